Context: an optimization exercise on an open-source flow, tuned for small area. The choices shown serve that exercise and are no tape-out recipe.
At most, simulation tests tie the RTL to the original design; equivalence was not proved.
Runs are listed by start time; runs that overlapped did not see each other's results, and the first one shown may already differ from the original design.
Not every run is shown, and edits may drop behaviour that the tests do not exercise.
For runs 4 to 8, only the layout was checked, not whether the RTL still works.
The flow treats the clock pin as an ideal source, which a real chip does not have.

## flow/config.mk

```make
export PLATFORM = sky130hd
export DESIGN_NAME = bdm
export DESIGN_NICKNAME = bdm
export VERILOG_FILES = /design/flow/design.v
export SDC_FILE = /design/flow/constraint.sdc
export NUM_CORES = 4
export LEC_CHECK = 0
export CAP_MARGIN = 20
export CORE_MARGIN = 2
export CORE_UTILIZATION = 40
export SLEW_MARGIN = 20
```

## flow/constraint.sdc

```tcl
create_clock -name core_clock -period 5.0 [get_ports {clk}]
set_input_delay 1.0000 -clock core_clock [delete_from_list [all_inputs] [get_ports {clk}]]
set_output_delay 1.0000 -clock core_clock [all_outputs]
set_load 0.01 [all_outputs]
```

## flow/design.v

```verilog
`timescale 1ns / 1ps
module startup_controller(
	input clk,
	input rst,
	input start,
	input stop,
	output reg mcu_pwr,
	output reg is_sending,
	output reg ready
);
reg is_pulling_low, is_waiting_for_clock, is_waiting_for_bkgd_stable;
reg [15:0] timer;
always @(posedge clk) begin
	if (rst || stop) begin  
		is_pulling_low <= 0;
		is_waiting_for_clock <= 0;
		is_waiting_for_bkgd_stable <= 0;
		is_sending <= 0;
		mcu_pwr <= 0;
		ready <= 1;
	end else if (start) begin
		is_pulling_low <= 1;
		is_sending <= 1;
		timer <= 250;  
		ready <= 0;
	end else if (is_pulling_low) begin
		if (timer == 0) begin
			mcu_pwr <= 1;
			is_pulling_low <= 0;
			is_waiting_for_clock <= 1;
			timer <= 1200;  
		end else begin
			timer <= timer - 1;
		end
	end else if (is_waiting_for_clock) begin
		if (timer == 0) begin
			is_sending <= 0;  
			is_waiting_for_clock <= 0;
			is_waiting_for_bkgd_stable <= 1;
			timer <= 500;  
		end else begin
			timer <= timer - 1;
		end
	end else if (is_waiting_for_bkgd_stable) begin
		if (timer == 0) begin
			is_waiting_for_bkgd_stable <= 0;
			ready <= 1;
		end else begin
			timer <= timer - 1;
		end
	end
end
endmodule
`timescale 1ns / 1ps
module sync_controller(
	input clk,
	input rst,
	input bkgd_in,
	output is_sending,
	input start_sync,
	output [31:0] sync_length,
	output sync_length_is_ready,
	output reg ready,
	output [4:0] debug
);
parameter HIGHTIME = 32'd6500;  
reg [2:0] state;
reg [31:0] sync_count;
assign debug = {2'd0, state};
assign is_sending = state == 1;
assign sync_length = sync_count;
assign sync_length_is_ready = (state != 1) && (state != 4);
always @(posedge clk) begin
	sync_count <= sync_count;
	if (rst) begin
		state <= 0;
		sync_count <= HIGHTIME;  
		ready <= 0;
	end else if (start_sync) begin
		state <= 1;
		sync_count <= HIGHTIME;
		ready <= 0;
	end else if (state == 1) begin
		if (sync_count == 0) begin
			state <= 2;
			sync_count <= 8'h0f;
		end else begin
			sync_count <= sync_count - 1;
		end
	end else if (state == 2) begin
		if (sync_count == 0) begin
			state <= 3;
		end else begin
			sync_count <= sync_count - 1;
		end
	end else if (state == 3) begin
		if (bkgd_in == 0) begin
			state <= 4;
		end
	end else if (state == 4) begin
		if (bkgd_in == 1) begin
			state <= 0;
			ready <= 1;
		end else begin
			sync_count <= sync_count + 1;
		end
	end
end
endmodule
`timescale 1ns / 1ps
module bdc_clk_pulse_generator(
	input clk,
	input rst,
	output bdc_clk_pulse,
	input [31:0] sync_length,
	input set_sync_length
);
reg [15:0] counter;
reg [31:0] target_time;  
reg [31:0] residual;
assign bdc_clk_pulse = counter == 0;
always @(posedge clk) begin
	if (rst) begin
		counter <= 0;
		target_time <= 0;
		residual <= 0;
	end else if (set_sync_length) begin
		target_time <= sync_length;
		residual <= sync_length;
	end else if (counter > residual[31:7]) begin
		counter <= 0;
		residual <= residual[6:0] + target_time;
	end else begin
		counter <= counter + 1;
	end
end
endmodule
`timescale 1ns / 1ps
module bdc_interface(
	input clk,
	input rst,
	output reg is_sending,
	input bkgd_in,
	input tgt_clk_pulse,
	input [7:0] data_in,
	input send_data,
	output reg [7:0] data_out,
	input read_data,
	output ready
);
reg [3:0] state;
reg [7:0] tgt_clk_timer;
reg [7:0] data;
reg [3:0] bitsleft;
assign ready = state == 0 && !read_data && !send_data;
always @(posedge clk) begin
	if (rst) begin
		state <= 0;
		tgt_clk_timer <= 0;
		is_sending <= 0;
	end else if (tgt_clk_timer > 0) begin
		if (tgt_clk_pulse) begin
			tgt_clk_timer <= tgt_clk_timer - 1;
		end
	end else begin
		case (state)
		0: begin
			if (send_data) begin
				state <= 1;
				data <= data_in;
				bitsleft <= 8;
			end else if (read_data) begin
				state <= 3;
				bitsleft <= 8;
			end
		end
		1: begin
			if (bitsleft > 0) begin
				state <= 2;
				is_sending <= 1;
				if (data[7]) begin
					tgt_clk_timer <= 4;
				end else begin
					tgt_clk_timer <= 14;
				end
			end else begin
				state <= 0;
			end
		end
		2: begin
			is_sending <= 0;
			if (data[7]) begin
				tgt_clk_timer <= 14;
			end else begin
				tgt_clk_timer <= 4;
			end
			state <= 1;
			bitsleft <= bitsleft - 1;
			data <= {data[6:0], 1'd0};
		end
		3: begin
			if (bitsleft > 0) begin
				is_sending <= 1;
				tgt_clk_timer <= 3;
				state <= 4;
			end else begin
				data_out <= data;
				state <= 0;
			end
		end
		4: begin
			is_sending <= 0;
			tgt_clk_timer <= 7;
			state <= 5;
		end
		5: begin
			data <= {data[6:0], bkgd_in};
			bitsleft <= bitsleft - 1;
			tgt_clk_timer <= 6;
			state <= 3;
		end
		endcase
	end
end
endmodule
`timescale 1ns / 1ps
module bdm(
	input clk,
	input rst,
	input bkgd_in,
	output bkgd_out,
	output bkgd_is_high_z,
	output mcu_pwr,
	output mcu_vpp,
	input do_read,
	input do_write,
	input do_start_mcu,
	input do_stop_mcu,
	input do_delay,
	input do_echo_test,
	input do_enable_vpp,
	input do_disable_vpp,
	input do_echo_sync_value,
	input do_resync,
	input [7:0] data_in,
	output [7:0] data_out,
	output ready,
	output reg valid,
	output [3:0] debug
);
reg [7:0] echo_data;
wire [31:0] sync_count;
wire sync_is_sending;
wire [4:0] sync_debug;
reg sync_start;
wire sync_ready;
wire startup_start;
reg startup_stop;
wire startup_is_sending, startup_ready;
wire bdc_is_sending, bdc_ready;
wire [7:0] bdc_data_out;
wire bdc_read_data, bdc_send_data;
wire hold_commands_in_reset;
assign hold_commands_in_reset = 1'd0;  
wire bdc_clk_pulse;
reg [3:0] state;
reg [7:0] delay_counter;
startup_controller startup_controller(
	.clk(clk),
	.rst(rst || hold_commands_in_reset),
	.start(startup_start),
	.stop(startup_stop),
	.mcu_pwr(mcu_pwr),
	.is_sending(startup_is_sending),
	.ready(startup_ready)
);
sync_controller sync_controller(
	.clk(clk),
	.rst(rst || hold_commands_in_reset || do_stop_mcu || do_resync),
	.bkgd_in(bkgd_in),
	.is_sending(sync_is_sending),
	.start_sync(sync_start),
	.sync_length(sync_count),
	.sync_length_is_ready(),
	.ready(sync_ready),
	.debug(sync_debug)
);
reg set_bdc_pulse_gen;
bdc_clk_pulse_generator bdc_clk_pulse_generator(
	.clk(clk),
	.rst(rst || hold_commands_in_reset),
	.bdc_clk_pulse(bdc_clk_pulse),
	.sync_length(sync_count),
	.set_sync_length(set_bdc_pulse_gen)
);
bdc_interface bdc_interface(
	.clk(clk),
	.rst(rst || hold_commands_in_reset),
	.is_sending(bdc_is_sending),
	.bkgd_in(bkgd_in),
	.tgt_clk_pulse(bdc_clk_pulse),
	.data_in(data_in),
	.send_data(bdc_send_data),
	.data_out(bdc_data_out),
	.read_data(bdc_read_data),
	.ready(bdc_ready)
);
assign debug = sync_debug; 
assign bkgd_out = 1'd0;
assign bkgd_is_high_z =
	(state == 1 && startup_is_sending) ? 1'd0 :
	(state == 2 && sync_is_sending) ? 1'd0 :
	(state == 3 && bdc_is_sending) ? 1'd0 :
	(state == 4 && bdc_is_sending) ? 1'd0 :
	1'd1;
assign startup_start = state == 0 && do_start_mcu;
assign bdc_read_data = state == 0 && do_read;
assign bdc_send_data = state == 0 && do_write;
assign data_out =
	state == 5 ? echo_data :
	state == 7 ? sync_count[15:8] :
	state == 8 ? sync_count[7:0] :
	bdc_data_out;
assign ready = state == 0 && !do_start_mcu && !do_stop_mcu && !do_read && !do_write && !do_delay && !do_echo_test && !do_echo_sync_value && !do_resync;
reg vpp_enabled;
assign mcu_vpp = vpp_enabled;
always @(posedge clk) begin
	startup_stop <= 0;
	sync_start <= 0;
	set_bdc_pulse_gen <= 0;
	valid <= 0;
	if (rst) begin
		state <= 0;
		vpp_enabled <= 0;
	end else if (state == 0) begin
		if (do_start_mcu) begin
			state <= 1;
		end else if (do_stop_mcu) begin
			startup_stop <= 1;
		end else if (do_read) begin
			state <= 3;
		end else if (do_write) begin
			state <= 4;
		end else if (do_delay) begin
			state <= 6;
			delay_counter <= {data_in, 4'd0};
		end else if (do_echo_test) begin
			state <= 5;
			echo_data <= data_in;
			valid <= 1;
		end else if (do_enable_vpp) begin
			vpp_enabled <= 1;
		end else if (do_disable_vpp) begin
			vpp_enabled <= 0;
		end else if (do_echo_sync_value) begin
			state <= 7;
			valid <= 1;
		end else if (do_resync) begin
			state <= 2;
			sync_start <= 1;
		end
	end else if (state == 1) begin
		if (startup_ready) begin
			state <= 2;
			sync_start <= 1;
		end
	end else if (state == 2) begin
		if (sync_ready) begin
			set_bdc_pulse_gen <= 1;
			state <= 0;
		end
	end else if (state == 3) begin
		if (bdc_ready) begin
			state <= 0;
			valid <= 1;
		end
	end else if (state == 4) begin
		if (bdc_ready) begin
			state <= 0;
		end
	end else if (state == 6) begin
		if (delay_counter == 0) begin
			state <= 0;
		end else begin
			delay_counter <= delay_counter - 1;
		end
	end else if (state == 5) begin
		state <= 0;
	end else if (state == 7) begin
		state <= 8;
		valid <= 1;
	end else if (state == 8) begin
		state <= 0;
	end
end
endmodule
```

## flow/run.sh

```bash
#!/bin/bash
# synth_recipe.tcl (not shown) runs the flow's synth.tcl, then flattens the netlist and writes it again
# the make line also repeats each setting of config.mk as NAME=value (left out here)
make -C /OpenROAD-flow-scripts/flow DESIGN_CONFIG=/design/flow/config.mk WORK_HOME=/design/flow/orfs CLKGATE_MAP_FILE= SYNTH_SCRIPT=/design/flow/synth_recipe.tcl finish
```

==> impl_metrics.toml, run 1 <==
[status]
status = "timing/DRC/antenna clean"

[critical_path]
critical_path.max_fanout = 6
critPathRequiredTime_ns = 4.00
ff2ff_setup_slack_ns = 1.66
crit_type = "in2out"
worstPathArrival_ns = 3.06
startpoint_type = "primary input"
cp-end-kind = "output port"

[grt]
grt_max_degree = 43
grt_util_all_layers = 0.201
antenna_found_initial = 0
grt_pass1_vias = 8745
grt-ovfl-total = 0
grt_pass1_wl_um = 46400

[final_layout]
final_area_um2 = 12200
nets = 1344
drive_above_1_share = 0.0660
fillCellCount = 2670
stdcell_count = 1644
utilization = 0.450
antenna_cells = 0
mostFrequentLayoutCells = "nor2_1, dfxtp_1, nand2_1"
syn_to_final_growth_pct = 10.4
layout_commonest_cell = "nor2_1"

[placement]
place.gp.congestion = 0.891
dp_hpwl_um = 20400
dp.cells = 1612
postPlaceCellArea_um2 = 11600
port_buffers = 36

[clock_tree]
cts_buffer_depth = 2
root_buffer = "clkbuf_16"
cts_tree = "yes"
htreeDepth = 4
cts.sinks = 195
clkLatencyLatePin_ns = 0.46
cts_hold_buf = 0
path_clk_slew_ns = 0.08
cts-buffers-inserted = 17
cts_setup_buffers = 0
cts-resized-gates = 0

[synth]
synthXorXnorAreaFrac = 0.0501
synth_compound_area_frac = 0.166
syn-mean-instance-area_um2 = 8.49
synth_flop_cell = "dfxtp_1"
synth_simple_gate_area_share = 0.248
ys_ff_latch = 195
synth_warnings = 5
synth_top_family_by_area = "simple AND/OR/NAND/NOR gates"
ys_seq_area_frac = 0.402
synth.distinct_cells = 79
synthMuxAreaShare = 0.0492
synth-edff-count = 52
syn_area_um2 = 11000
syn_inst = 1297
ys_async_sr_fraction = 0
synthAdderAreaFrac = 0.0382

[timing]
max_slew_margin = 0.382
rsz0062_at_grt = "false"
timing.final.hold_violations = 0
setup_viol = 0
worst_pin_slew_ns = 0.927
finClkSkew_ns = 0.0175
setup_tns_ns = 0
final.min_clock_period_ns = 4.06
max_freq_mhz = 246
drv_slew = 0
finalCritPeriodShare = 0.812

[floorplan]
dieArea_um2 = 28900
io_pins = 39
die_w_um = 170
start_util = 0.408
dieHeight_um = 170
core_um2 = 27000
rows = 60

[worst_hold_path]
hp-class = "reg2reg"

[drt]
drtPass1Iterations = 5
drcViolationCount = 0
routed_wl_um = 28200
post_drt_wl_per_cell_um = 17.1
via_count = 9366
avgViaCountPerCell = 5.70
initialDrtViolationCount = 534
ant_nets = 0

[job]
max-cap-violations = 0
synth_stat cells, types with 4 or more instances:
cell	n	area share
nor2_1	157	0.053
dfxtp_1	143	0.26
nand2_1	110	0.037
a21oi_1	88	0.040
o21ai_0	62	0.028
clkbuf_1	56	0.019
edfxtp_1	52	0.14
nand3_1	52	0.024
inv_1	48	0.016
mux2i_1	44	0.040
nor3_1	36	0.016
ha_1	32	0.036
xor2_1	32	0.025
xnor2_1	31	0.025
nand4_1	29	0.016
or3_1	29	0.016
nor4_1	28	0.016
a31oi_1	20	0.011
and3_1	17	0.0097
a211oi_1	12	0.0082
buf_2	12	0.0055
nand2b_1	12	0.0068
or2_2	11	0.0062
or4_1	11	0.0075
a21o_1	10	0.0068
a22o_1	9	0.0072
mux2_2	9	0.0092
nor4b_1	9	0.0072
a22oi_1	8	0.0055
nor2b_1	8	0.0045
nor3b_1	8	0.0055
a32o_1	7	0.0064
buf_1	7	0.0024
o21a_1	7	0.0048
o31ai_1	7	0.0048
a32oi_1	6	0.0048
and2_1	6	0.0034
o22ai_1	6	0.0034
and4_1	4	0.0032
o211ai_1	4	0.0027
o21bai_1	4	0.0027
or3b_2	4	0.0032
kinds of logic after synthesis:
logic type / after synthesis
and+or+nand+nor: 543
AOI/OAI and AO/OA: 282
DFF: 195
xor gates and xnor gates: 63
buffers and inverters: 127
adders and majority gates: 33
other: 1
muxes: 53
area by class of cell:
class,count,area [um^2],area share
Tap cell,341,427,0.0351
Clock buffer,17,425,0.0350
Inverter,49,184,0.0151
Sequential cell,195,4430,0.364
Timing Repair Buffer,51,468,0.0385
Multi-Input combinational cell,976,6090,0.501
Clock inverter,15,141,0.0116
through the flow:
step | hold WS (ns) | worst slack [ns]
after global routing | 0.459 | 0.785
final | 0.447 | 0.938
after CTS | 0.451 | 0.917
after global placement | 0.424 | 0.927
after floorplan | 0.422 | 1.94
after detailed placement | 0.432 | 0.936
state kept, by name, indices dropped and copies added (netlist names), 3 cells and up:
name / count
bdc_clk_pulse_generator.counter: 16
bdc_clk_pulse_generator.residual: 32
bdc_clk_pulse_generator.target_time: 32
bdc_interface.bitsleft: 4
bdc_interface.data: 8
bdc_interface.data_out: 8
bdc_interface.state: 3
bdc_interface.tgt_clk_timer: 8
delay_counter: 8
echo_data: 8
startup_controller.timer: 16
state: 4
sync_controller.state: 3
sync_controller.sync_count: 32
worst max-delay path, cell delays in order:
cell and delay [ns]:
clkdlybuf4s50_1 0.50, nor2_1 0.17, nand2_1 0.12, or4_1 0.48
nor4_1 0.20, clkdlybuf4s50_1 0.59
path summary, 6_finish.rpt:
check	start	endpoint	depth (start not counted)
setup reg to reg	sync_controller.sync_count[11]	sync_controller.sync_count[3]	7
setup / recovery	do_start_mcu	ready	6
hold / removal	bdc_interface.data[2]	bdc_interface.data_out[2]	0
hold reg to reg	bdc_interface.data[2]	bdc_interface.data_out[2]	0
metal layers:
metal,GRT usage,wire length (um),vias up,share of wire
met5,0,0,-,0
met4,0.0665,558,0,0.020
met3,0.0349,1130,31,0.040
met2,0.328,13200,214,0.47
met1,0.270,13300,4417,0.47
li1,-,-,4704,-
Power of run 1 is not shown: the default activity estimate is doubtful for this run.
==> run 2: changes to the inputs <==
==> flow/design.v (replaced) <==
module sync_controller(
	input clk,
	input rst,
	input bkgd_in,
	input start_sync,
	output [19:0] sync_length,
	output reg ready,
	output reg [2:0] state
);
localparam HIGHTIME = 20'd6500;
localparam S_IDLE = 3'd0;
localparam S_SENDING_SYNC = 3'd1;
localparam S_WAITING_FOR_SETTLE = 3'd2;
localparam S_WAITING_FOR_PULL_LOW = 3'd3;
localparam S_COUNTING_SYNC = 3'd4;
reg [19:0] sync_count;
assign sync_length = sync_count;
wire down_zero = sync_count[12:0] == 13'd0;
always @(posedge clk) begin
	if (rst) begin
		state <= S_IDLE;
		sync_count <= HIGHTIME;
		ready <= 0;
	end else if (start_sync) begin
		state <= S_SENDING_SYNC;
		sync_count <= HIGHTIME;
		ready <= 0;
	end else begin
		case (state)
		S_SENDING_SYNC:
			if (down_zero) begin
				state <= S_WAITING_FOR_SETTLE;
				sync_count[12:0] <= 13'h0f;
			end else
				sync_count[12:0] <= sync_count[12:0] - 1'd1;
		S_WAITING_FOR_SETTLE:
			if (down_zero)
				state <= S_WAITING_FOR_PULL_LOW;
			else
				sync_count[12:0] <= sync_count[12:0] - 1'd1;
		S_WAITING_FOR_PULL_LOW:
			if (!bkgd_in)
				state <= S_COUNTING_SYNC;
		S_COUNTING_SYNC:
			if (bkgd_in) begin
				state <= S_IDLE;
				ready <= 1;
			end else
				sync_count <= sync_count + 1'd1;
		default: ;
		endcase
	end
end
endmodule
module bdc_clk_pulse_generator(
	input clk,
	input rst,
	output bdc_clk_pulse,
	input [19:0] sync_length,
	input set_sync_length
);
reg [13:0] counter;
reg [19:0] target_time;  
reg [6:0] frac;
reg carry;
assign bdc_clk_pulse = counter == 0;
wire [13:0] whole = target_time[19:7] + carry;
always @(posedge clk) begin
	if (rst) begin
		counter <= 0;
		target_time <= 0;
		frac <= 0;
		carry <= 0;
	end else if (set_sync_length) begin
		target_time <= sync_length;
		frac <= sync_length[6:0];
		carry <= 0;
	end else if (counter > whole) begin
		counter <= 0;
		{carry, frac} <= frac + target_time[6:0];
	end else begin
		counter <= counter + 1'd1;
	end
end
endmodule
module bdm(
	input clk,
	input rst,
	input bkgd_in,
	output bkgd_out,
	output bkgd_is_high_z,
	output mcu_pwr,
	output mcu_vpp,
	input do_read,
	input do_write,
	input do_start_mcu,
	input do_stop_mcu,
	input do_delay,
	input do_echo_test,
	input do_enable_vpp,
	input do_disable_vpp,
	input do_echo_sync_value,
	input do_resync,
	input [7:0] data_in,
	output [7:0] data_out,
	output ready,
	output reg valid,
	output [3:0] debug
);
localparam ST_IDLE        = 4'd0;
localparam ST_BOOT_SEND   = 4'd1;   
localparam ST_BOOT_STABLE = 4'd2;   
localparam ST_SYNC_START  = 4'd3;   
localparam ST_SYNCING     = 4'd4;
localparam ST_W_SEND      = 4'd5;
localparam ST_W_WAIT      = 4'd6;   
localparam ST_R_RX        = 4'd7;
localparam ST_R_REPLY     = 4'd8;   
localparam ST_R_BIT       = 4'd9;
localparam ST_R_DONE      = 4'd10;
localparam ST_ONE         = 4'd11;  
localparam ST_DELAY       = 4'd12;
localparam ST_ESYNC_HI    = 4'd13;
localparam ST_ESYNC_LO    = 4'd14;
reg [3:0] state;
reg [10:0] timer;
reg [7:0] data;
reg set_bdc_pulse_gen;
reg stop_pending;
reg pwr;
reg vpp_enabled;
wire [19:0] sync_count;
wire [2:0] sync_state;
wire sync_ready;
wire bdc_clk_pulse;
sync_controller sync_controller(
	.clk(clk),
	.rst(rst || do_stop_mcu || do_resync),
	.bkgd_in(bkgd_in),
	.start_sync(state == ST_SYNC_START),
	.sync_length(sync_count),
	.ready(sync_ready),
	.state(sync_state)
);
bdc_clk_pulse_generator bdc_clk_pulse_generator(
	.clk(clk),
	.rst(rst),
	.bdc_clk_pulse(bdc_clk_pulse),
	.sync_length(sync_count),
	.set_sync_length(set_bdc_pulse_gen)
);
assign debug = {1'b0, sync_state};
assign bkgd_out = 1'd0;
assign mcu_pwr = pwr;
assign mcu_vpp = vpp_enabled;
wire sync_sending = sync_state == 3'd1;
assign bkgd_is_high_z = !(state == ST_BOOT_SEND || state == ST_W_WAIT || state == ST_R_REPLY ||
	((state == ST_SYNC_START || state == ST_SYNCING) && sync_sending));
assign ready = state == ST_IDLE && !do_start_mcu && !do_stop_mcu && !do_read && !do_write &&
	!do_delay && !do_echo_test && !do_echo_sync_value && !do_resync;
assign data_out =
	state == ST_ESYNC_HI ? sync_count[15:8] :
	state == ST_ESYNC_LO ? sync_count[7:0] :
	data;
wire timer_zero = timer == 11'd0;
wire tclk_zero = timer[3:0] == 4'd0;
wire bits_left = |timer[7:4];
wire [10:0] timer_dec = timer - 1'd1;
always @(posedge clk) begin
	set_bdc_pulse_gen <= 0;
	stop_pending <= 0;
	valid <= 0;
	if (rst) begin
		state <= ST_IDLE;
		vpp_enabled <= 0;
		pwr <= 0;
	end else begin
		if (stop_pending)
			pwr <= 0;
		case (state)
		ST_IDLE:
			if (do_start_mcu) begin
				state <= ST_BOOT_SEND;
				timer <= 11'd1451;
			end else if (do_stop_mcu) begin
				stop_pending <= 1;
			end else if (do_read) begin
				state <= ST_R_RX;
				timer <= 11'd128;
			end else if (do_write) begin
				state <= ST_W_SEND;
				timer <= 11'd128;
				data <= data_in;
			end else if (do_delay) begin
				state <= ST_DELAY;
				timer <= {3'd0, data_in[3:0], 4'd0};
			end else if (do_echo_test) begin
				state <= ST_ONE;
				data <= data_in;
				valid <= 1;
			end else if (do_enable_vpp) begin
				vpp_enabled <= 1;
			end else if (do_disable_vpp) begin
				vpp_enabled <= 0;
			end else if (do_echo_sync_value) begin
				state <= ST_ESYNC_HI;
				valid <= 1;
			end else if (do_resync) begin
				state <= ST_SYNC_START;
			end
		ST_BOOT_SEND: begin
			if (timer == 11'd1201)
				pwr <= 1;
			if (timer_zero) begin
				state <= ST_BOOT_STABLE;
				timer <= 11'd501;
			end else
				timer <= timer_dec;
		end
		ST_BOOT_STABLE:
			if (timer_zero)
				state <= ST_SYNC_START;
			else
				timer <= timer_dec;
		ST_SYNC_START, ST_SYNCING:
			if (sync_ready) begin
				set_bdc_pulse_gen <= 1;
				state <= ST_IDLE;
			end else
				state <= ST_SYNCING;
		ST_W_SEND, ST_W_WAIT, ST_R_RX, ST_R_REPLY, ST_R_BIT:
			if (!tclk_zero) begin
				if (bdc_clk_pulse)
					timer <= timer_dec;
			end else case (state)
			ST_W_SEND:
				if (bits_left) begin
					state <= ST_W_WAIT;
					timer <= {timer_dec[10:4], data[7] ? 4'd4 : 4'd14};
				end else
					state <= ST_ONE;
			ST_W_WAIT: begin
				state <= ST_W_SEND;
				timer[3:0] <= data[7] ? 4'd14 : 4'd4;
				data <= {data[6:0], 1'd0};
			end
			ST_R_RX:
				if (bits_left) begin
					state <= ST_R_REPLY;
					timer <= {timer_dec[10:4], 4'd3};
				end else
					state <= ST_R_DONE;
			ST_R_REPLY: begin
				state <= ST_R_BIT;
				timer[3:0] <= 4'd7;
			end
			default: begin  
				state <= ST_R_RX;
				timer[3:0] <= 4'd6;
				data <= {data[6:0], bkgd_in};
			end
			endcase
		ST_R_DONE: begin
			state <= ST_IDLE;
			valid <= 1;
		end
		ST_DELAY:
			if (timer_zero)
				state <= ST_IDLE;
			else
				timer <= timer_dec;
		ST_ESYNC_HI: begin
			state <= ST_ESYNC_LO;
			valid <= 1;
		end
		default:  
			state <= ST_IDLE;
		endcase
	end
end
endmodule
==> impl_metrics.toml, run 2 <==
[drt]
avgViaCountPerCell = 5.73
ant_nets = 0
drcViolationCount = 0
drtPass1Iterations = 5
routed_wl_um = 16800
post_drt_wl_per_cell_um = 16.9
initialDrtViolationCount = 572
via_count = 5677

[critical_path]
timing.rr.end = "timer[6]"
ff2ff_setup_slack_ns = 1.48
critPathCapture = "data_out[7]"
crit_type = "reg2out"
startpoint_type = "flop"
cp-end-kind = "output port"
max_stage_delay_ns = 0.73
crit-reg2reg-launch = "state[3]"
worstPathCellList = "inv_1 > nor2_1 > nand3_1 > a21oi_1 > clkdlybuf4s50_1"
critPathSlowestCell = "dfxtp_1"
worstPathArrival_ns = 3.14
critPathRequiredTime_ns = 4.00
r2r_cells = 7
critPathLaunch = "state[0]"
critical_path.max_fanout = 19

[synth]
synth_flop_cell = "dfxtp_1"
synth-edff-count = 19
synthTopCellsByArea = "dfxtp_1, edfxtp_1, ha_1, nor2_1, a21oi_1"
ys_ff_latch = 94
yosys.area.top_type = "dfxtp_1"
syn_area_um2 = 6270
syn-mean-instance-area_um2 = 8.22
synth.distinct_cells = 81
synth_common_cells = "nor2_1, dfxtp_1, a21oi_1"
netlist.area_leader.share = 0.240
synth_warnings = 3
syn_inst = 762
synthMostInstantiatedCell = "nor2_1"
ys_async_sr_fraction = 0
ys_seq_area_frac = 0.331

[timing]
drv_slew = 0
final.min_clock_period_ns = 4.14
worst_pin_slew_ns = 0.918
max_slew_margin = 0.385
finClkSkew_ns = 0.00465
setup_viol = 0
finalCritPeriodShare = 0.829
max_freq_mhz = 241
rsz0062_at_grt = "false"
timing.final.hold_violations = 0
setup_tns_ns = 0

[clock_tree]
root_buffer = "clkbuf_16"
cts_hold_buf = 0
cts_setup_buffers = 0
cts.sinks = 94
cts_tree = "yes"
cts-resized-gates = 0
htreeDepth = 3
path_clk_slew_ns = 0.07
cts_buffer_depth = 2
clkLatencyLatePin_ns = 0.34
cts-buffers-inserted = 9

[final_layout]
top_regs = "bdc_clk_pulse_generator.target_time x20, sync_controller.sync_count x20, bdc_clk_pulse_generator.counter x14"
nets = 827
antenna_cells = 0
layout_commonest_cell = "nor2_1"
fillCellCount = 1521
syn_to_final_growth_pct = 12.5
mostFrequentLayoutCells = "nor2_1, dfxtp_1, a21oi_1"
drive_above_1_share = 0.0641

[floorplan]
start_util = 0.411
dieArea_um2 = 16700
die_w_um = 129
core_um2 = 15300
io_pins = 39
rows = 45
dieHeight_um = 129

[grt]
grt_pass1_vias = 5353
grt_max_degree = 38
grt-ovfl-total = 0
antenna_found_initial = 0
grt_pass1_wl_um = 27700
grt_util_all_layers = 0.207

[worst_hold_path]
hp-class = "reg2reg"
holdPathStages = 2

[placement]
dp_hpwl_um = 12400
port_buffers = 36
place.gp.congestion = 0.949

[job]
max-cap-violations = 0

[status]
status = "timing/DRC/antenna clean"
==> run 2: cell count changes after synthesis, moves of 16 or more <==
cell and change:
inv_1 -29, mux2i_1 -21, clkbuf_1 -37, nor2_1 -60, or3_1 -21, dfxtp_1 -68
xnor2_1 -16, a21oi_1 -22, o21ai_0 -31, nor4_1 -21, nor3_1 -16, edfxtp_1 -33
nand3_1 -23, nand2_1 -47
==> run 2: metal layers <==
metal / vias up / share of wire / GRT usage
li1: 2810 / - / -
met3: 16 / 0.041 / 0.0235
met5: - / 0 / 0
met4: 0 / 0.015 / 0.0582
met1: 2699 / 0.50 / 0.299
met2: 152 / 0.44 / 0.326
==> run 2: logic make-up after synthesis <==
family	Yosys count	synth area share
AND/OR/NAND/NOR	316	0.256
flip-flops	94	0.331
other	1	0.000598
buffers and inverters	62	0.0457
multiplexers	31	0.0511
AO/OA/AOI/OAI	186	0.195
XOR/XNOR	41	0.0573
adder cells (fa/ha/maj)	31	0.0631
==> run 2: worst min path at each step <==
stage,startpoint,to,slack (ns)
floorplan,bdc_clk_pulse_generator.frac[4],bdc_clk_pulse_generator.frac[4],0.44
global placement,bdc_clk_pulse_generator.target_time[3],bdc_clk_pulse_generator.target_time[3],0.46
detailed placement,bdc_clk_pulse_generator.target_time[2],bdc_clk_pulse_generator.target_time[2],0.47
CTS,bdc_clk_pulse_generator.target_time[2],bdc_clk_pulse_generator.target_time[2],0.47
global route,bdc_clk_pulse_generator.target_time[2],bdc_clk_pulse_generator.target_time[2],0.50
finish,bdc_clk_pulse_generator.target_time[2],bdc_clk_pulse_generator.target_time[2],0.48
==> run 2: area by class of cell <==
type / instances / area [um^2] / area share
sequential: 94 / 2070 / 0.294
multi-input combinational: 607 / 3910 / 0.555
tap: 211 / 264 / 0.0374
inverter: 20 / 75.1 / 0.0106
clock inverter: 6 / 66.3 / 0.00940
clock buffer: 10 / 250 / 0.0355
timing repair buffer: 43 / 413 / 0.0586
==> run 2: stage by stage <==
stage	utilization	cell area (um^2)	instances	setup slack (ns)	hold slack [ns]
floorplan	-	6270	763	1.96	0.440
global placement	0.441	6740	975	0.902	0.455
detailed placement	0.441	6740	975	0.903	0.465
CTS	0.462	7050	991	0.867	0.474
global route	0.462	7050	991	0.606	0.499
finish	0.462	7050	991	0.857	0.477
==> run 2: worst max-delay path: cells and delay by family (launching register included) <==
kind	cells	cell delay [ns]
AO/OA/AOI/OAI	1	0.37
buffers and inverters	2	0.97
flip-flops	1	0.73
AND/OR/NAND/NOR	2	0.72
Power of run 2 is not shown: the default activity estimate is doubtful for this run.
==> run 3: changes to the inputs <==
--- a/flow/config.mk
+++ b/flow/config.mk
@@ -5,6 +5,7 @@
 export SDC_FILE = /design/flow/constraint.sdc
 export NUM_CORES = 4
 export LEC_CHECK = 0
+export ABC_AREA = 1
 export CAP_MARGIN = 20
 export CORE_MARGIN = 2
 export CORE_UTILIZATION = 40
==> impl_metrics.toml, run 3 <==
[final_layout]
fillCellCount = 1671
multiInputGateArea_um2 = 3800
regArea_um2 = 2070
nets = 1040
drive_above_1_share = 0.0675
top_regs = "bdc_clk_pulse_generator.target_time x20, sync_controller.sync_count x20, bdc_clk_pulse_generator.counter x14"
mostFrequentLayoutCells = "nand2_1, inv_1, nor2_1"
antenna_cells = 0
layout_commonest_cell = "nand2_1"
syn_to_final_growth_pct = 12.9

[clock_tree]
clkLatencyLatePin_ns = 0.36
root_buffer = "clkbuf_16"
cts_tree = "yes"
cts_setup_buffers = 0
cts-buffers-inserted = 9
cts_hold_buf = 0
cts-resized-gates = 0
htreeDepth = 3
cts_buffer_depth = 2
cts.sinks = 94
path_clk_slew_ns = 0.06

[floorplan]
start_util = 0.409
core_um2 = 15800
rows = 46
dieHeight_um = 131
dieArea_um2 = 17200
io_pins = 39
die_w_um = 131

[synth]
ys_async_sr_fraction = 0
synth_simple_gate_area_share = 0.344
synth_compound_area_frac = 0.129
synthMostInstantiatedCell = "nand2_1"
synth.distinct_cells = 49
synth_flop_cell = "dfxtp_1"
ys_seq_area_frac = 0.320
synth_top_family_by_area = "simple AND/OR/NAND/NOR gates"
syn_area_um2 = 6480
synthTopCellsByArea = "dfxtp_1, nand2_1, edfxtp_1, inv_1, a21oi_1"
syn_inst = 963
netlist.area_leader.share = 0.232
yosys.area.top_type = "dfxtp_1"
synthXorXnorAreaFrac = 0.0514
synth_common_cells = "nand2_1, inv_1, nor2_1"
ys_ff_latch = 94
synth-edff-count = 19
synthAdderAreaFrac = 0.0611
synth_warnings = 3
syn-mean-instance-area_um2 = 6.73
synthMuxAreaShare = 0

[timing]
worst_pin_slew_ns = 1.02
setup_tns_ns = 0
final.min_clock_period_ns = 3.88
finalCritPeriodShare = 0.777
rsz0062_at_grt = "false"
max_slew_margin = 0.318
timing.final.hold_violations = 0
finClkSkew_ns = 0.00792
setup_viol = 0
max_freq_mhz = 258
drv_slew = 0

[grt]
grt_util_all_layers = 0.205
antenna_found_initial = 0
grt_pass1_wl_um = 29000
grt_pass1_vias = 5681
grt_max_degree = 45
grt-ovfl-total = 0

[worst_hold_path]
hp-class = "reg2reg"
holdPathStages = 2
holdPathEnd = "set_bdc_pulse_gen"
min_from = "sync_controller.ready"

[drt]
ant_nets = 0
routed_wl_um = 17300
initialDrtViolationCount = 415
avgViaCountPerCell = 5.03
drtPass1Iterations = 5
post_drt_wl_per_cell_um = 14.3
drcViolationCount = 0
via_count = 6082

[critical_path]
worstPathArrival_ns = 2.88
crit-reg2reg-launch = "bdc_clk_pulse_generator.carry"
crit_type = "in2out"
r2r_cells = 16
startpoint_type = "primary input"
critPathRequiredTime_ns = 4.00
timing.rr.end = "bdc_clk_pulse_generator.frac[3]"
ff2ff_setup_slack_ns = 1.92
cp-end-kind = "output port"
critical_path.max_fanout = 4

[placement]
port_buffers = 36
dp_hpwl_um = 13200
place.gp.congestion = 0.947

[job]
max-cap-violations = 0

[status]
status = "timing/DRC/antenna clean"
[run 3: per-layer routing]
| layer | share of wire | routed length (um) | global-route usage |
|---|---|---|---|
| met1 | 0.51 | 8800 | 0.298 |
| met2 | 0.43 | 7400 | 0.312 |
| met3 | 0.046 | 792 | 0.0409 |
| met4 | 0.016 | 273 | 0.0519 |
| met5 | 0 | 0 | 0 |
[run 3: area by class of cell]
type	count	area share
clock inverters	5	0.00787
inverters	120	0.0616
multi-input cells	721	0.520
repair buffers	42	0.0555
clock buffers	11	0.0346
well taps	216	0.0370
flip-flops and latches	94	0.283
[run 3: cell families (layout without fill, tap and decap cells)]
| family | Yosys count | in the layout |
|---|---|---|
| xor+xnor | 38 | 38 |
| fa+ha+maj | 31 | 31 |
| compound gates | 160 | 160 |
| flops | 94 | 94 |
| buf+inv | 149 | 178 |
| other cells | 1 | 2 |
| simple gates | 490 | 490 |
[run 3: worst max-delay path by stage]
| stage | from | end | slack (ns) | depth (start not counted) |
|---|---|---|---|---|
| floorplan | do_start_mcu | ready | 2.15 | 5 |
| global placement | do_start_mcu | ready | 1.14 | 7 |
| detailed placement | do_start_mcu | ready | 1.12 | 7 |
| CTS | do_start_mcu | ready | 1.11 | 7 |
| global route | do_start_mcu | ready | 0.93 | 7 |
| finish | do_start_mcu | ready | 1.12 | 7 |
[run 3: worst max-delay path, cell delays in order]
cell and delay [ns]:
clkdlybuf4s50_1 0.48, nor2_1 0.21, nand2_1 0.07, nor2_1 0.24
nand2_1 0.13, nor4_1 0.17, clkdlybuf4s50_1 0.57
[run 3: stage by stage]
step            util  area (um^2)  hold slack (ns)  setup WS [ns]  instances
2_1_floorplan      -         6480            0.419           2.15        964
3_3_place_gp   0.442         7000            0.431           1.14       1193
3_5_place_dp   0.442         7000            0.429           1.12       1193
4_1_cts        0.462         7310            0.439           1.11       1209
5_1_grt        0.462         7310            0.484          0.929       1209
6_report       0.462         7310            0.438           1.12       1209
Power of run 3 is not shown: the default activity estimate is doubtful for this run.
==> run 4: changes to the inputs <==
--- a/flow/design.v
+++ b/flow/design.v
@@ -7,37 +7,40 @@
 	output reg ready,
 	output reg [2:0] state
 );
-localparam HIGHTIME = 20'd6500;
 localparam S_IDLE = 3'd0;
 localparam S_SENDING_SYNC = 3'd1;
 localparam S_WAITING_FOR_SETTLE = 3'd2;
 localparam S_WAITING_FOR_PULL_LOW = 3'd3;
 localparam S_COUNTING_SYNC = 3'd4;
-reg [19:0] sync_count;
-assign sync_length = sync_count;
-wire down_zero = sync_count[12:0] == 13'd0;
+reg [19:0] cnt;
+wire inverted = state == S_SENDING_SYNC || state == S_WAITING_FOR_SETTLE ||
+	(state == S_IDLE && !ready);
+assign sync_length = {cnt[19:13] & {7{!inverted}}, cnt[12:0] ^ {13{inverted}}};
+wire down_zero = &cnt[12:0];
+wire [19:0] cnt_inc = cnt + 1'd1;
 always @(posedge clk) begin
 	if (rst) begin
 		state <= S_IDLE;
-		sync_count <= HIGHTIME;
+		cnt <= ~20'd6500;
 		ready <= 0;
 	end else if (start_sync) begin
 		state <= S_SENDING_SYNC;
-		sync_count <= HIGHTIME;
+		cnt <= ~20'd6500;
 		ready <= 0;
 	end else begin
 		case (state)
 		S_SENDING_SYNC:
 			if (down_zero) begin
 				state <= S_WAITING_FOR_SETTLE;
-				sync_count[12:0] <= 13'h0f;
-			end else
-				sync_count[12:0] <= sync_count[12:0] - 1'd1;
+				cnt[12:0] <= ~13'h0f;
+			end else
+				cnt <= cnt_inc;
 		S_WAITING_FOR_SETTLE:
-			if (down_zero)
+			if (down_zero) begin
 				state <= S_WAITING_FOR_PULL_LOW;
-			else
-				sync_count[12:0] <= sync_count[12:0] - 1'd1;
+				cnt <= 20'd0;
+			end else
+				cnt <= cnt_inc;
 		S_WAITING_FOR_PULL_LOW:
 			if (!bkgd_in)
 				state <= S_COUNTING_SYNC;
@@ -46,7 +49,7 @@
 				state <= S_IDLE;
 				ready <= 1;
 			end else
-				sync_count <= sync_count + 1'd1;
+				cnt <= cnt_inc;
 		default: ;
 		endcase
 	end
@@ -63,20 +66,28 @@
 reg [19:0] target_time;  
 reg [6:0] frac;
 reg carry;
+reg stall;
 assign bdc_clk_pulse = counter == 0;
-wire [13:0] whole = target_time[19:7] + carry;
+wire at_end = counter > target_time[19:7];
 always @(posedge clk) begin
 	if (rst) begin
 		counter <= 0;
 		target_time <= 0;
 		frac <= 0;
 		carry <= 0;
+		stall <= 0;
 	end else if (set_sync_length) begin
 		target_time <= sync_length;
 		frac <= sync_length[6:0];
 		carry <= 0;
-	end else if (counter > whole) begin
+		stall <= 0;
+		if (stall)
+			counter <= counter + 1'd1;
+	end else if (at_end && carry && !stall) begin
+		stall <= 1;
+	end else if (at_end) begin
 		counter <= 0;
+		stall <= 0;
 		{carry, frac} <= frac + target_time[6:0];
 	end else begin
 		counter <= counter + 1'd1;
--- a/flow/config.mk
+++ b/flow/config.mk
@@ -5,7 +5,6 @@
 export SDC_FILE = /design/flow/constraint.sdc
 export NUM_CORES = 4
 export LEC_CHECK = 0
-export ABC_AREA = 1
 export CAP_MARGIN = 20
 export CORE_MARGIN = 2
 export CORE_UTILIZATION = 40
==> impl_metrics.toml, run 4 <==
[synth]
netlist.area_leader.share = 0.244
synth-edff-count = 19
synth_common_cells = "dfxtp_1, nor2_1, a21oi_1"
yosys.area.top_type = "dfxtp_1"
synthMostInstantiatedCell = "dfxtp_1"
ys_async_sr_fraction = 0
synth_warnings = 3
synth.distinct_cells = 80
syn_inst = 775
syn-mean-instance-area_um2 = 8.06
synthTopCellsByArea = "dfxtp_1, edfxtp_1, ha_1, a21oi_1, nor2_1"
synth_flop_cell = "dfxtp_1"
ys_seq_area_frac = 0.335
syn_area_um2 = 6250
ys_ff_latch = 95

[grt]
gr-usage-met2 = 0.321
grt_max_degree = 41
antenna_found_initial = 0
top_usage_layer = "met2"
grt_pass1_wl_um = 27500
grt_pass1_vias = 5293
met3_usage = 0.0220
grt_util_all_layers = 0.207
grt-ovfl-total = 0
met1_usage = 0.298

[timing]
finalCritPeriodShare = 0.829
final.min_clock_period_ns = 4.14
setup_viol = 0
rsz0062_at_grt = "false"
worst_pin_slew_ns = 1.07
setup_tns_ns = 0
timing.final.hold_violations = 0
max_freq_mhz = 241
max_slew_margin = 0.288
drv_slew = 0
fin_hold_ws_ns = 0.472
finClkSkew_ns = 0.00896
setup_ws_ns = 0.856

[clock_tree]
cts_tree = "yes"
cts_hold_buf = 0
root_buffer = "clkbuf_16"
path_clk_slew_ns = 0.06
cts_setup_buffers = 0
cts-resized-gates = 0
cts_buffer_depth = 2
htreeDepth = 3
clkLatencyLatePin_ns = 0.35
cts.sinks = 95
cts-buffers-inserted = 9

[final_layout]
mostFrequentLayoutCells = "dfxtp_1, nor2_1, a21oi_1"
fillCellCount = 1490
top_regs = "bdc_clk_pulse_generator.target_time x20, sync_controller.cnt x20, bdc_clk_pulse_generator.counter x14"
antenna_cells = 0
syn_to_final_growth_pct = 11.2
layout_commonest_cell = "dfxtp_1"
nets = 826
regArea_um2 = 2090
multiInputGateArea_um2 = 3820
drive_above_1_share = 0.0550

[worst_hold_path]
holdPathEnd = "bdc_clk_pulse_generator.target_time[15]"
holdPathStages = 2
hp-class = "reg2reg"
min_from = "bdc_clk_pulse_generator.target_time[15]"

[drt]
routed_wl_um = 16800
post_drt_wl_per_cell_um = 17.0
via_count = 5799
drtPass1Iterations = 5
initialDrtViolationCount = 552
drcViolationCount = 0
ant_nets = 0
avgViaCountPerCell = 5.84

[critical_path]
ff2ff_setup_slack_ns = 1.74
crit-reg2reg-launch = "state[1]"
worst_path_most_repeated_cell = "clkdlybuf4s50_1"
r2r_cells = 5
crit_type = "in2out"
timing.rr.end = "timer[4]"
critPathSlowestCell = "clkdlybuf4s50_1"
cp-end-kind = "output port"
worstPathCellList = "clkdlybuf4s50_1 > nor3_1 > nand2_1 > nor4_1 > nor3b_1 > clkdlybuf4s50_1"
max_stage_delay_ns = 0.57
worstPathArrival_ns = 3.14
startpoint_type = "primary input"
critPathRequiredTime_ns = 4.00
critical_path.max_fanout = 6

[floorplan]
die_w_um = 129
dieArea_um2 = 16600
io_pins = 39
core_um2 = 15300
start_util = 0.409
rows = 45
dieHeight_um = 129

[status]
status = "timing/DRC/antenna clean"

[job]
max-cap-violations = 0

[placement]
place_worst_setup_slack_ns = 0.885
port_buffers = 36
place.gp.congestion = 0.898
dp_hpwl_um = 12400
[run 4: cell count changes after synthesis, sizes merged, moves of 13 or more]
cell | previous run | this run
nand2 | 248 | 54
inv | 118 | 33
nor2 | 112 | 69
nand3 | 78 | 38
xor2 | 31 | 5
clkbuf | 15 | 38
o21ai | 70 | 52
a21oi | 78 | 61
a211oi | 1 | 17
and3 | 0 | 14
nand2b | 0 | 14
xnor2 | 7 | 21
or3 | 0 | 13
[run 4: critical path, delay by kind of cell]
family | cells | cell delay [ns]
buf+inv | 2 | 1.08
simple gates | 4 | 1.07
[run 4: cell families (layout without fill, tap and decap cells)]
logic type | Yosys count | count (layout) | share of synthesized area
adders and majority gates | 26 | 26 | 0.0533
and+or+nand+nor | 301 | 301 | 0.253
muxes | 18 | 18 | 0.0304
DFF | 95 | 95 | 0.335
other | 1 | 2 | 0.000600
buffers and inverters | 83 | 89 | 0.0547
xor gates and xnor gates | 26 | 26 | 0.0365
AOI/OAI and AO/OA | 225 | 225 | 0.236
[run 4: cell type report]
cell class / count / share of cell area
clock buffers: 12 / 0.0340
clock inverters: 2 / 0.00144
inverters: 33 / 0.0178
multi-input cells: 598 / 0.550
flip-flops and latches: 95 / 0.301
well taps: 211 / 0.0380
repair buffers: 42 / 0.0576
[run 4: routing by layer]
layer,routed length [um],share of wire
met5,0,0
met4,353,0.021
met3,771,0.046
met2,7570,0.45
met1,8140,0.48
[run 4: worst max path at each step]
stage,startpoint,end,slack (ns)
floorplan,do_write,ready,1.97
global placement,do_start_mcu,ready,0.89
detailed placement,do_start_mcu,ready,0.89
CTS,do_start_mcu,ready,0.87
global route,do_start_mcu,ready,0.65
finish,do_start_mcu,ready,0.86
[run 4: per-stage QoR]
step / cells / cell area, um^2 / utilization
2_1_floorplan: 776 / 6250 / -
3_3_place_gp: 979 / 6700 / 0.439
3_5_place_dp: 979 / 6700 / 0.439
4_1_cts: 993 / 6940 / 0.455
5_1_grt: 993 / 6950 / 0.455
6_report: 993 / 6950 / 0.455
Power of run 4 is not shown: the default activity estimate is doubtful for this run.
==> run 5: changes to the inputs <==
--- a/flow/config.mk
+++ b/flow/config.mk
@@ -8,4 +8,6 @@
 export CAP_MARGIN = 20
 export CORE_MARGIN = 2
 export CORE_UTILIZATION = 40
+export CTS_BUF_LIST = sky130_fd_sc_hd__clkbuf_4 sky130_fd_sc_hd__clkbuf_8
+export CTS_CLUSTER_SIZE = 10
 export SLEW_MARGIN = 20
==> impl_metrics.toml, run 5 <==
[synth]
synthMuxAreaShare = 0.0304
syn_area_um2 = 6250
synth_flop_cell = "dfxtp_1"
synth.distinct_cells = 80
synthTopCellsByArea = "dfxtp_1, edfxtp_1, ha_1, a21oi_1, nor2_1"
ys_seq_area_frac = 0.335
synth_warnings = 3
ys_ff_latch = 95
synthXorXnorAreaFrac = 0.0365
syn_inst = 775
synthAdderAreaFrac = 0.0533
netlist.area_leader.share = 0.244
synth_top_family_by_area = "simple AND/OR/NAND/NOR gates"
ys_async_sr_fraction = 0
syn-mean-instance-area_um2 = 8.06
synthMostInstantiatedCell = "dfxtp_1"
synth-edff-count = 19
yosys.area.top_type = "dfxtp_1"
synth_simple_gate_area_share = 0.253
synth_compound_area_frac = 0.236
synth_common_cells = "dfxtp_1, nor2_1, a21oi_1"

[floorplan]
start_util = 0.409
dieHeight_um = 129
io_pins = 39
dieArea_um2 = 16600
die_w_um = 129
core_um2 = 15300
rows = 45

[timing]
rsz0062_at_grt = "false"
max_freq_mhz = 241
finClkSkew_ns = 0.0145
timing.final.hold_violations = 0
drv_slew = 0
final.min_clock_period_ns = 4.15
finalCritPeriodShare = 0.829
setup_tns_ns = 0
worst_pin_slew_ns = 1.10
max_slew_margin = 0.267
setup_viol = 0
fin_hold_ws_ns = 0.476

[clock_tree]
root_buffer = "clkbuf_8"
clkLatencyLatePin_ns = 0.38
cts-resized-gates = 0
cts_hold_buf = 0
htreeDepth = 3
cts_buffer_depth = 2
cts.sinks = 95
cts_tree = "yes"
path_clk_slew_ns = 0.09
cts-buffers-inserted = 9
cts_setup_buffers = 0

[drt]
wl_met3_um = 794
post_drt_wl_per_cell_um = 16.9
initialDrtViolationCount = 571
drcViolationCount = 0
ant_nets = 0
met1_length_um = 8030
avgViaCountPerCell = 5.86
routed_wl_um = 16800
wl_met2_um = 7580
via_count = 5817
drtPass1Iterations = 6
highest_layer = "met4"

[worst_hold_path]
hp-class = "reg2reg"

[grt]
grt_max_degree = 41
grt_pass1_vias = 5330
antenna_found_initial = 0
grt_pass1_wl_um = 27500
grt_util_all_layers = 0.207
grt-ovfl-total = 0

[final_layout]
drive_above_1_share = 0.0588
syn_to_final_growth_pct = 9.80
mostFrequentLayoutCells = "dfxtp_1, nor2_1, a21oi_1"
stdcell_count = 993
utilization = 0.449
top_regs = "bdc_clk_pulse_generator.target_time x20, sync_controller.cnt x20, bdc_clk_pulse_generator.counter x14"
fillCellCount = 1508
nets = 826
antenna_cells = 0
layout_commonest_cell = "dfxtp_1"

[critical_path]
critPathSlowestCell = "clkdlybuf4s50_1"
critPathBufInv = 2
max_stage_delay_ns = 0.57
startpoint_type = "primary input"
critPathRequiredTime_ns = 4.00
worstPathArrival_ns = 3.15
worstPathCellList = "clkdlybuf4s50_1 > nor3_1 > nand2_1 > nor4_1 > nor3b_1 > clkdlybuf4s50_1"
worst_path_most_repeated_cell = "clkdlybuf4s50_1"
critical_path.max_fanout = 6
crit_type = "in2out"
crit_family = "buffers and inverters"
cp-end-kind = "output port"

[placement]
port_buffers = 36
dp_hpwl_um = 12400
place.gp.congestion = 0.898
dp.cells = 979

[status]
status = "timing/DRC/antenna clean"

[job]
max-cap-violations = 0
run 5: metal layers:
| layer | vias up | GRT usage |
|---|---|---|
| li1 | 2869 | - |
| met3 | 27 | 0.0291 |
| met1 | 2741 | 0.293 |
| met5 | - | 0 |
| met2 | 180 | 0.320 |
| met4 | 0 | 0.0799 |
run 5: kinds of logic after synthesis:
group	Yosys count
AO/OA/AOI/OAI	225
XOR/XNOR	26
adder cells (fa/ha/maj)	26
buffers and inverters	83
flip-flops	95
multiplexers	18
other	1
AND/OR/NAND/NOR	301
run 5: final timing paths:
path                                           start                                      end  slack, ns  cells past startpoint
max                                     do_start_mcu                                    ready       0.85                      6
min          bdc_clk_pulse_generator.target_time[13]  bdc_clk_pulse_generator.target_time[13]       0.48                      2
max reg2reg                                 state[1]                                 timer[9]       1.75                      5
min reg2reg  bdc_clk_pulse_generator.target_time[13]  bdc_clk_pulse_generator.target_time[13]       0.48                      2
run 5: cell type report:
type	instances	area [um^2]	share of cell area
clock inverter	2	10.0	0.00146
inverter	33	124	0.0181
multi-input combinational	598	3820	0.557
timing repair buffer	42	400	0.0584
tap	211	264	0.0385
clock buffer	12	146	0.0213
sequential	95	2090	0.305
run 5: worst register-to-register path, cell delays in order, from the launching register on:
cell and delay, ns:
dfxtp_1 0.93, nor2_1 0.38, o2bb2ai_1 0.46, a311oi_1 0.36, nand3_1 0.17, a21oi_1 0.59
run 5: stage by stage:
stage          instance area [um^2]  worst slack (ns)
2_1_floorplan                  6250              1.97
3_3_place_gp                   6700             0.891
3_5_place_dp                   6700             0.885
4_1_cts                        6850             0.871
5_1_grt                        6860             0.613
6_report                       6860             0.855
Power of run 5 is not shown: the default activity estimate is doubtful for this run.
==> run 6: changes to the inputs <==
--- a/flow/config.mk
+++ b/flow/config.mk
@@ -8,6 +8,5 @@
 export CAP_MARGIN = 20
 export CORE_MARGIN = 2
 export CORE_UTILIZATION = 40
-export CTS_BUF_LIST = sky130_fd_sc_hd__clkbuf_4 sky130_fd_sc_hd__clkbuf_8
-export CTS_CLUSTER_SIZE = 10
+export CTS_BUF_LIST = sky130_fd_sc_hd__clkbuf_8
 export SLEW_MARGIN = 20
==> impl_metrics.toml, run 6 <==
[drt]
initialDrtViolationCount = 564
ant_nets = 0
post_drt_wl_per_cell_um = 16.9
via_count = 5807
drtPass1Iterations = 5
avgViaCountPerCell = 5.85
routed_wl_um = 16800
drcViolationCount = 0

[worst_hold_path]
hp-class = "reg2reg"
holdPathStages = 2

[final_layout]
syn_to_final_growth_pct = 9.62
antenna_cells = 0
layout_commonest_cell = "dfxtp_1"
nets = 826
top_regs = "bdc_clk_pulse_generator.target_time x20, sync_controller.cnt x20, bdc_clk_pulse_generator.counter x14"
drive_above_1_share = 0.0550
mostFrequentLayoutCells = "dfxtp_1, nor2_1, a21oi_1"
stdcell_count = 993
fillCellCount = 1508

[placement]
place.gp.congestion = 0.898
port_buffers = 36
dp.cells = 979
dp_hpwl_um = 12400

[critical_path]
critPathRequiredTime_ns = 4.00
max_stage_delay_ns = 0.57
critical_path.max_fanout = 6
crit_type = "in2out"
critPathSlowestCell = "clkdlybuf4s50_1"
r2r_cells = 5
cp-end-kind = "output port"
worstPathCellList = "clkdlybuf4s50_1 > nor3_1 > nand2_1 > nor4_1 > nor3b_1 > clkdlybuf4s50_1"
startpoint_type = "primary input"
worstPathArrival_ns = 3.15
worst_path_most_repeated_cell = "clkdlybuf4s50_1"

[synth]
syn-mean-instance-area_um2 = 8.06
synthTopCellsByArea = "dfxtp_1, edfxtp_1, ha_1, a21oi_1, nor2_1"
synth.distinct_cells = 80
synth-edff-count = 19
ys_async_sr_fraction = 0
synth_common_cells = "dfxtp_1, nor2_1, a21oi_1"
ys_seq_area_frac = 0.335
synthMostInstantiatedCell = "dfxtp_1"
synth_warnings = 3
yosys.area.top_type = "dfxtp_1"
synth_flop_cell = "dfxtp_1"
ys_ff_latch = 95
syn_area_um2 = 6250
syn_inst = 775
netlist.area_leader.share = 0.244

[timing]
finClkSkew_ns = 0.0158
max_freq_mhz = 241
setup_viol = 0
finalCritPeriodShare = 0.830
drv_slew = 0
max_slew_margin = 0.272
setup_tns_ns = 0
timing.final.hold_violations = 0
final.min_clock_period_ns = 4.15
worst_pin_slew_ns = 1.09
rsz0062_at_grt = "false"

[clock_tree]
cts-resized-gates = 0
cts_tree = "yes"
root_buffer = "clkbuf_8"
htreeDepth = 3
cts-buffers-inserted = 9
path_clk_slew_ns = 0.09
cts_setup_buffers = 0
cts_buffer_depth = 2
cts.sinks = 95
cts_hold_buf = 0
clkLatencyLatePin_ns = 0.38

[grt]
grt_util_all_layers = 0.206
grt_pass1_vias = 5296
antenna_found_initial = 0
grt_max_degree = 41
grt-ovfl-total = 0
grt_pass1_wl_um = 27400

[floorplan]
start_util = 0.409
die_w_um = 129
rows = 45
dieArea_um2 = 16600
dieHeight_um = 129
core_um2 = 15300
io_pins = 39

[job]
max-cap-violations = 0

[status]
status = "timing/DRC/antenna clean"
==> run 6: path summary, 6_finish.rpt <==
check	start	end	slack (ns)
max	do_start_mcu	ready	0.85
min	bdc_clk_pulse_generator.target_time[13]	bdc_clk_pulse_generator.target_time[13]	0.47
max reg2reg	state[1]	timer[9]	1.71
min reg2reg	bdc_clk_pulse_generator.target_time[13]	bdc_clk_pulse_generator.target_time[13]	0.47
==> run 6: cell families (layout without fill, tap and decap cells) <==
family          count (synthesis)  after routing  share of synthesized area
flops                          95             95                      0.335
xor+xnor                       26             26                     0.0365
simple gates                  301            301                      0.253
other cells                     1              2                   0.000600
compound gates                225            225                      0.236
fa+ha+maj                      26             26                     0.0533
mux                            18             18                     0.0304
buf+inv                        83             89                     0.0547
==> run 6: worst max-delay path, delay by kind of cell <==
| kind | cells | cell delay [ns] |
|---|---|---|
| simple gates | 4 | 1.07 |
| buf+inv | 2 | 1.08 |
==> run 6: layout make-up <==
class	count	area, um^2	share of cell area
Multi-Input combinational cell	598	3820	0.558
Sequential cell	95	2090	0.306
Timing Repair Buffer	42	400	0.0585
Tap cell	211	264	0.0386
Clock buffer	9	124	0.0181
Inverter	33	124	0.0181
Clock inverter	5	21.3	0.00311
==> run 6: layer usage <==
| layer | GRT usage | share of wire | routed length, um |
|---|---|---|---|
| met5 | 0 | 0 | 0 |
| met4 | 0.0742 | 0.021 | 355 |
| met3 | 0.0249 | 0.044 | 731 |
| met2 | 0.321 | 0.45 | 7540 |
| met1 | 0.295 | 0.49 | 8160 |
==> run 6: stage by stage <==
step | worst slack [ns] | area, um^2 | util | hold WS, ns
2_1_floorplan | 1.97 | 6250 | - | 0.441
3_3_place_gp | 0.891 | 6700 | 0.439 | 0.458
3_5_place_dp | 0.885 | 6700 | 0.439 | 0.463
4_1_cts | 0.871 | 6840 | 0.448 | 0.477
5_1_grt | 0.617 | 6850 | 0.449 | 0.500
6_report | 0.852 | 6850 | 0.449 | 0.473
Power of run 6 is not shown: the default activity estimate is doubtful for this run.
==> run 7: changes to the inputs <==
==> flow/flow/run.sh (new file) <==
#!/bin/bash
# Own layout flow: the standard flow (standard.sh) with one change to
# synthesis. ABC maps the combinational logic with an area-oriented script
# (abc_area.script) in place of ORFS's delay-oriented abc_speed.script; the
# script copy below differs from ORFS's scripts in that one file only.
# Everything before ABC (registers, their names and cells) and every step after
# synthesis are the standard flow's. Each tool's output goes to a log here and
# under orfs/logs/.
set -euo pipefail
W=$(pwd)
S="$W/orfs_scripts_area"
rm -rf "$S"
cp -r "$FLOW_HOME/scripts" "$S"
cp "$W/flow/abc_area.script" "$S/abc_speed.script"
bash "$W/standard.sh" SCRIPTS_DIR="$S" synth > "$W/run_synth.log" 2>&1
bash "$W/standard.sh" BUFFER_PORTS_ARGS="-buffer_cell sky130_fd_sc_hd__buf_1" finish > "$W/run_layout.log" 2>&1
==> flow/flow/abc_area.script (new file) <==
strash
dc2
dch -f
amap
strash
dch -f
amap
==> flow/standard.sh (new file) <==
#!/bin/bash
# synth_recipe.tcl (not shown) runs the flow's synth.tcl, then flattens the netlist and writes it again
# the make line also repeats each setting of config.mk as NAME=value (left out here)
make -C /OpenROAD-flow-scripts/flow DESIGN_CONFIG=/design/flow/config.mk WORK_HOME=/design/flow/orfs CLKGATE_MAP_FILE= SYNTH_SCRIPT=/design/flow/synth_recipe.tcl "${@:-finish}"
removed: flow/run.sh
==> impl_metrics.toml, run 7 <==
[synth]
synth_simple_gate_area_share = 0.242
synth_common_cells = "nor2_1, clkinv_1, dfxtp_1"
ys_async_sr_fraction = 0
synth.distinct_cells = 48
synth_warnings = 3
synth_compound_area_frac = 0.223
syn_inst = 697
netlist.area_leader.share = 0.289
synthAdderAreaFrac = 0.0632
syn-mean-instance-area_um2 = 7.55
synthMostInstantiatedCell = "nor2_1"
syn_area_um2 = 5260
ys_ff_latch = 95
synth_flop_cell = "dfxtp_1"
yosys.area.top_type = "dfxtp_1"
synth-edff-count = 19
synthMuxAreaShare = 0
synth_top_family_by_area = "simple AND/OR/NAND/NOR gates"
ys_seq_area_frac = 0.397
synthXorXnorAreaFrac = 0
synthTopCellsByArea = "dfxtp_1, edfxtp_1, nor2_1, clkinv_1, ha_1"

[clock_tree]
cts-resized-gates = 0
root_buffer = "clkbuf_8"
cts_hold_buf = 0
cts-buffers-inserted = 9
clkLatencyLatePin_ns = 0.38
cts_setup_buffers = 0
cts_buffer_depth = 2
htreeDepth = 3
path_clk_slew_ns = 0.10
cts.sinks = 95
cts_tree = "yes"

[floorplan]
dieHeight_um = 119
die_w_um = 119
core_um2 = 12700
io_pins = 39
rows = 41
start_util = 0.414
dieArea_um2 = 14100

[worst_hold_path]
hp-class = "reg2reg"
min_from = "bdc_clk_pulse_generator.frac[0]"

[grt]
grt_pass1_vias = 4738
grt_util_all_layers = 0.208
grt_max_degree = 24
antenna_found_initial = 0
grt-ovfl-total = 0
grt_pass1_wl_um = 23500

[placement]
port_buffers = 36
postPlaceCellArea_um2 = 5630
dp.cells = 908
place.gp.congestion = 0.931
dp_hpwl_um = 11100

[timing]
drv_slew = 0
setup_tns_ns = 0
rsz0062_at_grt = "false"
finalCritPeriodShare = 0.789
max_freq_mhz = 253
setup_viol = 0
final.min_clock_period_ns = 3.95
timing.final.hold_violations = 0
max_slew_margin = 0.284
finClkSkew_ns = 0.0128
worst_pin_slew_ns = 1.07

[critical_path]
critPathLaunch = "sync_controller.state[0]"
crit-reg2reg-launch = "state[1]"
critical_path.max_fanout = 16
startpoint_type = "flop"
critPathBufInv = 3
critPathSlowestCell = "o22ai_1"
crit_type = "reg2out"
crit_family = "compound AO/OA/AOI/OAI gates"
critPathRequiredTime_ns = 4.00
max_stage_delay_ns = 0.46
worstPathArrival_ns = 2.95
worstPathCellList = "or2_0 > o211ai_1 > buf_4 > clkinv_1 > o22ai_1 > nand2_1 > a32oi_1 > buf_1"
cp-end-kind = "output port"

[drt]
initialDrtViolationCount = 316
post_drt_wl_per_cell_um = 15.3
via_count = 5090
drtPass1Iterations = 5
routed_wl_um = 14200
drcViolationCount = 0
avgViaCountPerCell = 5.51
ant_nets = 0

[final_layout]
syn_to_final_growth_pct = 10.6
nets = 794
final_area_um2 = 5820
top_regs = "bdc_clk_pulse_generator.target_time x20, sync_controller.cnt x20, bdc_clk_pulse_generator.counter x14"
mostFrequentLayoutCells = "nor2_1, clkinv_1, dfxtp_1"
layout_commonest_cell = "nor2_1"
stdcell_count = 924
drive_above_1_share = 0.0239
antenna_cells = 0

[job]
max-cap-violations = 0

[status]
status = "timing/DRC/antenna clean"
==> run 7: cell types whose count changed after synthesis, sizes merged, moves of 14 or more <==
cell / before / now
o22ai: 6 / 31
nand3: 38 / 11
inv: 33 / 0
a21oi: 61 / 42
nand2: 54 / 68
o21ai: 52 / 36
xnor2: 21 / 0
clkbuf: 38 / 0
clkinv: 0 / 100
nor2: 69 / 129
==> run 7: per-layer routing <==
metal  routed length (um)  global-route usage  vias to the layer above
li1                     -                   -                     2584
met1                 7150               0.301                     2377
met2                 6220               0.319                      118
met3                  619              0.0294                       11
met4                  163              0.0677                        0
met5                    0                   0                        -
==> run 7: layout make-up <==
class | instances | area [um^2]
Timing Repair Buffer | 40 | 165
Fill cell | 1342 | 6900
Clock buffer | 9 | 124
Tap cell | 172 | 215
Sequential cell | 95 | 2090
Clock inverter | 7 | 63.8
Inverter | 100 | 375
Multi-Input combinational cell | 501 | 2790
==> run 7: tightest hold or removal path: stages (launching register included) <==
cell and delay (ns):
dfxtp_1 0.32, nand2_1 0.06, a21oi_1 0.05
==> run 7: worst paths after layout <==
check,cells after the start,slack [ns],to
worst min register to register,2,0.47,bdc_clk_pulse_generator.frac[0]
worst max register to register,10,1.06,timer[10]
worst min-delay path,2,0.47,bdc_clk_pulse_generator.frac[0]
worst max-delay path,8,1.05,data_out[3]
==> run 7: cells by family (layout without fill, tap and decap cells) <==
family | Yosys count | after routing
flops | 95 | 95
other cells | 1 | 2
buf+inv | 102 | 156
fa+ha+maj | 26 | 26
compound gates | 182 | 182
simple gates | 291 | 291
==> run 7: stage by stage <==
step	utilization	setup slack, ns	hold slack [ns]
after global routing	0.458	0.705	0.500
final	0.458	1.05	0.473
after global placement	0.443	1.23	0.446
after detailed placement	0.443	1.14	0.460
after CTS	0.458	1.07	0.474
after floorplan	-	1.52	0.429
Power of run 7 is not shown: the default activity estimate is doubtful for this run.
==> run 8: changes to the inputs <==
--- a/flow/flow/run.sh
+++ b/flow/flow/run.sh
@@ -13,4 +13,4 @@
 cp -r "$FLOW_HOME/scripts" "$S"
 cp "$W/flow/abc_area.script" "$S/abc_speed.script"
 bash "$W/standard.sh" SCRIPTS_DIR="$S" synth > "$W/run_synth.log" 2>&1
-bash "$W/standard.sh" BUFFER_PORTS_ARGS="-buffer_cell sky130_fd_sc_hd__buf_1" finish > "$W/run_layout.log" 2>&1
+bash "$W/standard.sh" ${BUFFER_ARGS:-} finish > "$W/run_layout.log" 2>&1
==> impl_metrics.toml, run 8 <==
[synth]
synth.distinct_cells = 48
ys_ff_latch = 95
synth_flop_cell = "dfxtp_1"
synth_warnings = 3
synthTopCellsByArea = "dfxtp_1, edfxtp_1, nor2_1, clkinv_1, ha_1"
yosys.area.top_type = "dfxtp_1"
netlist.area_leader.share = 0.289
syn_area_um2 = 5260
synth-edff-count = 19
ys_async_sr_fraction = 0
ys_seq_area_frac = 0.397
syn_inst = 697
syn-mean-instance-area_um2 = 7.55
synth_common_cells = "nor2_1, clkinv_1, dfxtp_1"
synthMostInstantiatedCell = "nor2_1"

[timing]
finalCritPeriodShare = 0.850
setup_viol = 0
setup_tns_ns = 0
max_slew_margin = 0.437
timing.final.hold_violations = 0
max_freq_mhz = 235
final.min_clock_period_ns = 4.25
worst_pin_slew_ns = 0.840
finClkSkew_ns = 0.0112
rsz0062_at_grt = "false"
drv_slew = 0

[drt]
drcViolationCount = 0
via_count = 5108
post_drt_wl_per_cell_um = 15.4
ant_nets = 0
drtPass1Iterations = 4
avgViaCountPerCell = 5.52
routed_wl_um = 14300
initialDrtViolationCount = 331

[floorplan]
core_um2 = 12700
dieHeight_um = 119
start_util = 0.414
dieArea_um2 = 14100
rows = 41
die_w_um = 119
io_pins = 39

[critical_path]
startpoint_type = "flop"
critPathLaunch = "sync_controller.state[0]"
cp-end-kind = "output port"
crit_type = "reg2out"
crit-reg2reg-launch = "bdc_clk_pulse_generator.target_time[8]"
critPathRequiredTime_ns = 4.00
critical_path.max_fanout = 16
worstPathArrival_ns = 3.25

[clock_tree]
cts_hold_buf = 0
cts.sinks = 95
cts_setup_buffers = 0
cts_tree = "yes"
cts_buffer_depth = 2
clkLatencyLatePin_ns = 0.37
cts-resized-gates = 0
root_buffer = "clkbuf_8"
path_clk_slew_ns = 0.09
cts-buffers-inserted = 9
htreeDepth = 3

[final_layout]
antenna_cells = 0
drive_above_1_share = 0.0266
stdcell_count = 925
syn_to_final_growth_pct = 15.5
nets = 795
mostFrequentLayoutCells = "nor2_1, clkinv_1, dfxtp_1"
top_regs = "bdc_clk_pulse_generator.target_time x20, sync_controller.cnt x20, bdc_clk_pulse_generator.counter x14"
final_area_um2 = 6080
layout_commonest_cell = "nor2_1"
fillCellCount = 1264

[grt]
grt-ovfl-total = 0
antenna_found_initial = 0
grt_max_degree = 23
grt_pass1_wl_um = 23500
grt_pass1_vias = 4678
grt_util_all_layers = 0.208

[placement]
place.gp.congestion = 0.931
postPlaceCellArea_um2 = 5870
dp.cells = 909
dp_hpwl_um = 11200
port_buffers = 36

[job]
max-cap-violations = 0

[worst_hold_path]
hp-class = "reg2reg"
min_from = "bdc_clk_pulse_generator.frac[0]"

[status]
status = "timing/DRC/antenna clean"
## run 8: worst paths after layout
check             slack [ns]  depth (start not counted)                             endpoint
hold / removal          0.46                          2      bdc_clk_pulse_generator.frac[0]
setup reg to reg        1.23                         20  bdc_clk_pulse_generator.counter[13]
setup / recovery        0.75                          8                          data_out[3]
hold reg to reg         0.46                          2      bdc_clk_pulse_generator.frac[0]
## run 8: per-stage QoR
step | utilization | hold slack [ns] | worst slack, ns
5_1_grt | 0.478 | 0.485 | 0.497
3_3_place_gp | 0.461 | 0.444 | 1.16
6_report | 0.478 | 0.464 | 0.751
4_1_cts | 0.478 | 0.465 | 0.781
2_1_floorplan | - | 0.429 | 1.52
3_5_place_dp | 0.461 | 0.455 | 1.04
## run 8: cell type report
type	instances	area, um^2	share of cell area
Clock buffer	12	165	0.0272
Sequential cell	95	2090	0.344
Tap cell	172	215	0.0354
Multi-Input combinational cell	501	2790	0.459
Timing Repair Buffer	41	398	0.0654
Clock inverter	4	45.0	0.00741
Inverter	100	375	0.0617
## run 8: layer usage
layer,wire (um),part of all wire,track usage,vias to the layer above
li1,-,-,-,2605
met1,7300,0.51,0.308,2362
met2,5980,0.42,0.305,122
met3,710,0.050,0.0280,19
met4,284,0.020,0.0759,0
met5,0,0,0,-
## run 8: kinds of logic after synthesis
family / count (synthesis) / synth area share
compound gates: 182 / 0.223
fa+ha+maj: 26 / 0.0632
buf+inv: 102 / 0.0742
flops: 95 / 0.397
other cells: 1 / 0.000712
simple gates: 291 / 0.242
## run 8: worst max-delay path, cell delays in order, from the launching register on
cell and delay, ns:
dfxtp_1 0.38, or2_0 0.28, o211ai_1 0.21, buf_4 0.23, clkinv_1 0.34, o22ai_1 0.36, nand2_1 0.09, a32oi_1 0.38
clkdlybuf4s50_1 0.61
Power of run 8 is not shown: the default activity estimate is doubtful for this run.
==> run 9: changes to the inputs <==
--- a/flow/design.v
+++ b/flow/design.v
@@ -253,7 +253,7 @@
 			ST_W_WAIT: begin
 				state <= ST_W_SEND;
 				timer[3:0] <= data[7] ? 4'd14 : 4'd4;
-				data <= {data[6:0], 1'd0};
+				data <= {data[6:0], bkgd_in};
 			end
 			ST_R_RX:
 				if (bits_left) begin
--- a/flow/flow/run.sh
+++ b/flow/flow/run.sh
@@ -13,4 +13,4 @@
 cp -r "$FLOW_HOME/scripts" "$S"
 cp "$W/flow/abc_area.script" "$S/abc_speed.script"
 bash "$W/standard.sh" SCRIPTS_DIR="$S" synth > "$W/run_synth.log" 2>&1
-bash "$W/standard.sh" ${BUFFER_ARGS:-} finish > "$W/run_layout.log" 2>&1
+bash "$W/standard.sh" BUFFER_PORTS_ARGS="-buffer_cell sky130_fd_sc_hd__buf_1" finish > "$W/run_layout.log" 2>&1
==> flow/flow/abc_area.script (replaced) <==
strash
dc2
dch -f
map -a
strash
dch -f
amap
==> impl_metrics.toml, run 9 <==
[synth]
synthTopCellsByArea = "dfxtp_1, edfxtp_1, nor2_1, clkinv_1, ha_1"
synth.distinct_cells = 45
syn-mean-instance-area_um2 = 7.65
syn_inst = 679
netlist.area_leader.share = 0.293
synthMostInstantiatedCell = "nor2_1"
synth_flop_cell = "dfxtp_1"
yosys.area.top_type = "dfxtp_1"
synth_warnings = 3
syn_area_um2 = 5190
ys_async_sr_fraction = 0
ys_ff_latch = 95
synth-edff-count = 19
synth_common_cells = "nor2_1, clkinv_1, dfxtp_1"
ys_seq_area_frac = 0.403

[grt]
grt_pass1_wl_um = 23300
grt-ovfl-total = 0
grt_pass1_vias = 4864
antenna_found_initial = 0
grt_util_all_layers = 0.207
grt_max_degree = 22

[worst_hold_path]
hp-class = "reg2reg"

[drt]
avgViaCountPerCell = 5.56
routed_wl_um = 13900
initialDrtViolationCount = 403
drtPass1Iterations = 4
ant_nets = 0
via_count = 5049
drcViolationCount = 0
post_drt_wl_per_cell_um = 15.3

[timing]
timing.final.hold_violations = 0
max_freq_mhz = 236
final.min_clock_period_ns = 4.24
max_slew_margin = 0.379
setup_viol = 0
drv_slew = 0
finalCritPeriodShare = 0.848
worst_pin_slew_ns = 0.922
rsz0062_at_grt = "false"
finClkSkew_ns = 0.0105
setup_tns_ns = 0

[floorplan]
rows = 41
io_pins = 39
core_um2 = 12700
dieArea_um2 = 13900
die_w_um = 118
dieHeight_um = 118
start_util = 0.410

[clock_tree]
cts-buffers-inserted = 9
htreeDepth = 3
cts_hold_buf = 0
cts_setup_buffers = 0
cts-resized-gates = 0
root_buffer = "clkbuf_8"
cts.sinks = 95
cts_buffer_depth = 2
cts_tree = "yes"
path_clk_slew_ns = 0.09
clkLatencyLatePin_ns = 0.39

[critical_path]
startpoint_type = "flop"
crit_type = "reg2reg"
critPathRequiredTime_ns = 5.30
cp-end-kind = "flop"
critical_path.max_fanout = 5
worstPathArrival_ns = 4.54

[final_layout]
top_regs = "bdc_clk_pulse_generator.target_time x20, sync_controller.cnt x20, bdc_clk_pulse_generator.counter x14"
antenna_cells = 0
nets = 778
layout_commonest_cell = "nor2_1"
mostFrequentLayoutCells = "nor2_1, clkinv_1, dfxtp_1"
fillCellCount = 1341
drive_above_1_share = 0.0258
syn_to_final_growth_pct = 11.1

[job]
max-cap-violations = 0

[placement]
port_buffers = 36
dp_hpwl_um = 10900
place.gp.congestion = 0.914

[status]
status = "timing/DRC/antenna clean"
## run 9: routing by layer
| metal | vias to the layer above | global-route usage | routed length (um) |
|---|---|---|---|
| li1 | 2539 | - | - |
| met5 | - | 0 | 0 |
| met1 | 2359 | 0.277 | 6640 |
| met4 | 0 | 0.0889 | 321 |
| met3 | 24 | 0.0305 | 582 |
| met2 | 127 | 0.334 | 6350 |
## run 9: per-stage QoR
step / instance area, um^2 / cells / utilization / hold WS [ns] / worst slack [ns]
final: 5770 / 908 / 0.456 / 0.475 / 0.761
after detailed placement: 5580 / 892 / 0.440 / 0.461 / 0.855
after floorplan: 5200 / 680 / - / 0.429 / 1.46
after global placement: 5580 / 892 / 0.440 / 0.442 / 1.05
after CTS: 5770 / 908 / 0.456 / 0.475 / 0.776
after global routing: 5770 / 908 / 0.456 / 0.495 / 0.184
## run 9: worst paths after layout
| check | cells past startpoint | start | end | slack [ns] |
|---|---|---|---|---|
| worst max-delay path | 23 | bdc_clk_pulse_generator.target_time[15] | bdc_clk_pulse_generator.counter[13] | 0.76 |
| worst min-delay path | 2 | bdc_clk_pulse_generator.target_time[14] | bdc_clk_pulse_generator.target_time[14] | 0.47 |
| worst max register to register | 23 | bdc_clk_pulse_generator.target_time[15] | bdc_clk_pulse_generator.counter[13] | 0.76 |
| worst min register to register | 2 | bdc_clk_pulse_generator.target_time[14] | bdc_clk_pulse_generator.target_time[14] | 0.47 |
## run 9: kinds of logic after synthesis
family	share of synthesized area
other	0.000722
buffers and inverters	0.0788
xor gates and xnor gates	0.00337
AOI/OAI and AO/OA	0.242
adders and majority gates	0.0641
and+or+nand+nor	0.209
DFF	0.403
## run 9: worst max-delay path: stages, from the launching register on
cell and delay, ns:
dfxtp_1 0.32, clkinv_1 0.08, ha_1 0.33, and2_0 0.18, a221o_1 0.33, a21oi_1 0.15, nor2_1 0.05, a211oi_1 0.19
nor2_1 0.07, a2111oi_0 0.44, a41oi_1 0.17, nand2_1 0.13, a21oi_1 0.13, nor4_1 0.28, nand2_1 0.12, nor2_1 0.14
nand2_1 0.09, nor2_1 0.14, clkinv_1 0.10, nor3_1 0.22, clkinv_1 0.12, nor2_1 0.15, nor2_1 0.05, a211oi_1 0.16
## run 9: cell type report
class,instances,area [um^2],area share
Tap cell,172,215,0.0373
Clock buffer,10,138,0.0238
Clock inverter,6,56.3,0.00975
Sequential cell,95,2090,0.362
Inverter,105,394,0.0683
Timing Repair Buffer,42,180,0.0312
Multi-Input combinational cell,478,2700,0.467
Power of run 9 is not shown: the default activity estimate is doubtful for this run.
==> run 10: changes to the inputs <==
--- a/flow/design.v
+++ b/flow/design.v
@@ -133,11 +133,10 @@
 localparam ST_DELAY       = 4'd12;
 localparam ST_ESYNC_HI    = 4'd13;
 localparam ST_ESYNC_LO    = 4'd14;
+localparam ST_SET_CLOCK   = 4'd15;  
 reg [3:0] state;
 reg [10:0] timer;
 reg [7:0] data;
-reg set_bdc_pulse_gen;
-reg stop_pending;
 reg pwr;
 reg vpp_enabled;
 wire [19:0] sync_count;
@@ -158,7 +157,7 @@
 	.rst(rst),
 	.bdc_clk_pulse(bdc_clk_pulse),
 	.sync_length(sync_count),
-	.set_sync_length(set_bdc_pulse_gen)
+	.set_sync_length(state == ST_SET_CLOCK)
 );
 assign debug = {1'b0, sync_state};
 assign bkgd_out = 1'd0;
@@ -167,7 +166,7 @@
 wire sync_sending = sync_state == 3'd1;
 assign bkgd_is_high_z = !(state == ST_BOOT_SEND || state == ST_W_WAIT || state == ST_R_REPLY ||
 	((state == ST_SYNC_START || state == ST_SYNCING) && sync_sending));
-assign ready = state == ST_IDLE && !do_start_mcu && !do_stop_mcu && !do_read && !do_write &&
+assign ready = (state == ST_IDLE || state == ST_SET_CLOCK) && !do_start_mcu && !do_stop_mcu && !do_read && !do_write &&
 	!do_delay && !do_echo_test && !do_echo_sync_value && !do_resync;
 assign data_out =
 	state == ST_ESYNC_HI ? sync_count[15:8] :
@@ -178,23 +177,19 @@
 wire bits_left = |timer[7:4];
 wire [10:0] timer_dec = timer - 1'd1;
 always @(posedge clk) begin
-	set_bdc_pulse_gen <= 0;
-	stop_pending <= 0;
 	valid <= 0;
 	if (rst) begin
 		state <= ST_IDLE;
 		vpp_enabled <= 0;
 		pwr <= 0;
 	end else begin
-		if (stop_pending)
+		if (state == ST_IDLE && sync_state == 3'd0 && !sync_ready)
 			pwr <= 0;
 		case (state)
 		ST_IDLE:
 			if (do_start_mcu) begin
 				state <= ST_BOOT_SEND;
 				timer <= 11'd1451;
-			end else if (do_stop_mcu) begin
-				stop_pending <= 1;
 			end else if (do_read) begin
 				state <= ST_R_RX;
 				timer <= 11'd128;
@@ -234,10 +229,9 @@
 			else
 				timer <= timer_dec;
 		ST_SYNC_START, ST_SYNCING:
-			if (sync_ready) begin
-				set_bdc_pulse_gen <= 1;
-				state <= ST_IDLE;
-			end else
+			if (sync_ready)
+				state <= ST_SET_CLOCK;
+			else
 				state <= ST_SYNCING;
 		ST_W_SEND, ST_W_WAIT, ST_R_RX, ST_R_REPLY, ST_R_BIT:
 			if (!tclk_zero) begin
==> flow/flow/run.sh (replaced) <==
#!/bin/bash
# Own layout flow: the standard flow (standard.sh) with two changes.
# 1. Synthesis: ABC maps the combinational logic with an area-oriented script
#    (abc_area.script) in place of ORFS's delay-oriented abc_speed.script; the
#    script copy below differs from ORFS's scripts in that one file only.
#    Everything before ABC (registers, their names and cells) is unchanged.
# 2. Placement: the port buffers that buffer_ports adds are buf_1 cells.
# Every other step is the standard flow's. Each tool's output goes to a log
# here (run_synth.log, run_layout.log) and under orfs/logs/.
set -euo pipefail
W=$(pwd)
S="$W/orfs_scripts_area"
rm -rf "$S"
cp -r "$FLOW_HOME/scripts" "$S"
cp "$W/flow/abc_area.script" "$S/abc_speed.script"
bash "$W/standard.sh" SCRIPTS_DIR="$S" synth > "$W/run_synth.log" 2>&1
bash "$W/standard.sh" BUFFER_PORTS_ARGS="-buffer_cell sky130_fd_sc_hd__buf_1" finish > "$W/run_layout.log" 2>&1
==> flow/flow/abc_area.script (replaced) <==
strash
&get -n
&deepsyn -T 60
&put
dch -f
amap
==> impl_metrics.toml, run 10 <==
[timing]
fin_hold_ws_ns = 0.467
setup_tns_ns = 0
max_slew_margin = 0.510
setup_viol = 0
worst_pin_slew_ns = 0.732
finalCritPeriodShare = 0.840
final.min_clock_period_ns = 4.20
rsz0062_at_grt = "false"
max_freq_mhz = 238
drv_slew = 0
timing.final.hold_violations = 0
finClkSkew_ns = 0.0157

[drt]
routed_wl_um = 13500
drcViolationCount = 0
drtPass1Iterations = 4
via_count = 4740
avgViaCountPerCell = 5.47
post_drt_wl_per_cell_um = 15.5
ant_nets = 0
initialDrtViolationCount = 316

[status]
status = "timing/DRC/antenna clean"

[clock_tree]
htreeDepth = 3
root_buffer = "clkbuf_8"
path_clk_slew_ns = 0.10
clkLatencyLatePin_ns = 0.38
cts_hold_buf = 0
cts_tree = "yes"
cts-buffers-inserted = 9
cts_buffer_depth = 2
cts_setup_buffers = 0
cts-resized-gates = 0
cts.sinks = 93

[critical_path]
r2r_cells = 23
worstPathArrival_ns = 3.20
cp-end-kind = "output port"
startpoint_type = "flop"
timing.rr.end = "bdc_clk_pulse_generator.counter[13]"
critPathRequiredTime_ns = 4.00
crit-reg2reg-launch = "bdc_clk_pulse_generator.target_time[8]"
ff2ff_setup_slack_ns = 1.06
critPathCapture = "data_out[0]"
critical_path.max_fanout = 11
crit_type = "reg2out"
critPathLaunch = "state[3]"

[final_layout]
mostFrequentLayoutCells = "nor2_1, clkinv_1, dfxtp_1"
fillCellCount = 1244
multiInputGateArea_um2 = 2550
stdcell_count = 867
drive_above_1_share = 0.0272
top_regs = "bdc_clk_pulse_generator.target_time x20, sync_controller.cnt x20, bdc_clk_pulse_generator.counter x14"
syn_to_final_growth_pct = 11.2
final_area_um2 = 5570
nets = 741
regArea_um2 = 2050
antenna_cells = 0
layout_commonest_cell = "nor2_1"

[grt]
grt_pass1_vias = 4418
grt_pass1_wl_um = 22300
antenna_found_initial = 0
grt_max_degree = 23
gr-usage-met2 = 0.322
grt-ovfl-total = 0
met1_usage = 0.303
met3_usage = 0.0497
grt_util_all_layers = 0.213
top_usage_layer = "met2"

[floorplan]
die_w_um = 116
dieHeight_um = 116
start_util = 0.413
io_pins = 39
dieArea_um2 = 13400
core_um2 = 12100
rows = 40

[synth]
synthMostInstantiatedCell = "nor2_1"
syn_inst = 645
syn_area_um2 = 5010
synth-edff-count = 19
netlist.area_leader.share = 0.296
synth_common_cells = "nor2_1, clkinv_1, dfxtp_1"
synth_warnings = 3
synthTopCellsByArea = "dfxtp_1, edfxtp_1, nor2_1, clkinv_1, ha_1"
synth_flop_cell = "dfxtp_1"
ys_seq_area_frac = 0.410
yosys.area.top_type = "dfxtp_1"
ys_ff_latch = 93
synth.distinct_cells = 44
syn-mean-instance-area_um2 = 7.76
ys_async_sr_fraction = 0

[placement]
dp_hpwl_um = 10500
place.gp.congestion = 0.952
port_buffers = 36
dp.cells = 851
postPlaceCellArea_um2 = 5360

[worst_hold_path]
holdPathStages = 1
hp-class = "reg2reg"

[job]
max-cap-violations = 0
==> run 10: cell types whose count changed after synthesis, sizes merged, moves of 4 or more <==
cell and change:
o22ai -14, nand2 -4, nor2 -19, o21ai +11
o221ai -4, and3 +5, nor3 -12, a21o +8
==> run 10: cells by family after synthesis <==
family                     share of synthesized area
AOI/OAI and AO/OA                              0.249
adders and majority gates                     0.0665
buffers and inverters                         0.0810
DFF                                            0.410
other                                       0.000749
and+or+nand+nor                                0.193
==> run 10: worst min path at each step <==
stage                                                 from                                     end  slack [ns]
floorplan           bdc_clk_pulse_generator.target_time[6]  bdc_clk_pulse_generator.target_time[6]        0.43
global placement    bdc_clk_pulse_generator.target_time[0]  bdc_clk_pulse_generator.target_time[0]        0.44
detailed placement  bdc_clk_pulse_generator.target_time[5]  bdc_clk_pulse_generator.target_time[5]        0.45
CTS                 bdc_clk_pulse_generator.target_time[5]  bdc_clk_pulse_generator.target_time[5]        0.47
global route        bdc_clk_pulse_generator.target_time[0]  bdc_clk_pulse_generator.target_time[0]        0.50
finish              bdc_clk_pulse_generator.target_time[5]  bdc_clk_pulse_generator.target_time[5]        0.47
==> run 10: layout make-up <==
type,count,area share
well taps,168,0.0378
multi-input cells,447,0.459
clock buffers,9,0.0223
inverters,104,0.0701
clock inverters,7,0.0142
flip-flops and latches,93,0.369
repair buffers,39,0.0283
==> run 10: per-layer routing <==
metal | vias up | part of all wire
li1 | 2387 | -
met1 | 2194 | 0.49
met2 | 139 | 0.43
met3 | 20 | 0.054
met4 | 0 | 0.018
met5 | - | 0
==> run 10: metrics by stage <==
| stage | setup WS, ns | utilization |
|---|---|---|
| after floorplan | 1.22 | - |
| after global placement | 0.748 | 0.443 |
| after detailed placement | 0.621 | 0.443 |
| after CTS | 0.850 | 0.460 |
| after global routing | 0.495 | 0.460 |
| final | 0.800 | 0.460 |
==> run 10: critical path: stages, from the launching register on <==
cell      delay [ns]
dfxtp_1         0.56
clkinv_1        0.25
nor2_1          0.19
clkinv_1        0.14
nor3_1          0.53
clkinv_1        0.28
nand2_1         0.25
nor2_1          0.07
a221oi_1        0.34
buf_1           0.20
Power of run 10 is not shown: the default activity estimate is doubtful for this run.
==> run 11: changes to the inputs <==
==> flow/flow/abc_area.script (replaced) <==
strash
&get -n
&deepsyn -J 200 -T 250
&put
dch -f
amap
==> impl_metrics.toml, run 11 <==
[status]
status = "timing/DRC/antenna clean"

[final_layout]
drive_above_1_share = 0.0272
nets = 741
utilization = 0.460
antenna_cells = 0
layout_commonest_cell = "nor2_1"
syn_to_final_growth_pct = 11.2
top_regs = "bdc_clk_pulse_generator.target_time x20, sync_controller.cnt x20, bdc_clk_pulse_generator.counter x14"
mostFrequentLayoutCells = "nor2_1, clkinv_1, dfxtp_1"

[drt]
routed_wl_um = 13500
drtPass1Iterations = 4
initialDrtViolationCount = 316
post_drt_wl_per_cell_um = 15.5
avgViaCountPerCell = 5.47
ant_nets = 0
drcViolationCount = 0
via_count = 4740

[critical_path]
cp-end-kind = "output port"
critPathLaunch = "state[3]"
critPathCapture = "data_out[0]"
r2r_cells = 23
crit_type = "reg2out"
startpoint_type = "flop"
critical_path.max_fanout = 11
timing.rr.end = "bdc_clk_pulse_generator.counter[13]"
worstPathArrival_ns = 3.20
ff2ff_setup_slack_ns = 1.06
crit-reg2reg-launch = "bdc_clk_pulse_generator.target_time[8]"
critPathRequiredTime_ns = 4.00

[synth]
yosys.area.top_type = "dfxtp_1"
synth-edff-count = 19
synth_flop_cell = "dfxtp_1"
syn_inst = 645
syn_area_um2 = 5010
netlist.area_leader.share = 0.296
ys_async_sr_fraction = 0
synthTopCellsByArea = "dfxtp_1, edfxtp_1, nor2_1, clkinv_1, ha_1"
syn-mean-instance-area_um2 = 7.76
ys_ff_latch = 93
synth_common_cells = "nor2_1, clkinv_1, dfxtp_1"
ys_seq_area_frac = 0.410
synth_warnings = 3
synth.distinct_cells = 44
synthMostInstantiatedCell = "nor2_1"

[timing]
max_freq_mhz = 238
final.min_clock_period_ns = 4.20
drv_slew = 0
rsz0062_at_grt = "false"
fin_hold_ws_ns = 0.467
finClkSkew_ns = 0.0157
setup_tns_ns = 0
max_slew_margin = 0.510
setup_ws_ns = 0.800
worst_pin_slew_ns = 0.732
timing.final.hold_violations = 0
finalCritPeriodShare = 0.840
setup_viol = 0

[floorplan]
rows = 40
die_w_um = 116
io_pins = 39
dieArea_um2 = 13400
core_um2 = 12100
dieHeight_um = 116
start_util = 0.413

[clock_tree]
clkLatencyLatePin_ns = 0.38
htreeDepth = 3
cts_tree = "yes"
cts-buffers-inserted = 9
cts.sinks = 93
cts_buffer_depth = 2
path_clk_slew_ns = 0.10
cts_setup_buffers = 0
cts_hold_buf = 0
cts-resized-gates = 0
root_buffer = "clkbuf_8"

[grt]
antenna_found_initial = 0
grt_util_all_layers = 0.213
grt_pass1_wl_um = 22300
grt_pass1_vias = 4418
grt-ovfl-total = 0
grt_max_degree = 23

[placement]
dp_hpwl_um = 10500
place_worst_setup_slack_ns = 0.621
port_buffers = 36
place.gp.congestion = 0.952

[job]
max-cap-violations = 0

[worst_hold_path]
hp-class = "reg2reg"
run 11: how the worst min path moves through the flow:
stage,start,to,depth (start not counted)
final,bdc_clk_pulse_generator.target_time[5],bdc_clk_pulse_generator.target_time[5],1
after global routing,bdc_clk_pulse_generator.target_time[0],bdc_clk_pulse_generator.target_time[0],1
after CTS,bdc_clk_pulse_generator.target_time[5],bdc_clk_pulse_generator.target_time[5],1
after detailed placement,bdc_clk_pulse_generator.target_time[5],bdc_clk_pulse_generator.target_time[5],1
after global placement,bdc_clk_pulse_generator.target_time[0],bdc_clk_pulse_generator.target_time[0],1
after floorplan,bdc_clk_pulse_generator.target_time[6],bdc_clk_pulse_generator.target_time[6],1
run 11: metal layers:
metal | up-vias | track usage | wire [um]
met4 | 0 | 0.0635 | 244
li1 | 2387 | - | -
met5 | - | 0 | 0
met1 | 2194 | 0.303 | 6670
met2 | 139 | 0.322 | 5830
met3 | 20 | 0.0497 | 729
run 11: layout make-up:
cell class / instances / area (um^2)
Clock inverter: 7 / 78.8
Fill cell: 1244 / 6550
Tap cell: 168 / 210
Multi-Input combinational cell: 447 / 2550
Timing Repair Buffer: 39 / 158
Sequential cell: 93 / 2050
Clock buffer: 9 / 124
Inverter: 104 / 390
run 11: metrics by stage:
step | cell area [um^2] | cells
after detailed placement | 5360 | 851
final | 5570 | 867
after CTS | 5570 | 867
after global placement | 5360 | 851
after global routing | 5570 | 867
after floorplan | 5010 | 646
run 11: worst max-delay path: stages, from the launching register on:
cell and delay [ns]:
dfxtp_1 0.56, clkinv_1 0.25, nor2_1 0.19, clkinv_1 0.14
nor3_1 0.53, clkinv_1 0.28, nand2_1 0.25, nor2_1 0.07
a221oi_1 0.34, buf_1 0.20
run 11: cells by family after synthesis:
kind of cell,after synthesis,synth area share
and+or+nand+nor,222,0.193
AOI/OAI and AO/OA,197,0.249
buffers and inverters,106,0.0810
DFF,93,0.410
adders and majority gates,26,0.0665
other,1,0.000749
Power of run 11 is not shown: the default activity estimate is doubtful for this run.
==> run 12: changes to the inputs <==
--- a/flow/config.mk
+++ b/flow/config.mk
@@ -5,8 +5,8 @@
 export SDC_FILE = /design/flow/constraint.sdc
 export NUM_CORES = 4
 export LEC_CHECK = 0
-export CAP_MARGIN = 20
+export CAP_MARGIN = 0
 export CORE_MARGIN = 2
 export CORE_UTILIZATION = 40
 export CTS_BUF_LIST = sky130_fd_sc_hd__clkbuf_8
-export SLEW_MARGIN = 20
+export SLEW_MARGIN = 0
==> impl_metrics.toml, run 12 <==
[grt]
antenna_found_initial = 0
grt_pass1_vias = 4418
grt_util_all_layers = 0.213
grt_max_degree = 23
grt-ovfl-total = 0
grt_pass1_wl_um = 22300

[timing]
timing.final.hold_violations = 0
rsz0062_at_grt = "false"
finClkSkew_ns = 0.0157
setup_viol = 0
setup_tns_ns = 0
drv_slew = 0
max_slew_margin = 0.510
fin_hold_ws_ns = 0.467
worst_pin_slew_ns = 0.732
max_freq_mhz = 238
finalCritPeriodShare = 0.840
final.min_clock_period_ns = 4.20

[drt]
via_count = 4740
drtPass1Iterations = 4
avgViaCountPerCell = 5.47
initialDrtViolationCount = 316
drcViolationCount = 0
ant_nets = 0
post_drt_wl_per_cell_um = 15.5
routed_wl_um = 13500

[final_layout]
drive_above_1_share = 0.0272
regArea_um2 = 2050
utilization = 0.460
top_regs = "bdc_clk_pulse_generator.target_time x20, sync_controller.cnt x20, bdc_clk_pulse_generator.counter x14"
antenna_cells = 0
multiInputGateArea_um2 = 2550
syn_to_final_growth_pct = 11.2
mostFrequentLayoutCells = "nor2_1, clkinv_1, dfxtp_1"
fillCellCount = 1244
final_area_um2 = 5570
layout_commonest_cell = "nor2_1"
nets = 741

[clock_tree]
cts_hold_buf = 0
path_clk_slew_ns = 0.10
cts.sinks = 93
cts_tree = "yes"
cts_buffer_depth = 2
htreeDepth = 3
clkLatencyLatePin_ns = 0.38
cts_setup_buffers = 0
cts-resized-gates = 0
cts-buffers-inserted = 9
root_buffer = "clkbuf_8"

[critical_path]
critPathSlowestCell = "dfxtp_1"
crit_type = "reg2out"
cp-end-kind = "output port"
max_stage_delay_ns = 0.56
worst_path_most_repeated_cell = "clkinv_1"
critPathBufInv = 4
worstPathArrival_ns = 3.20
critPathRequiredTime_ns = 4.00
worstPathCellList = "clkinv_1 > nor2_1 > clkinv_1 > nor3_1 > clkinv_1 > nand2_1 > nor2_1 > a221oi_1 > buf_1"
critical_path.max_fanout = 11
startpoint_type = "flop"
crit_family = "simple AND/OR/NAND/NOR gates"

[placement]
postPlaceCellArea_um2 = 5360
port_buffers = 36
dp_hpwl_um = 10500
place.gp.congestion = 0.952

[synth]
synthTopCellsByArea = "dfxtp_1, edfxtp_1, nor2_1, clkinv_1, ha_1"
synthMostInstantiatedCell = "nor2_1"
synth.distinct_cells = 44
synth_common_cells = "nor2_1, clkinv_1, dfxtp_1"
syn_area_um2 = 5010
ys_async_sr_fraction = 0
yosys.area.top_type = "dfxtp_1"
ys_ff_latch = 93
netlist.area_leader.share = 0.296
synth-edff-count = 19
syn-mean-instance-area_um2 = 7.76
synth_flop_cell = "dfxtp_1"
syn_inst = 645
synth_warnings = 3
ys_seq_area_frac = 0.410

[floorplan]
dieArea_um2 = 13400
die_w_um = 116
start_util = 0.413
rows = 40
io_pins = 39
dieHeight_um = 116
core_um2 = 12100

[worst_hold_path]
hp-class = "reg2reg"

[job]
max-cap-violations = 0

[status]
status = "timing/DRC/antenna clean"
-- run 12: cell counts in the layout (fill, tap and decap cells not counted) --
Identical to the previous run, type by type.
-- run 12: worst reg2reg max path: stages, from the launching register on --
cell and delay (ns):
dfxtp_1 0.33, clkinv_1 0.09, ha_1 0.33, clkinv_1 0.05, o21bai_1 0.06, a21o_1 0.18, a21oi_1 0.14, nor2_1 0.05
nor2_1 0.08, nor2_1 0.04, o21a_1 0.15, a2111oi_0 0.38, a41oi_1 0.15, nor2_1 0.17, nor2_1 0.09, nor2_1 0.13
nand3_1 0.14, nor3_1 0.28, and3_1 0.24, and3_1 0.20, and3_1 0.19, and3_1 0.18, nor2_1 0.05, a211oi_1 0.15
-- run 12: final timing paths --
kind | startpoint | endpoint | slack (ns) | depth (start not counted)
worst max-delay path | state[3] | data_out[0] | 0.80 | 9
worst min-delay path | bdc_clk_pulse_generator.target_time[5] | bdc_clk_pulse_generator.target_time[5] | 0.47 | 1
worst min register to register | bdc_clk_pulse_generator.target_time[5] | bdc_clk_pulse_generator.target_time[5] | 0.47 | 1
worst max register to register | bdc_clk_pulse_generator.target_time[8] | bdc_clk_pulse_generator.counter[13] | 1.06 | 23
-- run 12: kinds of logic (layout without fill, tap and decap cells) --
| kind of cell | after synthesis | in the layout | synth area share |
|---|---|---|---|
| simple gates | 222 | 222 | 0.193 |
| compound gates | 197 | 197 | 0.249 |
| buf+inv | 106 | 159 | 0.0810 |
| flops | 93 | 93 | 0.410 |
| fa+ha+maj | 26 | 26 | 0.0665 |
| other cells | 1 | 2 | 0.000749 |
-- run 12: per-stage QoR --
stage,worst slack [ns],cells
after floorplan,1.22,646
after global placement,0.748,851
after detailed placement,0.621,851
after CTS,0.850,867
after global routing,0.495,867
final,0.800,867
-- run 12: layer usage --
layer | global-route usage | routed length (um) | share of wire
met2 | 0.322 | 5830 | 0.43
met4 | 0.0635 | 244 | 0.018
met1 | 0.303 | 6670 | 0.49
met3 | 0.0497 | 729 | 0.054
met5 | 0 | 0 | 0
-- run 12: layout make-up --
cell class	count	area share
clock buffers	9	0.0223
clock inverters	7	0.0142
inverters	104	0.0701
multi-input cells	447	0.459
flip-flops and latches	93	0.369
well taps	168	0.0378
repair buffers	39	0.0283
Power of run 12 is not shown: the default activity estimate is doubtful for this run.
==> run 13: changes to the inputs <==
--- a/flow/config.mk
+++ b/flow/config.mk
@@ -5,8 +5,10 @@
 export SDC_FILE = /design/flow/constraint.sdc
 export NUM_CORES = 4
 export LEC_CHECK = 0
-export CAP_MARGIN = 0
+export CAP_MARGIN = 20
 export CORE_MARGIN = 2
 export CORE_UTILIZATION = 40
 export CTS_BUF_LIST = sky130_fd_sc_hd__clkbuf_8
-export SLEW_MARGIN = 0
+export CTS_CLUSTER_DIAMETER = 150
+export CTS_CLUSTER_SIZE = 40
+export SLEW_MARGIN = 20
==> impl_metrics.toml, run 13 <==
[status]
status = "timing/DRC/antenna clean"

[timing]
final.min_clock_period_ns = 4.20
drv_slew = 0
max_freq_mhz = 238
setup_tns_ns = 0
setup_viol = 0
fin_hold_ws_ns = 0.467
finClkSkew_ns = 0.0157
finalCritPeriodShare = 0.840
rsz0062_at_grt = "false"
worst_pin_slew_ns = 0.732
max_slew_margin = 0.510
timing.final.hold_violations = 0

[synth]
synth.distinct_cells = 44
yosys.area.top_type = "dfxtp_1"
ys_async_sr_fraction = 0
ys_ff_latch = 93
synth_flop_cell = "dfxtp_1"
synth_common_cells = "nor2_1, clkinv_1, dfxtp_1"
ys_seq_area_frac = 0.410
synth-edff-count = 19
synthMostInstantiatedCell = "nor2_1"
syn_inst = 645
synth_warnings = 3
syn-mean-instance-area_um2 = 7.76
syn_area_um2 = 5010
synthTopCellsByArea = "dfxtp_1, edfxtp_1, nor2_1, clkinv_1, ha_1"
netlist.area_leader.share = 0.296

[clock_tree]
cts.sinks = 93
path_clk_slew_ns = 0.10
root_buffer = "clkbuf_8"
cts-buffers-inserted = 9
cts-resized-gates = 0
cts_hold_buf = 0
htreeDepth = 3
cts_setup_buffers = 0
cts_buffer_depth = 2
clkLatencyLatePin_ns = 0.38
cts_tree = "yes"

[critical_path]
worst_path_most_repeated_cell = "clkinv_1"
max_stage_delay_ns = 0.56
critPathRequiredTime_ns = 4.00
critPathSlowestCell = "dfxtp_1"
crit_type = "reg2out"
critical_path.max_fanout = 11
cp-end-kind = "output port"
worstPathArrival_ns = 3.20
worstPathCellList = "clkinv_1 > nor2_1 > clkinv_1 > nor3_1 > clkinv_1 > nand2_1 > nor2_1 > a221oi_1 > buf_1"
startpoint_type = "flop"

[final_layout]
utilization = 0.460
layout_commonest_cell = "nor2_1"
nets = 741
syn_to_final_growth_pct = 11.2
top_regs = "bdc_clk_pulse_generator.target_time x20, sync_controller.cnt x20, bdc_clk_pulse_generator.counter x14"
final_area_um2 = 5570
drive_above_1_share = 0.0272
antenna_cells = 0
mostFrequentLayoutCells = "nor2_1, clkinv_1, dfxtp_1"

[worst_hold_path]
hp-class = "reg2reg"

[floorplan]
core_um2 = 12100
dieArea_um2 = 13400
rows = 40
start_util = 0.413
die_w_um = 116
dieHeight_um = 116
io_pins = 39

[grt]
grt-ovfl-total = 0
antenna_found_initial = 0
grt_pass1_vias = 4418
grt_util_all_layers = 0.213
grt_pass1_wl_um = 22300
grt_max_degree = 23

[drt]
ant_nets = 0
routed_wl_um = 13500
avgViaCountPerCell = 5.47
drtPass1Iterations = 4
via_count = 4740
initialDrtViolationCount = 316
drcViolationCount = 0
post_drt_wl_per_cell_um = 15.5

[placement]
place.gp.congestion = 0.952
postPlaceCellArea_um2 = 5360
dp_hpwl_um = 10500
port_buffers = 36

[job]
max-cap-violations = 0
[run 13: final cells by class]
cell class	instances	area [um^2]
Inverter	104	390
Tap cell	168	210
Sequential cell	93	2050
Clock inverter	7	78.8
Fill cell	1244	6550
Timing Repair Buffer	39	158
Clock buffer	9	124
Multi-Input combinational cell	447	2550
[run 13: cell families (layout without fill, tap and decap cells)]
family          after synthesis  in the layout  share of synthesized area
fa+ha+maj                    26             26                     0.0665
other cells                   1              2                   0.000749
buf+inv                     106            159                     0.0810
flops                        93             93                      0.410
compound gates              197            197                      0.249
simple gates                222            222                      0.193
[run 13: worst paths after layout]
kind,from,end,slack (ns),cells after the start
hold / removal,bdc_clk_pulse_generator.target_time[5],bdc_clk_pulse_generator.target_time[5],0.47,1
hold reg to reg,bdc_clk_pulse_generator.target_time[5],bdc_clk_pulse_generator.target_time[5],0.47,1
setup reg to reg,bdc_clk_pulse_generator.target_time[8],bdc_clk_pulse_generator.counter[13],1.06,23
setup / recovery,state[3],data_out[0],0.80,9
[run 13: critical path, delay by kind of cell, from the launching register on]
kind / cells / cell delay (ns)
AND/OR/NAND/NOR: 4 / 1.04
flip-flops: 1 / 0.56
buffers and inverters: 4 / 0.87
AO/OA/AOI/OAI: 1 / 0.34
[run 13: per-stage QoR]
| step | worst slack, ns | std cells |
|---|---|---|
| 3_3_place_gp | 0.748 | 851 |
| 6_report | 0.800 | 867 |
| 3_5_place_dp | 0.621 | 851 |
| 4_1_cts | 0.850 | 867 |
| 5_1_grt | 0.495 | 867 |
| 2_1_floorplan | 1.22 | 646 |
[run 13: routing by layer]
metal / track usage / routed length, um
met5: 0 / 0
met4: 0.0635 / 244
met3: 0.0497 / 729
met2: 0.322 / 5830
met1: 0.303 / 6670
Power of run 13 is not shown: the default activity estimate is doubtful for this run.
==> run 14: changes to the inputs <==
--- a/flow/config.mk
+++ b/flow/config.mk
@@ -7,8 +7,7 @@
 export LEC_CHECK = 0
 export CAP_MARGIN = 20
 export CORE_MARGIN = 2
-export CORE_UTILIZATION = 40
+export CORE_UTILIZATION = 65
 export CTS_BUF_LIST = sky130_fd_sc_hd__clkbuf_8
-export CTS_CLUSTER_DIAMETER = 150
-export CTS_CLUSTER_SIZE = 40
+export PLACE_DENSITY = 0.75
 export SLEW_MARGIN = 20
==> impl_metrics.toml, run 14 <==
[synth]
ys_async_sr_fraction = 0
syn_inst = 645
syn-mean-instance-area_um2 = 7.76
synthTopCellsByArea = "dfxtp_1, edfxtp_1, nor2_1, clkinv_1, ha_1"
syn_area_um2 = 5010
yosys.area.top_type = "dfxtp_1"
synth_flop_cell = "dfxtp_1"
synth_warnings = 3
netlist.area_leader.share = 0.296
synth_common_cells = "nor2_1, clkinv_1, dfxtp_1"
ys_ff_latch = 93
ys_seq_area_frac = 0.410
synth.distinct_cells = 44
synth-edff-count = 19
synthMostInstantiatedCell = "nor2_1"

[clock_tree]
cts-buffers-inserted = 9
root_buffer = "clkbuf_8"
cts-resized-gates = 0
clkLatencyLatePin_ns = 0.36
cts_buffer_depth = 2
cts.sinks = 93
cts_setup_buffers = 0
cts_tree = "yes"
htreeDepth = 3
cts_hold_buf = 0
path_clk_slew_ns = 0.10

[grt]
grt_util_all_layers = 0.318
antenna_found_initial = 0
grt_pass1_wl_um = 21500
grt_pass1_vias = 4508
grt_max_degree = 23
grt-ovfl-total = 0

[floorplan]
dieArea_um2 = 8420
die_w_um = 91.8
dieHeight_um = 91.8
start_util = 0.658
io_pins = 39
rows = 32
core_um2 = 7610

[drt]
initialDrtViolationCount = 323
avgViaCountPerCell = 6.09
post_drt_wl_per_cell_um = 16.1
via_count = 4882
ant_nets = 0
drtPass1Iterations = 5
drcViolationCount = 0
routed_wl_um = 12900

[status]
status = "timing/DRC/antenna clean"

[final_layout]
mostFrequentLayoutCells = "nor2_1, clkinv_1, dfxtp_1"
antenna_cells = 0
fillCellCount = 645
stdcell_count = 801
layout_commonest_cell = "nor2_1"
top_regs = "bdc_clk_pulse_generator.target_time x20, sync_controller.cnt x20, bdc_clk_pulse_generator.counter x14"
syn_to_final_growth_pct = 9.99
nets = 741
drive_above_1_share = 0.0272

[timing]
finClkSkew_ns = 0.0125
max_freq_mhz = 234
setup_viol = 0
drv_slew = 0
timing.final.hold_violations = 0
rsz0062_at_grt = "false"
max_slew_margin = 0.510
finalCritPeriodShare = 0.855
worst_pin_slew_ns = 0.729
fin_hold_ws_ns = 0.470
setup_tns_ns = 0
final.min_clock_period_ns = 4.28

[critical_path]
worst_path_most_repeated_cell = "clkinv_1"
worstPathCellList = "clkinv_1 > nor2_1 > clkinv_1 > nor3_1 > clkinv_1 > nand2_1 > nor2_1 > a221oi_1 > buf_1"
critPathSlowestCell = "nor3_1"
crit_type = "reg2out"
critical_path.max_fanout = 11
cp-end-kind = "output port"
startpoint_type = "flop"
worstPathArrival_ns = 3.28
critPathRequiredTime_ns = 4.00
max_stage_delay_ns = 0.58

[worst_hold_path]
hp-class = "reg2reg"

[job]
max-cap-violations = 0

[placement]
place.gp.congestion = 0.979
dp.cells = 785
port_buffers = 36
dp_hpwl_um = 10100
run 14: final cells by class:
class	instances	area, um^2	area share
Tap cell	102	128	0.0232
Clock inverter	7	103	0.0186
Multi-Input combinational cell	447	2550	0.464
Clock buffer	9	124	0.0225
Inverter	104	390	0.0709
Sequential cell	93	2050	0.373
Timing Repair Buffer	39	158	0.0286
run 14: logic make-up after synthesis:
kind of cell / after synthesis / synth area share
AND/OR/NAND/NOR: 222 / 0.193
AO/OA/AOI/OAI: 197 / 0.249
buffers and inverters: 106 / 0.0810
flip-flops: 93 / 0.410
adder cells (fa/ha/maj): 26 / 0.0665
other: 1 / 0.000749
run 14: final timing paths:
check / startpoint / endpoint / slack [ns] / cells after the start
setup / recovery: state[3] / data_out[1] / 0.72 / 9
hold / removal: bdc_clk_pulse_generator.target_time[6] / bdc_clk_pulse_generator.target_time[6] / 0.47 / 1
setup reg to reg: bdc_clk_pulse_generator.target_time[8] / bdc_clk_pulse_generator.counter[13] / 0.99 / 23
hold reg to reg: bdc_clk_pulse_generator.target_time[6] / bdc_clk_pulse_generator.target_time[6] / 0.47 / 1
run 14: stage by stage:
stage	util	instance area [um^2]	worst slack, ns
after floorplan	-	5010	1.22
after global placement	0.694	5280	0.836
after detailed placement	0.694	5280	0.649
after CTS	0.724	5510	0.830
after global routing	0.724	5510	0.444
final	0.724	5510	0.725
run 14: layer usage:
| layer | up-vias | GRT usage | share of wire | wire length, um |
|---|---|---|---|---|
| met1 | 2265 | 0.451 | 0.46 | 5900 |
| met5 | - | 0 | 0 | 0 |
| met4 | 0 | 0.111 | 0.021 | 277 |
| li1 | 2393 | - | - | - |
| met2 | 197 | 0.502 | 0.45 | 5810 |
| met3 | 27 | 0.0435 | 0.071 | 917 |
run 14: critical path, delay by kind of cell, from the launching register on:
family | cells | cell delay (ns)
compound gates | 1 | 0.30
buf+inv | 4 | 0.93
flops | 1 | 0.57
simple gates | 4 | 1.12
Power of run 14 is not shown: the default activity estimate is doubtful for this run.
==> run 15: changes to the inputs <==
--- a/flow/flow/run.sh
+++ b/flow/flow/run.sh
@@ -14,4 +14,4 @@
 cp -r "$FLOW_HOME/scripts" "$S"
 cp "$W/flow/abc_area.script" "$S/abc_speed.script"
 bash "$W/standard.sh" SCRIPTS_DIR="$S" synth > "$W/run_synth.log" 2>&1
-bash "$W/standard.sh" BUFFER_PORTS_ARGS="-buffer_cell sky130_fd_sc_hd__buf_1" finish > "$W/run_layout.log" 2>&1
+bash "$W/standard.sh" BUFFER_PORTS_ARGS="-buffer_cell sky130_fd_sc_hd__buf_1" CTS_ARGS="-sink_clustering_enable -repair_clock_nets -buf_list sky130_fd_sc_hd__clkbuf_8 -dont_use_dummy_load" finish > "$W/run_layout.log" 2>&1
--- a/flow/config.mk
+++ b/flow/config.mk
@@ -7,7 +7,6 @@
 export LEC_CHECK = 0
 export CAP_MARGIN = 20
 export CORE_MARGIN = 2
-export CORE_UTILIZATION = 65
+export CORE_UTILIZATION = 40
 export CTS_BUF_LIST = sky130_fd_sc_hd__clkbuf_8
-export PLACE_DENSITY = 0.75
 export SLEW_MARGIN = 20
==> impl_metrics.toml, run 15 <==
[critical_path]
worst_path_most_repeated_cell = "clkinv_1"
cp_num_cells = 9
ff2ff_setup_slack_ns = 1.08
critPathSlowestCell = "dfxtp_1"
critPathLaunch = "state[3]"
critPathCapture = "data_out[3]"
max_stage_delay_ns = 0.55
critPathRequiredTime_ns = 4.00
r2r_cells = 23
worstPathCellList = "clkinv_1 > nor2_1 > clkinv_1 > nor3_1 > clkinv_1 > nand2_1 > nor2_1 > a221oi_1 > buf_1"
startpoint_type = "flop"
timing.rr.end = "bdc_clk_pulse_generator.counter[13]"
crit-reg2reg-launch = "bdc_clk_pulse_generator.target_time[8]"
crit_family = "simple AND/OR/NAND/NOR gates"
crit_type = "reg2out"
worstPathArrival_ns = 3.18
cp-end-kind = "output port"
critPathBufInv = 4
critical_path.max_fanout = 11

[grt]
antenna_found_initial = 0
met1_usage = 0.303
grt_util_all_layers = 0.212
grt_max_degree = 23
grt_pass1_vias = 4396
met3_usage = 0.0513
grt-ovfl-total = 0
top_usage_layer = "met2"
gr-usage-met2 = 0.319
grt_pass1_wl_um = 22100

[timing]
max_slew_margin = 0.508
worst_pin_slew_ns = 0.736
finClkSkew_ns = 0.0369
max_freq_mhz = 240
setup_tns_ns = 0
rsz0062_at_grt = "false"
final.min_clock_period_ns = 4.18
drv_slew = 0
timing.final.hold_violations = 0
setup_viol = 0
finalCritPeriodShare = 0.835

[job]
max-cap-violations = 0

[drt]
post_drt_wl_per_cell_um = 15.6
routed_wl_um = 13400
via_count = 4753
drcViolationCount = 0
drtPass1Iterations = 4
ant_nets = 0
initialDrtViolationCount = 335
avgViaCountPerCell = 5.53

[final_layout]
stdcell_count = 860
nets = 741
top_regs = "bdc_clk_pulse_generator.target_time x20, sync_controller.cnt x20, bdc_clk_pulse_generator.counter x14"
drive_above_1_share = 0.0173
utilization = 0.453
mostFrequentLayoutCells = "nor2_1, clkinv_1, dfxtp_1"
syn_to_final_growth_pct = 9.60
layout_commonest_cell = "nor2_1"
final_area_um2 = 5490
antenna_cells = 0

[clock_tree]
cts-buffers-inserted = 9
root_buffer = "clkbuf_8"
path_clk_slew_ns = 0.09
cts-resized-gates = 0
cts_buffer_depth = 2
cts_setup_buffers = 0
cts_hold_buf = 0
clkLatencyLatePin_ns = 0.38
cts_tree = "yes"
cts.sinks = 93
htreeDepth = 3

[floorplan]
start_util = 0.413
rows = 40
io_pins = 39
core_um2 = 12100
dieHeight_um = 116
die_w_um = 116
dieArea_um2 = 13400

[placement]
dp.cells = 851
postPlaceCellArea_um2 = 5360
dp_hpwl_um = 10500
port_buffers = 36
place.gp.congestion = 0.952

[status]
status = "timing/DRC/antenna clean"

[synth]
synth-edff-count = 19
syn_area_um2 = 5010
syn-mean-instance-area_um2 = 7.76
synthMostInstantiatedCell = "nor2_1"
ys_async_sr_fraction = 0
synth.distinct_cells = 44
synth_common_cells = "nor2_1, clkinv_1, dfxtp_1"
ys_seq_area_frac = 0.410
yosys.area.top_type = "dfxtp_1"
synthTopCellsByArea = "dfxtp_1, edfxtp_1, nor2_1, clkinv_1, ha_1"
synth_flop_cell = "dfxtp_1"
ys_ff_latch = 93
syn_inst = 645
synth_warnings = 3
netlist.area_leader.share = 0.296

[worst_hold_path]
hp-class = "reg2reg"
[run 15: final cells by class]
type                            count  area, um^2
Tap cell                          168         210
Timing Repair Buffer               39         158
Inverter                          104         390
Sequential cell                    93        2050
Multi-Input combinational cell    447        2550
Fill cell                        1255        6620
Clock buffer                        9         124
[run 15: worst min-delay path by stage]
stage / start / endpoint / depth (start not counted)
2_1_floorplan: bdc_clk_pulse_generator.target_time[6] / bdc_clk_pulse_generator.target_time[6] / 1
3_3_place_gp: bdc_clk_pulse_generator.target_time[0] / bdc_clk_pulse_generator.target_time[0] / 1
3_5_place_dp: bdc_clk_pulse_generator.target_time[5] / bdc_clk_pulse_generator.target_time[5] / 1
4_1_cts: bdc_clk_pulse_generator.target_time[5] / bdc_clk_pulse_generator.target_time[5] / 1
5_1_grt: bdc_clk_pulse_generator.target_time[0] / bdc_clk_pulse_generator.target_time[0] / 1
6_report: bdc_clk_pulse_generator.target_time[5] / bdc_clk_pulse_generator.target_time[5] / 1
[run 15: metal layers]
layer / wire [um] / up-vias / share of wire
met5: 0 / - / 0
met4: 242 / 0 / 0.018
met3: 757 / 19 / 0.056
met2: 5730 / 140 / 0.43
met1: 6720 / 2215 / 0.50
li1: - / 2379 / -
[run 15: cell families after synthesis]
family	count (synthesis)	share of synthesized area
AOI/OAI and AO/OA	197	0.249
adders and majority gates	26	0.0665
buffers and inverters	106	0.0810
DFF	93	0.410
other	1	0.000749
and+or+nand+nor	222	0.193
[run 15: stage by stage]
stage / hold WS, ns / setup slack, ns
after floorplan: 0.430 / 1.22
after global placement: 0.439 / 0.748
after detailed placement: 0.448 / 0.621
after CTS: 0.469 / 0.880
after global routing: 0.499 / 0.526
final: 0.464 / 0.825
Power of run 15 is not shown: the default activity estimate is doubtful for this run.
==> run 16: changes to the inputs <==
--- a/flow/design.v
+++ b/flow/design.v
@@ -3,6 +3,8 @@
 	input rst,
 	input bkgd_in,
 	input start_sync,
+	output [19:0] count,       
+	output inverted,
 	output [19:0] sync_length,
 	output reg ready,
 	output reg [2:0] state
@@ -13,9 +15,10 @@
 localparam S_WAITING_FOR_PULL_LOW = 3'd3;
 localparam S_COUNTING_SYNC = 3'd4;
 reg [19:0] cnt;
-wire inverted = state == S_SENDING_SYNC || state == S_WAITING_FOR_SETTLE ||
+assign inverted = state == S_SENDING_SYNC || state == S_WAITING_FOR_SETTLE ||
 	(state == S_IDLE && !ready);
-assign sync_length = {cnt[19:13] & {7{!inverted}}, cnt[12:0] ^ {13{inverted}}};
+assign count = cnt;
+assign sync_length = inverted ? 20'd6500 : cnt;
 wire down_zero = &cnt[12:0];
 wire [19:0] cnt_inc = cnt + 1'd1;
 always @(posedge clk) begin
@@ -140,6 +143,8 @@
 reg pwr;
 reg vpp_enabled;
 wire [19:0] sync_count;
+wire [19:0] sync_cnt;
+wire sync_inverted;
 wire [2:0] sync_state;
 wire sync_ready;
 wire bdc_clk_pulse;
@@ -148,6 +153,8 @@
 	.rst(rst || do_stop_mcu || do_resync),
 	.bkgd_in(bkgd_in),
 	.start_sync(state == ST_SYNC_START),
+	.count(sync_cnt),
+	.inverted(sync_inverted),
 	.sync_length(sync_count),
 	.ready(sync_ready),
 	.state(sync_state)
@@ -168,10 +175,13 @@
 	((state == ST_SYNC_START || state == ST_SYNCING) && sync_sending));
 assign ready = (state == ST_IDLE || state == ST_SET_CLOCK) && !do_start_mcu && !do_stop_mcu && !do_read && !do_write &&
 	!do_delay && !do_echo_test && !do_echo_sync_value && !do_resync;
-assign data_out =
-	state == ST_ESYNC_HI ? sync_count[15:8] :
-	state == ST_ESYNC_LO ? sync_count[7:0] :
+wire echo_hi = state == ST_ESYNC_HI;
+wire echo_lo = state == ST_ESYNC_LO;
+wire [7:0] out_sel =
+	echo_hi ? {sync_cnt[15:13] & {3{!sync_inverted}}, sync_cnt[12:8]} :
+	echo_lo ? sync_cnt[7:0] :
 	data;
+assign data_out = out_sel ^ {{3{echo_lo && sync_inverted}}, {5{(echo_hi || echo_lo) && sync_inverted}}};
 wire timer_zero = timer == 11'd0;
 wire tclk_zero = timer[3:0] == 4'd0;
 wire bits_left = |timer[7:4];
==> flow/flow/run.sh (replaced) <==
#!/bin/bash
# Own layout flow: the standard flow (standard.sh) with these changes.
# 1. Synthesis: ABC maps the combinational logic with an area-oriented script
#    (abc_area.script) in place of ORFS's delay-oriented abc_speed.script; the
#    script copy below differs from ORFS's scripts in that one file only.
#    Everything before ABC (registers, their names and cells) is unchanged.
# 2. Placement: the port buffers that buffer_ports adds are buf_1 cells.
# 3. Clock tree: clkbuf_8 buffers (as config.mk's CTS_BUF_LIST) and no dummy
#    loads; the other clock_tree_synthesis options are ORFS's defaults.
# Every other step is the standard flow's. Each tool's output goes to a log
# here (run_synth.log, run_layout.log) and under orfs/logs/.
set -euo pipefail
W=$(pwd)
S="$W/orfs_scripts_area"
rm -rf "$S"
cp -r "$FLOW_HOME/scripts" "$S"
cp "$W/flow/abc_area.script" "$S/abc_speed.script"
bash "$W/standard.sh" SCRIPTS_DIR="$S" synth > "$W/run_synth.log" 2>&1
bash "$W/standard.sh" \
  BUFFER_PORTS_ARGS="-buffer_cell sky130_fd_sc_hd__buf_1" \
  CTS_ARGS="-sink_clustering_enable -repair_clock_nets -buf_list sky130_fd_sc_hd__clkbuf_8 -dont_use_dummy_load" \
  finish > "$W/run_layout.log" 2>&1
==> flow/flow/abc_area.script (replaced) <==
strash
&get -n
&deepsyn -J 200 -T 250
&put
&get -n
&dch -f
&nf -a -R 1000
&put
==> impl_metrics.toml, run 16 <==
[floorplan]
dieArea_um2 = 13300
io_pins = 39
core_um2 = 12100
rows = 40
start_util = 0.411
dieHeight_um = 115
die_w_um = 115

[synth]
synth_common_cells = "dfxtp_1, nor2_1, nand2_1"
synthTopCellsByArea = "dfxtp_1, edfxtp_1, ha_1, a21oi_1, nor2_1"
synth_warnings = 3
syn-mean-instance-area_um2 = 8.60
synth-edff-count = 19
ys_ff_latch = 93
ys_seq_area_frac = 0.414
syn_area_um2 = 4960
syn_inst = 577
yosys.area.top_type = "dfxtp_1"
synthMostInstantiatedCell = "dfxtp_1"
ys_async_sr_fraction = 0
netlist.area_leader.share = 0.299
synth_flop_cell = "dfxtp_1"
synth.distinct_cells = 51

[timing]
rsz0062_at_grt = "false"
final.min_clock_period_ns = 3.76
drv_slew = 0
setup_tns_ns = 0
finalCritPeriodShare = 0.752
worst_pin_slew_ns = 0.887
max_freq_mhz = 266
max_slew_margin = 0.407
timing.final.hold_violations = 0
setup_viol = 0
finClkSkew_ns = 0.0223

[final_layout]
layout_commonest_cell = "dfxtp_1"
syn_to_final_growth_pct = 9.98
drive_above_1_share = 0.0224
fillCellCount = 1251
utilization = 0.452
top_regs = "bdc_clk_pulse_generator.target_time x20, sync_controller.cnt x20, bdc_clk_pulse_generator.counter x14"
antenna_cells = 0
mostFrequentLayoutCells = "dfxtp_1, nor2_1, nand2_1"
nets = 675

[critical_path]
ff2ff_setup_slack_ns = 1.42
crit-reg2reg-launch = "bdc_clk_pulse_generator.target_time[8]"
r2r_cells = 18
crit_type = "reg2out"
worstPathArrival_ns = 2.76
critPathRequiredTime_ns = 4.00
critical_path.max_fanout = 20
worstPathCellList = "nand2_1 > nor3b_1 > nor2_1 > a221o_1 > buf_1"
startpoint_type = "flop"
critPathSlowestCell = "dfxtp_1"
cp-end-kind = "output port"
critPathLaunch = "state[3]"
max_stage_delay_ns = 0.72

[placement]
port_buffers = 36
dp_hpwl_um = 9870
place.gp.congestion = 0.833

[drt]
drcViolationCount = 0
drtPass1Iterations = 5
via_count = 4507
ant_nets = 0
post_drt_wl_per_cell_um = 16.5
initialDrtViolationCount = 266
routed_wl_um = 13100
avgViaCountPerCell = 5.68

[clock_tree]
cts_hold_buf = 0
cts_setup_buffers = 0
cts.sinks = 93
clkLatencyLatePin_ns = 0.39
cts-resized-gates = 0
cts-buffers-inserted = 9
path_clk_slew_ns = 0.08
cts_tree = "yes"

[grt]
met1_usage = 0.273
grt_max_degree = 25
antenna_found_initial = 0
grt_util_all_layers = 0.210
grt-ovfl-total = 0
gr-usage-met2 = 0.347
top_usage_layer = "met2"
grt_pass1_wl_um = 21700
met3_usage = 0.0469
grt_pass1_vias = 4376

[job]
max-cap-violations = 0

[worst_hold_path]
hp-class = "reg2reg"
min_from = "bdc_clk_pulse_generator.target_time[8]"
holdPathStages = 2

[status]
status = "timing/DRC/antenna clean"
==> run 16: cell types whose count changed in the layout (fill, tap and decap cells not counted), moves of 8 or more <==
cell and change:
xnor2_1 +9, and3_1 +8, o22ai_1 -23, nand2_1 +10
o21ai_0 -17, nor2_1 -44, a22o_1 +14, nor2b_1 +11
mux2_1 +8, clkinv_1 -78, a211oi_1 -10, and2_0 +9
==> run 16: routing by layer <==
| layer | share of wire | vias to the layer above |
|---|---|---|
| met4 | 0.021 | 0 |
| met1 | 0.45 | 2104 |
| li1 | - | 2238 |
| met2 | 0.47 | 146 |
| met5 | 0 | - |
| met3 | 0.060 | 19 |
==> run 16: logic make-up (layout without fill, tap and decap cells) <==
logic type | count (synthesis) | after routing | share of synthesized area
AOI/OAI and AO/OA | 168 | 168 | 0.220
xor gates and xnor gates | 14 | 14 | 0.0247
adders and majority gates | 26 | 26 | 0.0671
buffers and inverters | 28 | 76 | 0.0227
DFF | 93 | 93 | 0.414
muxes | 9 | 9 | 0.0202
other | 1 | 2 | 0.000756
and+or+nand+nor | 238 | 238 | 0.231
==> run 16: final cells by class <==
class                           instances  area, um^2  area share
Clock buffer                            9         124      0.0227
Timing Repair Buffer                   41         173      0.0316
Inverter                               26        97.6      0.0179
Sequential cell                        93        2050       0.376
Multi-Input combinational cell        457        2800       0.513
Tap cell                              168         210      0.0385
==> run 16: worst paths after layout <==
check / endpoint
setup / recovery: data_out[7]
setup reg to reg: bdc_clk_pulse_generator.counter[13]
hold / removal: bdc_clk_pulse_generator.target_time[8]
hold reg to reg: bdc_clk_pulse_generator.target_time[8]
==> run 16: critical path: cells and delay by family (launching register included) <==
family / cells / cell delay, ns
flip-flops: 1 / 0.72
AO/OA/AOI/OAI: 1 / 0.45
AND/OR/NAND/NOR: 3 / 1.06
buffers and inverters: 1 / 0.15
==> run 16: per-stage QoR <==
| step | setup slack (ns) | area, um^2 | instances | hold slack (ns) |
|---|---|---|---|---|
| 2_1_floorplan | 1.53 | 4970 | 578 | 0.423 |
| 3_3_place_gp | 1.53 | 5330 | 785 | 0.435 |
| 3_5_place_dp | 1.44 | 5330 | 785 | 0.443 |
| 4_1_cts | 1.27 | 5460 | 794 | 0.455 |
| 5_1_grt | 0.972 | 5460 | 794 | 0.475 |
| 6_report | 1.24 | 5460 | 794 | 0.450 |
Power of run 16 is not shown: the default activity estimate is doubtful for this run.
==> run 17: changes to the inputs <==
--- a/flow/design.v
+++ b/flow/design.v
@@ -138,8 +138,8 @@
 localparam ST_ESYNC_LO    = 4'd14;
 localparam ST_SET_CLOCK   = 4'd15;  
 reg [3:0] state;
-reg [10:0] timer;
-reg [7:0] data;
+reg [3:0] tclk;
+reg [8:0] data;
 reg pwr;
 reg vpp_enabled;
 wire [19:0] sync_count;
@@ -180,11 +180,11 @@
 wire [7:0] out_sel =
 	echo_hi ? {sync_cnt[15:13] & {3{!sync_inverted}}, sync_cnt[12:8]} :
 	echo_lo ? sync_cnt[7:0] :
-	data;
+	data[7:0];
 assign data_out = out_sel ^ {{3{echo_lo && sync_inverted}}, {5{(echo_hi || echo_lo) && sync_inverted}}};
+wire [10:0] timer = {data[6:0], tclk};
 wire timer_zero = timer == 11'd0;
-wire tclk_zero = timer[3:0] == 4'd0;
-wire bits_left = |timer[7:4];
+wire tclk_zero = tclk == 4'd0;
 wire [10:0] timer_dec = timer - 1'd1;
 always @(posedge clk) begin
 	valid <= 0;
@@ -199,20 +199,21 @@
 		ST_IDLE:
 			if (do_start_mcu) begin
 				state <= ST_BOOT_SEND;
-				timer <= 11'd1451;
+				{data[6:0], tclk} <= 11'd1451;
 			end else if (do_read) begin
 				state <= ST_R_RX;
-				timer <= 11'd128;
+				tclk <= 4'd0;
+				data <= 9'd1;
 			end else if (do_write) begin
 				state <= ST_W_SEND;
-				timer <= 11'd128;
-				data <= data_in;
+				tclk <= 4'd0;
+				data <= {data_in, 1'b1};
 			end else if (do_delay) begin
 				state <= ST_DELAY;
-				timer <= {3'd0, data_in[3:0], 4'd0};
+				{data[6:0], tclk} <= {3'd0, data_in[3:0], 4'd0};
 			end else if (do_echo_test) begin
 				state <= ST_ONE;
-				data <= data_in;
+				data[7:0] <= data_in;
 				valid <= 1;
 			end else if (do_enable_vpp) begin
 				vpp_enabled <= 1;
@@ -229,15 +230,15 @@
 				pwr <= 1;
 			if (timer_zero) begin
 				state <= ST_BOOT_STABLE;
-				timer <= 11'd501;
-			end else
-				timer <= timer_dec;
+				{data[6:0], tclk} <= 11'd501;
+			end else
+				{data[6:0], tclk} <= timer_dec;
 		end
 		ST_BOOT_STABLE:
 			if (timer_zero)
 				state <= ST_SYNC_START;
 			else
-				timer <= timer_dec;
+				{data[6:0], tclk} <= timer_dec;
 		ST_SYNC_START, ST_SYNCING:
 			if (sync_ready)
 				state <= ST_SET_CLOCK;
@@ -246,33 +247,33 @@
 		ST_W_SEND, ST_W_WAIT, ST_R_RX, ST_R_REPLY, ST_R_BIT:
 			if (!tclk_zero) begin
 				if (bdc_clk_pulse)
-					timer <= timer_dec;
+					tclk <= tclk - 1'd1;
 			end else case (state)
 			ST_W_SEND:
-				if (bits_left) begin
+				if (data[7:0] != 8'd0) begin
 					state <= ST_W_WAIT;
-					timer <= {timer_dec[10:4], data[7] ? 4'd4 : 4'd14};
+					tclk <= data[8] ? 4'd4 : 4'd14;
 				end else
 					state <= ST_ONE;
 			ST_W_WAIT: begin
 				state <= ST_W_SEND;
-				timer[3:0] <= data[7] ? 4'd14 : 4'd4;
-				data <= {data[6:0], bkgd_in};
+				tclk <= data[8] ? 4'd14 : 4'd4;
+				data <= {data[7:0], 1'b0};
 			end
 			ST_R_RX:
-				if (bits_left) begin
+				if (!data[8]) begin
 					state <= ST_R_REPLY;
-					timer <= {timer_dec[10:4], 4'd3};
+					tclk <= 4'd3;
 				end else
 					state <= ST_R_DONE;
 			ST_R_REPLY: begin
 				state <= ST_R_BIT;
-				timer[3:0] <= 4'd7;
+				tclk <= 4'd7;
 			end
 			default: begin  
 				state <= ST_R_RX;
-				timer[3:0] <= 4'd6;
-				data <= {data[6:0], bkgd_in};
+				tclk <= 4'd6;
+				data <= {data[7:0], bkgd_in};
 			end
 			endcase
 		ST_R_DONE: begin
@@ -283,7 +284,7 @@
 			if (timer_zero)
 				state <= ST_IDLE;
 			else
-				timer <= timer_dec;
+				{data[6:0], tclk} <= timer_dec;
 		ST_ESYNC_HI: begin
 			state <= ST_ESYNC_LO;
 			valid <= 1;
==> impl_metrics.toml, run 17 <==
[floorplan]
core_um2 = 12000
rows = 40
die_w_um = 114
dieArea_um2 = 13100
dieHeight_um = 114
start_util = 0.407
io_pins = 39

[clock_tree]
clkLatencyLatePin_ns = 0.37
cts.sinks = 87
cts_setup_buffers = 0
cts_hold_buf = 0
cts-buffers-inserted = 9
cts_tree = "yes"
cts-resized-gates = 0
path_clk_slew_ns = 0.09

[timing]
max_slew_margin = 0.479
setup_tns_ns = 0
rsz0062_at_grt = "false"
worst_pin_slew_ns = 0.762
final.min_clock_period_ns = 4.12
drv_slew = 0
finClkSkew_ns = 0.0266
timing.final.hold_violations = 0
max_freq_mhz = 243
setup_viol = 0
finalCritPeriodShare = 0.824

[placement]
dp_hpwl_um = 9950
port_buffers = 36
place.gp.congestion = 0.877

[critical_path]
crit_family = "simple AND/OR/NAND/NOR gates"
critPathRequiredTime_ns = 5.29
crit-reg2reg-launch = "bdc_clk_pulse_generator.target_time[14]"
worst_path_most_repeated_cell = "and3_1"
r2r_cells = 21
ff2ff_setup_slack_ns = 0.88
startpoint_type = "flop"
cp-end-kind = "flop"
crit_type = "reg2reg"
critical_path.max_fanout = 6
timing.rr.end = "bdc_clk_pulse_generator.counter[13]"
max_stage_delay_ns = 0.46
worstPathCellList = "clkinv_1 > ha_1 > a21o_1 > a21oi_1 > nor2b_1 > o21ai_0 > nand2b_1 > a21oi_1 > o21ai_0 > a211oi_1 > nor2_1 > o21ai_0 > and2_0 > and3_1 > and2_0 > and3_1 > and3_1 > and3_1 > and3_1 > a21oi_1 > nor3_1"
worstPathArrival_ns = 4.41
critPathBufInv = 1
critPathSlowestCell = "o21ai_0"

[drt]
routed_wl_um = 12900
initialDrtViolationCount = 232
drcViolationCount = 0
avgViaCountPerCell = 5.70
ant_nets = 0
post_drt_wl_per_cell_um = 16.3
drtPass1Iterations = 5
via_count = 4518

[job]
max-cap-violations = 0

[final_layout]
mostFrequentLayoutCells = "dfxtp_1, nor2_1, nand2_1"
fillCellCount = 1193
layout_commonest_cell = "dfxtp_1"
drive_above_1_share = 0.0248
syn_to_final_growth_pct = 9.94
antenna_cells = 0
top_regs = "bdc_clk_pulse_generator.target_time x20, sync_controller.cnt x20, bdc_clk_pulse_generator.counter x14"
nets = 694

[grt]
grt_pass1_vias = 4274
grt-ovfl-total = 0
grt_pass1_wl_um = 21100
grt_max_degree = 23
grt_util_all_layers = 0.205
antenna_found_initial = 0

[worst_hold_path]
holdPathEnd = "bdc_clk_pulse_generator.target_time[2]"
min_from = "bdc_clk_pulse_generator.target_time[2]"
holdPathStages = 2
hp-class = "reg2reg"

[synth]
synth-edff-count = 13
netlist.area_leader.share = 0.304
ys_ff_latch = 87
syn_inst = 594
synth.distinct_cells = 49
syn-mean-instance-area_um2 = 8.20
synth_flop_cell = "dfxtp_1"
yosys.area.top_type = "dfxtp_1"
synthTopCellsByArea = "dfxtp_1, edfxtp_1, ha_1, a21oi_1, nor2_1"
ys_async_sr_fraction = 0
synth_common_cells = "dfxtp_1, nor2_1, nand2_1"
synthMostInstantiatedCell = "dfxtp_1"
ys_seq_area_frac = 0.384
syn_area_um2 = 4870
synth_warnings = 3

[status]
status = "timing/DRC/antenna clean"
run 17: kinds of logic (layout without fill, tap and decap cells):
group	after synthesis	count (layout)	share of synthesized area
AOI/OAI and AO/OA	174	174	0.224
xor gates and xnor gates	20	20	0.0360
adders and majority gates	26	26	0.0683
buffers and inverters	29	79	0.0239
DFF	87	87	0.384
muxes	6	6	0.0123
other	1	2	0.000770
and+or+nand+nor	251	251	0.250
run 17: worst min-delay path, delay by kind of cell, from the launching register on:
kind | cells | cell delay [ns]
AND/OR/NAND/NOR | 2 | 0.09
flip-flops | 1 | 0.32
run 17: final cells by class:
class	count	area, um^2	share of cell area
Timing Repair Buffer	43	188	0.0350
Tap cell	147	184	0.0343
Inverter	27	101	0.0189
Clock buffer	9	124	0.0231
Multi-Input combinational cell	479	2890	0.539
Sequential cell	87	1870	0.350
run 17: worst max-delay path by stage:
stage                                                 start                                   to  slack [ns]  depth (start not counted)
finish              bdc_clk_pulse_generator.target_time[14]  bdc_clk_pulse_generator.counter[13]        0.88                         21
global route        bdc_clk_pulse_generator.target_time[14]  bdc_clk_pulse_generator.counter[13]        0.36                         21
CTS                 bdc_clk_pulse_generator.target_time[14]  bdc_clk_pulse_generator.counter[13]        0.86                         21
detailed placement  bdc_clk_pulse_generator.target_time[14]  bdc_clk_pulse_generator.counter[13]        0.89                         21
global placement    bdc_clk_pulse_generator.target_time[14]  bdc_clk_pulse_generator.counter[13]        1.08                         21
floorplan                                           do_read                                ready        1.31                          4
run 17: stage by stage:
step	hold slack, ns	setup slack, ns	area [um^2]	utilization	cells
CTS	0.452	0.856	5360	0.448	792
detailed placement	0.440	0.891	5230	0.437	783
global route	0.480	0.357	5360	0.448	792
global placement	0.438	1.08	5230	0.437	783
floorplan	0.424	1.31	4870	-	595
finish	0.451	0.880	5360	0.448	792
run 17: metal layers:
metal  global-route usage  wire (um)  vias up  part of all wire
met5                    0          0        -                 0
met4               0.0935        346        0             0.027
met3               0.0318        606       21             0.047
met2                0.333       6040      122              0.47
met1                0.268       5930     2097              0.46
li1                     -          -     2278                 -
Power of run 17 is not shown: the default activity estimate is doubtful for this run.
==> run 18: changes to the inputs <==
--- a/flow/config.mk
+++ b/flow/config.mk
@@ -9,4 +9,5 @@
 export CORE_MARGIN = 2
 export CORE_UTILIZATION = 40
 export CTS_BUF_LIST = sky130_fd_sc_hd__clkbuf_8
+export GPL_TIMING_DRIVEN = 0
 export SLEW_MARGIN = 20
==> impl_metrics.toml, run 18 <==
[clock_tree]
cts_hold_buf = 0
path_clk_slew_ns = 0.10
cts-buffers-inserted = 9
cts_setup_buffers = 0
cts_tree = "yes"
clkLatencyLatePin_ns = 0.38
cts-resized-gates = 0
cts.sinks = 87

[drt]
via_count = 4495
routed_wl_um = 12700
ant_nets = 0
avgViaCountPerCell = 5.70
drcViolationCount = 0
post_drt_wl_per_cell_um = 16.1
drtPass1Iterations = 6
initialDrtViolationCount = 294

[synth]
synthTopCellsByArea = "dfxtp_1, edfxtp_1, ha_1, a21oi_1, nor2_1"
synth_common_cells = "dfxtp_1, nor2_1, nand2_1"
synthMostInstantiatedCell = "dfxtp_1"
ys_async_sr_fraction = 0
syn_inst = 594
synth_flop_cell = "dfxtp_1"
ys_ff_latch = 87
synth.distinct_cells = 49
synth_simple_gate_area_share = 0.250
synth-edff-count = 13
synth_warnings = 3
synthMuxAreaShare = 0.0123
yosys.area.top_type = "dfxtp_1"
ys_seq_area_frac = 0.384
syn_area_um2 = 4870
synthAdderAreaFrac = 0.0683
syn-mean-instance-area_um2 = 8.20
synth_top_family_by_area = "simple AND/OR/NAND/NOR gates"
netlist.area_leader.share = 0.304
synthXorXnorAreaFrac = 0.0360
synth_compound_area_frac = 0.224

[timing]
setup_viol = 0
finClkSkew_ns = 0.0267
setup_tns_ns = 0
drv_slew = 0
final.min_clock_period_ns = 4.15
timing.final.hold_violations = 0
max_slew_margin = 0.320
max_freq_mhz = 241
rsz0062_at_grt = "false"
finalCritPeriodShare = 0.830
worst_pin_slew_ns = 1.01

[critical_path]
critPathSlowestCell = "o21ai_0"
critical_path.max_fanout = 6
cp-end-kind = "flop"
max_stage_delay_ns = 0.48
worstPathArrival_ns = 4.40
startpoint_type = "flop"
crit_type = "reg2reg"
ff2ff_setup_slack_ns = 0.85
worst_path_most_repeated_cell = "and3_1"
worstPathCellList = "clkinv_1 > ha_1 > a21o_1 > a21oi_1 > nor2b_1 > o21ai_0 > nand2b_1 > a21oi_1 > o21ai_0 > a211oi_1 > nor2_1 > o21ai_0 > and2_0 > and3_1 > and2_0 > and3_1 > and3_1 > and3_1 > and3_1 > and3_1 > nor3_1"
critPathRequiredTime_ns = 5.25

[floorplan]
dieHeight_um = 114
rows = 40
io_pins = 39
die_w_um = 114
dieArea_um2 = 13100
core_um2 = 12000
start_util = 0.407

[placement]
port_buffers = 36
dp_hpwl_um = 9680
place.gp.congestion = 0.925

[grt]
gr-usage-met2 = 0.319
met3_usage = 0.0402
grt-ovfl-total = 0
grt_pass1_wl_um = 21200
grt_max_degree = 23
met1_usage = 0.285
grt_util_all_layers = 0.205
antenna_found_initial = 0
grt_pass1_vias = 4201
top_usage_layer = "met2"

[final_layout]
regArea_um2 = 1870
fillCellCount = 1211
layout_commonest_cell = "dfxtp_1"
multiInputGateArea_um2 = 2910
top_regs = "bdc_clk_pulse_generator.target_time x20, sync_controller.cnt x20, bdc_clk_pulse_generator.counter x14"
syn_to_final_growth_pct = 9.97
drive_above_1_share = 0.0296
antenna_cells = 0
nets = 691
mostFrequentLayoutCells = "dfxtp_1, nor2_1, nand2_1"

[status]
status = "timing/DRC/antenna clean"

[worst_hold_path]
hp-class = "reg2reg"

[job]
max-cap-violations = 0
[run 18: cell counts after synthesis]
No cell type changed its count.
[run 18: stage by stage]
stage | worst slack [ns] | cells | hold WS [ns] | area (um^2) | util
4_1_cts | 0.790 | 789 | 0.454 | 5350 | 0.447
5_1_grt | 0.306 | 789 | 0.474 | 5360 | 0.448
3_3_place_gp | 0.894 | 778 | 0.437 | 5190 | 0.434
6_report | 0.849 | 789 | 0.453 | 5360 | 0.448
3_5_place_dp | 0.804 | 780 | 0.443 | 5230 | 0.437
2_1_floorplan | 1.31 | 595 | 0.424 | 4870 | -
[run 18: cell families (layout without fill, tap and decap cells)]
kind of cell	Yosys count	after routing
adder cells (fa/ha/maj)	26	26
buffers and inverters	29	76
other	1	2
XOR/XNOR	20	20
AND/OR/NAND/NOR	251	251
flip-flops	87	87
AO/OA/AOI/OAI	174	174
multiplexers	6	6
[run 18: per-layer routing]
| metal | routed length (um) | vias to the layer above |
|---|---|---|
| li1 | - | 2284 |
| met1 | 6050 | 2090 |
| met2 | 5910 | 105 |
| met3 | 524 | 16 |
| met4 | 212 | 0 |
| met5 | 0 | - |
[run 18: layout make-up]
type	instances	area share
buffer	2	0.00280
clock buffer	9	0.0231
inverter	27	0.0189
multi-input combinational	479	0.543
sequential	87	0.349
tap	147	0.0343
timing repair buffer	38	0.0283
[run 18: worst paths after layout]
kind,from,to,cells past startpoint
hold reg to reg,bdc_clk_pulse_generator.target_time[2],bdc_clk_pulse_generator.target_time[2],2
hold / removal,bdc_clk_pulse_generator.target_time[2],bdc_clk_pulse_generator.target_time[2],2
setup / recovery,bdc_clk_pulse_generator.target_time[14],bdc_clk_pulse_generator.counter[13],21
setup reg to reg,bdc_clk_pulse_generator.target_time[14],bdc_clk_pulse_generator.counter[13],21
[run 18: worst max-delay path: cells and delay by family, from the launching register on]
| family | cells | cell delay, ns |
|---|---|---|
| and+or+nand+nor | 12 | 1.90 |
| AOI/OAI and AO/OA | 7 | 1.41 |
| DFF | 1 | 0.35 |
| adders and majority gates | 1 | 0.30 |
| buffers and inverters | 1 | 0.07 |
Power of run 18 is not shown: the default activity estimate is doubtful for this run.
==> run 19: changes to the inputs <==
--- a/flow/flow/run.sh
+++ b/flow/flow/run.sh
@@ -18,5 +18,5 @@
 bash "$W/standard.sh" SCRIPTS_DIR="$S" synth > "$W/run_synth.log" 2>&1
 bash "$W/standard.sh" \
   BUFFER_PORTS_ARGS="-buffer_cell sky130_fd_sc_hd__buf_1" \
-  CTS_ARGS="-sink_clustering_enable -repair_clock_nets -buf_list sky130_fd_sc_hd__clkbuf_8 -dont_use_dummy_load" \
+  CTS_ARGS="-sink_clustering_enable -repair_clock_nets -buf_list sky130_fd_sc_hd__clkbuf_4 -root_buf sky130_fd_sc_hd__clkbuf_8 -sink_clustering_size 10 -dont_use_dummy_load" \
   finish > "$W/run_layout.log" 2>&1
--- a/flow/config.mk
+++ b/flow/config.mk
@@ -9,5 +9,4 @@
 export CORE_MARGIN = 2
 export CORE_UTILIZATION = 40
 export CTS_BUF_LIST = sky130_fd_sc_hd__clkbuf_8
-export GPL_TIMING_DRIVEN = 0
 export SLEW_MARGIN = 20
==> impl_metrics.toml, run 19 <==
[worst_hold_path]
hp-class = "reg2reg"

[floorplan]
die_w_um = 114
start_util = 0.407
dieHeight_um = 114
dieArea_um2 = 13100
core_um2 = 12000
rows = 40
io_pins = 39

[final_layout]
regArea_um2 = 1870
multiInputGateArea_um2 = 2890
fillCellCount = 1193
syn_to_final_growth_pct = 9.94
stdcell_count = 792
layout_commonest_cell = "dfxtp_1"
top_regs = "bdc_clk_pulse_generator.target_time x20, sync_controller.cnt x20, bdc_clk_pulse_generator.counter x14"
nets = 694
final_area_um2 = 5360
drive_above_1_share = 0.0248
antenna_cells = 0
mostFrequentLayoutCells = "dfxtp_1, nor2_1, nand2_1"

[clock_tree]
clkLatencyLatePin_ns = 0.37
path_clk_slew_ns = 0.09
cts_hold_buf = 0
cts_setup_buffers = 0
cts-resized-gates = 0
cts.sinks = 87
cts_tree = "yes"
cts-buffers-inserted = 9

[drt]
drcViolationCount = 0
post_drt_wl_per_cell_um = 16.3
avgViaCountPerCell = 5.70
routed_wl_um = 12900
ant_nets = 0
drtPass1Iterations = 5
initialDrtViolationCount = 232
via_count = 4518

[grt]
grt_pass1_vias = 4274
antenna_found_initial = 0
grt_max_degree = 23
grt-ovfl-total = 0
grt_util_all_layers = 0.205
grt_pass1_wl_um = 21100

[synth]
syn_inst = 594
ys_seq_area_frac = 0.384
synth_warnings = 3
syn_area_um2 = 4870
netlist.area_leader.share = 0.304
synthTopCellsByArea = "dfxtp_1, edfxtp_1, ha_1, a21oi_1, nor2_1"
ys_ff_latch = 87
syn-mean-instance-area_um2 = 8.20
synth.distinct_cells = 49
synthMostInstantiatedCell = "dfxtp_1"
synth-edff-count = 13
yosys.area.top_type = "dfxtp_1"
synth_common_cells = "dfxtp_1, nor2_1, nand2_1"
ys_async_sr_fraction = 0
synth_flop_cell = "dfxtp_1"

[critical_path]
worstPathArrival_ns = 4.41
cp-end-kind = "flop"
crit_type = "reg2reg"
worstPathCellList = "clkinv_1 > ha_1 > a21o_1 > a21oi_1 > nor2b_1 > o21ai_0 > nand2b_1 > a21oi_1 > o21ai_0 > a211oi_1 > nor2_1 > o21ai_0 > and2_0 > and3_1 > and2_0 > and3_1 > and3_1 > and3_1 > and3_1 > a21oi_1 > nor3_1"
startpoint_type = "flop"
critPathSlowestCell = "o21ai_0"
worst_path_most_repeated_cell = "and3_1"
max_stage_delay_ns = 0.46
critical_path.max_fanout = 6
critPathRequiredTime_ns = 5.29

[timing]
setup_tns_ns = 0
rsz0062_at_grt = "false"
max_freq_mhz = 243
finalCritPeriodShare = 0.824
worst_pin_slew_ns = 0.762
fin_hold_ws_ns = 0.451
setup_viol = 0
max_slew_margin = 0.479
finClkSkew_ns = 0.0266
drv_slew = 0
final.min_clock_period_ns = 4.12
timing.final.hold_violations = 0

[placement]
dp.cells = 783
port_buffers = 36
dp_hpwl_um = 9950
postPlaceCellArea_um2 = 5230
place.gp.congestion = 0.877

[job]
max-cap-violations = 0

[status]
status = "timing/DRC/antenna clean"
run 19: final timing paths:
kind,startpoint,to,slack [ns],cells past startpoint
setup / recovery,bdc_clk_pulse_generator.target_time[14],bdc_clk_pulse_generator.counter[13],0.88,21
hold / removal,bdc_clk_pulse_generator.target_time[2],bdc_clk_pulse_generator.target_time[2],0.45,2
setup reg to reg,bdc_clk_pulse_generator.target_time[14],bdc_clk_pulse_generator.counter[13],0.88,21
hold reg to reg,bdc_clk_pulse_generator.target_time[2],bdc_clk_pulse_generator.target_time[2],0.45,2
run 19: critical path, delay by kind of cell (launching register included):
kind | cells | cell delay, ns
AOI/OAI and AO/OA | 8 | 1.48
adders and majority gates | 1 | 0.31
buffers and inverters | 1 | 0.07
DFF | 1 | 0.35
and+or+nand+nor | 11 | 1.83
run 19: area by class of cell:
cell class,count,share of cell area
multi-input combinational,479,0.539
sequential,87,0.350
timing repair buffer,43,0.0350
tap,147,0.0343
clock buffer,9,0.0231
inverter,27,0.0189
run 19: kinds of logic after synthesis:
family | after synthesis | synth area share
AOI/OAI and AO/OA | 174 | 0.224
xor gates and xnor gates | 20 | 0.0360
adders and majority gates | 26 | 0.0683
buffers and inverters | 29 | 0.0239
DFF | 87 | 0.384
muxes | 6 | 0.0123
other | 1 | 0.000770
and+or+nand+nor | 251 | 0.250
run 19: metrics by stage:
step,worst slack (ns),util
after floorplan,1.31,-
after global placement,1.08,0.437
after detailed placement,0.891,0.437
after CTS,0.856,0.448
after global routing,0.357,0.448
final,0.880,0.448
run 19: routing by layer:
| layer | global-route usage | routed length (um) | vias up |
|---|---|---|---|
| li1 | - | - | 2278 |
| met1 | 0.268 | 5930 | 2097 |
| met2 | 0.333 | 6040 | 122 |
| met3 | 0.0318 | 606 | 21 |
| met4 | 0.0935 | 346 | 0 |
| met5 | 0 | 0 | - |
Power of run 19 is not shown: the default activity estimate is doubtful for this run.
==> run 20: changes to the inputs <==
--- a/flow/design.v
+++ b/flow/design.v
@@ -71,7 +71,24 @@
 reg carry;
 reg stall;
 assign bdc_clk_pulse = counter == 0;
-wire at_end = counter > target_time[19:7];
+reg at_end;
+integer i;
+always @(*) begin
+	at_end = 1'b0;
+	for (i = 0; i < 13; i = i + 1)
+		at_end = (counter[i] & !target_time[7 + i]) | (at_end & !(counter[i] ^ target_time[7 + i]));
+	at_end = at_end | counter[13];
+end
+reg [7:0] frac_sum;
+reg fc;
+always @(*) begin
+	fc = 1'b0;
+	for (i = 0; i < 7; i = i + 1) begin
+		frac_sum[i] = frac[i] ^ target_time[i] ^ fc;
+		fc = (frac[i] & target_time[i]) | (fc & (frac[i] ^ target_time[i]));
+	end
+	frac_sum[7] = fc;
+end
 always @(posedge clk) begin
 	if (rst) begin
 		counter <= 0;
@@ -91,7 +108,7 @@
 	end else if (at_end) begin
 		counter <= 0;
 		stall <= 0;
-		{carry, frac} <= frac + target_time[6:0];
+		{carry, frac} <= frac_sum;
 	end else begin
 		counter <= counter + 1'd1;
 	end
--- a/flow/flow/run.sh
+++ b/flow/flow/run.sh
@@ -18,5 +18,5 @@
 bash "$W/standard.sh" SCRIPTS_DIR="$S" synth > "$W/run_synth.log" 2>&1
 bash "$W/standard.sh" \
   BUFFER_PORTS_ARGS="-buffer_cell sky130_fd_sc_hd__buf_1" \
-  CTS_ARGS="-sink_clustering_enable -repair_clock_nets -buf_list sky130_fd_sc_hd__clkbuf_4 -root_buf sky130_fd_sc_hd__clkbuf_8 -sink_clustering_size 10 -dont_use_dummy_load" \
+  CTS_ARGS="-sink_clustering_enable -repair_clock_nets -buf_list sky130_fd_sc_hd__clkbuf_8 -dont_use_dummy_load" \
   finish > "$W/run_layout.log" 2>&1
==> flow/flow/abc_area.script (replaced) <==
strash
&get -n
&deepsyn -J 200 -T 250
&put
&get -n
&dch -f
&nf -R 1000 -F 10
&put
==> impl_metrics.toml, run 20 <==
[timing]
drv_slew = 0
final.min_clock_period_ns = 4.37
setup_tns_ns = 0
timing.final.hold_violations = 0
max_freq_mhz = 229
finalCritPeriodShare = 0.874
setup_viol = 0
max_slew_margin = 0.337
setup_ws_ns = 0.631
rsz0062_at_grt = "false"
finClkSkew_ns = 0.0136
fin_hold_ws_ns = 0.464
worst_pin_slew_ns = 0.990

[synth]
syn_inst = 554
synth_flop_cell = "dfxtp_1"
synthTopCellsByArea = "dfxtp_1, edfxtp_1, ha_1, o21ai_0, nor2_1"
synthMostInstantiatedCell = "dfxtp_1"
syn-mean-instance-area_um2 = 8.47
ys_ff_latch = 87
netlist.area_leader.share = 0.316
synth_warnings = 3
synth.distinct_cells = 51
syn_area_um2 = 4690
synth_common_cells = "dfxtp_1, nor2_1, nand2_1"
ys_async_sr_fraction = 0
yosys.area.top_type = "dfxtp_1"
synth-edff-count = 13
ys_seq_area_frac = 0.399

[grt]
grt_max_degree = 24
grt_util_all_layers = 0.208
grt_pass1_wl_um = 21200
grt_pass1_vias = 4161
antenna_found_initial = 0
grt-ovfl-total = 0

[critical_path]
critPathSlowestCell = "dfxtp_1"
crit_family = "simple AND/OR/NAND/NOR gates"
cp-end-kind = "flop"
critPathRequiredTime_ns = 5.21
crit_type = "reg2reg"
critPathBufInv = 1
worst_path_most_repeated_cell = "and3_1"
critical_path.max_fanout = 4
startpoint_type = "flop"
worstPathArrival_ns = 4.58
max_stage_delay_ns = 0.33

[final_layout]
mostFrequentLayoutCells = "dfxtp_1, nor2_1, nand2_1"
syn_to_final_growth_pct = 9.89
regArea_um2 = 1870
nets = 650
multiInputGateArea_um2 = 2670
drive_above_1_share = 0.0232
top_regs = "bdc_clk_pulse_generator.target_time x20, sync_controller.cnt x20, bdc_clk_pulse_generator.counter x14"
utilization = 0.452
antenna_cells = 0
fillCellCount = 1165
layout_commonest_cell = "dfxtp_1"

[clock_tree]
cts_setup_buffers = 0
cts.sinks = 87
cts_tree = "yes"
cts-resized-gates = 0
cts_hold_buf = 0
cts-buffers-inserted = 9
clkLatencyLatePin_ns = 0.37
path_clk_slew_ns = 0.07

[placement]
place_worst_setup_slack_ns = 0.662
dp_hpwl_um = 9440
place.gp.congestion = 0.961
port_buffers = 36

[status]
status = "timing/DRC/antenna clean"

[floorplan]
rows = 39
dieArea_um2 = 12600
core_um2 = 11400
io_pins = 39
dieHeight_um = 112
start_util = 0.411
die_w_um = 112

[drt]
drtPass1Iterations = 5
initialDrtViolationCount = 309
post_drt_wl_per_cell_um = 16.9
via_count = 4395
avgViaCountPerCell = 5.89
routed_wl_um = 12600
ant_nets = 0
drcViolationCount = 0

[job]
max-cap-violations = 0

[worst_hold_path]
hp-class = "reg2reg"
run 20: cell types whose count changed after synthesis, sizes merged, moves of 9 or more:
cell / change
nand2: -15
xor2: -9
nor3: +10
a21oi: -13
nor2: -10
clkinv: +10
run 20: layout make-up:
class / count / area share
clock buffers: 9 / 0.0240
inverters: 37 / 0.0269
multi-input cells: 429 / 0.518
flip-flops and latches: 87 / 0.363
well taps: 143 / 0.0347
repair buffers: 41 / 0.0335
run 20: worst register-to-register path: cells and delay by family, from the launching register on:
family                   cells  cell delay [ns]
adder cells (fa/ha/maj)      1             0.27
AO/OA/AOI/OAI                8             1.24
flip-flops                   1             0.33
buffers and inverters        1             0.07
AND/OR/NAND/NOR             18             2.32
run 20: worst paths after layout:
path                                                             start                                endpoint  depth (start not counted)  slack, ns
worst max-delay path            bdc_clk_pulse_generator.target_time[8]     bdc_clk_pulse_generator.counter[13]                         28       0.63
worst min register to register  bdc_clk_pulse_generator.target_time[8]  bdc_clk_pulse_generator.target_time[8]                          2       0.46
worst max register to register  bdc_clk_pulse_generator.target_time[8]     bdc_clk_pulse_generator.counter[13]                         28       0.63
worst min-delay path            bdc_clk_pulse_generator.target_time[8]  bdc_clk_pulse_generator.target_time[8]                          2       0.46
run 20: metal layers:
layer	part of all wire	vias up	routed length [um]	global-route usage
li1	-	2174	-	-
met1	0.48	2049	6060	0.300
met2	0.43	150	5390	0.307
met3	0.072	22	901	0.0432
met4	0.019	0	243	0.0797
met5	0	-	0	0
run 20: per-stage QoR:
stage          area [um^2]  instances
2_1_floorplan         4700        555
3_3_place_gp          5020        736
3_5_place_dp          5030        737
4_1_cts               5160        746
5_1_grt               5160        746
6_report              5160        746
run 20: kinds of logic after synthesis:
family / share of synthesized area
xor gates and xnor gates: 0.0149
adders and majority gates: 0.0736
and+or+nand+nor: 0.220
muxes: 0.00427
AOI/OAI and AO/OA: 0.254
DFF: 0.399
buffers and inverters: 0.0328
other: 0.000799
Power of run 20 is not shown: the default activity estimate is doubtful for this run.
==> run 21: changes to the inputs <==
--- a/flow/design.v
+++ b/flow/design.v
@@ -203,112 +203,114 @@
 wire timer_zero = timer == 11'd0;
 wire tclk_zero = tclk == 4'd0;
 wire [10:0] timer_dec = timer - 1'd1;
+wire load_cmd = do_start_mcu | do_read | do_write | do_delay | do_echo_test;
+wire [3:0] state_cmd =
+	({4{do_start_mcu}} & ST_BOOT_SEND) |
+	({4{do_read}} & ST_R_RX) |
+	({4{do_write}} & ST_W_SEND) |
+	({4{do_delay}} & ST_DELAY) |
+	({4{do_echo_test}} & ST_ONE) |
+	({4{do_echo_sync_value}} & ST_ESYNC_HI) |
+	({4{do_resync}} & ST_SYNC_START);
+wire [12:0] load_value =
+	({13{do_start_mcu}} & {2'd0, 11'd1451}) |
+	({13{do_read}} & {9'd1, 4'd0}) |
+	({13{do_write}} & {data_in, 1'b1, 4'd0}) |
+	({13{do_delay}} & {5'd0, data_in[3:0], 4'd0}) |
+	({13{do_echo_test}} & {1'b0, data_in, 4'd0});
+reg [3:0] fsm_state;
+reg [8:0] fsm_data;
+reg [3:0] fsm_tclk;
+reg set_pwr;
+always @(*) begin
+	fsm_state = ST_IDLE;
+	fsm_data = data;
+	fsm_tclk = tclk;
+	set_pwr = 1'b0;
+	case (state)
+	ST_BOOT_SEND: begin
+		set_pwr = timer == 11'd1201;
+		if (timer_zero) begin
+			fsm_state = ST_BOOT_STABLE;
+			{fsm_data[6:0], fsm_tclk} = 11'd501;
+		end else begin
+			fsm_state = ST_BOOT_SEND;
+			{fsm_data[6:0], fsm_tclk} = timer_dec;
+		end
+	end
+	ST_BOOT_STABLE:
+		if (timer_zero)
+			fsm_state = ST_SYNC_START;
+		else begin
+			fsm_state = ST_BOOT_STABLE;
+			{fsm_data[6:0], fsm_tclk} = timer_dec;
+		end
+	ST_SYNC_START, ST_SYNCING:
+		fsm_state = sync_ready ? ST_SET_CLOCK : ST_SYNCING;
+	ST_W_SEND, ST_W_WAIT, ST_R_RX, ST_R_REPLY, ST_R_BIT: begin
+		fsm_state = state;
+		if (!tclk_zero) begin
+			if (bdc_clk_pulse)
+				fsm_tclk = timer_dec[3:0];
+		end else case (state)
+		ST_W_SEND:
+			if (data[7:0] != 8'd0) begin
+				fsm_state = ST_W_WAIT;
+				fsm_tclk = data[8] ? 4'd4 : 4'd14;
+			end else
+				fsm_state = ST_ONE;
+		ST_W_WAIT: begin
+			fsm_state = ST_W_SEND;
+			fsm_tclk = data[8] ? 4'd14 : 4'd4;
+			fsm_data = {data[7:0], 1'b0};
+		end
+		ST_R_RX:
+			if (!data[8]) begin
+				fsm_state = ST_R_REPLY;
+				fsm_tclk = 4'd3;
+			end else
+				fsm_state = ST_R_DONE;
+		ST_R_REPLY: begin
+			fsm_state = ST_R_BIT;
+			fsm_tclk = 4'd7;
+		end
+		default: begin  
+			fsm_state = ST_R_RX;
+			fsm_tclk = 4'd6;
+			fsm_data = {data[7:0], bkgd_in};
+		end
+		endcase
+	end
+	ST_DELAY:
+		if (!timer_zero) begin
+			fsm_state = ST_DELAY;
+			{fsm_data[6:0], fsm_tclk} = timer_dec;
+		end
+	ST_ESYNC_HI:
+		fsm_state = ST_ESYNC_LO;
+	default: ;  
+	endcase
+end
 always @(posedge clk) begin
-	valid <= 0;
+	valid <= !rst && (do_echo_test || do_echo_sync_value || state == ST_ESYNC_HI || state == ST_R_DONE);
 	if (rst) begin
 		state <= ST_IDLE;
 		vpp_enabled <= 0;
 		pwr <= 0;
 	end else begin
+		state <= state_cmd | fsm_state;
+		if (load_cmd)
+			{data, tclk} <= load_value;
+		else
+			{data, tclk} <= {fsm_data, fsm_tclk};
+		if (do_enable_vpp)
+			vpp_enabled <= 1;
+		if (do_disable_vpp)
+			vpp_enabled <= 0;
 		if (state == ST_IDLE && sync_state == 3'd0 && !sync_ready)
 			pwr <= 0;
-		case (state)
-		ST_IDLE:
-			if (do_start_mcu) begin
-				state <= ST_BOOT_SEND;
-				{data[6:0], tclk} <= 11'd1451;
-			end else if (do_read) begin
-				state <= ST_R_RX;
-				tclk <= 4'd0;
-				data <= 9'd1;
-			end else if (do_write) begin
-				state <= ST_W_SEND;
-				tclk <= 4'd0;
-				data <= {data_in, 1'b1};
-			end else if (do_delay) begin
-				state <= ST_DELAY;
-				{data[6:0], tclk} <= {3'd0, data_in[3:0], 4'd0};
-			end else if (do_echo_test) begin
-				state <= ST_ONE;
-				data[7:0] <= data_in;
-				valid <= 1;
-			end else if (do_enable_vpp) begin
-				vpp_enabled <= 1;
-			end else if (do_disable_vpp) begin
-				vpp_enabled <= 0;
-			end else if (do_echo_sync_value) begin
-				state <= ST_ESYNC_HI;
-				valid <= 1;
-			end else if (do_resync) begin
-				state <= ST_SYNC_START;
-			end
-		ST_BOOT_SEND: begin
-			if (timer == 11'd1201)
-				pwr <= 1;
-			if (timer_zero) begin
-				state <= ST_BOOT_STABLE;
-				{data[6:0], tclk} <= 11'd501;
-			end else
-				{data[6:0], tclk} <= timer_dec;
-		end
-		ST_BOOT_STABLE:
-			if (timer_zero)
-				state <= ST_SYNC_START;
-			else
-				{data[6:0], tclk} <= timer_dec;
-		ST_SYNC_START, ST_SYNCING:
-			if (sync_ready)
-				state <= ST_SET_CLOCK;
-			else
-				state <= ST_SYNCING;
-		ST_W_SEND, ST_W_WAIT, ST_R_RX, ST_R_REPLY, ST_R_BIT:
-			if (!tclk_zero) begin
-				if (bdc_clk_pulse)
-					tclk <= tclk - 1'd1;
-			end else case (state)
-			ST_W_SEND:
-				if (data[7:0] != 8'd0) begin
-					state <= ST_W_WAIT;
-					tclk <= data[8] ? 4'd4 : 4'd14;
-				end else
-					state <= ST_ONE;
-			ST_W_WAIT: begin
-				state <= ST_W_SEND;
-				tclk <= data[8] ? 4'd14 : 4'd4;
-				data <= {data[7:0], 1'b0};
-			end
-			ST_R_RX:
-				if (!data[8]) begin
-					state <= ST_R_REPLY;
-					tclk <= 4'd3;
-				end else
-					state <= ST_R_DONE;
-			ST_R_REPLY: begin
-				state <= ST_R_BIT;
-				tclk <= 4'd7;
-			end
-			default: begin  
-				state <= ST_R_RX;
-				tclk <= 4'd6;
-				data <= {data[7:0], bkgd_in};
-			end
-			endcase
-		ST_R_DONE: begin
-			state <= ST_IDLE;
-			valid <= 1;
-		end
-		ST_DELAY:
-			if (timer_zero)
-				state <= ST_IDLE;
-			else
-				{data[6:0], tclk} <= timer_dec;
-		ST_ESYNC_HI: begin
-			state <= ST_ESYNC_LO;
-			valid <= 1;
-		end
-		default:  
-			state <= ST_IDLE;
-		endcase
+		if (set_pwr)
+			pwr <= 1;
 	end
 end
 endmodule
==> impl_metrics.toml, run 21 <==
[synth]
syn_inst = 548
ys_seq_area_frac = 0.404
synth_warnings = 3
synth-edff-count = 13
syn_area_um2 = 4630
synth_flop_cell = "dfxtp_1"
synth_common_cells = "dfxtp_1, nand2_1, nor2_1, o21ai_0, a21oi_1"
synth_top_family_by_area = "compound AO/OA/AOI/OAI gates"
synth.distinct_cells = 50
syn-mean-instance-area_um2 = 8.45
synthMuxAreaShare = 0.00216
netlist.area_leader.share = 0.320
ys_ff_latch = 87
synth_simple_gate_area_share = 0.231
ys_async_sr_fraction = 0
synthMostInstantiatedCell = "dfxtp_1"
synth_compound_area_frac = 0.232
synthTopCellsByArea = "dfxtp_1, edfxtp_1, o21ai_0, ha_1, a21oi_1"
synthXorXnorAreaFrac = 0.0208
synthAdderAreaFrac = 0.0746
yosys.area.top_type = "dfxtp_1"

[grt]
grt_util_all_layers = 0.206
grt_max_degree = 19
met3_usage = 0.0408
met1_usage = 0.278
grt_pass1_vias = 4101
top_usage_layer = "met2"
gr-usage-met2 = 0.330
antenna_found_initial = 0
grt_pass1_wl_um = 20800
grt-ovfl-total = 0

[clock_tree]
clkLatencyLatePin_ns = 0.36
cts_hold_buf = 0
cts-buffers-inserted = 9
cts_tree = "yes"
cts.sinks = 87
cts-resized-gates = 0
cts_setup_buffers = 0
path_clk_slew_ns = 0.07

[drt]
initialDrtViolationCount = 463
routed_wl_um = 12600
via_count = 4364
drcViolationCount = 0
post_drt_wl_per_cell_um = 17.0
ant_nets = 0
avgViaCountPerCell = 5.91
drtPass1Iterations = 5

[critical_path]
critPathRequiredTime_ns = 5.21
r2r_cells = 26
ff2ff_setup_slack_ns = 0.69
crit_type = "reg2reg"
max_stage_delay_ns = 0.32
worstPathArrival_ns = 4.52
critical_path.max_fanout = 5
worst_path_most_repeated_cell = "and3_1"
critPathBufInv = 1
critPathSlowestCell = "dfxtp_1"
crit_family = "simple AND/OR/NAND/NOR gates"
cp-end-kind = "flop"
cp_num_cells = 26
startpoint_type = "flop"

[floorplan]
rows = 39
dieHeight_um = 112
die_w_um = 112
start_util = 0.407
core_um2 = 11400
io_pins = 39
dieArea_um2 = 12500

[final_layout]
utilization = 0.449
layout_commonest_cell = "dfxtp_1"
top_regs = "bdc_clk_pulse_generator.target_time x20, sync_controller.cnt x20, bdc_clk_pulse_generator.counter x14"
final_area_um2 = 5100
mostFrequentLayoutCells = "dfxtp_1, nand2_1, nor2_1, o21ai_0, a21oi_1"
syn_to_final_growth_pct = 10.2
antenna_cells = 0
drive_above_1_share = 0.0252
nets = 643

[timing]
finClkSkew_ns = 0.0215
max_freq_mhz = 232
final.min_clock_period_ns = 4.31
setup_ws_ns = 0.690
setup_viol = 0
setup_tns_ns = 0
max_slew_margin = 0.395
worst_pin_slew_ns = 0.907
drv_slew = 0
finalCritPeriodShare = 0.862
timing.final.hold_violations = 0
rsz0062_at_grt = "false"

[placement]
postPlaceCellArea_um2 = 4970
dp_hpwl_um = 9530
place_worst_setup_slack_ns = 0.740
port_buffers = 36
place.gp.congestion = 0.942

[status]
status = "timing/DRC/antenna clean"

[worst_hold_path]
holdPathStages = 2
hp-class = "reg2reg"

[job]
max-cap-violations = 0
-- run 21: layout make-up --
cell class / count / area, um^2
Multi-Input combinational cell: 422 / 2620
Inverter: 38 / 143
Fill cell: 1120 / 6270
Tap cell: 143 / 179
Clock buffer: 9 / 124
Sequential cell: 87 / 1870
Timing Repair Buffer: 40 / 165
-- run 21: stage by stage --
step / std cells / hold WS, ns
4_1_cts: 739 / 0.473
3_5_place_dp: 730 / 0.462
6_report: 739 / 0.466
2_1_floorplan: 549 / 0.436
5_1_grt: 739 / 0.495
3_3_place_gp: 730 / 0.445
-- run 21: worst paths after layout --
kind | start | to
hold / removal | bdc_clk_pulse_generator.target_time[10] | bdc_clk_pulse_generator.target_time[10]
setup reg to reg | bdc_clk_pulse_generator.target_time[8] | bdc_clk_pulse_generator.counter[13]
hold reg to reg | bdc_clk_pulse_generator.target_time[10] | bdc_clk_pulse_generator.target_time[10]
setup / recovery | bdc_clk_pulse_generator.target_time[8] | bdc_clk_pulse_generator.counter[13]
-- run 21: cell families (layout without fill, tap and decap cells) --
family,Yosys count,in the layout
DFF,87,87
and+or+nand+nor,215,215
buffers and inverters,40,87
AOI/OAI and AO/OA,169,169
xor gates and xnor gates,11,11
adders and majority gates,24,24
other,1,2
muxes,1,1
-- run 21: metal layers --
metal	vias up	share of wire
met1	2046	0.45
met2	173	0.45
met5	-	0
met3	24	0.070
met4	0	0.022
li1	2121	-
-- run 21: worst reg2reg max path, cell delays in order, from the launching register on --
cell,delay (ns)
dfxtp_1,0.32
clkinv_1,0.07
ha_1,0.28
nor3b_1,0.14
o21a_1,0.16
o21ai_0,0.14
nand2b_1,0.08
a21oi_1,0.14
nor2b_1,0.05
o21ai_0,0.15
nand2b_1,0.08
a21oi_1,0.15
nor2b_1,0.05
o21ai_0,0.14
nand2b_1,0.07
a21oi_1,0.14
nor2b_1,0.05
o21ai_0,0.25
a31oi_1,0.22
nor2_1,0.22
and4_1,0.26
and3_1,0.21
and3_1,0.21
and3_1,0.20
and3_1,0.20
and3_1,0.16
nor3_1,0.05
Power of run 21 is not shown: the default activity estimate is doubtful for this run.
==> run 22: changes to the inputs <==
--- a/flow/design.v
+++ b/flow/design.v
@@ -139,21 +139,21 @@
 	output [3:0] debug
 );
 localparam ST_IDLE        = 4'd0;
-localparam ST_BOOT_SEND   = 4'd1;   
-localparam ST_BOOT_STABLE = 4'd2;   
-localparam ST_SYNC_START  = 4'd3;   
-localparam ST_SYNCING     = 4'd4;
-localparam ST_W_SEND      = 4'd5;
-localparam ST_W_WAIT      = 4'd6;   
-localparam ST_R_RX        = 4'd7;
-localparam ST_R_REPLY     = 4'd8;   
-localparam ST_R_BIT       = 4'd9;
-localparam ST_R_DONE      = 4'd10;
-localparam ST_ONE         = 4'd11;  
-localparam ST_DELAY       = 4'd12;
-localparam ST_ESYNC_HI    = 4'd13;
-localparam ST_ESYNC_LO    = 4'd14;
-localparam ST_SET_CLOCK   = 4'd15;  
+localparam ST_BOOT_SEND   = 4'd3;   
+localparam ST_BOOT_STABLE = 4'd8;   
+localparam ST_SYNC_START  = 4'd11;   
+localparam ST_SYNCING     = 4'd1;
+localparam ST_W_SEND      = 4'd9;
+localparam ST_W_WAIT      = 4'd13;   
+localparam ST_R_RX        = 4'd15;
+localparam ST_R_REPLY     = 4'd7;   
+localparam ST_R_BIT       = 4'd5;
+localparam ST_R_DONE      = 4'd4;
+localparam ST_ONE         = 4'd14;  
+localparam ST_DELAY       = 4'd2;
+localparam ST_ESYNC_HI    = 4'd12;
+localparam ST_ESYNC_LO    = 4'd6;
+localparam ST_SET_CLOCK   = 4'd10;  
 reg [3:0] state;
 reg [3:0] tclk;
 reg [8:0] data;
==> impl_metrics.toml, run 22 <==
[final_layout]
syn_to_final_growth_pct = 10.3
regArea_um2 = 1870
top_regs = "bdc_clk_pulse_generator.target_time x20, sync_controller.cnt x20, bdc_clk_pulse_generator.counter x14"
antenna_cells = 0
layout_commonest_cell = "dfxtp_1"
fillCellCount = 1137
nets = 626
drive_above_1_share = 0.0276
multiInputGateArea_um2 = 2570
mostFrequentLayoutCells = "dfxtp_1, nor2_1, a21oi_1"
utilization = 0.447

[synth]
netlist.area_leader.share = 0.323
syn_area_um2 = 4580
synthMostInstantiatedCell = "dfxtp_1"
synth_warnings = 3
syn-mean-instance-area_um2 = 8.66
syn_inst = 529
yosys.area.top_type = "dfxtp_1"
ys_ff_latch = 87
ys_seq_area_frac = 0.408
synth-edff-count = 13
synth_flop_cell = "dfxtp_1"
ys_async_sr_fraction = 0
synth_common_cells = "dfxtp_1, nor2_1, a21oi_1"
synth.distinct_cells = 51
synthTopCellsByArea = "dfxtp_1, edfxtp_1, ha_1, a21oi_1, nor2_1"

[critical_path]
r2r_cells = 27
crit_family = "simple AND/OR/NAND/NOR gates"
worstPathArrival_ns = 4.70
critPathLaunch = "bdc_clk_pulse_generator.counter[1]"
critPathRequiredTime_ns = 5.19
ff2ff_setup_slack_ns = 0.49
startpoint_type = "flop"
max_stage_delay_ns = 0.43
crit-reg2reg-launch = "bdc_clk_pulse_generator.counter[1]"
cp-end-kind = "flop"
crit_type = "reg2reg"
critPathCapture = "bdc_clk_pulse_generator.counter[13]"
critical_path.max_fanout = 6
timing.rr.end = "bdc_clk_pulse_generator.counter[13]"
critPathBufInv = 1
critPathSlowestCell = "dfxtp_1"
cp_num_cells = 27

[floorplan]
die_w_um = 111
rows = 39
io_pins = 39
dieArea_um2 = 12300
start_util = 0.405
core_um2 = 11300
dieHeight_um = 111

[grt]
grt-ovfl-total = 0
grt_pass1_vias = 4036
grt_util_all_layers = 0.203
grt_pass1_wl_um = 20100
antenna_found_initial = 0
grt_max_degree = 19

[timing]
max_freq_mhz = 222
worst_pin_slew_ns = 0.929
max_slew_margin = 0.378
setup_tns_ns = 0
finalCritPeriodShare = 0.902
drv_slew = 0
rsz0062_at_grt = "false"
timing.final.hold_violations = 0
setup_viol = 0
final.min_clock_period_ns = 4.51
finClkSkew_ns = 0.0204

[clock_tree]
cts_hold_buf = 0
cts_tree = "yes"
clkLatencyLatePin_ns = 0.36
cts-buffers-inserted = 9
path_clk_slew_ns = 0.07
cts.sinks = 87
cts-resized-gates = 0
cts_setup_buffers = 0

[drt]
drtPass1Iterations = 5
routed_wl_um = 12100
post_drt_wl_per_cell_um = 16.7
avgViaCountPerCell = 5.89
ant_nets = 0
via_count = 4251
drcViolationCount = 0
initialDrtViolationCount = 273

[worst_hold_path]
min_from = "bdc_clk_pulse_generator.target_time[2]"
hp-class = "reg2reg"

[placement]
port_buffers = 36
place.gp.congestion = 0.896
dp_hpwl_um = 9260

[job]
max-cap-violations = 0

[status]
status = "timing/DRC/antenna clean"
[run 22: how the worst min path moves through the flow]
stage	depth (start not counted)	end
2_1_floorplan	2	bdc_clk_pulse_generator.target_time[6]
3_3_place_gp	2	bdc_clk_pulse_generator.target_time[6]
3_5_place_dp	2	bdc_clk_pulse_generator.target_time[2]
4_1_cts	2	bdc_clk_pulse_generator.target_time[2]
5_1_grt	2	bdc_clk_pulse_generator.target_time[6]
6_report	2	bdc_clk_pulse_generator.target_time[2]
[run 22: tightest hold or removal path: cells and delay by family (launching register included)]
family	cells	cell delay, ns
AND/OR/NAND/NOR	2	0.09
flip-flops	1	0.32
[run 22: metal layers]
layer,global-route usage,vias up,routed length [um]
met3,0.0421,17,694
met4,0.0716,0,217
met5,0,-,0
li1,-,2092,-
met1,0.280,1999,5600
met2,0.316,143,5540
[run 22: logic make-up after synthesis]
| group | count (synthesis) | synth area share |
|---|---|---|
| muxes | 1 | 0.00218 |
| DFF | 87 | 0.408 |
| AOI/OAI and AO/OA | 158 | 0.231 |
| and+or+nand+nor | 210 | 0.230 |
| xor gates and xnor gates | 10 | 0.0191 |
| other | 1 | 0.000818 |
| buffers and inverters | 38 | 0.0328 |
| adders and majority gates | 24 | 0.0753 |
[run 22: layout make-up]
| type | instances | area share |
|---|---|---|
| Multi-Input combinational cell | 405 | 0.508 |
| Sequential cell | 87 | 0.370 |
| Timing Repair Buffer | 42 | 0.0356 |
| Tap cell | 143 | 0.0354 |
| Inverter | 36 | 0.0267 |
| Clock buffer | 9 | 0.0245 |
[run 22: through the flow]
step / instances / setup slack (ns) / area [um^2] / hold WS, ns
2_1_floorplan: 530 / 0.822 / 4590 / 0.427
3_3_place_gp: 713 / 0.670 / 4930 / 0.438
3_5_place_dp: 713 / 0.460 / 4930 / 0.452
4_1_cts: 722 / 0.425 / 5050 / 0.465
5_1_grt: 722 / 0.0554 / 5060 / 0.488
6_report: 722 / 0.489 / 5060 / 0.460
Power of run 22 is not shown: the default activity estimate is doubtful for this run.
==> run 23: changes to the inputs <==
--- a/flow/flow/run.sh
+++ b/flow/flow/run.sh
@@ -18,5 +18,5 @@
 bash "$W/standard.sh" SCRIPTS_DIR="$S" synth > "$W/run_synth.log" 2>&1
 bash "$W/standard.sh" \
   BUFFER_PORTS_ARGS="-buffer_cell sky130_fd_sc_hd__buf_1" \
-  CTS_ARGS="-sink_clustering_enable -repair_clock_nets -buf_list sky130_fd_sc_hd__clkbuf_8 -dont_use_dummy_load" \
+  CTS_ARGS="-repair_clock_nets -buf_list sky130_fd_sc_hd__clkbuf_8 -dont_use_dummy_load" \
   finish > "$W/run_layout.log" 2>&1
==> impl_metrics.toml, run 23 <==
[synth]
ys_async_sr_fraction = 0
synthMostInstantiatedCell = "dfxtp_1"
netlist.area_leader.share = 0.323
synthAdderAreaFrac = 0.0753
synth.distinct_cells = 51
synthTopCellsByArea = "dfxtp_1, edfxtp_1, ha_1, a21oi_1, nor2_1"
synthMuxAreaShare = 0.00218
synth_simple_gate_area_share = 0.230
syn-mean-instance-area_um2 = 8.66
synth_common_cells = "dfxtp_1, nor2_1, a21oi_1"
synth_compound_area_frac = 0.231
synth_flop_cell = "dfxtp_1"
syn_area_um2 = 4580
ys_seq_area_frac = 0.408
synth_top_family_by_area = "compound AO/OA/AOI/OAI gates"
ys_ff_latch = 87
yosys.area.top_type = "dfxtp_1"
syn_inst = 529
synth_warnings = 3
synth-edff-count = 13
synthXorXnorAreaFrac = 0.0191

[floorplan]
dieArea_um2 = 12300
io_pins = 39
die_w_um = 111
start_util = 0.405
core_um2 = 11300
dieHeight_um = 111
rows = 39

[final_layout]
top_regs = "bdc_clk_pulse_generator.target_time x20, sync_controller.cnt x20, bdc_clk_pulse_generator.counter x14"
layout_commonest_cell = "dfxtp_1"
antenna_cells = 0
syn_to_final_growth_pct = 10.3
stdcell_count = 722
nets = 626
mostFrequentLayoutCells = "dfxtp_1, nor2_1, a21oi_1"
drive_above_1_share = 0.0276

[drt]
routed_wl_um = 12100
avgViaCountPerCell = 5.89
initialDrtViolationCount = 273
drcViolationCount = 0
drtPass1Iterations = 5
ant_nets = 0
post_drt_wl_per_cell_um = 16.7
via_count = 4251

[grt]
met3_usage = 0.0421
grt-ovfl-total = 0
grt_pass1_vias = 4036
top_usage_layer = "met2"
grt_util_all_layers = 0.203
antenna_found_initial = 0
gr-usage-met2 = 0.316
grt_max_degree = 19
grt_pass1_wl_um = 20100
met1_usage = 0.280

[critical_path]
crit_family = "simple AND/OR/NAND/NOR gates"
crit_type = "reg2reg"
critPathSlowestCell = "dfxtp_1"
worstPathArrival_ns = 4.70
critPathBufInv = 1
startpoint_type = "flop"
max_stage_delay_ns = 0.43
critical_path.max_fanout = 6
critPathRequiredTime_ns = 5.19
cp-end-kind = "flop"

[timing]
setup_tns_ns = 0
drv_slew = 0
max_freq_mhz = 222
final.min_clock_period_ns = 4.51
rsz0062_at_grt = "false"
finalCritPeriodShare = 0.902
finClkSkew_ns = 0.0204
max_slew_margin = 0.378
worst_pin_slew_ns = 0.929
timing.final.hold_violations = 0
setup_viol = 0

[placement]
dp.cells = 713
dp_hpwl_um = 9260
place.gp.congestion = 0.896
port_buffers = 36

[worst_hold_path]
hp-class = "reg2reg"

[clock_tree]
clkLatencyLatePin_ns = 0.36
cts_setup_buffers = 0
cts_tree = "yes"
cts.sinks = 87
cts-resized-gates = 0
cts_hold_buf = 0
cts-buffers-inserted = 9
path_clk_slew_ns = 0.07

[job]
max-cap-violations = 0

[status]
status = "timing/DRC/antenna clean"
## run 23: cell counts after synthesis
Identical to the previous run, type by type.
## run 23: through the flow
stage / area (um^2) / setup WS [ns] / hold slack (ns) / util
2_1_floorplan: 4590 / 0.822 / 0.427 / -
3_3_place_gp: 4930 / 0.670 / 0.438 / 0.436
3_5_place_dp: 4930 / 0.460 / 0.452 / 0.436
4_1_cts: 5050 / 0.425 / 0.465 / 0.447
5_1_grt: 5060 / 0.0554 / 0.488 / 0.447
6_report: 5060 / 0.489 / 0.460 / 0.447
## run 23: logic make-up (layout without fill, tap and decap cells)
kind of cell,after synthesis,in the layout
and+or+nand+nor,210,210
AOI/OAI and AO/OA,158,158
DFF,87,87
buffers and inverters,38,87
adders and majority gates,24,24
xor gates and xnor gates,10,10
other,1,2
muxes,1,1
## run 23: worst register-to-register path, stage by stage, from the launching register on
cell and delay (ns):
dfxtp_1 0.43, ha_1 0.26, nor3b_1 0.13, o21a_1 0.15, o21ai_0 0.14, nand2b_1 0.08
a21oi_1 0.16, nor2b_1 0.06, o21ai_0 0.14, nand2b_1 0.07, a21oi_1 0.15, nor2b_1 0.06
o21ai_0 0.15, nand2b_1 0.07, a21oi_1 0.14, nor2b_1 0.06, o21ai_0 0.20, nand2_1 0.11
o21ai_0 0.16, buf_4 0.16, and2_0 0.19, and4_1 0.25, and3_1 0.20, and3_1 0.20
and3_1 0.20, and3_1 0.20, and3_1 0.16, nor3_1 0.05
## run 23: per-layer routing
layer | up-vias | wire length [um]
li1 | 2092 | -
met1 | 1999 | 5600
met5 | - | 0
met2 | 143 | 5540
met4 | 0 | 217
met3 | 17 | 694
## run 23: final timing paths
check	to	startpoint	slack [ns]	cells after the start
worst min register to register	bdc_clk_pulse_generator.target_time[2]	bdc_clk_pulse_generator.target_time[2]	0.46	2
worst max-delay path	bdc_clk_pulse_generator.counter[13]	bdc_clk_pulse_generator.counter[1]	0.49	27
worst min-delay path	bdc_clk_pulse_generator.target_time[2]	bdc_clk_pulse_generator.target_time[2]	0.46	2
worst max register to register	bdc_clk_pulse_generator.counter[13]	bdc_clk_pulse_generator.counter[1]	0.49	27
## run 23: layout make-up
class                           count  area [um^2]
Clock buffer                        9          124
Fill cell                        1137         6260
Inverter                           36          135
Multi-Input combinational cell    405         2570
Sequential cell                    87         1870
Tap cell                          143          179
Timing Repair Buffer               42          180
Power of run 23 is not shown: the default activity estimate is doubtful for this run.
==> run 24: changes to the inputs <==
--- a/flow/design.v
+++ b/flow/design.v
@@ -76,7 +76,7 @@
 always @(*) begin
 	at_end = 1'b0;
 	for (i = 0; i < 13; i = i + 1)
-		at_end = (counter[i] & !target_time[7 + i]) | (at_end & !(counter[i] ^ target_time[7 + i]));
+		at_end = (counter[i] & !target_time[7 + i]) | (counter[i] & at_end) | (!target_time[7 + i] & at_end);
 	at_end = at_end | counter[13];
 end
 reg [7:0] frac_sum;
--- a/flow/flow/run.sh
+++ b/flow/flow/run.sh
@@ -18,5 +18,5 @@
 bash "$W/standard.sh" SCRIPTS_DIR="$S" synth > "$W/run_synth.log" 2>&1
 bash "$W/standard.sh" \
   BUFFER_PORTS_ARGS="-buffer_cell sky130_fd_sc_hd__buf_1" \
-  CTS_ARGS="-repair_clock_nets -buf_list sky130_fd_sc_hd__clkbuf_8 -dont_use_dummy_load" \
+  CTS_ARGS="-sink_clustering_enable -repair_clock_nets -buf_list sky130_fd_sc_hd__clkbuf_8 -dont_use_dummy_load" \
   finish > "$W/run_layout.log" 2>&1
==> impl_metrics.toml, run 24 <==
[critical_path]
crit-reg2reg-launch = "bdc_clk_pulse_generator.counter[0]"
worstPathArrival_ns = 4.54
crit_type = "reg2reg"
r2r_cells = 23
cp-end-kind = "flop"
critPathLaunch = "bdc_clk_pulse_generator.counter[0]"
critical_path.max_fanout = 7
startpoint_type = "flop"
critPathRequiredTime_ns = 5.29

[timing]
setup_tns_ns = 0
timing.final.hold_violations = 0
setup_viol = 0
finalCritPeriodShare = 0.850
drv_slew = 0
max_freq_mhz = 235
final.min_clock_period_ns = 4.25
finClkSkew_ns = 0.0301
setup_ws_ns = 0.751
max_slew_margin = 0.436
worst_pin_slew_ns = 0.843
rsz0062_at_grt = "false"

[floorplan]
dieArea_um2 = 12100
core_um2 = 10900
start_util = 0.412
rows = 38
dieHeight_um = 110
io_pins = 39
die_w_um = 110

[final_layout]
regArea_um2 = 1870
final_area_um2 = 4950
fillCellCount = 1071
antenna_cells = 0
drive_above_1_share = 0.0242
top_regs = "bdc_clk_pulse_generator.target_time x20, sync_controller.cnt x20, bdc_clk_pulse_generator.counter x14"
mostFrequentLayoutCells = "dfxtp_1, nand2_1, nor2_1"
syn_to_final_growth_pct = 10.3
utilization = 0.454
multiInputGateArea_um2 = 2490
layout_commonest_cell = "dfxtp_1"
nets = 613

[clock_tree]
cts_tree = "yes"
cts_hold_buf = 0
cts-resized-gates = 0
path_clk_slew_ns = 0.09
cts_setup_buffers = 0
cts.sinks = 87
cts-buffers-inserted = 9
clkLatencyLatePin_ns = 0.36

[grt]
grt-ovfl-total = 0
grt_max_degree = 22
grt_util_all_layers = 0.218
grt_pass1_vias = 3844
antenna_found_initial = 0
grt_pass1_wl_um = 20200

[job]
max-cap-violations = 0

[synth]
synth_common_cells = "dfxtp_1, nand2_1, nor2_1"
netlist.area_leader.share = 0.330
ys_async_sr_fraction = 0
syn_inst = 529
synth.distinct_cells = 51
syn-mean-instance-area_um2 = 8.48
ys_seq_area_frac = 0.417
synth_flop_cell = "dfxtp_1"
ys_ff_latch = 87
synthTopCellsByArea = "dfxtp_1, edfxtp_1, a21oi_1, o21ai_0, nand2_1"
synthMostInstantiatedCell = "dfxtp_1"
synth-edff-count = 13
synth_warnings = 3
yosys.area.top_type = "dfxtp_1"
syn_area_um2 = 4490

[drt]
drtPass1Iterations = 5
routed_wl_um = 12400
post_drt_wl_per_cell_um = 17.3
avgViaCountPerCell = 5.88
initialDrtViolationCount = 322
ant_nets = 0
drcViolationCount = 0
via_count = 4224

[placement]
postPlaceCellArea_um2 = 4820
place_worst_setup_slack_ns = 0.749
place.gp.congestion = 0.980
dp_hpwl_um = 9210
port_buffers = 36

[worst_hold_path]
min_from = "bdc_clk_pulse_generator.target_time[8]"
hp-class = "reg2reg"
holdPathStages = 2

[status]
status = "timing/DRC/antenna clean"
[run 24: changes by cell type after synthesis, sizes merged, moves of 8 or more]
cell	previous run	this run
a22oi	12	3
a31oi	7	15
ha	18	6
nand2	32	51
nor3	38	25
o22ai	2	12
[run 24: per-stage QoR]
step | instances | hold slack (ns)
CTS | 718 | 0.452
global placement | 709 | 0.437
finish | 718 | 0.450
global route | 718 | 0.472
detailed placement | 709 | 0.438
floorplan | 530 | 0.420
[run 24: final timing paths]
check	slack [ns]	to
worst max-delay path	0.75	bdc_clk_pulse_generator.counter[13]
worst max register to register	0.75	bdc_clk_pulse_generator.counter[13]
worst min register to register	0.45	bdc_clk_pulse_generator.target_time[8]
worst min-delay path	0.45	bdc_clk_pulse_generator.target_time[8]
[run 24: metal layers]
layer  share of wire  track usage  vias to the layer above
li1                -            -                     2080
met2            0.44        0.319                      131
met5               0            0                        -
met1            0.48        0.319                     1993
met3           0.063       0.0391                       20
met4           0.018       0.0787                        0
[run 24: final cells by class]
type / count / area share
clock buffer: 9 / 0.0250
tap: 140 / 0.0354
inverter: 31 / 0.0235
multi-input combinational: 410 / 0.503
sequential: 87 / 0.378
timing repair buffer: 41 / 0.0349
[run 24: cell families (layout without fill, tap and decap cells)]
| logic type | count (synthesis) | in the layout | synth area share |
|---|---|---|---|
| multiplexers | 4 | 4 | 0.00976 |
| adder cells (fa/ha/maj) | 14 | 14 | 0.0480 |
| XOR/XNOR | 11 | 11 | 0.0215 |
| flip-flops | 87 | 87 | 0.417 |
| AO/OA/AOI/OAI | 178 | 178 | 0.258 |
| other | 1 | 2 | 0.000836 |
| buffers and inverters | 33 | 81 | 0.0293 |
| AND/OR/NAND/NOR | 201 | 201 | 0.216 |
[run 24: critical path: stages, from the launching register on]
cell and delay (ns):
dfxtp_1 0.42, nand2b_1 0.09, maj3_1 0.36, a21oi_1 0.12, o2bb2ai_1 0.08, a21oi_1 0.14
a21oi_1 0.05, a21oi_1 0.11, o2bb2ai_1 0.08, maj3_1 0.34, a21oi_1 0.12, a2bb2oi_1 0.17
a21oi_1 0.05, o21ai_0 0.26, o21ai_0 0.29, nand2_1 0.15, nor3_1 0.07, and3_1 0.19
and2_0 0.18, and3_1 0.21, and3_1 0.21, and3_1 0.21, and3_1 0.18, nor3_1 0.11
Power of run 24 is not shown: the default activity estimate is doubtful for this run.
==> run 25: changes to the inputs <==
--- a/flow/design.v
+++ b/flow/design.v
@@ -85,7 +85,7 @@
 	fc = 1'b0;
 	for (i = 0; i < 7; i = i + 1) begin
 		frac_sum[i] = frac[i] ^ target_time[i] ^ fc;
-		fc = (frac[i] & target_time[i]) | (fc & (frac[i] ^ target_time[i]));
+		fc = (frac[i] & target_time[i]) | (frac[i] & fc) | (target_time[i] & fc);
 	end
 	frac_sum[7] = fc;
 end
==> impl_metrics.toml, run 25 <==
[final_layout]
layout_commonest_cell = "dfxtp_1"
mostFrequentLayoutCells = "dfxtp_1, nand2_1, nor2_1"
drive_above_1_share = 0.0260
fillCellCount = 1084
top_regs = "bdc_clk_pulse_generator.target_time x20, sync_controller.cnt x20, bdc_clk_pulse_generator.counter x14"
nets = 613
syn_to_final_growth_pct = 10.4
antenna_cells = 0
multiInputGateArea_um2 = 2470
regArea_um2 = 1870

[synth]
ys_ff_latch = 87
netlist.area_leader.share = 0.331
synth_common_cells = "dfxtp_1, nand2_1, nor2_1"
synthMostInstantiatedCell = "dfxtp_1"
syn-mean-instance-area_um2 = 8.46
syn_inst = 528
synthTopCellsByArea = "dfxtp_1, edfxtp_1, o21ai_0, a21oi_1, nand2_1"
ys_async_sr_fraction = 0
yosys.area.top_type = "dfxtp_1"
synth_flop_cell = "dfxtp_1"
syn_area_um2 = 4470
synth-edff-count = 13
synth.distinct_cells = 53
synth_warnings = 3
ys_seq_area_frac = 0.419

[job]
max-cap-violations = 0

[worst_hold_path]
min_from = "bdc_clk_pulse_generator.target_time[6]"
hp-class = "reg2reg"
holdPathStages = 2
holdPathEnd = "bdc_clk_pulse_generator.target_time[6]"

[critical_path]
critPathSlowestCell = "dfxtp_1"
crit_family = "simple AND/OR/NAND/NOR gates"
ff2ff_setup_slack_ns = 1.0
crit-reg2reg-launch = "bdc_clk_pulse_generator.counter[1]"
critPathBufInv = 1
cp-end-kind = "flop"
worstPathArrival_ns = 4.27
max_stage_delay_ns = 0.38
worst_path_most_repeated_cell = "and3_1"
r2r_cells = 23
worstPathCellList = "clkinv_1 > maj3_1 > a21oi_1 > o2bb2ai_1 > o21ai_0 > o2bb2ai_1 > a21oi_1 > a221oi_1 > o2bb2ai_1 > a21oi_1 > a21oi_1 > o21bai_1 > nand2_1 > o21bai_1 > and2_0 > nand3_1 > nor2_1 > and3_1 > and3_1 > and3_1 > and3_1 > and3_1 > nor3_1"
critical_path.max_fanout = 6
critPathRequiredTime_ns = 5.27
timing.rr.end = "bdc_clk_pulse_generator.counter[13]"
crit_type = "reg2reg"
startpoint_type = "flop"

[timing]
max_freq_mhz = 250
finalCritPeriodShare = 0.800
drv_slew = 0
worst_pin_slew_ns = 1.07
final.min_clock_period_ns = 4.00
setup_viol = 0
max_slew_margin = 0.283
timing.final.hold_violations = 0
finClkSkew_ns = 0.0200
setup_tns_ns = 0
rsz0062_at_grt = "false"

[placement]
place.gp.congestion = 0.919
port_buffers = 36
dp_hpwl_um = 9170

[status]
status = "timing/DRC/antenna clean"

[grt]
antenna_found_initial = 0
met3_usage = 0.0379
met1_usage = 0.271
grt_pass1_vias = 3961
top_usage_layer = "met2"
grt_pass1_wl_um = 19700
grt_util_all_layers = 0.214
grt_max_degree = 25
gr-usage-met2 = 0.351
grt-ovfl-total = 0

[drt]
routed_wl_um = 12000
drtPass1Iterations = 8
initialDrtViolationCount = 229
drcViolationCount = 0
via_count = 4265
ant_nets = 0
avgViaCountPerCell = 5.94
post_drt_wl_per_cell_um = 16.8

[clock_tree]
cts_hold_buf = 0
cts-resized-gates = 0
cts_setup_buffers = 0
cts_tree = "yes"
clkLatencyLatePin_ns = 0.36
cts.sinks = 87
cts-buffers-inserted = 9
path_clk_slew_ns = 0.07

[floorplan]
dieHeight_um = 110
core_um2 = 10900
rows = 38
start_util = 0.410
die_w_um = 110
dieArea_um2 = 12000
io_pins = 39
run 25: changes by cell type in the layout (fill, tap and decap cells not counted), sizes merged, moves of 5 or more:
cell,before,now
a31oi,15,8
nor3,25,30
nor2,50,44
nand4,0,5
xnor2,9,3
o22ai,12,7
nand3,17,24
run 25: kinds of logic (layout without fill, tap and decap cells):
| kind of cell | Yosys count | count (layout) | share of synthesized area |
|---|---|---|---|
| other cells | 1 | 2 | 0.000839 |
| mux | 2 | 2 | 0.00448 |
| xor+xnor | 8 | 8 | 0.0157 |
| fa+ha+maj | 13 | 13 | 0.0459 |
| compound gates | 171 | 171 | 0.252 |
| simple gates | 213 | 213 | 0.233 |
| buf+inv | 33 | 82 | 0.0294 |
| flops | 87 | 87 | 0.419 |
run 25: layout make-up:
class	count	share of cell area
Tap cell	140	0.0355
Multi-Input combinational cell	409	0.501
Timing Repair Buffer	42	0.0360
Inverter	31	0.0236
Clock buffer	9	0.0251
Sequential cell	87	0.379
run 25: how the worst max path moves through the flow:
stage | slack [ns] | cells after the start | end | from
6_report | 1.0 | 23 | bdc_clk_pulse_generator.counter[13] | bdc_clk_pulse_generator.counter[1]
5_1_grt | 0.62 | 23 | bdc_clk_pulse_generator.counter[13] | bdc_clk_pulse_generator.counter[1]
4_1_cts | 1.03 | 23 | bdc_clk_pulse_generator.counter[13] | bdc_clk_pulse_generator.counter[1]
3_5_place_dp | 1.07 | 23 | bdc_clk_pulse_generator.counter[13] | bdc_clk_pulse_generator.counter[1]
3_3_place_gp | 1.18 | 23 | bdc_clk_pulse_generator.counter[13] | bdc_clk_pulse_generator.counter[1]
2_1_floorplan | 1.42 | 23 | bdc_clk_pulse_generator.counter[13] | bdc_clk_pulse_generator.counter[1]
run 25: worst reg2reg max path: stages, from the launching register on:
cell and delay, ns:
dfxtp_1 0.38, clkinv_1 0.13, maj3_1 0.35, a21oi_1 0.12, o2bb2ai_1 0.08, o21ai_0 0.07, o2bb2ai_1 0.13, a21oi_1 0.08
a221oi_1 0.22, o2bb2ai_1 0.12, a21oi_1 0.15, a21oi_1 0.05, o21bai_1 0.19, nand2_1 0.12, o21bai_1 0.14, and2_0 0.27
nand3_1 0.10, nor2_1 0.06, and3_1 0.20, and3_1 0.20, and3_1 0.20, and3_1 0.21, and3_1 0.19, nor3_1 0.16
run 25: through the flow:
stage	util	setup WS, ns	std cells	cell area (um^2)	hold slack [ns]
floorplan	-	1.42	529	4470	0.424
global placement	0.441	1.18	708	4810	0.436
detailed placement	0.441	1.07	708	4810	0.444
CTS	0.453	1.03	717	4930	0.455
global route	0.453	0.619	718	4930	0.484
finish	0.453	1.00	718	4930	0.450
run 25: routing by layer:
metal | share of wire | vias to the layer above
li1 | - | 2089
met2 | 0.48 | 114
met5 | 0 | -
met1 | 0.45 | 2033
met3 | 0.041 | 29
met4 | 0.029 | 0
Power of run 25 is not shown: the default activity estimate is doubtful for this run.
==> run 26: changes to the inputs <==
--- a/flow/design.v
+++ b/flow/design.v
@@ -139,21 +139,21 @@
 	output [3:0] debug
 );
 localparam ST_IDLE        = 4'd0;
-localparam ST_BOOT_SEND   = 4'd3;   
-localparam ST_BOOT_STABLE = 4'd8;   
-localparam ST_SYNC_START  = 4'd11;   
+localparam ST_BOOT_SEND   = 4'd9;   
+localparam ST_BOOT_STABLE = 4'd14;   
+localparam ST_SYNC_START  = 4'd13;   
 localparam ST_SYNCING     = 4'd1;
-localparam ST_W_SEND      = 4'd9;
-localparam ST_W_WAIT      = 4'd13;   
-localparam ST_R_RX        = 4'd15;
-localparam ST_R_REPLY     = 4'd7;   
-localparam ST_R_BIT       = 4'd5;
-localparam ST_R_DONE      = 4'd4;
-localparam ST_ONE         = 4'd14;  
-localparam ST_DELAY       = 4'd2;
-localparam ST_ESYNC_HI    = 4'd12;
-localparam ST_ESYNC_LO    = 4'd6;
-localparam ST_SET_CLOCK   = 4'd10;  
+localparam ST_W_SEND      = 4'd15;
+localparam ST_W_WAIT      = 4'd4;   
+localparam ST_R_RX        = 4'd6;
+localparam ST_R_REPLY     = 4'd8;   
+localparam ST_R_BIT       = 4'd10;
+localparam ST_R_DONE      = 4'd2;
+localparam ST_ONE         = 4'd12;  
+localparam ST_DELAY       = 4'd7;
+localparam ST_ESYNC_HI    = 4'd3;
+localparam ST_ESYNC_LO    = 4'd5;
+localparam ST_SET_CLOCK   = 4'd11;  
 reg [3:0] state;
 reg [3:0] tclk;
 reg [8:0] data;
==> impl_metrics.toml, run 26 <==
[status]
status = "timing/DRC/antenna clean"

[critical_path]
timing.rr.end = "bdc_clk_pulse_generator.counter[13]"
ff2ff_setup_slack_ns = 0.41
crit_type = "reg2reg"
critical_path.max_fanout = 3
startpoint_type = "flop"
critPathRequiredTime_ns = 5.29
cp-end-kind = "flop"
worstPathArrival_ns = 4.89
crit-reg2reg-launch = "bdc_clk_pulse_generator.counter[1]"
r2r_cells = 22

[timing]
setup_viol = 0
rsz0062_at_grt = "false"
worst_pin_slew_ns = 0.837
finClkSkew_ns = 0.0229
finalCritPeriodShare = 0.919
final.min_clock_period_ns = 4.59
max_freq_mhz = 218
max_slew_margin = 0.436
setup_tns_ns = 0
timing.final.hold_violations = 0
drv_slew = 0

[clock_tree]
cts-buffers-inserted = 9
cts_tree = "yes"
clkLatencyLatePin_ns = 0.37
path_clk_slew_ns = 0.09
cts.sinks = 87
cts_setup_buffers = 0
cts_hold_buf = 0

[worst_hold_path]
holdPathStages = 2
holdPathEnd = "bdc_clk_pulse_generator.target_time[8]"
min_from = "bdc_clk_pulse_generator.target_time[8]"
hp-class = "reg2reg"

[floorplan]
die_w_um = 109
dieHeight_um = 109
rows = 38
dieArea_um2 = 12000
core_um2 = 10800
io_pins = 39
start_util = 0.410

[placement]
dp_hpwl_um = 8970
port_buffers = 36
place.gp.congestion = 0.931

[final_layout]
fillCellCount = 1074
antenna_cells = 0
layout_commonest_cell = "dfxtp_1"
syn_to_final_growth_pct = 10.7
nets = 603
top_regs = "bdc_clk_pulse_generator.target_time x20, sync_controller.cnt x20, bdc_clk_pulse_generator.counter x14"
drive_above_1_share = 0.0299
regArea_um2 = 1870
mostFrequentLayoutCells = "dfxtp_1, a21oi_1, nand2_1"
multiInputGateArea_um2 = 2450

[drt]
initialDrtViolationCount = 292
met1_length_um = 5350
drcViolationCount = 0
highest_layer = "met4"
post_drt_wl_per_cell_um = 16.8
drtPass1Iterations = 6
avgViaCountPerCell = 5.93
ant_nets = 0
wl_met2_um = 5580
via_count = 4197
wl_met3_um = 760
routed_wl_um = 11900

[synth]
synth_warnings = 3
ys_async_sr_fraction = 0
ys_ff_latch = 87
syn-mean-instance-area_um2 = 8.59
synth-edff-count = 13
synth_flop_cell = "dfxtp_1"
yosys.area.top_type = "dfxtp_1"
netlist.area_leader.share = 0.333
syn_area_um2 = 4450
ys_seq_area_frac = 0.421
synth.distinct_cells = 57
syn_inst = 518
synthTopCellsByArea = "dfxtp_1, edfxtp_1, a21oi_1, o21ai_0, nand2_1"
synth_common_cells = "dfxtp_1, a21oi_1, nand2_1"
synthMostInstantiatedCell = "dfxtp_1"

[job]
max-cap-violations = 0

[grt]
grt_util_all_layers = 0.214
grt_pass1_wl_um = 19900
grt_pass1_vias = 4013
antenna_found_initial = 0
grt-ovfl-total = 0
grt_max_degree = 24
==> run 26: cell count changes in the layout (fill, tap and decap cells not counted), sizes merged, moves of 3 or more <==
cell / previous run / this run
a21o: 2 / 7
a21oi: 42 / 48
a221oi: 7 / 2
a311oi: 0 / 6
a31oi: 8 / 12
nand2: 51 / 44
nand2b: 9 / 6
nand3: 24 / 19
nand4: 5 / 2
nor2: 44 / 41
nor4: 8 / 4
o21ai: 43 / 40
or2: 4 / 7
==> run 26: metrics by stage <==
stage / hold WS, ns / worst slack (ns) / cell area, um^2 / utilization / std cells
final: 0.453 / 0.407 / 4920 / 0.454 / 708
after global routing: 0.471 / 0.0582 / 4920 / 0.454 / 708
after CTS: 0.457 / 0.337 / 4920 / 0.454 / 708
after detailed placement: 0.444 / 0.397 / 4790 / 0.442 / 699
after global placement: 0.436 / 0.561 / 4790 / 0.442 / 699
after floorplan: 0.424 / 0.810 / 4450 / - / 519
==> run 26: kinds of logic after synthesis <==
kind of cell | share of synthesized area
AOI/OAI and AO/OA | 0.265
xor gates and xnor gates | 0.0138
adders and majority gates | 0.0506
DFF | 0.421
muxes | 0.00225
buffers and inverters | 0.0295
and+or+nand+nor | 0.217
other | 0.000843
==> run 26: worst max-delay path by stage <==
stage | start | to | slack (ns)
2_1_floorplan | bdc_clk_pulse_generator.counter[1] | bdc_clk_pulse_generator.counter[13] | 0.81
3_3_place_gp | bdc_clk_pulse_generator.counter[1] | bdc_clk_pulse_generator.counter[13] | 0.56
3_5_place_dp | bdc_clk_pulse_generator.counter[1] | bdc_clk_pulse_generator.counter[13] | 0.40
4_1_cts | bdc_clk_pulse_generator.counter[1] | bdc_clk_pulse_generator.counter[13] | 0.34
5_1_grt | bdc_clk_pulse_generator.counter[1] | bdc_clk_pulse_generator.counter[13] | 0.06
6_report | bdc_clk_pulse_generator.counter[1] | bdc_clk_pulse_generator.counter[13] | 0.41
==> run 26: area by class of cell <==
class,instances,share of cell area
inverters,31,0.0236
multi-input cells,399,0.499
clock buffers,9,0.0252
flip-flops and latches,87,0.380
well taps,140,0.0356
repair buffers,42,0.0366
==> run 26: worst max-delay path, stage by stage, from the launching register on <==
cell and delay [ns]:
dfxtp_1 0.37, clkinv_1 0.12, maj3_1 0.37, maj3_1 0.36, maj3_1 0.35, o21ai_0 0.08, o2bb2ai_1 0.13, o21ai_0 0.09
a222oi_1 0.27, o2bb2ai_1 0.11, o21ai_0 0.08, o221ai_1 0.13, a22o_1 0.24, o21ai_2 0.08, a21oi_1 0.11, and3_1 0.21
and3_1 0.19, and2_0 0.20, and3_1 0.22, and3_1 0.21, and3_1 0.21, and3_1 0.18, nor3_1 0.18
==> run 26: timing repair <==
action,in CTS,in global routing
endpoints found under the setup margin,0,1
resized for setup,0,2
endpoints found under the hold margin,0,0
==> run 26: layer usage <==
layer | GRT usage | vias to the layer above
met5 | 0 | -
met4 | 0.0796 | 0
met3 | 0.0391 | 22
met1 | 0.276 | 1965
li1 | - | 2051
met2 | 0.358 | 159
Power of run 26 is not shown: the default activity estimate is doubtful for this run.

-- re-timing with driven ports --
Ports are ideal in the flow. The routed layouts listed here were re-timed in OpenROAD.
Step 1 assumes that a clkbuf_16 drives the clock port and a buf_2 every other input.
Step 2 times the ports against the registers' clock, not the clock port: input delays grow and output delays shrink by t, the midpoint of the rising clock arrivals with the driver on.
Slacks: no drivers / after step 1 / after step 2; pairs: no drivers / after step 1.
run | t, ns | slack for setup (ns) | worst setup path at the end
run 1 | 0.502 | 0.938 / 0.917 / 0.917 | input to output
run 2 | 0.381 | 0.857 / 0.818 / 0.841 | input to output
run 3 | 0.394 | 1.117 / 1.093 / 1.093 | input to output
run 4 | 0.386 | 0.856 / 0.835 / 0.835 | input to output
run 5 | 0.408 | 0.855 / 0.834 / 0.834 | input to output
run 6 | 0.405 | 0.852 / 0.831 / 0.831 | input to output
run 7 | 0.404 | 1.054 / 1.020 / 1.061 | register to register
run 8 | 0.401 | 0.751 / 0.718 / 0.981 | input to register
run 9 | 0.417 | 0.761 / 0.761 / 0.761 | register to register
run 10 | 0.408 | 0.800 / 0.765 / 0.557 | input to register
run 11 | 0.408 | 0.800 / 0.765 / 0.557 | input to register
run 12 | 0.408 | 0.800 / 0.765 / 0.557 | input to register
run 13 | 0.408 | 0.800 / 0.765 / 0.557 | input to register
run 14 | 0.394 | 0.725 / 0.689 / 0.563 | input to register
run 15 | 0.397 | 0.825 / 0.790 / 0.556 | input to register
run 16 | 0.408 | 1.239 / 1.207 / 1.423 | register to register
run 17 | 0.393 | 0.880 / 0.880 / 0.880 | register to register
run 18 | 0.402 | 0.849 / 0.849 / 0.849 | register to register
run 19 | 0.393 | 0.880 / 0.880 / 0.880 | register to register
run 20 | 0.395 | 0.631 / 0.631 / 0.631 | register to register
run 21 | 0.381 | 0.690 / 0.690 / 0.690 | register to register
run 22 | 0.383 | 0.489 / 0.489 / 0.489 | register to register
run 23 | 0.383 | 0.489 / 0.489 / 0.489 | register to register
run 24 | 0.381 | 0.751 / 0.751 / 0.751 | register to register
run 25 | 0.388 | 1.000 / 1.000 / 1.000 | register to register
run 26 | 0.390 | 0.407 / 0.407 / 0.407 | register to register
After both steps every run listed still meets setup and hold. For run 15, which loses most, drivers alone change the setup slack by -0.035 ns; drivers and shift together by -0.269 ns.
